Source: an optimization exercise on an open RTL-to-GDS flow (aim: small area, a short achievable clock period and few clock cycles). Production flows keep margins and buffers that such runs may drop. Where RTL was checked, it was by simulation tests only, not by an equivalence proof against the original. The runs stand in the order in which they began. Some may have run side by side, so a run need not build on the results above it, and the first need not be the original design. The series may have gaps, and a smaller design here may also do less where the tests do not look. Function not checked in runs 1 and 3: the RTL went through the layout flow alone.

## flow/design.v

```verilog
module fxp_add #(parameter total_bits = 16)
(   input  signed  [total_bits-1:0] a,  
    input  signed  [total_bits-1:0] b,   
    output signed  [total_bits-1:0] y    
);
    assign y = a + b;  
endmodule
module fxp_mult #(
parameter int_bits =8, 
parameter frac_bits =8, 
parameter total_bits = int_bits+frac_bits 
)
(
input signed [total_bits-1:0] a,  
input signed [total_bits-1:0] b,  
output signed [total_bits-1:0] result  
);
wire signed [2*total_bits-1:0] mult_full;
assign mult_full = a*b;
assign result = mult_full[total_bits+frac_bits-1 : frac_bits];
endmodule
module mac_3x3#(
    parameter int_bits = 8,  
    parameter frac_bits = 8,    
    parameter total_bits=16   
 )
(
    input  signed [total_bits-1:0] I00, I01, I02,
    input  signed [total_bits-1:0] I10, I11, I12,
    input  signed [total_bits-1:0] I20, I21, I22,
    input  signed [total_bits-1:0] K00, K01, K02,
    input  signed [total_bits-1:0] K10, K11, K12,
    input  signed [total_bits-1:0] K20, K21, K22,
    output signed [total_bits-1:0] Y
);
    wire signed [total_bits-1:0] m00,m01,m02,m10,m11,m12,m20,m21,m22;  
    wire signed [total_bits-1:0] s1,s2,s3,s4,s5,s6,s7,s8;  
    fxp_mult #(int_bits, frac_bits) M00(I00,K00,m00);        
    fxp_mult #(int_bits, frac_bits) M01(I01,K01,m01);
    fxp_mult #(int_bits, frac_bits) M02(I02,K02,m02);
    fxp_mult #(int_bits, frac_bits) M10(I10,K10,m10);
    fxp_mult #(int_bits, frac_bits) M11(I11,K11,m11);
    fxp_mult #(int_bits, frac_bits) M12(I12,K12,m12);
    fxp_mult #(int_bits, frac_bits) M20(I20,K20,m20);
    fxp_mult #(int_bits, frac_bits) M21(I21,K21,m21);
    fxp_mult #(int_bits, frac_bits) M22(I22,K22,m22);
    fxp_add #(total_bits) A1(m00, m01, s1);
    fxp_add #(total_bits) A2(s1, m02, s2);
    fxp_add #(total_bits) A3(s2, m10, s3);
    fxp_add #(total_bits) A4(s3, m11, s4);
    fxp_add #(total_bits) A5(s4, m12, s5);
    fxp_add #(total_bits) A6(s5, m20, s6);
    fxp_add #(total_bits) A7(s6, m21, s7);
    fxp_add #(total_bits) A8(s7, m22, Y);  
endmodule
`timescale 1ns / 1ps
module conv3x3 #(
    parameter total_bits = 16, 
    parameter frac_bits  = 8,
    parameter max_rows   = 8,
    parameter max_cols   = 8
)(
    input clk,
    input rst,
    input  [3:0] rows, 
    input  [3:0] cols,
    input  [max_rows*max_cols*total_bits-1 : 0] matrix_data,  
    input  signed [total_bits-1:0] K00, K01, K02,  
    input  signed [total_bits-1:0] K10, K11, K12,
    input  signed [total_bits-1:0] K20, K21, K22,
    output reg [(max_rows-2)*(max_cols-2)*total_bits-1 : 0] filtered_matrix,
    output reg done
);
    integer r, c;    
    reg [3:0] row_cnt, col_cnt;  
    reg signed [total_bits-1:0] I00, I01, I02;
    reg signed [total_bits-1:0] I10, I11, I12;
    reg signed [total_bits-1:0] I20, I21, I22;
    wire signed [total_bits-1:0] Y;
    mac_3x3 #(
        .total_bits(total_bits),
        .frac_bits(frac_bits)
    ) mac_unit (
        .I00(I00), .I01(I01), .I02(I02),
        .I10(I10), .I11(I11), .I12(I12),
        .I20(I20), .I21(I21), .I22(I22),
        .K00(K00), .K01(K01), .K02(K02),
        .K10(K10), .K11(K11), .K12(K12),
        .K20(K20), .K21(K21), .K22(K22),
        .Y(Y)
    );
    function signed [total_bits-1:0] pixel;
        input integer row;
        input integer col;
        integer index;
        begin 
            index = (row*max_cols + col) * total_bits;   
            pixel = matrix_data[index +: total_bits];
        end
    endfunction
    localparam IDLE = 2'b00;
    localparam LOAD = 2'b01;
    localparam COMPUTE = 2'b10;
    localparam STORE = 2'b11;
    reg [1:0] state;
    always @(posedge clk or posedge rst) begin
        if (rst) begin   
            row_cnt <= 0;
            col_cnt <= 0;
            filtered_matrix <= 0;
            done <= 0;
            state <= IDLE;
        end else begin
            case (state)
                IDLE: begin
                    if (!done)
                        state <= LOAD;  
                end
                LOAD: begin
                    I00 <= pixel(row_cnt,col_cnt);
                    I01 <= pixel(row_cnt,col_cnt + 1);
                    I02 <= pixel(row_cnt,col_cnt + 2);
                    I10 <= pixel(row_cnt+1,col_cnt);
                    I11 <= pixel(row_cnt+1,col_cnt + 1);
                    I12 <= pixel(row_cnt+1,col_cnt + 2);
                    I20 <= pixel(row_cnt+2,col_cnt);
                    I21 <= pixel(row_cnt+2,col_cnt + 1);
                    I22 <= pixel(row_cnt+2,col_cnt + 2);
                    state <= COMPUTE;  
                end
                COMPUTE: begin
                    state <= STORE;  
                end
                STORE: begin
                    filtered_matrix[(((row_cnt*(cols-2)) + col_cnt)*total_bits) +: total_bits] <= Y;
                    if (col_cnt < cols - 3) begin
                        col_cnt <= col_cnt + 1;
                        state <= LOAD;
                    end else if (row_cnt < rows - 3) begin
                        col_cnt <= 0;
                        row_cnt <= row_cnt + 1;
                        state <= LOAD;
                    end else begin
                        done <= 1;   
                        state <= IDLE;  
                    end
                end
            endcase
        end
    end
endmodule
```

## flow/run.sh

```bash
#!/bin/bash
# synth_recipe.tcl (not shown) runs the flow's synth.tcl, then flattens the netlist and writes it again
# the make line also repeats each setting of config.mk as NAME=value (left out here)
make -C /OpenROAD-flow-scripts/flow DESIGN_CONFIG=/design/flow/config.mk WORK_HOME=/design/flow/orfs CLKGATE_MAP_FILE= SYNTH_SCRIPT=/design/flow/synth_recipe.tcl finish
```

## flow/config.mk

```make
export PLATFORM = sky130hd
export DESIGN_NAME = conv3x3
export DESIGN_NICKNAME = conv3x3
export VERILOG_FILES = /design/flow/design.v
export SDC_FILE = /design/flow/constraint.sdc
export NUM_CORES = 4
export LEC_CHECK = 0
export CAP_MARGIN = 35
export CORE_MARGIN = 2
export CORE_UTILIZATION = 40
export SLEW_MARGIN = 35
```

## flow/constraint.sdc

```tcl
create_clock -name core_clock -period 14.0 [get_ports {clk}]
set_input_delay 2.8000 -clock core_clock [delete_from_list [all_inputs] [get_ports {clk}]]
set_output_delay 2.8000 -clock core_clock [all_outputs]
set_load 0.01 [all_outputs]
```

==> impl_metrics.json, run 1 <==
{
  "whs_ps": 484,
  "arrival_ps": 13950,
  "overflow": 0,
  "initial_core_util": 0.402,
  "cts_buffers": 88,
  "yosysTopAreaCell": "fa_1",
  "ys_ff_latch": 731,
  "reg2regPathDepth": 43,
  "whs_path_depth": 1,
  "postSynth.asyncResetShare": 0.803,
  "nFillCells": 29200,
  "timing.fmax_mhz": 74.8,
  "cp_slowest_cell": "clkdlybuf4s50_1",
  "synth_commonest_cells": "2225 x inv_1, 1795 x fa_1, 1304 x nand2_1",
  "num-nets-final": 17200,
  "drv_slew": 0,
  "yosysSeqAreaShare": 0.152,
  "via_per_inst": 5.71,
  "largest_reg_flops": 576,
  "netlist_top_cells_area": "fa_1 29%, mux4_2 12%, dfrtp_1 12%",
  "finalWeightedCongestion": 1.11,
  "synth_cell_types": 82,
  "final_layout_size_suffix_gt1_frac": 0.166,
  "multi_input_area_um2": 95900,
  "cp.required_ps": 14590,
  "cp_max_fo": 36,
  "synth.most_common_cell": "inv_1",
  "critical_path.top_delay_family": "adder cells",
  "clk_pin_slew_ps": 60,
  "clk_latency_ps": 780,
  "die_w_um": 564,
  "drt_wl_total_um": 629000,
  "grt_antenna_before_repair": 304,
  "worstMarginPinSlew_ps": 1080,
  "ys_warn_count": 1,
  "dieArea_um2": 318000,
  "fin_tns_setup_ps": 0,
  "num_rows": 205,
  "route.vias.total": 102000,
  "grt_max_degree": 162,
  "start_kind": "primary input",
  "io_pins": 1755,
  "drc": 0,
  "drt_iter0_markers": 11000,
  "dr.pass1.iters": 6,
  "top_register": "filtered_matrix",
  "synth_top_area_share": 0.287,
  "cpPeakStageDelay_ps": 780,
  "areaGrowthSynthToFinish_pct": 22.3,
  "ant_nets": 0,
  "syn_area_um2": 125000,
  "critPathMostFrequentCell": "fa_1",
  "rsz0062_at_grt": "false",
  "post_cts_buffers": 0,
  "timing.max_cap.violations": 0,
  "timing.final.crit_share": 0.955,
  "cts_buffer_depth": 3,
  "htree_num_levels": 3,
  "crit_path_end_kind": "register",
  "wl_per_cell_um": 35.1,
  "grt_pass1_wl_um": 848000,
  "cts_root_buf": "clkbuf_16",
  "hold_viol_final": 0,
  "path_buf_inv": 13,
  "fin_crit_ps": 13360,
  "grt_pass1_vias": 101000,
  "syn-num-nets": 15600,
  "finalSetupViolCount": 0,
  "ctsHoldBuffers": 0,
  "tritoncts": "yes",
  "portBuffers": 1754,
  "cts_resized": 0,
  "crit_cells": 44,
  "relSlewSlack": 0.280,
  "hp-class": "register to register",
  "avgSynthCellArea_um2": 10.5,
  "core_area_um2": 312000,
  "synth-edff-count": 144,
  "finClkSkew_ps": 97.7,
  "synth_flop_cell": "dfrtp_1",
  "outcome": "finished clean",
  "track_usage": 0.394,
  "die_h_um": 564,
  "hpwl_um": 542000,
  "seq_area_um2": 19000,
  "criticalPathCategory": "primary input to register",
  "postSynthCellCount": 11900,
  "cts.sinks": 731
}
==> final cells by class <==
| type | instances | area share |
|---|---|---|
| multi-input cells | 8261 | 0.626 |
| repair buffers | 2175 | 0.139 |
| flip-flops and latches | 731 | 0.124 |
| inverters | 2229 | 0.0546 |
| well taps | 4140 | 0.0338 |
| clock buffers | 128 | 0.0165 |
| diodes | 211 | 0.00345 |
| clock inverters | 30 | 0.00261 |
==> cell families (layout without fill, tap and decap cells) <==
family          after synthesis  in the layout  synth area share
mux                        2069           2069             0.241
flops                       731            731             0.152
other cells                   0            211                 0
buf+inv                    2902           4562            0.0878
xor+xnor                    389            389            0.0277
fa+ha+maj                  2504           2504             0.358
compound gates              511            511            0.0248
simple gates               2788           2788             0.109
==> layout by cell type, fill, tap and decap left out, types with 110 or more instances in the layout <==
cell type and instances:
and2_1 920, diode_2 211, fa_1 1792, buf_4 356
edfxtp_1 144, inv_1 2224, mux4_2 658, ha_1 697
mux2_2 897, xnor2_1 250, clkdlybuf4s50_1 1754, dfrtp_1 583
mux2i_1 392, nand2_1 1303, o21ai_0 247, nor2_1 281
xor2_1 110
==> per-stage QoR <==
step / utilization / instance area, um^2 / setup WS, ps / std cells
floorplan: - / 125000 / 1030 / 11900
global placement: 0.479 / 149000 / 65.2 / 17500
detailed placement: 0.480 / 150000 / 21.2 / 17500
CTS: 0.490 / 153000 / 764 / 17700
global route: 0.490 / 153000 / 57.2 / 17800
finish: 0.492 / 153000 / 635 / 17900
==> worst paths after layout <==
check	startpoint	end	slack, ps
max	K00[4]	filtered_matrix[399]	640
min	filtered_matrix[324]	filtered_matrix[324]	480
max reg2reg	I00[0]	filtered_matrix[399]	2590
min reg2reg	filtered_matrix[324]	filtered_matrix[324]	480
max in group asynchronous	rst	filtered_matrix[470]	8510
min in group asynchronous	rst	state[1]	2980
==> per-layer routing <==
metal | up-vias | GRT usage | wire length [um]
met1 | 53300 | 0.477 | 231000
met4 | 184 | 0.232 | 43200
met2 | 5880 | 0.546 | 256000
met5 | - | 0 | 1420
met3 | 1247 | 0.216 | 96900
li1 | 41500 | - | -
Power of run 1 is not shown: default switching activity piles up to over one toggle a cycle in this logic, so the estimate is an artifact.
==> run 2: too many edits to list; what changed since run 1 <==
flow/design.v: 151 -> 5937 lines; modules unchanged: 3
  conv3x3: edited, 95 -> 5882 lines, shown in part
  code outside the modules changed too, not shown
==> module conv3x3, changes in run 2, first 54 of 5958 lines <==
@@ -1,95 +1,5882 @@
 module conv3x3 #(
-    parameter total_bits = 16, 
+    parameter total_bits = 16,
     parameter frac_bits  = 8,
     parameter max_rows   = 8,
     parameter max_cols   = 8
 )(
     input clk,
     input rst,
-    input  [3:0] rows, 
+    input  [3:0] rows,
     input  [3:0] cols,
-    input  [max_rows*max_cols*total_bits-1 : 0] matrix_data,  
-    input  signed [total_bits-1:0] K00, K01, K02,  
+    input  [max_rows*max_cols*total_bits-1 : 0] matrix_data,
+    input  signed [total_bits-1:0] K00, K01, K02,
     input  signed [total_bits-1:0] K10, K11, K12,
     input  signed [total_bits-1:0] K20, K21, K22,
     output reg [(max_rows-2)*(max_cols-2)*total_bits-1 : 0] filtered_matrix,
     output reg done
 );
-    integer r, c;    
-    reg [3:0] row_cnt, col_cnt;  
-    reg signed [total_bits-1:0] I00, I01, I02;
-    reg signed [total_bits-1:0] I10, I11, I12;
-    reg signed [total_bits-1:0] I20, I21, I22;
-    wire signed [total_bits-1:0] Y;
-    mac_3x3 #(
-        .total_bits(total_bits),
-        .frac_bits(frac_bits)
-    ) mac_unit (
-        .I00(I00), .I01(I01), .I02(I02),
-        .I10(I10), .I11(I11), .I12(I12),
-        .I20(I20), .I21(I21), .I22(I22),
-        .K00(K00), .K01(K01), .K02(K02),
-        .K10(K10), .K11(K11), .K12(K12),
-        .K20(K20), .K21(K21), .K22(K22),
-        .Y(Y)
-    );
-    function signed [total_bits-1:0] pixel;
-        input integer row;
-        input integer col;
-        integer index;
-        begin 
-            index = (row*max_cols + col) * total_bits;   
-            pixel = matrix_data[index +: total_bits];
+    function [15:0] pix;
+        input integer r;
+        input integer c;
+        begin
+            pix = matrix_data[(r*8 + c)*16 +: 16];
         end
     endfunction
==> impl_metrics.json, run 2 <==
{
  "ant_nets": 0,
  "overflow": 0,
  "largest_reg_flops": 576,
  "wl_per_cell_um": 44.7,
  "grt_max_degree": 169,
  "cp.required_ps": 14670,
  "synth_cell_types": 66,
  "dr_wl_met3_um": 111000,
  "dp_cells": 17100,
  "hold_viol_final": 0,
  "timing.final.crit_share": 0.541,
  "cpPeakStageDelay_ps": 580,
  "top_regs": "filtered_matrix (576), M (146)",
  "path_buf_inv": 5,
  "timing.max_cap.violations": 0,
  "cts.sinks": 1031,
  "clk_latency_ps": 880,
  "final-instance-count-excl-fill": 17600,
  "die_h_um": 519,
  "crit_path_end_kind": "register",
  "avgSynthCellArea_um2": 8.23,
  "finalWeightedCongestion": 1.21,
  "cp_slowest_cell": "fa_1",
  "num_rows": 189,
  "syn-num-nets": 15000,
  "wl_met1_um": 244000,
  "layout_commonest_cell": "a22oi_1",
  "die_w_um": 519,
  "ys_ff_latch": 1031,
  "outcome": "finished clean",
  "drv_slew": 0,
  "drt_wl_total_um": 786000,
  "cts_buffer_depth": 3,
  "final_cell_mix": "1983 x a22oi_1, 1702 x clkdlybuf4s50_1, 1362 x nand2_1",
  "postSynthCellCount": 12900,
  "netlist_top_cells_area": "fa_1 18%, edfxtp_1 16%, a22oi_1 14%",
  "dieArea_um2": 270000,
  "grt_antenna_before_repair": 261,
  "tritoncts": "yes",
  "areaGrowthSynthToFinish_pct": 23.3,
  "grt_pass1_wl_um": 1030000,
  "worstMarginPinSlew_ps": 1250,
  "timing.fmax_mhz": 132,
  "via_per_inst": 7.14,
  "criticalPathCategory": "register to register",
  "core_area_um2": 265000,
  "synth.most_common_cell": "a22oi_1",
  "fin_tns_setup_ps": 0,
  "rsz0062_at_grt": "false",
  "final_layout_size_suffix_gt1_frac": 0.0609,
  "track_usage": 0.566,
  "dr.pass1.iters": 13,
  "postSynth.asyncResetShare": 0.00679,
  "hp-class": "register to register",
  "fin_crit_ps": 7570,
  "finClkSkew_ps": 117,
  "placed_area_um2": 126000,
  "drt_iter0_markers": 24300,
  "wl_met2_um": 317000,
  "initial_core_util": 0.401,
  "ctsHoldBuffers": 0,
  "top_register": "filtered_matrix",
  "relSlewSlack": 0.165,
  "synth_commonest_cells": "1999 x a22oi_1, 1371 x nand2_1, 1243 x clkbuf_1",
  "ys_warn_count": 3,
  "arrival_ps": 8240,
  "finish.instance_area_um2": 131000,
  "yosysTopAreaCell": "fa_1",
  "synth-edff-count": 582,
  "htree_num_levels": 3,
  "synth_top_area_share": 0.175,
  "critical_path.top_delay_family": "adder cells",
  "cp_max_fo": 23,
  "clk_pin_slew_ps": 70,
  "start_kind": "register",
  "hpwl_um": 622000,
  "cts_buffers": 119,
  "post_cts_buffers": 0,
  "cts_root_buf": "clkbuf_16",
  "grt_pass1_vias": 109000,
  "whs_ps": 431,
  "route.vias.total": 125000,
  "crit_chain": "inv_1 -> fa_1 -> fa_1 -> fa_1 -> fa_1 -> inv_1 -> fa_1 -> fa_1 -> fa_1 -> fa_1 -> fa_1 -> inv_1 -> fa_1 -> inv_1 -> ha_1 -> nand2b_1 -> o31ai_1 -> a31o_2 -> a211oi_1 -> o21bai_1 -> a21oi_1 -> xnor2_1 -> nor2_4 -> buf_16",
  "portBuffers": 1754,
  "num-nets-final": 15800,
  "finalSetupViolCount": 0,
  "io_pins": 1755,
  "cts_resized": 0,
  "syn_area_um2": 106000,
  "drc": 0,
  "synth_flop_cell": "edfxtp_1",
  "dr.max_layer_used": "met5",
  "yosysSeqAreaShare": 0.250,
  "critPathMostFrequentCell": "fa_1"
}
-- run 2: area by class of cell --
type,count,area (um^2)
Fill cell,24800,134000
Multi-Input combinational cell,9500,71100
Sequential cell,1031,26700
Timing Repair Buffer,2126,20300
Tap cell,3533,4420
Inverter,884,3330
Clock buffer,151,3230
Clock inverter,76,1200
Antenna cell,275,688
-- run 2: path summary, 6_finish.rpt --
path                       startpoint                  end  slack (ps)  cells past startpoint
min                             last2                 done         430                      1
min reg2reg                     last2                 done         430                      1
max                              M[2]  filtered_matrix[47]        6430                     24
max in group asynchronous         rst               cnt[3]       10750                      3
max reg2reg                      M[2]  filtered_matrix[47]        6430                     24
min in group asynchronous         rst                 done        2670                      3
-- run 2: metrics by stage --
stage               setup WS, ps   util
detailed placement          6490  0.475
global placement            6170  0.474
finish                      6430  0.495
CTS                         6540  0.491
global route                6150  0.493
floorplan                   6580      -
-- run 2: worst register-to-register path: cells and delay by family (launching register included) --
| family | cells | cell delay, ps |
|---|---|---|
| adder cells (fa/ha/maj) | 11 | 4820 |
| flip-flops | 1 | 310 |
| AND/OR/NAND/NOR | 2 | 650 |
| XOR/XNOR | 1 | 140 |
| AO/OA/AOI/OAI | 5 | 1000 |
| buffers and inverters | 5 | 520 |
-- run 2: kinds of logic (layout without fill, tap and decap cells) --
| group | count (synthesis) | after routing | share of synthesized area |
|---|---|---|---|
| AO/OA/AOI/OAI | 4863 | 4863 | 0.304 |
| buffers and inverters | 2372 | 3237 | 0.0843 |
| flip-flops | 1031 | 1031 | 0.250 |
| AND/OR/NAND/NOR | 3057 | 3057 | 0.129 |
| other | 0 | 275 | 0 |
| adder cells (fa/ha/maj) | 1191 | 1191 | 0.200 |
| XOR/XNOR | 366 | 366 | 0.0304 |
| multiplexers | 23 | 23 | 0.00253 |
-- run 2: routing by layer --
| layer | vias to the layer above | track usage |
|---|---|---|
| li1 | 48500 | - |
| met4 | 78 | 0.640 |
| met3 | 3889 | 0.274 |
| met5 | - | 0.0165 |
| met1 | 60500 | 0.588 |
| met2 | 12500 | 0.785 |
Testbench counts for the RTL of run 2, summed over its fixed seeds: cycles 3,626.
Power of run 2 is not shown: the default activity estimate is doubtful for this run.
## Run 3: large edit since run 2, in outline
flow/design.v: 5937 -> 5884 lines; modules unchanged: 3
  conv3x3: edited, 5882 -> 5829 lines, shown in part
==> module conv3x3 as of run 3, first 51 of 5829 lines <==
module conv3x3 #(
    parameter total_bits = 16,
    parameter frac_bits  = 8,
    parameter max_rows   = 8,
    parameter max_cols   = 8
)(
    input clk,
    input rst,
    input  [3:0] rows,
    input  [3:0] cols,
    input  [max_rows*max_cols*total_bits-1 : 0] matrix_data,
    input  signed [total_bits-1:0] K00, K01, K02,
    input  signed [total_bits-1:0] K10, K11, K12,
    input  signed [total_bits-1:0] K20, K21, K22,
    output reg [(max_rows-2)*(max_cols-2)*total_bits-1 : 0] filtered_matrix,
    output reg done
);
    function [15:0] pix;
        input integer r;
        input integer c;
        begin
            pix = matrix_data[(r*8 + c)*16 +: 16];
        end
    endfunction
    reg [5:0] r1, c1;
    reg last1;
    wire [5:0] cend = (cols == 4'd3) ? 6'b000001 : (cols == 4'd4) ? 6'b000010 :
                      (cols == 4'd5) ? 6'b000100 : (cols == 4'd6) ? 6'b001000 :
                      (cols == 4'd7) ? 6'b010000 : 6'b100000;
    wire [5:0] rend = (rows == 4'd3) ? 6'b000001 : (rows == 4'd4) ? 6'b000010 :
                      (rows == 4'd5) ? 6'b000100 : (rows == 4'd6) ? 6'b001000 :
                      (rows == 4'd7) ? 6'b010000 : 6'b100000;
    wire wrapc = |(c1 & cend);
    wire lastpos = wrapc & |(r1 & rend);
    always @(posedge clk) begin
        if (rst) begin
            c1 <= (cols == 4'd3) ? 6'b000001 : 6'b000010;
            r1 <= (cols == 4'd3) ? 6'b000010 : 6'b000001;
            last1 <= (rows == 4'd3) && (cols == 4'd3);
        end else begin
            if (wrapc) begin
                c1 <= 6'b000001;
                r1 <= {r1[4:0], 1'b0};
            end else begin
                c1 <= {c1[4:0], 1'b0};
            end
            last1 <= lastpos;
        end
    end
    reg [15:0] rsel [0:2][0:7];
    reg [15:0] wsel [0:2][0:2];
--- a/flow/config.mk
+++ b/flow/config.mk
@@ -5,7 +5,8 @@
 export SDC_FILE = /design/flow/constraint.sdc
 export NUM_CORES = 4
 export LEC_CHECK = 0
+export ABC_AREA = 1
 export CAP_MARGIN = 35
 export CORE_MARGIN = 2
-export CORE_UTILIZATION = 40
+export CORE_UTILIZATION = 60
 export SLEW_MARGIN = 35
==> impl_metrics.json, run 3 <==
{
  "outcome": "aborted with a tool error",
  "lastStage": "I/O pin placement (3_2_place_iop)",
  "error": "[ERROR PPL-0024] Number of IO pins (1755) exceeds maximum number of available positions (1430). Increase the die perimeter from 1580.82um to 2386.80um.",
  "ys_warn_count": 12,
  "die_h_um": 395,
  "ys_ff_latch": 981,
  "synth_commonest_cells": "1864 x nand2_1, 1700 x inv_1, 1234 x o22ai_1",
  "synth_flop_cell": "edfxtp_1",
  "synth_cell_types": 66,
  "die_w_um": 395,
  "synth-edff-count": 582,
  "postSynthCellCount": 10900,
  "yosysSeqAreaShare": 0.278,
  "synth_top_area_share": 0.191,
  "num_rows": 143,
  "avgSynthCellArea_um2": 8.42,
  "initial_core_util": 0.604,
  "netlist_top_cells_area": "fa_1 19%, edfxtp_1 19%, xor2_1 9.4%",
  "synth.most_common_cell": "nand2_1",
  "yosysTopAreaCell": "fa_1",
  "syn-num-nets": 13100,
  "postSynth.asyncResetShare": 0.00714,
  "syn_area_um2": 91800
}
[run 3: changes by cell type after synthesis, moves of 145 or more]
cell / change
nand2_1: +493
nor2b_1: -173
xor2_1: +779
clkbuf_1: -818
nand3_1: -252
inv_1: +830
o21a_1: -145
o22ai_1: +977
buf_2: +175
nor2_1: -298
maj3_1: -248
a21oi_1: -601
a22oi_1: -1953
o21ai_0: -349
[run 3: cells by family after synthesis]
kind of cell             after synthesis  share of synthesized area
AO/OA/AOI/OAI                       2713                      0.186
AND/OR/NAND/NOR                     2638                      0.117
buffers and inverters               2521                      0.109
adder cells (fa/ha/maj)             1029                      0.212
XOR/XNOR                            1021                     0.0974
flip-flops                           981                      0.278
multiplexers                           8                   0.000872
--- run 4: outline of the changes from run 3 ---
flow/design.v: 5884 -> 7367 lines; modules unchanged: 3
  conv3x3: edited, 5829 -> 7312 lines, shown in part
==> module conv3x3, changes in run 4, first 47 of 11483 lines <==
@@ -19,19 +19,24 @@
         input integer r;
         input integer c;
         begin
-            pix = matrix_data[(r*8 + c)*16 +: 16];
+            pix = (r < 8 && c < 8) ? matrix_data[(r*8 + c)*16 +: 16] : 16'd0;
         end
     endfunction
-    reg [5:0] r1, c1;
-    reg last1;
     wire [5:0] cend = (cols == 4'd3) ? 6'b000001 : (cols == 4'd4) ? 6'b000010 :
                       (cols == 4'd5) ? 6'b000100 : (cols == 4'd6) ? 6'b001000 :
                       (cols == 4'd7) ? 6'b010000 : 6'b100000;
     wire [5:0] rend = (rows == 4'd3) ? 6'b000001 : (rows == 4'd4) ? 6'b000010 :
                       (rows == 4'd5) ? 6'b000100 : (rows == 4'd6) ? 6'b001000 :
                       (rows == 4'd7) ? 6'b010000 : 6'b100000;
-    wire wrapc = |(c1 & cend);
-    wire lastpos = wrapc & |(r1 & rend);
+    reg [5:0] cend_r, rend_r;
+    always @(posedge clk) begin
+        cend_r <= cend;
+        rend_r <= rend;
+    end
+    reg [5:0] r1, c1;
+    reg last1;
+    wire wrapc = |(c1 & cend_r);
+    wire lastpos = wrapc & |(r1 & rend_r);
     always @(posedge clk) begin
         if (rst) begin
             c1 <= (cols == 4'd3) ? 6'b000001 : 6'b000010;
@@ -47,6 +52,8 @@
             last1 <= lastpos;
         end
     end
+    wire [5:0] r1s = rst ? 6'b000001 : r1;
+    wire [5:0] c1s = rst ? 6'b000001 : c1;
     reg [15:0] rsel [0:2][0:7];
     reg [15:0] wsel [0:2][0:2];
     integer i, j, x, q;
@@ -55,2580 +62,1436 @@
             for (x = 0; x < 8; x = x + 1) begin
                 rsel[i][x] = 16'd0;
                 for (q = 0; q < 6; q = q + 1)
-                    rsel[i][x] = rsel[i][x] | ({16{r1[q]}} & pix(q + i, x));
+                    rsel[i][x] = rsel[i][x] | ({16{r1s[q]}} & pix(q + i, x));
             end
         for (i = 0; i < 3; i = i + 1)
removed: flow/run.sh
==> flow/flow/run.sh (new file) <==
#!/bin/bash
# The standard layout (standard.sh: ORFS from synthesis to finish) with two
# changes to how the layout is optimised:
#  - the port buffers that global placement adds are buf_1 cells rather than
#    the default pick (clkdlybuf4s50_1); every port still gets its own buffer;
set -euo pipefail
export BUFFER_PORTS_ARGS="-buffer_cell sky130_fd_sc_hd__buf_1"
export SETUP_SLACK_MARGIN=9.5
bash standard.sh > standard.log 2>&1
==> flow/standard.sh (new file) <==
#!/bin/bash
# synth_recipe.tcl (not shown) runs the flow's synth.tcl, then flattens the netlist and writes it again
# the make line also repeats each setting of config.mk as NAME=value (left out here)
make -C /OpenROAD-flow-scripts/flow DESIGN_CONFIG=/design/flow/config.mk WORK_HOME=/design/flow/orfs CLKGATE_MAP_FILE= SYNTH_SCRIPT=/design/flow/synth_recipe.tcl "${@:-finish}"
--- a/flow/config.mk
+++ b/flow/config.mk
@@ -8,5 +8,5 @@
 export ABC_AREA = 1
 export CAP_MARGIN = 35
 export CORE_MARGIN = 2
-export CORE_UTILIZATION = 60
+export CORE_UTILIZATION = 40
 export SLEW_MARGIN = 35
==> impl_metrics.json, run 4 <==
{
  "postSynth.asyncResetShare": 0.00629,
  "error": "[ERROR GRT-0116] Global routing finished with congestion. Check the congestion regions in the DRC Viewer.",
  "hpwl_um": 662000,
  "avgSynthCellArea_um2": 8.84,
  "lastStage": "global routing (5_1_grt)",
  "yosysSeqAreaShare": 0.304,
  "synth.most_common_cell": "inv_1",
  "synth_cell_types": 63,
  "cts_root_buf": "clkbuf_16",
  "cts.sinks": 1113,
  "cts_buffers": 120,
  "syn-num-nets": 12600,
  "postSynthCellCount": 10500,
  "synth_commonest_cells": "1754 x inv_1, 1452 x o22ai_1, 1077 x nand2_1",
  "placed_area_um2": 102000,
  "finalWeightedCongestion": 1.31,
  "place_ws_ps": 6760,
  "synth_top_area_share": 0.191,
  "outcome": "aborted with a tool error",
  "syn_area_um2": 92400,
  "synth_flop_cell": "edfxtp_1",
  "ys_warn_count": 12,
  "synth-edff-count": 582,
  "num_rows": 176,
  "grt_max_degree": 68,
  "cts_buffer_depth": 3,
  "io_pins": 1755,
  "netlist_top_cells_area": "fa_1 19%, edfxtp_1 19%, dfxtp_1 11%",
  "ys_ff_latch": 1113,
  "yosysTopAreaCell": "fa_1",
  "htree_num_levels": 3,
  "initial_core_util": 0.402,
  "portBuffers": 1754,
  "die_w_um": 485,
  "die_h_um": 485
}
-- run 4: worst max-delay path by stage --
| stage | from | to | slack, ps | cells past startpoint |
|---|---|---|---|---|
| CTS | MA[0] | filtered_matrix[505] | 9300 | 15 |
| floorplan | rst | filtered_matrix[0] | 9320 | 4 |
| global placement | rst | WA2[13] | 6770 | 10 |
| detailed placement | rst | WA3[15] | 6760 | 10 |
-- run 4: timing repair --
item                                   in CTS
gates resized for setup                   787
buffers inserted                          344
hold buffers                                0
endpoints found under the hold margin       0
pin swaps                                  45
setup endpoints to repair                1279
gates cloned                               64
-- run 4: kinds of logic after synthesis --
group / share of synthesized area
fa+ha+maj: 0.206
xor+xnor: 0.104
mux: 0.00987
compound gates: 0.183
buf+inv: 0.106
simple gates: 0.0872
flops: 0.304
-- run 4: through the flow --
step / hold WS [ps] / utilization / std cells
after floorplan: 388 / - / 10500
after global placement: 405 / 0.443 / 14700
after detailed placement: 403 / 0.444 / 14800
after CTS: 434 / 0.494 / 15400
Testbench counts for the RTL of run 4, summed over its fixed seeds: cycles 3,626.
--- run 5: outline of the changes from run 4 ---
flow/design.v: 7367 -> 14373 lines; modules unchanged: 3
  conv3x3: edited, 7312 -> 14318 lines, shown in part
==> module conv3x3, changes in run 5, first 51 of 7223 lines <==
@@ -33,64 +33,88 @@
         cend_r <= cend;
         rend_r <= rend;
     end
-    reg [5:0] r1, c1;
-    reg last1;
-    wire wrapc = |(c1 & cend_r);
-    wire lastpos = wrapc & |(r1 & rend_r);
+    reg [5:0] rA, cA;
+    reg last1, binv1;
+    wire wrapA = |(cA & cend_r);
+    wire [5:0] rB = wrapA ? {rA[4:0], 1'b0} : rA;
+    wire [5:0] cB = wrapA ? 6'b000001 : {cA[4:0], 1'b0};
+    wire wrapB = |(cB & cend_r);
+    wire [5:0] rN = wrapB ? {rB[4:0], 1'b0} : rB;
+    wire [5:0] cN = wrapB ? 6'b000001 : {cB[4:0], 1'b0};
+    wire lastA = wrapA & |(rA & rend_r);
+    wire lastB = wrapB & |(rB & rend_r);
+    wire wrap0 = cend[0];
+    wire [5:0] rB0 = wrap0 ? 6'b000010 : 6'b000001;
+    wire [5:0] cB0 = wrap0 ? 6'b000001 : 6'b000010;
+    wire wrapB0 = |(cB0 & cend);
+    wire [5:0] rN0 = wrapB0 ? {rB0[4:0], 1'b0} : rB0;
+    wire [5:0] cN0 = wrapB0 ? 6'b000001 : {cB0[4:0], 1'b0};
+    wire lastA0 = wrap0 & rend[0];
+    wire lastB0 = wrapB0 & |(rB0 & rend);
     always @(posedge clk) begin
         if (rst) begin
-            c1 <= (cols == 4'd3) ? 6'b000001 : 6'b000010;
-            r1 <= (cols == 4'd3) ? 6'b000010 : 6'b000001;
-            last1 <= (rows == 4'd3) && (cols == 4'd3);
+            rA <= rN0;
+            cA <= cN0;
+            last1 <= lastA0 | lastB0;
+            binv1 <= lastA0;
         end else begin
-            if (wrapc) begin
-                c1 <= 6'b000001;
-                r1 <= {r1[4:0], 1'b0};
-            end else begin
-                c1 <= {c1[4:0], 1'b0};
-            end
-            last1 <= lastpos;
+            rA <= rN;
+            cA <= cN;
+            last1 <= lastA | lastB;
+            binv1 <= lastA;
         end
     end
-    wire [5:0] r1s = rst ? 6'b000001 : r1;
-    wire [5:0] c1s = rst ? 6'b000001 : c1;
--- a/flow/flow/run.sh
+++ b/flow/flow/run.sh
@@ -5,5 +5,5 @@
 #    the default pick (clkdlybuf4s50_1); every port still gets its own buffer;
 set -euo pipefail
 export BUFFER_PORTS_ARGS="-buffer_cell sky130_fd_sc_hd__buf_1"
-export SETUP_SLACK_MARGIN=9.5
+export SETUP_SLACK_MARGIN=8.8
 bash standard.sh > standard.log 2>&1
==> impl_metrics.json, run 5 <==
{
  "yosysSeqAreaShare": 0.233,
  "cts_buffers": 166,
  "outcome": "finished clean",
  "top_regs": "filtered_matrix (576), MA (144), MB (144)",
  "dr.pass1.iters": 9,
  "die_h_um": 607,
  "timing.fmax_mhz": 179,
  "ant_nets": 0,
  "synth-edff-count": 576,
  "areaGrowthSynthToFinish_pct": 14.5,
  "synth_top_family_by_area": "adder cells",
  "layout_commonest_cell": "inv_1",
  "fin_crit_ps": 5580,
  "htree_num_levels": 4,
  "placed_area_um2": 157000,
  "clk_latency_ps": 1000,
  "crit_path_end_kind": "register",
  "synthXorXnorAreaFrac": 0.133,
  "reg2regPathDepth": 16,
  "finish.instance_area_um2": 166000,
  "core_area_um2": 362000,
  "hold_viol_final": 0,
  "criticalPathCategory": "primary input to register",
  "endpoint": "WB3[3]",
  "syn-num-nets": 20000,
  "synth_commonest_cells": "2645 x inv_1, 2336 x o22ai_1, 2103 x xor2_1",
  "track_usage": 0.581,
  "synth_cell_types": 61,
  "grt_max_degree": 98,
  "postSynthCellCount": 16900,
  "arrival_ps": 6430,
  "synth_top_area_share": 0.243,
  "netlist_top_cells_area": "fa_1 24%, xor2_1 13%, edfxtp_1 12%",
  "cp.required_ps": 14850,
  "die_w_um": 607,
  "portBuffers": 1754,
  "timing.max_cap.violations": 0,
  "synth.most_common_cell": "inv_1",
  "grt_antenna_before_repair": 229,
  "initial_core_util": 0.401,
  "final_layout_size_suffix_gt1_frac": 0.0852,
  "top_register": "filtered_matrix",
  "route.vias.total": 154000,
  "cts.sinks": 1403,
  "timing.final.crit_share": 0.399,
  "utilization": 0.459,
  "clk_pin_slew_ps": 60,
  "avgSynthCellArea_um2": 8.61,
  "ys_ff_latch": 1403,
  "dieArea_um2": 368000,
  "r2r_start": "b1_6_5",
  "finalSetupViolCount": 0,
  "synth_fa_ha_area_frac": 0.262,
  "num_rows": 221,
  "relSlewSlack": 0.213,
  "synth-simple-area-share": 0.0888,
  "drv_slew": 0,
  "wl_per_cell_um": 47.0,
  "cp_max_fo": 69,
  "cts_buffer_depth": 4,
  "num-nets-final": 21400,
  "crit_start": "rst",
  "synth_compound_area_frac": 0.170,
  "muxShareOfSynthArea": 0.00721,
  "r2r_slack_ps": 8480,
  "yosysTopAreaCell": "fa_1",
  "via_per_inst": 6.60,
  "io_pins": 1755,
  "rr_endpoint": "MB[138]",
  "ys_warn_count": 22,
  "largest_reg_flops": 576,
  "grt_pass1_vias": 142000,
  "cts_root_buf": "clkbuf_16",
  "start_kind": "primary input",
  "final_cell_mix": "2558 x inv_1, 2336 x o22ai_1, 2096 x xor2_1",
  "hp-class": "register to register",
  "synth_flop_cell": "dfxtp_1",
  "fin_tns_setup_ps": 0,
  "syn_area_um2": 145000,
  "drt_wl_total_um": 1100000,
  "rsz0062_at_grt": "true",
  "drc": 0,
  "grt_pass1_wl_um": 1400000,
  "finClkSkew_ps": 112,
  "overflow": 0,
  "tritoncts": "yes",
  "postSynth.asyncResetShare": 0.00499,
  "finalWeightedCongestion": 1.19,
  "drt_iter0_markers": 26400,
  "worstMarginPinSlew_ps": 1180,
  "hpwl_um": 874000
}
==> run 5: cell count changes after synthesis, sizes merged, moves of 303 or more <==
cell / delta
clkbuf: +303
fa: +880
inv: +946
nand2: +868
o22ai: +884
xor2: +1043
==> run 5: final cells by class <==
class / instances / area [um^2]
clock buffers: 214 / 4520
well taps: 4794 / 6000
multi-input cells: 11500 / 97200
inverters: 2796 / 10900
repair inverters: 3 / 22.5
clock inverters: 83 / 852
fillers: 36500 / 196000
flip-flops and latches: 1403 / 34100
repair buffers: 2386 / 12000
diodes: 260 / 651
==> run 5: repair_timing <==
action | 4_1_cts | 5_1_grt
resized for setup | 217 | 170
hold buffers | 0 | 0
pin swaps | 13 | 9
gates cloned | 17 | 4
buffers inserted | 107 | 124
endpoints found under the setup margin | 479 | 280
==> run 5: critical path: stages <==
cell	delay (ps)
clkbuf_8	330
nor2_4	80
buf_12	180
buf_6	480
buf_6	330
nand2_1	110
nand2_1	90
nor4_2	900
inv_1	170
a21oi_1	190
nand2_1	140
nand2_1	90
o21ai_1	90
==> run 5: cells by family (layout without fill, tap and decap cells) <==
| group | after synthesis | count (layout) |
|---|---|---|
| buf+inv | 4010 | 5482 |
| simple gates | 3226 | 3240 |
| mux | 93 | 93 |
| xor+xnor | 2197 | 2197 |
| other cells | 0 | 260 |
| flops | 1403 | 1403 |
| compound gates | 3943 | 3943 |
| fa+ha+maj | 1986 | 1986 |
==> run 5: how the worst min path moves through the flow <==
| stage | start | endpoint | slack, ps | cells past startpoint |
|---|---|---|---|---|
| after floorplan | binv1 | binv2 | 310 | 0 |
| after global routing | binv1 | binv2 | 350 | 0 |
| after global placement | binv1 | binv2 | 320 | 0 |
| after CTS | binv1 | binv2 | 330 | 0 |
| final | binv1 | binv2 | 350 | 0 |
| after detailed placement | binv1 | binv2 | 320 | 0 |
==> run 5: layer usage <==
metal  GRT usage  part of all wire  up-vias
met5     0.00784           0.00082        -
met2       0.805              0.39    15000
li1            -                 -    58600
met1       0.601              0.31    75700
met4       0.667              0.15       60
met3       0.283              0.15     4897
==> run 5: stage by stage <==
| step | setup WS [ps] | hold slack (ps) | std cells |
|---|---|---|---|
| 2_1_floorplan | 9410 | 310 | 16900 |
| 3_3_place_gp | 6470 | 316 | 22600 |
| 3_5_place_dp | 6360 | 321 | 22600 |
| 4_1_cts | 8760 | 335 | 23000 |
| 5_1_grt | 8660 | 355 | 23300 |
| 6_report | 8420 | 347 | 23400 |
Testbench counts for the RTL of run 5, summed over its fixed seeds: cycles 2,098.
Power of run 5 is not shown: default switching activity piles up to over one toggle a cycle in this logic, so the estimate is an artifact.
==> inputs of run 6 (changes only) <==
==> flow/design.v: back to that of run 4 <==
--- a/flow/config.mk
+++ b/flow/config.mk
@@ -8,5 +8,5 @@
 export ABC_AREA = 1
 export CAP_MARGIN = 35
 export CORE_MARGIN = 2
-export CORE_UTILIZATION = 40
+export CORE_UTILIZATION = 35
 export SLEW_MARGIN = 35
==> impl_metrics.json, run 6 <==
{
  "outcome": "finished clean",
  "postSynthCellCount": 10500,
  "areaGrowthSynthToFinish_pct": 17.7,
  "num_rows": 188,
  "fin_crit_ps": 5530,
  "track_usage": 0.526,
  "nFillCells": 27200,
  "ctsHoldBuffers": 0,
  "dp_cells": 15200,
  "hp-class": "register to register",
  "dr.pass1.iters": 9,
  "path_buf_inv": 3,
  "relSlewSlack": 0.248,
  "drt_iter0_markers": 15800,
  "top_register": "filtered_matrix",
  "arrival_ps": 6290,
  "crit_path_end_kind": "register",
  "portBuffers": 1754,
  "timing.final.crit_share": 0.395,
  "rsz0062_at_grt": "true",
  "worstMarginPinSlew_ps": 1130,
  "crit_start": "WA5[5]",
  "synth_flop_cell": "edfxtp_1",
  "postSynth.asyncResetShare": 0.00629,
  "cts.sinks": 1113,
  "synth-edff-count": 582,
  "syn_area_um2": 92400,
  "dieArea_um2": 268000,
  "r2r_slack_ps": 8470,
  "cp_slowest_cell": "dfxtp_1",
  "largest_reg_flops": 576,
  "cp_max_fo": 2,
  "seq_area_um2": 28200,
  "clk_latency_ps": 890,
  "whs_ps": 406,
  "drc": 0,
  "min-delay-start": "last2",
  "criticalPathCategory": "register to register",
  "synth_top_area_share": 0.191,
  "hpwl_um": 612000,
  "synth.most_common_cell": "inv_1",
  "htree_num_levels": 4,
  "whs_path_depth": 1,
  "ys_ff_latch": 1113,
  "drv_slew": 0,
  "clk_pin_slew_ps": 60,
  "final_layout_size_suffix_gt1_frac": 0.0663,
  "ys_warn_count": 12,
  "die_h_um": 518,
  "io_pins": 1755,
  "grt_pass1_wl_um": 924000,
  "ant_nets": 0,
  "critical_path.top_delay_family": "adder cells",
  "finClkSkew_ps": 80.4,
  "initial_core_util": 0.352,
  "final-instance-count-excl-fill": 15800,
  "core_area_um2": 263000,
  "netlist_top_cells_area": "fa_1 19%, edfxtp_1 19%, dfxtp_1 11%",
  "overflow": 0,
  "yosysTopAreaCell": "fa_1",
  "grt_antenna_before_repair": 263,
  "cts_root_buf": "clkbuf_16",
  "wl_per_cell_um": 46.6,
  "multi_input_area_um2": 55300,
  "synth_cell_types": 63,
  "finalWeightedCongestion": 1.14,
  "num-nets-final": 14100,
  "synth_commonest_cells": "1754 x inv_1, 1452 x o22ai_1, 1077 x nand2_1",
  "top_regs": "filtered_matrix (576), MA (144)",
  "grt_pass1_vias": 89500,
  "yosysSeqAreaShare": 0.304,
  "cts_buffers": 136,
  "timing.fmax_mhz": 181,
  "r2r_start": "WA5[5]",
  "cp.required_ps": 14760,
  "fin_tns_setup_ps": 0,
  "final_cell_mix": "1725 x buf_1, 1720 x inv_1, 1452 x o22ai_1",
  "reg2regPathDepth": 19,
  "start_kind": "register",
  "tritoncts": "yes",
  "cpPeakStageDelay_ps": 790,
  "syn-num-nets": 12600,
  "finalSetupViolCount": 0,
  "hold_viol_final": 0,
  "via_per_inst": 6.21,
  "die_w_um": 518,
  "route.vias.total": 98100,
  "avgSynthCellArea_um2": 8.84,
  "grt_max_degree": 118,
  "timing.max_cap.violations": 0,
  "cts_buffer_depth": 3,
  "crit_chain": "clkinvlp_4 -> buf_4 -> o22ai_1 -> xor2_1 -> fa_1 -> fa_1 -> fa_1 -> fa_1 -> xnor2_1 -> xor2_1 -> nand3_1 -> nand2_1 -> inv_1 -> nand2_1 -> nand2_1 -> nand2_1 -> nand2_1 -> nor2_1 -> nor2_1",
  "crit_cells": 19,
  "critPathMostFrequentCell": "nand2_1",
  "utilization": 0.414,
  "layout_commonest_cell": "buf_1",
  "drt_wl_total_um": 736000
}
run 6: metrics by stage:
stage | cell area, um^2 | setup WS [ps]
after floorplan | 92400 | 9000
after global placement | 102000 | 7410
after detailed placement | 102000 | 7380
after CTS | 107000 | 8620
after global routing | 108000 | 8570
final | 109000 | 8470
run 6: worst reg2reg max path, delay by kind of cell (launching register included):
family	cells	cell delay, ps
and+or+nand+nor	8	1030
buffers and inverters	3	470
adders and majority gates	4	2130
AOI/OAI and AO/OA	1	190
xor gates and xnor gates	3	820
DFF	1	790
run 6: kinds of logic after synthesis:
logic type,after synthesis,share of synthesized area
multiplexers,81,0.00987
AND/OR/NAND/NOR,1993,0.0872
XOR/XNOR,1097,0.104
buffers and inverters,2505,0.106
flip-flops,1113,0.304
AO/OA/AOI/OAI,2668,0.183
adder cells (fa/ha/maj),993,0.206
run 6: cell type report:
| type | count | share of cell area |
|---|---|---|
| clock inverter | 82 | 0.0101 |
| tap | 3515 | 0.0404 |
| multi-input combinational | 6837 | 0.508 |
| clock buffer | 166 | 0.0333 |
| inverter | 1850 | 0.0655 |
| timing repair buffer | 1970 | 0.0779 |
| antenna | 257 | 0.00591 |
| sequential | 1113 | 0.259 |
run 6: metal layers:
layer | GRT usage | vias up | routed length (um)
li1 | - | 38400 | -
met1 | 0.596 | 48800 | 251000
met2 | 0.726 | 8521 | 295000
met3 | 0.208 | 2278 | 96100
met4 | 0.553 | 90 | 92600
met5 | 0.000356 | - | 973
run 6: path summary, 6_finish.rpt:
check / end
max in group asynchronous: cnt[0]
min: done
min reg2reg: done
max reg2reg: MA[138]
max: MA[138]
min in group asynchronous: done
run 6: repair_timing:
action,4_1_cts,5_1_grt
pin swaps,3,4
gates resized for setup,59,74
buffers inserted,18,55
endpoints found under the setup margin,212,374
gates cloned,2,4
Testbench counts for the RTL of run 6, summed over its fixed seeds: cycles 3,626.
Power of run 6 is left out for the same reason.
## Run 7: large edit since run 6, in outline
flow/design.v: 7367 -> 14704 lines; modules unchanged: 3
  conv3x3: edited, 7312 -> 14649 lines, shown in part
==> module conv3x3, changes in run 7, first 53 of 12493 lines <==
@@ -33,64 +33,81 @@
         cend_r <= cend;
         rend_r <= rend;
     end
-    reg [5:0] r1, c1;
-    reg last1;
-    wire wrapc = |(c1 & cend_r);
-    wire lastpos = wrapc & |(r1 & rend_r);
+    reg [5:0] rA, cA;
+    reg seq, wv, last1, binv1, rst_q;
+    wire wrapA = |(cA & cend);
+    wire [5:0] rB = wrapA ? {rA[4:0], 1'b0} : rA;
+    wire [5:0] cB = wrapA ? 6'b000001 : {cA[4:0], 1'b0};
+    wire wrapB = |(cB & cend);
+    wire [5:0] rN = wrapB ? {rB[4:0], 1'b0} : rB;
+    wire [5:0] cN = wrapB ? 6'b000001 : {cB[4:0], 1'b0};
+    wire lastA = wrapA & |(rA & rend);
+    wire lastB = wrapB & |(rB & rend);
+    wire at0 = (rA == 6'b000001) && (cA == 6'b000001);
+    wire go = rst ? (~rst_q & at0) : seq;
     always @(posedge clk) begin
-        if (rst) begin
-            c1 <= (cols == 4'd3) ? 6'b000001 : 6'b000010;
-            r1 <= (cols == 4'd3) ? 6'b000010 : 6'b000001;
-            last1 <= (rows == 4'd3) && (cols == 4'd3);
+        rst_q <= rst;
+        wv <= go;
+        last1 <= go & (lastA | lastB);
+        binv1 <= lastA;
+        if (go & ~(lastA | lastB)) begin
+            rA <= rN;
+            cA <= cN;
+            seq <= 1'b1;
         end else begin
-            if (wrapc) begin
-                c1 <= 6'b000001;
-                r1 <= {r1[4:0], 1'b0};
-            end else begin
-                c1 <= {c1[4:0], 1'b0};
-            end
-            last1 <= lastpos;
+            rA <= 6'b000001;
+            cA <= 6'b000001;
+            seq <= rst & ~go;
         end
     end
-    wire [5:0] r1s = rst ? 6'b000001 : r1;
-    wire [5:0] c1s = rst ? 6'b000001 : c1;
-    reg [15:0] rsel [0:2][0:7];
-    reg [15:0] wsel [0:2][0:2];
+    reg [15:0] rsel [0:3][0:7];
+    reg [15:0] wselA [0:2][0:2];
+    reg [15:0] wselB [0:2][0:2];
--- a/flow/flow/run.sh
+++ b/flow/flow/run.sh
@@ -5,5 +5,5 @@
 #    the default pick (clkdlybuf4s50_1); every port still gets its own buffer;
 set -euo pipefail
 export BUFFER_PORTS_ARGS="-buffer_cell sky130_fd_sc_hd__buf_1"
-export SETUP_SLACK_MARGIN=8.8
+export SETUP_SLACK_MARGIN=9.1
 bash standard.sh > standard.log 2>&1
--- a/flow/config.mk
+++ b/flow/config.mk
@@ -8,5 +8,5 @@
 export ABC_AREA = 1
 export CAP_MARGIN = 35
 export CORE_MARGIN = 2
-export CORE_UTILIZATION = 35
+export CORE_UTILIZATION = 40
 export SLEW_MARGIN = 35
==> impl_metrics.json, run 7 <==
{
  "utilization": 0.468,
  "outcome": "finished clean",
  "drc": 0,
  "drt_iter0_markers": 24500,
  "cts_buffer_depth": 4,
  "initial_core_util": 0.402,
  "finalSetupViolCount": 0,
  "ctsHoldBuffers": 0,
  "start_kind": "register",
  "num_rows": 223,
  "synthXorXnorAreaFrac": 0.129,
  "crit_chain": "maj3_1 -> a21oi_1 -> o21ai_0 -> a22oi_2 -> fa_2 -> clkinvlp_4 -> ha_1 -> inv_1 -> fa_1 -> inv_1 -> fa_1 -> ha_1 -> o21bai_1 -> a21oi_2 -> buf_4 -> buf_6 -> nor3_4 -> nor2_2 -> nor2_2 -> nor2_2 -> xor2_2 -> nor2_4 -> clkbuf_16",
  "cp.required_ps": 14660,
  "timing.final.crit_share": 0.366,
  "synth_flop_cell": "dfxtp_1",
  "timing.fmax_mhz": 195,
  "synth_commonest_cells": "2623 x inv_1, 2485 x nand2_1, 2217 x o22ai_1",
  "postSynthCellCount": 17100,
  "rr_endpoint": "filtered_matrix[39]",
  "top_register": "filtered_matrix",
  "drt_wl_total_um": 1080000,
  "synth-simple-area-share": 0.0953,
  "yosysTopAreaCell": "fa_1",
  "portBuffers": 1754,
  "worstMarginPinSlew_ps": 1200,
  "synth_fa_ha_area_frac": 0.259,
  "die_h_um": 614,
  "top_regs": "filtered_matrix (576), MA (225), MB (225)",
  "synth-edff-count": 576,
  "drv_slew": 0,
  "hp-class": "register to register",
  "grt_max_degree": 140,
  "layout_commonest_cell": "inv_1",
  "arrival_ps": 5780,
  "finClkSkew_ps": 93.6,
  "rsz0062_at_grt": "true",
  "netlist_top_cells_area": "fa_1 24%, dfxtp_1 13%, xor2_1 12%",
  "clk_latency_ps": 950,
  "areaGrowthSynthToFinish_pct": 16.3,
  "final_layout_size_suffix_gt1_frac": 0.0995,
  "htree_num_levels": 4,
  "synth_top_area_share": 0.236,
  "final_cell_mix": "2496 x inv_1, 2470 x nand2_1, 2214 x o22ai_1",
  "postSynth.asyncResetShare": 0.00386,
  "cts_buffers": 172,
  "cp_slowest_cell": "fa_1",
  "largest_reg_flops": 576,
  "overflow": 0,
  "via_per_inst": 6.39,
  "criticalPathCategory": "register to register",
  "whs_path_depth": 1,
  "io_pins": 1755,
  "yosysSeqAreaShare": 0.249,
  "synth_top_family_by_area": "adder cells",
  "cpPeakStageDelay_ps": 400,
  "route.vias.total": 153000,
  "fin_tns_setup_ps": 0,
  "relSlewSlack": 0.196,
  "dr.pass1.iters": 8,
  "syn-num-nets": 20300,
  "reg2regPathDepth": 23,
  "cts.sinks": 1556,
  "ant_nets": 0,
  "core_area_um2": 369000,
  "grt_pass1_vias": 141000,
  "hold_viol_final": 0,
  "synth_cell_types": 65,
  "track_usage": 0.557,
  "grt_pass1_wl_um": 1380000,
  "wl_per_cell_um": 45.2,
  "syn_area_um2": 149000,
  "ys_warn_count": 40,
  "hpwl_um": 876000,
  "hold_end": "done",
  "critPathMostFrequentCell": "nor2_2",
  "cp_max_fo": 9,
  "r2r_slack_ps": 8870,
  "tritoncts": "yes",
  "cts_root_buf": "clkbuf_16",
  "crit_path_end_kind": "register",
  "dieArea_um2": 377000,
  "avgSynthCellArea_um2": 8.68,
  "muxShareOfSynthArea": 0.00773,
  "ys_ff_latch": 1556,
  "min-delay-start": "last2",
  "synth.most_common_cell": "inv_1",
  "die_w_um": 614,
  "grt_antenna_before_repair": 270,
  "r2r_start": "MA[27]",
  "num-nets-final": 21800,
  "finalWeightedCongestion": 1.16,
  "whs_ps": 442,
  "synth_compound_area_frac": 0.158,
  "timing.max_cap.violations": 0,
  "clk_pin_slew_ps": 60,
  "fin_crit_ps": 5130
}
-- run 7: changes by cell type in the layout (fill, tap and decap cells not counted), sizes merged, moves of 52 or more --
cell      before   now
nor2         576   524
inv         1769  2610
buf         1967  2542
clkinvlp      48   138
dfxtp        524   974
nand4         15    83
xor2        1060  2107
ha           109   245
nand3        121   189
o22ai       1452  2217
nand2       1087  2490
o21ai        384   581
o2111ai       76   154
fa           882  1754
-- run 7: timing repair --
action                                 in CTS  in global routing
setup endpoints to repair                 626                498
pin swaps                                  43                 28
endpoints found under the hold margin       0                  0
buffers inserted                          151                139
cloned                                      9                 16
resized for setup                         224                218
-- run 7: worst max-delay path by stage --
stage,from,to,slack [ps],cells past startpoint
detailed placement,cols[2],cA[1],7740,16
finish,MA[27],filtered_matrix[39],8870,23
CTS,MA[93],filtered_matrix[232],8880,18
global route,MA[95],filtered_matrix[135],8730,20
global placement,cols[2],WB5[8],7420,9
floorplan,MA[93],filtered_matrix[100],9110,13
-- run 7: routing by layer --
| layer | share of wire | GRT usage | vias up |
|---|---|---|---|
| li1 | - | - | 59600 |
| met1 | 0.33 | 0.599 | 75500 |
| met2 | 0.40 | 0.779 | 13900 |
| met3 | 0.13 | 0.229 | 4109 |
| met4 | 0.14 | 0.630 | 58 |
| met5 | 0.00068 | 0.00801 | - |
-- run 7: critical path: cells and delay by family (launching register included) --
family                     cells  cell delay [ps]
DFF                            1              300
AOI/OAI and AO/OA              5              930
and+or+nand+nor                5              490
xor gates and xnor gates       1              220
buffers and inverters          6              960
adders and majority gates      6             1940
-- run 7: area by class of cell --
cell class / instances / area, um^2
Timing Repair inverter: 8 / 48.8
Tap cell: 4950 / 6190
Inverter: 2764 / 10900
Fill cell: 36700 / 197000
Clock buffer: 206 / 4630
Antenna cell: 259 / 648
Timing Repair Buffer: 2553 / 13600
Clock inverter: 111 / 1460
Multi-Input combinational cell: 11600 / 98200
Sequential cell: 1556 / 37100
-- run 7: through the flow --
step | worst slack (ps) | cells | cell area (um^2)
2_1_floorplan | 9110 | 17100 | 149000
3_3_place_gp | 7420 | 23100 | 161000
3_5_place_dp | 7740 | 23100 | 162000
4_1_cts | 8880 | 23600 | 170000
5_1_grt | 8730 | 23900 | 173000
6_report | 8870 | 24000 | 173000
-- run 7: cell families (layout without fill, tap and decap cells) --
family	after synthesis	in the layout
buffers and inverters	3996	5642
AO/OA/AOI/OAI	3751	3751
AND/OR/NAND/NOR	3506	3507
XOR/XNOR	2194	2194
adder cells (fa/ha/maj)	2024	2024
flip-flops	1556	1556
multiplexers	102	102
other	0	259
Testbench counts for the RTL of run 7, summed over its fixed seeds: cycles 2,106.
Power of run 7 is left out for the same reason.
## Run 8: large edit since run 7, in outline
flow/design.v: 14704 -> 14344 lines; modules unchanged: 3
  conv3x3: edited, 14649 -> 14289 lines, shown in part
==> module conv3x3, changes in run 8, first 102 of 13817 lines <==
@@ -1517,8 +1517,8 @@
     wire c1174;
     wire s1175;
     wire c1176;
-    wire s1178;
-    wire c1179;
+    wire lgA1178;
+    wire lpA1179;
     wire s1180;
     wire c1181;
     wire s1182;
@@ -1541,10 +1541,10 @@
     wire c1199;
     wire s1200;
     wire c1201;
-    wire s1203;
-    wire c1204;
-    wire s1205;
-    wire c1206;
+    wire s1202;
+    wire c1203;
+    wire lgA1205;
+    wire lpA1206;
     wire s1207;
     wire c1208;
     wire s1209;
@@ -1565,12 +1565,12 @@
     wire c1224;
     wire s1225;
     wire c1226;
-    wire s1228;
-    wire c1229;
-    wire s1230;
-    wire c1231;
-    wire s1232;
-    wire c1233;
+    wire s1227;
+    wire c1228;
+    wire s1229;
+    wire c1230;
+    wire lgA1232;
+    wire lpA1233;
     wire s1234;
     wire c1235;
     wire s1236;
@@ -1589,14 +1589,14 @@
     wire c1249;
     wire s1250;
     wire c1251;
-    wire s1253;
-    wire c1254;
-    wire s1255;
-    wire c1256;
-    wire s1257;
-    wire c1258;
-    wire s1259;
-    wire c1260;
+    wire s1252;
+    wire c1253;
+    wire s1254;
+    wire c1255;
+    wire s1256;
+    wire c1257;
+    wire lgA1259;
+    wire lpA1260;
     wire s1261;
     wire c1262;
     wire s1263;
@@ -1613,16 +1613,16 @@
     wire c1274;
     wire s1275;
     wire c1276;
-    wire s1278;
-    wire c1279;
-    wire s1280;
-    wire c1281;
-    wire s1282;
-    wire c1283;
-    wire s1284;
-    wire c1285;
-    wire s1286;
-    wire c1287;
+    wire s1277;
+    wire c1278;
+    wire s1279;
+    wire c1280;
+    wire s1281;
+    wire c1282;
+    wire s1283;
+    wire c1284;
+    wire lgA1286;
+    wire lpA1287;
     wire s1288;
     wire c1289;
     wire s1290;
@@ -1637,18 +1637,18 @@
     wire c1299;
     wire s1300;
     wire c1301;
-    wire s1303;
-    wire c1304;
-    wire s1305;
==> impl_metrics.json, run 8 <==
{
  "outcome": "finished clean",
  "cp_max_fo": 5,
  "arrival_ps": 6030,
  "relSlewSlack": 0.260,
  "yosysSeqAreaShare": 0.236,
  "syn-num-nets": 20600,
  "top_regs": "filtered_matrix (576), MA (171), MB (171)",
  "grt_antenna_before_repair": 329,
  "utilization": 0.465,
  "final_layout_size_suffix_gt1_frac": 0.0960,
  "cts_buffers": 168,
  "fin_crit_ps": 5260,
  "clk_latency_ps": 960,
  "ys_warn_count": 40,
  "ys_ff_latch": 1448,
  "grt_max_degree": 194,
  "die_w_um": 611,
  "overflow": 0,
  "wl_per_cell_um": 45.5,
  "num_rows": 223,
  "dieArea_um2": 374000,
  "tritoncts": "yes",
  "start_kind": "register",
  "nFillCells": 36700,
  "grt_pass1_vias": 141000,
  "drc": 0,
  "worstMarginPinSlew_ps": 1110,
  "top_register": "filtered_matrix",
  "syn_area_um2": 148000,
  "rsz0062_at_grt": "true",
  "ant_nets": 0,
  "via_per_inst": 6.41,
  "synth-edff-count": 576,
  "hold_viol_final": 0,
  "drv_slew": 0,
  "grt_pass1_wl_um": 1400000,
  "cp.required_ps": 14770,
  "synth_commonest_cells": "2824 x nand2_1, 2638 x inv_1, 2155 x o22ai_1",
  "avgSynthCellArea_um2": 8.49,
  "die_h_um": 611,
  "cpPeakStageDelay_ps": 800,
  "crit_chain": "clkinvlp_4 -> buf_4 -> o22ai_1 -> xor2_1 -> fa_1 -> inv_1 -> fa_1 -> fa_1 -> inv_1 -> fa_1 -> fa_1",
  "multi_input_area_um2": 98800,
  "largest_reg_flops": 576,
  "fin_tns_setup_ps": 0,
  "netlist_top_cells_area": "fa_1 24%, xor2_1 12%, dfxtp_1 12%",
  "timing.final.crit_share": 0.376,
  "crit_path_end_kind": "register",
  "critPathMostFrequentCell": "fa_1",
  "dr.pass1.iters": 9,
  "layout_commonest_cell": "nand2_1",
  "cts_root_buf": "clkbuf_16",
  "timing.fmax_mhz": 190,
  "core_area_um2": 368000,
  "cts_buffer_depth": 4,
  "htree_num_levels": 4,
  "hpwl_um": 888000,
  "areaGrowthSynthToFinish_pct": 15.9,
  "synth_top_area_share": 0.238,
  "postSynth.asyncResetShare": 0.00414,
  "seq_area_um2": 35000,
  "finalSetupViolCount": 0,
  "finalWeightedCongestion": 1.18,
  "io_pins": 1755,
  "synth.most_common_cell": "nand2_1",
  "synth_cell_types": 61,
  "reg2regPathDepth": 11,
  "cp_slowest_cell": "dfxtp_1",
  "initial_core_util": 0.401,
  "postSynthCellCount": 17400,
  "timing.max_cap.violations": 0,
  "drt_wl_total_um": 1100000,
  "drt_iter0_markers": 26100,
  "finClkSkew_ps": 96.4,
  "portBuffers": 1754,
  "final_cell_mix": "2793 x nand2_1, 2514 x inv_1, 2155 x o22ai_1",
  "criticalPathCategory": "register to register",
  "whs_path_depth": 0,
  "hp-class": "register to register",
  "clk_pin_slew_ps": 60,
  "whs_ps": 336,
  "track_usage": 0.569,
  "cts.sinks": 1448,
  "synth_flop_cell": "dfxtp_1",
  "route.vias.total": 155000,
  "yosysTopAreaCell": "fa_1",
  "num-nets-final": 22100
}
-- run 8: worst max-delay path, delay by kind of cell (launching register included) --
kind,cells,cell delay [ps]
compound gates,1,190
xor+xnor,1,240
fa+ha+maj,5,2900
buf+inv,4,980
flops,1,800
-- run 8: cell type report --
cell class | instances | area share
clock buffers | 195 | 0.0258
diodes | 314 | 0.00460
multi-input cells | 11900 | 0.578
repair inverters | 6 | 0.000205
clock inverters | 110 | 0.00726
well taps | 4837 | 0.0354
inverters | 2762 | 0.0637
flip-flops and latches | 1448 | 0.205
repair buffers | 2554 | 0.0805
-- run 8: final timing paths --
path / startpoint / slack (ps) / end
max: WB5[14] / 8740 / MB[92]
min: binv1 / 340 / binv2
max reg2reg: WB5[14] / 8740 / MB[92]
min reg2reg: binv1 / 340 / binv2
max in group asynchronous: rst / 10740 / wcnt[2]
min in group asynchronous: rst / 2700 / done
-- run 8: stage by stage --
step,instance area (um^2),setup slack (ps),std cells
5_1_grt,171000,8790,24000
6_report,171000,8740,24200
2_1_floorplan,148000,9110,17400
4_1_cts,168000,8960,23700
3_3_place_gp,159000,6290,23200
3_5_place_dp,160000,8210,23200
-- run 8: routing by layer --
| layer | global-route usage | share of wire | vias up |
|---|---|---|---|
| li1 | - | - | 60200 |
| met1 | 0.611 | 0.32 | 76100 |
| met2 | 0.789 | 0.40 | 14200 |
| met3 | 0.251 | 0.14 | 4428 |
| met4 | 0.637 | 0.14 | 66 |
| met5 | 0.00594 | 0.00078 | - |
-- run 8: kinds of logic (layout without fill, tap and decap cells) --
| family | Yosys count | after routing | share of synthesized area |
|---|---|---|---|
| buffers and inverters | 3994 | 5627 | 0.105 |
| AO/OA/AOI/OAI | 3646 | 3646 | 0.153 |
| AND/OR/NAND/NOR | 4010 | 4010 | 0.110 |
| flip-flops | 1448 | 1448 | 0.236 |
| multiplexers | 104 | 104 | 0.00794 |
| other | 0 | 314 | 0 |
| adder cells (fa/ha/maj) | 2007 | 2007 | 0.259 |
| XOR/XNOR | 2168 | 2168 | 0.129 |
-- run 8: repair_timing --
item,CTS,global route
endpoints found under the setup margin,555,481
gates cloned,11,8
pin swaps,43,43
gates resized for setup,194,256
hold buffers,0,0
endpoints found under the hold margin,0,0
setup buffers,149,137
Testbench counts for the RTL of run 8, summed over its fixed seeds: cycles 2,106.
Power of run 8 is left out for the same reason.
==> inputs of run 9 (changes only) <==
--- a/flow/design.v
+++ b/flow/design.v
@@ -3394,100 +3394,100 @@
     wire c3005;
     wire s3006;
     wire c3007;
-    wire s3017;
-    wire c3018;
-    wire s3019;
-    wire c3020;
-    wire s3021;
-    wire c3022;
-    wire s3023;
-    wire c3024;
-    wire s3025;
-    wire c3026;
-    wire s3027;
-    wire c3028;
-    wire s3029;
-    wire c3030;
-    wire s3031;
-    wire c3032;
-    wire s3033;
-    wire c3034;
-    wire s3035;
-    wire c3036;
-    wire s3037;
-    wire c3038;
-    wire s3039;
-    wire c3040;
-    wire s3041;
-    wire c3042;
-    wire s3043;
-    wire c3044;
-    wire s3045;
-    wire c3046;
-    wire s3047;
-    wire c3048;
-    wire s3049;
-    wire c3050;
-    wire s3051;
-    wire c3052;
-    wire s3053;
-    wire c3054;
-    wire s3055;
-    wire c3056;
-    wire s3057;
-    wire c3058;
-    wire s3059;
-    wire c3060;
-    wire s3061;
-    wire c3062;
-    wire s3063;
-    wire c3064;
-    wire s3065;
-    wire c3066;
-    wire s3067;
-    wire c3068;
-    wire s3069;
-    wire c3070;
-    wire s3071;
-    wire c3072;
-    wire s3073;
-    wire c3074;
-    wire s3075;
-    wire c3076;
-    wire s3077;
-    wire c3078;
-    wire s3079;
-    wire c3080;
-    wire s3081;
-    wire c3082;
-    wire s3083;
-    wire c3084;
-    wire s3085;
-    wire c3086;
-    wire s3087;
-    wire c3088;
-    wire s3089;
-    wire c3090;
-    wire s3091;
-    wire c3092;
-    wire s3093;
-    wire c3094;
-    wire s3095;
-    wire c3096;
-    wire s3097;
-    wire c3098;
-    wire s3099;
-    wire c3100;
-    wire s3101;
-    wire c3102;
-    wire s3103;
-    wire c3104;
-    wire s3105;
-    wire c3106;
-    wire s3107;
-    wire c3108;
-    wire s3109;
-    wire c3110;
+    wire s3008;
+    wire c3009;
+    wire s3010;
+    wire c3011;
+    wire s3012;
+    wire c3013;
+    wire s3014;
+    wire c3015;
+    wire s3016;
+    wire c3017;
+    wire s3018;
+    wire c3019;
+    wire s3020;
+    wire c3021;
+    wire s3022;
+    wire c3023;
+    wire s3024;
+    wire c3025;
+    wire s3026;
+    wire c3027;
+    wire s3028;
+    wire c3029;
+    wire s3030;
+    wire c3031;
+    wire s3032;
+    wire c3033;
+    wire s3034;
+    wire c3035;
+    wire s3036;
+    wire c3037;
+    wire s3038;
+    wire c3039;
+    wire s3040;
+    wire c3041;
+    wire s3042;
+    wire c3043;
+    wire s3044;
+    wire c3045;
+    wire s3046;
+    wire c3047;
+    wire s3048;
+    wire c3049;
+    wire s3050;
+    wire c3051;
+    wire s3052;
+    wire c3053;
+    wire s3054;
+    wire c3055;
+    wire s3056;
+    wire c3057;
+    wire s3058;
+    wire c3059;
+    wire s3060;
+    wire c3061;
+    wire s3062;
+    wire c3063;
+    wire s3064;
+    wire c3065;
+    wire s3066;
+    wire c3067;
+    wire s3068;
+    wire c3069;
+    wire s3070;
+    wire c3071;
+    wire s3072;
+    wire c3073;
+    wire s3074;
+    wire c3075;
+    wire s3076;
+    wire c3077;
+    wire s3078;
+    wire c3079;
+    wire s3080;
+    wire c3081;
+    wire s3082;
+    wire c3083;
+    wire s3084;
+    wire c3085;
+    wire s3086;
+    wire c3087;
+    wire s3088;
+    wire c3089;
+    wire s3090;
+    wire c3091;
+    wire s3092;
+    wire c3093;
+    wire s3094;
+    wire c3095;
+    wire s3096;
+    wire c3097;
+    wire s3098;
+    wire c3099;
+    wire s3100;
+    wire c3101;
     wire s3111;
     wire c3112;
     wire s3113;
@@ -6658,100 +6658,100 @@
     wire c6287;
     wire s6288;
     wire c6289;
-    wire s6299;
-    wire c6300;
-    wire s6301;
-    wire c6302;
-    wire s6303;
-    wire c6304;
-    wire s6305;
-    wire c6306;
-    wire s6307;
-    wire c6308;
-    wire s6309;
-    wire c6310;
-    wire s6311;
-    wire c6312;
-    wire s6313;
-    wire c6314;
-    wire s6315;
-    wire c6316;
-    wire s6317;
-    wire c6318;
-    wire s6319;
-    wire c6320;
-    wire s6321;
-    wire c6322;
-    wire s6323;
-    wire c6324;
-    wire s6325;
-    wire c6326;
-    wire s6327;
-    wire c6328;
-    wire s6329;
-    wire c6330;
-    wire s6331;
-    wire c6332;
-    wire s6333;
-    wire c6334;
-    wire s6335;
-    wire c6336;
-    wire s6337;
-    wire c6338;
-    wire s6339;
-    wire c6340;
-    wire s6341;
-    wire c6342;
-    wire s6343;
-    wire c6344;
-    wire s6345;
-    wire c6346;
-    wire s6347;
-    wire c6348;
-    wire s6349;
-    wire c6350;
-    wire s6351;
-    wire c6352;
-    wire s6353;
-    wire c6354;
-    wire s6355;
-    wire c6356;
-    wire s6357;
-    wire c6358;
-    wire s6359;
-    wire c6360;
-    wire s6361;
-    wire c6362;
-    wire s6363;
-    wire c6364;
-    wire s6365;
-    wire c6366;
-    wire s6367;
-    wire c6368;
-    wire s6369;
-    wire c6370;
-    wire s6371;
-    wire c6372;
-    wire s6373;
-    wire c6374;
-    wire s6375;
-    wire c6376;
-    wire s6377;
-    wire c6378;
-    wire s6379;
-    wire c6380;
-    wire s6381;
-    wire c6382;
-    wire s6383;
-    wire c6384;
-    wire s6385;
-    wire c6386;
-    wire s6387;
-    wire c6388;
-    wire s6389;
-    wire c6390;
-    wire s6391;
-    wire c6392;
+    wire s6290;
+    wire c6291;
+    wire s6292;
+    wire c6293;
+    wire s6294;
+    wire c6295;
+    wire s6296;
+    wire c6297;
+    wire s6298;
+    wire c6299;
+    wire s6300;
+    wire c6301;
+    wire s6302;
+    wire c6303;
+    wire s6304;
+    wire c6305;
+    wire s6306;
+    wire c6307;
+    wire s6308;
+    wire c6309;
+    wire s6310;
+    wire c6311;
+    wire s6312;
+    wire c6313;
+    wire s6314;
+    wire c6315;
+    wire s6316;
+    wire c6317;
+    wire s6318;
+    wire c6319;
+    wire s6320;
+    wire c6321;
+    wire s6322;
+    wire c6323;
+    wire s6324;
+    wire c6325;
+    wire s6326;
+    wire c6327;
+    wire s6328;
+    wire c6329;
+    wire s6330;
+    wire c6331;
+    wire s6332;
+    wire c6333;
+    wire s6334;
+    wire c6335;
+    wire s6336;
+    wire c6337;
+    wire s6338;
+    wire c6339;
+    wire s6340;
+    wire c6341;
+    wire s6342;
+    wire c6343;
+    wire s6344;
+    wire c6345;
+    wire s6346;
+    wire c6347;
+    wire s6348;
+    wire c6349;
+    wire s6350;
+    wire c6351;
+    wire s6352;
+    wire c6353;
+    wire s6354;
+    wire c6355;
+    wire s6356;
+    wire c6357;
+    wire s6358;
+    wire c6359;
+    wire s6360;
+    wire c6361;
+    wire s6362;
+    wire c6363;
+    wire s6364;
+    wire c6365;
+    wire s6366;
+    wire c6367;
+    wire s6368;
+    wire c6369;
+    wire s6370;
+    wire c6371;
+    wire s6372;
+    wire c6373;
+    wire s6374;
+    wire c6375;
+    wire s6376;
+    wire c6377;
+    wire s6378;
+    wire c6379;
+    wire s6380;
+    wire c6381;
+    wire s6382;
+    wire c6383;
     wire s6393;
     wire c6394;
     wire s6395;
@@ -10057,6 +10057,100 @@
     assign c3005 = (s2878 & s2880) | (c2869 & (s2878 ^ s2880));
     assign s3006 = c2871 ^ c2873 ^ s2882;
     assign c3007 = (c2871 & c2873) | (s2882 & (c2871 ^ c2873));
+    assign s3008 = s2430 ^ s2432 ^ s2434;
+    assign c3009 = (s2430 & s2432) | (s2434 & (s2430 ^ s2432));
+    assign s3010 = s2436 ^ s2702;
+    assign c3011 = s2436 & s2702;
+    assign s3012 = c2705 ^ c2707 ^ c2887;
+    assign c3013 = (c2705 & c2707) | (c2887 & (c2705 ^ c2707));
+    assign s3014 = c2889 ^ s2714 ^ s2716;
+    assign c3015 = (c2889 & s2714) | (s2716 & (c2889 ^ s2714));
+    assign s3016 = s2890 ^ s2892;
+    assign c3017 = s2890 & s2892;
+    assign s3018 = c2891 ^ c2893 ^ c2895;
+    assign c3019 = (c2891 & c2893) | (c2895 & (c2891 ^ c2893));
+    assign s3020 = s2726 ^ s2728 ^ s2896;
+    assign c3021 = (s2726 & s2728) | (s2896 & (s2726 ^ s2728));
+    assign s3022 = s2898 ^ s2900 ^ s2902;
+    assign c3023 = (s2898 & s2900) | (s2902 & (s2898 ^ s2900));
+    assign s3024 = c2897 ^ c2899 ^ s2740;
+    assign c3025 = (c2897 & c2899) | (s2740 & (c2897 ^ c2899));
+    assign s3026 = s2904 ^ s2906 ^ c2901;
+    assign c3027 = (s2904 & s2906) | (c2901 & (s2904 ^ s2906));
+    assign s3028 = c2903 ^ s2908 ^ s2910;
+    assign c3029 = (c2903 & s2908) | (s2910 & (c2903 ^ s2908));
+    assign s3030 = c2905 ^ c2907 ^ s2752;
+    assign c3031 = (c2905 & c2907) | (s2752 & (c2905 ^ c2907));
+    assign s3032 = s2912 ^ c2909 ^ c2911;
+    assign c3033 = (s2912 & c2909) | (c2911 & (s2912 ^ c2909));
+    assign s3034 = s2914 ^ s2916 ^ s2918;
+    assign c3035 = (s2914 & s2916) | (s2918 & (s2914 ^ s2916));
+    assign s3036 = c2913 ^ s2764 ^ c2915;
+    assign c3037 = (c2913 & s2764) | (c2915 & (c2913 ^ s2764));
+    assign s3038 = c2917 ^ c2919 ^ s2920;
+    assign c3039 = (c2917 & c2919) | (s2920 & (c2917 ^ c2919));
+    assign s3040 = s2922 ^ s2924 ^ s2926;
+    assign c3041 = (s2922 & s2924) | (s2926 & (s2922 ^ s2924));
+    assign s3042 = s2776 ^ c2921 ^ c2923;
+    assign c3043 = (s2776 & c2921) | (c2923 & (s2776 ^ c2921));
+    assign s3044 = c2925 ^ c2927 ^ s2928;
+    assign c3045 = (c2925 & c2927) | (s2928 & (c2925 ^ c2927));
+    assign s3046 = s2930 ^ s2932 ^ s2934;
+    assign c3047 = (s2930 & s2932) | (s2934 & (s2930 ^ s2932));
+    assign s3048 = c2929 ^ c2931 ^ c2933;
+    assign c3049 = (c2929 & c2931) | (c2933 & (c2929 ^ c2931));
+    assign s3050 = c2935 ^ s2788 ^ s2936;
+    assign c3051 = (c2935 & s2788) | (s2936 & (c2935 ^ s2788));
+    assign s3052 = s2938 ^ s2940 ^ s2942;
+    assign c3053 = (s2938 & s2940) | (s2942 & (s2938 ^ s2940));
+    assign s3054 = c2937 ^ c2939 ^ c2941;
+    assign c3055 = (c2937 & c2939) | (c2941 & (c2937 ^ c2939));
+    assign s3056 = c2943 ^ s2800 ^ s2944;
+    assign c3057 = (c2943 & s2800) | (s2944 & (c2943 ^ s2800));
+    assign s3058 = s2946 ^ s2948 ^ s2950;
+    assign c3059 = (s2946 & s2948) | (s2950 & (s2946 ^ s2948));
+    assign s3060 = c2945 ^ c2947 ^ c2949;
+    assign c3061 = (c2945 & c2947) | (c2949 & (c2945 ^ c2947));
+    assign s3062 = s2812 ^ s2952 ^ s2954;
+    assign c3063 = (s2812 & s2952) | (s2954 & (s2812 ^ s2952));
+    assign s3064 = s2956 ^ c2951 ^ s2958;
+    assign c3065 = (s2956 & c2951) | (s2958 & (s2956 ^ c2951));
+    assign s3066 = c2953 ^ c2955 ^ c2957;
+    assign c3067 = (c2953 & c2955) | (c2957 & (c2953 ^ c2955));
+    assign s3068 = s2824 ^ s2960 ^ s2962;
+    assign c3069 = (s2824 & s2960) | (s2962 & (s2824 ^ s2960));
+    assign s3070 = s2964 ^ c2959 ^ s2966;
+    assign c3071 = (s2964 & c2959) | (s2966 & (s2964 ^ c2959));
+    assign s3072 = c2961 ^ c2963 ^ c2965;
+    assign c3073 = (c2961 & c2963) | (c2965 & (c2961 ^ c2963));
+    assign s3074 = s2836 ^ s2968 ^ s2970;
+    assign c3075 = (s2836 & s2968) | (s2970 & (s2836 ^ s2968));
+    assign s3076 = s2972 ^ c2967 ^ s2974;
+    assign c3077 = (s2972 & c2967) | (s2974 & (s2972 ^ c2967));
+    assign s3078 = c2837 ^ c2969 ^ c2971;
+    assign c3079 = (c2837 & c2969) | (c2971 & (c2837 ^ c2969));
+    assign s3080 = c2973 ^ s2976 ^ s2978;
+    assign c3081 = (c2973 & s2976) | (s2978 & (c2973 ^ s2976));
+    assign s3082 = s2980 ^ s2982 ^ c2975;
+    assign c3083 = (s2980 & s2982) | (c2975 & (s2980 ^ s2982));
+    assign s3084 = s2860 ^ c2977 ^ c2979;
+    assign c3085 = (s2860 & c2977) | (c2979 & (s2860 ^ c2977));
+    assign s3086 = c2981 ^ c2983 ^ s2984;
+    assign c3087 = (c2981 & c2983) | (s2984 & (c2981 ^ c2983));
+    assign s3088 = s2986 ^ s2988 ^ s2990;
+    assign c3089 = (s2986 & s2988) | (s2990 & (s2986 ^ s2988));
+    assign s3090 = s2872 ^ s2992 ^ c2985;
+    assign c3091 = (s2872 & s2992) | (c2985 & (s2872 ^ s2992));
+    assign s3092 = c2987 ^ c2989 ^ c2991;
+    assign c3093 = (c2987 & c2989) | (c2991 & (c2987 ^ c2989));
+    assign s3094 = s2994 ^ s2996 ^ s2998;
+    assign c3095 = (s2994 & s2996) | (s2998 & (s2994 ^ s2996));
+    assign s3096 = c2993 ^ s2884 ^ s3000;
+    assign c3097 = (c2993 & s2884) | (s3000 & (c2993 ^ s2884));
+    assign s3098 = s3002 ^ c2995 ^ c2997;
+    assign c3099 = (s3002 & c2995) | (c2997 & (s3002 ^ c2995));
+    assign s3100 = c2999 ^ s3004 ^ s3006;
+    assign c3101 = (c2999 & s3004) | (s3006 & (c2999 ^ s3004));
     assign ppB0_3283 = ((b1_0_0 & WB0[0])) ^ bn_0_0;
     assign ppB0_3284 = ((b1_0_0 & WB0[1]) | (b2_0_0 & WB0[0])) ^ bn_0_0;
     assign ppB0_3285 = ((b1_0_0 & WB0[2]) | (b2_0_0 & WB0[1])) ^ bn_0_0;
@@ -13190,8 +13284,102 @@
     assign c6287 = (s6160 & s6162) | (c6151 & (s6160 ^ s6162));
     assign s6288 = c6153 ^ c6155 ^ s6164;
     assign c6289 = (c6153 & c6155) | (s6164 & (c6153 ^ c6155));
-    reg [170:0] MA;
-    reg [170:0] MB;
+    assign s6290 = s5712 ^ s5714 ^ s5716;
+    assign c6291 = (s5712 & s5714) | (s5716 & (s5712 ^ s5714));
+    assign s6292 = s5718 ^ s5984;
+    assign c6293 = s5718 & s5984;
+    assign s6294 = c5987 ^ c5989 ^ c6169;
+    assign c6295 = (c5987 & c5989) | (c6169 & (c5987 ^ c5989));
+    assign s6296 = c6171 ^ s5996 ^ s5998;
+    assign c6297 = (c6171 & s5996) | (s5998 & (c6171 ^ s5996));
+    assign s6298 = s6172 ^ s6174;
+    assign c6299 = s6172 & s6174;
+    assign s6300 = c6173 ^ c6175 ^ c6177;
+    assign c6301 = (c6173 & c6175) | (c6177 & (c6173 ^ c6175));
+    assign s6302 = s6008 ^ s6010 ^ s6178;
+    assign c6303 = (s6008 & s6010) | (s6178 & (s6008 ^ s6010));
+    assign s6304 = s6180 ^ s6182 ^ s6184;
+    assign c6305 = (s6180 & s6182) | (s6184 & (s6180 ^ s6182));
+    assign s6306 = c6179 ^ c6181 ^ s6022;
+    assign c6307 = (c6179 & c6181) | (s6022 & (c6179 ^ c6181));
+    assign s6308 = s6186 ^ s6188 ^ c6183;
+    assign c6309 = (s6186 & s6188) | (c6183 & (s6186 ^ s6188));
+    assign s6310 = c6185 ^ s6190 ^ s6192;
+    assign c6311 = (c6185 & s6190) | (s6192 & (c6185 ^ s6190));
+    assign s6312 = c6187 ^ c6189 ^ s6034;
+    assign c6313 = (c6187 & c6189) | (s6034 & (c6187 ^ c6189));
+    assign s6314 = s6194 ^ c6191 ^ c6193;
+    assign c6315 = (s6194 & c6191) | (c6193 & (s6194 ^ c6191));
+    assign s6316 = s6196 ^ s6198 ^ s6200;
+    assign c6317 = (s6196 & s6198) | (s6200 & (s6196 ^ s6198));
+    assign s6318 = c6195 ^ s6046 ^ c6197;
+    assign c6319 = (c6195 & s6046) | (c6197 & (c6195 ^ s6046));
+    assign s6320 = c6199 ^ c6201 ^ s6202;
+    assign c6321 = (c6199 & c6201) | (s6202 & (c6199 ^ c6201));
+    assign s6322 = s6204 ^ s6206 ^ s6208;
+    assign c6323 = (s6204 & s6206) | (s6208 & (s6204 ^ s6206));
+    assign s6324 = s6058 ^ c6203 ^ c6205;
+    assign c6325 = (s6058 & c6203) | (c6205 & (s6058 ^ c6203));
+    assign s6326 = c6207 ^ c6209 ^ s6210;
+    assign c6327 = (c6207 & c6209) | (s6210 & (c6207 ^ c6209));
+    assign s6328 = s6212 ^ s6214 ^ s6216;
+    assign c6329 = (s6212 & s6214) | (s6216 & (s6212 ^ s6214));
+    assign s6330 = c6211 ^ c6213 ^ c6215;
+    assign c6331 = (c6211 & c6213) | (c6215 & (c6211 ^ c6213));
+    assign s6332 = c6217 ^ s6070 ^ s6218;
+    assign c6333 = (c6217 & s6070) | (s6218 & (c6217 ^ s6070));
+    assign s6334 = s6220 ^ s6222 ^ s6224;
+    assign c6335 = (s6220 & s6222) | (s6224 & (s6220 ^ s6222));
+    assign s6336 = c6219 ^ c6221 ^ c6223;
+    assign c6337 = (c6219 & c6221) | (c6223 & (c6219 ^ c6221));
+    assign s6338 = c6225 ^ s6082 ^ s6226;
+    assign c6339 = (c6225 & s6082) | (s6226 & (c6225 ^ s6082));
+    assign s6340 = s6228 ^ s6230 ^ s6232;
+    assign c6341 = (s6228 & s6230) | (s6232 & (s6228 ^ s6230));
+    assign s6342 = c6227 ^ c6229 ^ c6231;
+    assign c6343 = (c6227 & c6229) | (c6231 & (c6227 ^ c6229));
+    assign s6344 = s6094 ^ s6234 ^ s6236;
+    assign c6345 = (s6094 & s6234) | (s6236 & (s6094 ^ s6234));
+    assign s6346 = s6238 ^ c6233 ^ s6240;
+    assign c6347 = (s6238 & c6233) | (s6240 & (s6238 ^ c6233));
+    assign s6348 = c6235 ^ c6237 ^ c6239;
+    assign c6349 = (c6235 & c6237) | (c6239 & (c6235 ^ c6237));
+    assign s6350 = s6106 ^ s6242 ^ s6244;
+    assign c6351 = (s6106 & s6242) | (s6244 & (s6106 ^ s6242));
+    assign s6352 = s6246 ^ c6241 ^ s6248;
+    assign c6353 = (s6246 & c6241) | (s6248 & (s6246 ^ c6241));
+    assign s6354 = c6243 ^ c6245 ^ c6247;
+    assign c6355 = (c6243 & c6245) | (c6247 & (c6243 ^ c6245));
+    assign s6356 = s6118 ^ s6250 ^ s6252;
+    assign c6357 = (s6118 & s6250) | (s6252 & (s6118 ^ s6250));
+    assign s6358 = s6254 ^ c6249 ^ s6256;
+    assign c6359 = (s6254 & c6249) | (s6256 & (s6254 ^ c6249));
+    assign s6360 = c6119 ^ c6251 ^ c6253;
+    assign c6361 = (c6119 & c6251) | (c6253 & (c6119 ^ c6251));
+    assign s6362 = c6255 ^ s6258 ^ s6260;
+    assign c6363 = (c6255 & s6258) | (s6260 & (c6255 ^ s6258));
+    assign s6364 = s6262 ^ s6264 ^ c6257;
+    assign c6365 = (s6262 & s6264) | (c6257 & (s6262 ^ s6264));
+    assign s6366 = s6142 ^ c6259 ^ c6261;
+    assign c6367 = (s6142 & c6259) | (c6261 & (s6142 ^ c6259));
+    assign s6368 = c6263 ^ c6265 ^ s6266;
+    assign c6369 = (c6263 & c6265) | (s6266 & (c6263 ^ c6265));
+    assign s6370 = s6268 ^ s6270 ^ s6272;
+    assign c6371 = (s6268 & s6270) | (s6272 & (s6268 ^ s6270));
+    assign s6372 = s6154 ^ s6274 ^ c6267;
+    assign c6373 = (s6154 & s6274) | (c6267 & (s6154 ^ s6274));
+    assign s6374 = c6269 ^ c6271 ^ c6273;
+    assign c6375 = (c6269 & c6271) | (c6273 & (c6269 ^ c6271));
+    assign s6376 = s6276 ^ s6278 ^ s6280;
+    assign c6377 = (s6276 & s6278) | (s6280 & (s6276 ^ s6278));
+    assign s6378 = c6275 ^ s6166 ^ s6282;
+    assign c6379 = (c6275 & s6166) | (s6282 & (c6275 ^ s6166));
+    assign s6380 = s6284 ^ c6277 ^ c6279;
+    assign c6381 = (s6284 & c6277) | (c6279 & (s6284 ^ c6277));
+    assign s6382 = c6281 ^ s6286 ^ s6288;
+    assign c6383 = (c6281 & s6286) | (s6288 & (c6281 ^ s6286));
+    reg [122:0] MA;
+    reg [122:0] MB;
     reg last2, binv2;
     reg mv;
     always @(posedge clk) begin
@@ -13222,150 +13410,102 @@
         MA[24] <= lgA1394;
         MA[25] <= lpA1395;
         MA[26] <= lcA1393;
-        MA[27] <= s2430;
-        MA[28] <= s2432;
-        MA[29] <= s2434;
-        MA[30] <= s2436;
-        MA[31] <= s2702;
-        MA[32] <= s2704;
-        MA[33] <= s2706;
-        MA[34] <= s2886;
-        MA[35] <= s2888;
-        MA[36] <= c2705;
-        MA[37] <= c2707;
-        MA[38] <= s2714;
-        MA[39] <= s2716;
-        MA[40] <= s2890;
-        MA[41] <= s2892;
-        MA[42] <= s2894;
-        MA[43] <= c2887;
-        MA[44] <= c2889;
-        MA[45] <= s2726;
-        MA[46] <= s2728;
-        MA[47] <= s2896;
-        MA[48] <= s2898;
-        MA[49] <= s2900;
-        MA[50] <= s2902;
-        MA[51] <= c2891;
-        MA[52] <= c2893;
-        MA[53] <= c2895;
-        MA[54] <= s2740;
-        MA[55] <= s2904;
-        MA[56] <= s2906;
-        MA[57] <= s2908;
-        MA[58] <= s2910;
-        MA[59] <= c2897;
-        MA[60] <= c2899;
-        MA[61] <= c2901;
-        MA[62] <= c2903;
-        MA[63] <= s2752;
-        MA[64] <= s2912;
-        MA[65] <= s2914;
-        MA[66] <= s2916;
-        MA[67] <= s2918;
-        MA[68] <= c2905;
-        MA[69] <= c2907;
-        MA[70] <= c2909;
-        MA[71] <= c2911;
-        MA[72] <= s2764;
-        MA[73] <= s2920;
-        MA[74] <= s2922;
-        MA[75] <= s2924;
-        MA[76] <= s2926;
-        MA[77] <= c2913;
-        MA[78] <= c2915;
-        MA[79] <= c2917;
-        MA[80] <= c2919;
-        MA[81] <= s2776;
-        MA[82] <= s2928;
-        MA[83] <= s2930;
-        MA[84] <= s2932;
-        MA[85] <= s2934;
-        MA[86] <= c2921;
-        MA[87] <= c2923;
-        MA[88] <= c2925;
-        MA[89] <= c2927;
-        MA[90] <= s2788;
-        MA[91] <= s2936;
-        MA[92] <= s2938;
-        MA[93] <= s2940;
-        MA[94] <= s2942;
-        MA[95] <= c2929;
-        MA[96] <= c2931;
-        MA[97] <= c2933;
-        MA[98] <= c2935;
-        MA[99] <= s2800;
-        MA[100] <= s2944;
-        MA[101] <= s2946;
-        MA[102] <= s2948;
-        MA[103] <= s2950;
-        MA[104] <= c2937;
-        MA[105] <= c2939;
-        MA[106] <= c2941;
-        MA[107] <= c2943;
-        MA[108] <= s2812;
-        MA[109] <= s2952;
-        MA[110] <= s2954;
-        MA[111] <= s2956;
-        MA[112] <= s2958;
-        MA[113] <= c2945;
-        MA[114] <= c2947;
-        MA[115] <= c2949;
-        MA[116] <= c2951;
-        MA[117] <= s2824;
-        MA[118] <= s2960;
-        MA[119] <= s2962;
-        MA[120] <= s2964;
-        MA[121] <= s2966;
-        MA[122] <= c2953;
-        MA[123] <= c2955;
-        MA[124] <= c2957;
-        MA[125] <= c2959;
-        MA[126] <= s2836;
-        MA[127] <= s2968;
-        MA[128] <= s2970;
-        MA[129] <= s2972;
-        MA[130] <= s2974;
-        MA[131] <= c2961;
-        MA[132] <= c2963;
-        MA[133] <= c2965;
-        MA[134] <= c2967;
-        MA[135] <= c2837;
-        MA[136] <= s2976;
-        MA[137] <= s2978;
-        MA[138] <= s2980;
-        MA[139] <= s2982;
-        MA[140] <= c2969;
-        MA[141] <= c2971;
-        MA[142] <= c2973;
-        MA[143] <= c2975;
-        MA[144] <= s2860;
-        MA[145] <= s2984;
-        MA[146] <= s2986;
-        MA[147] <= s2988;
-        MA[148] <= s2990;
-        MA[149] <= c2977;
-        MA[150] <= c2979;
-        MA[151] <= c2981;
-        MA[152] <= c2983;
-        MA[153] <= s2872;
-        MA[154] <= s2992;
-        MA[155] <= s2994;
-        MA[156] <= s2996;
-        MA[157] <= s2998;
-        MA[158] <= c2985;
-        MA[159] <= c2987;
-        MA[160] <= c2989;
-        MA[161] <= c2991;
-        MA[162] <= s2884;
-        MA[163] <= s3000;
-        MA[164] <= s3002;
-        MA[165] <= s3004;
-        MA[166] <= s3006;
-        MA[167] <= c2993;
-        MA[168] <= c2995;
-        MA[169] <= c2997;
-        MA[170] <= c2999;
+        MA[27] <= s2704;
+        MA[28] <= s2706;
+        MA[29] <= s2886;
+        MA[30] <= s2888;
+        MA[31] <= s3008;
+        MA[32] <= s3010;
+        MA[33] <= s2894;
+        MA[34] <= s3012;
+        MA[35] <= s3014;
+        MA[36] <= s3016;
+        MA[37] <= c3009;
+        MA[38] <= c3011;
+        MA[39] <= s3018;
+        MA[40] <= s3020;
+        MA[41] <= s3022;
+        MA[42] <= c3013;
+        MA[43] <= c3015;
+        MA[44] <= c3017;
+        MA[45] <= s3024;
+        MA[46] <= s3026;
+        MA[47] <= s3028;
+        MA[48] <= c3019;
+        MA[49] <= c3021;
+        MA[50] <= c3023;
+        MA[51] <= s3030;
+        MA[52] <= s3032;
+        MA[53] <= s3034;
+        MA[54] <= c3025;
+        MA[55] <= c3027;
+        MA[56] <= c3029;
+        MA[57] <= s3036;
+        MA[58] <= s3038;
+        MA[59] <= s3040;
+        MA[60] <= c3031;
+        MA[61] <= c3033;
+        MA[62] <= c3035;
+        MA[63] <= s3042;
+        MA[64] <= s3044;
+        MA[65] <= s3046;
+        MA[66] <= c3037;
+        MA[67] <= c3039;
+        MA[68] <= c3041;
+        MA[69] <= s3048;
+        MA[70] <= s3050;
+        MA[71] <= s3052;
+        MA[72] <= c3043;
+        MA[73] <= c3045;
+        MA[74] <= c3047;
+        MA[75] <= s3054;
+        MA[76] <= s3056;
+        MA[77] <= s3058;
+        MA[78] <= c3049;
+        MA[79] <= c3051;
+        MA[80] <= c3053;
+        MA[81] <= s3060;
+        MA[82] <= s3062;
+        MA[83] <= s3064;
+        MA[84] <= c3055;
+        MA[85] <= c3057;
+        MA[86] <= c3059;
+        MA[87] <= s3066;
+        MA[88] <= s3068;
+        MA[89] <= s3070;
+        MA[90] <= c3061;
+        MA[91] <= c3063;
+        MA[92] <= c3065;
+        MA[93] <= s3072;
+        MA[94] <= s3074;
+        MA[95] <= s3076;
+        MA[96] <= c3067;
+        MA[97] <= c3069;
+        MA[98] <= c3071;
+        MA[99] <= s3078;
+        MA[100] <= s3080;
+        MA[101] <= s3082;
+        MA[102] <= c3073;
+        MA[103] <= c3075;
+        MA[104] <= c3077;
+        MA[105] <= s3084;
+        MA[106] <= s3086;
+        MA[107] <= s3088;
+        MA[108] <= c3079;
+        MA[109] <= c3081;
+        MA[110] <= c3083;
+        MA[111] <= s3090;
+        MA[112] <= s3092;
+        MA[113] <= s3094;
+        MA[114] <= c3085;
+        MA[115] <= c3087;
+        MA[116] <= c3089;
+        MA[117] <= s3096;
+        MA[118] <= s3098;
+        MA[119] <= s3100;
+        MA[120] <= c3091;
+        MA[121] <= c3093;
+        MA[122] <= c3095;
         MB[0] <= lgB4460;
         MB[1] <= lpB4461;
         MB[2] <= lcB4459;
@@ -13393,371 +13533,229 @@
         MB[24] <= lgB4676;
         MB[25] <= lpB4677;
         MB[26] <= lcB4675;
-        MB[27] <= s5712;
-        MB[28] <= s5714;
-        MB[29] <= s5716;
-        MB[30] <= s5718;
-        MB[31] <= s5984;
-        MB[32] <= s5986;
-        MB[33] <= s5988;
-        MB[34] <= s6168;
-        MB[35] <= s6170;
-        MB[36] <= c5987;
-        MB[37] <= c5989;
-        MB[38] <= s5996;
-        MB[39] <= s5998;
-        MB[40] <= s6172;
-        MB[41] <= s6174;
-        MB[42] <= s6176;
-        MB[43] <= c6169;
-        MB[44] <= c6171;
-        MB[45] <= s6008;
-        MB[46] <= s6010;
-        MB[47] <= s6178;
-        MB[48] <= s6180;
-        MB[49] <= s6182;
-        MB[50] <= s6184;
-        MB[51] <= c6173;
-        MB[52] <= c6175;
-        MB[53] <= c6177;
-        MB[54] <= s6022;
-        MB[55] <= s6186;
-        MB[56] <= s6188;
-        MB[57] <= s6190;
-        MB[58] <= s6192;
-        MB[59] <= c6179;
-        MB[60] <= c6181;
-        MB[61] <= c6183;
-        MB[62] <= c6185;
-        MB[63] <= s6034;
-        MB[64] <= s6194;
-        MB[65] <= s6196;
-        MB[66] <= s6198;
-        MB[67] <= s6200;
-        MB[68] <= c6187;
-        MB[69] <= c6189;
-        MB[70] <= c6191;
-        MB[71] <= c6193;
-        MB[72] <= s6046;
-        MB[73] <= s6202;
-        MB[74] <= s6204;
-        MB[75] <= s6206;
-        MB[76] <= s6208;
-        MB[77] <= c6195;
-        MB[78] <= c6197;
-        MB[79] <= c6199;
-        MB[80] <= c6201;
-        MB[81] <= s6058;
-        MB[82] <= s6210;
-        MB[83] <= s6212;
-        MB[84] <= s6214;
-        MB[85] <= s6216;
-        MB[86] <= c6203;
-        MB[87] <= c6205;
-        MB[88] <= c6207;
-        MB[89] <= c6209;
-        MB[90] <= s6070;
-        MB[91] <= s6218;
-        MB[92] <= s6220;
-        MB[93] <= s6222;
-        MB[94] <= s6224;
-        MB[95] <= c6211;
-        MB[96] <= c6213;
-        MB[97] <= c6215;
-        MB[98] <= c6217;
-        MB[99] <= s6082;
-        MB[100] <= s6226;
-        MB[101] <= s6228;
-        MB[102] <= s6230;
-        MB[103] <= s6232;
-        MB[104] <= c6219;
-        MB[105] <= c6221;
-        MB[106] <= c6223;
-        MB[107] <= c6225;
-        MB[108] <= s6094;
-        MB[109] <= s6234;
-        MB[110] <= s6236;
-        MB[111] <= s6238;
-        MB[112] <= s6240;
-        MB[113] <= c6227;
-        MB[114] <= c6229;
-        MB[115] <= c6231;
-        MB[116] <= c6233;
-        MB[117] <= s6106;
-        MB[118] <= s6242;
-        MB[119] <= s6244;
-        MB[120] <= s6246;
-        MB[121] <= s6248;
-        MB[122] <= c6235;
-        MB[123] <= c6237;
-        MB[124] <= c6239;
-        MB[125] <= c6241;
-        MB[126] <= s6118;
-        MB[127] <= s6250;
-        MB[128] <= s6252;
-        MB[129] <= s6254;
-        MB[130] <= s6256;
-        MB[131] <= c6243;
-        MB[132] <= c6245;
-        MB[133] <= c6247;
-        MB[134] <= c6249;
-        MB[135] <= c6119;
-        MB[136] <= s6258;
-        MB[137] <= s6260;
-        MB[138] <= s6262;
-        MB[139] <= s6264;
-        MB[140] <= c6251;
-        MB[141] <= c6253;
-        MB[142] <= c6255;
-        MB[143] <= c6257;
-        MB[144] <= s6142;
-        MB[145] <= s6266;
-        MB[146] <= s6268;
-        MB[147] <= s6270;
-        MB[148] <= s6272;
-        MB[149] <= c6259;
-        MB[150] <= c6261;
-        MB[151] <= c6263;
-        MB[152] <= c6265;
-        MB[153] <= s6154;
-        MB[154] <= s6274;
-        MB[155] <= s6276;
-        MB[156] <= s6278;
-        MB[157] <= s6280;
-        MB[158] <= c6267;
-        MB[159] <= c6269;
-        MB[160] <= c6271;
-        MB[161] <= c6273;
-        MB[162] <= s6166;
-        MB[163] <= s6282;
-        MB[164] <= s6284;
-        MB[165] <= s6286;
-        MB[166] <= s6288;
-        MB[167] <= c6275;
-        MB[168] <= c6277;
-        MB[169] <= c6279;
-        MB[170] <= c6281;
+        MB[27] <= s5986;
+        MB[28] <= s5988;
+        MB[29] <= s6168;
+        MB[30] <= s6170;
+        MB[31] <= s6290;
+        MB[32] <= s6292;
+        MB[33] <= s6176;
+        MB[34] <= s6294;
+        MB[35] <= s6296;
+        MB[36] <= s6298;
+        MB[37] <= c6291;
+        MB[38] <= c6293;
+        MB[39] <= s6300;
+        MB[40] <= s6302;
+        MB[41] <= s6304;
+        MB[42] <= c6295;
+        MB[43] <= c6297;
+        MB[44] <= c6299;
+        MB[45] <= s6306;
+        MB[46] <= s6308;
+        MB[47] <= s6310;
+        MB[48] <= c6301;
+        MB[49] <= c6303;
+        MB[50] <= c6305;
+        MB[51] <= s6312;
+        MB[52] <= s6314;
+        MB[53] <= s6316;
+        MB[54] <= c6307;
+        MB[55] <= c6309;
+        MB[56] <= c6311;
+        MB[57] <= s6318;
+        MB[58] <= s6320;
+        MB[59] <= s6322;
+        MB[60] <= c6313;
+        MB[61] <= c6315;
+        MB[62] <= c6317;
+        MB[63] <= s6324;
+        MB[64] <= s6326;
+        MB[65] <= s6328;
+        MB[66] <= c6319;
+        MB[67] <= c6321;
+        MB[68] <= c6323;
+        MB[69] <= s6330;
+        MB[70] <= s6332;
+        MB[71] <= s6334;
+        MB[72] <= c6325;
+        MB[73] <= c6327;
+        MB[74] <= c6329;
+        MB[75] <= s6336;
+        MB[76] <= s6338;
+        MB[77] <= s6340;
+        MB[78] <= c6331;
+        MB[79] <= c6333;
+        MB[80] <= c6335;
+        MB[81] <= s6342;
+        MB[82] <= s6344;
+        MB[83] <= s6346;
+        MB[84] <= c6337;
+        MB[85] <= c6339;
+        MB[86] <= c6341;
+        MB[87] <= s6348;
+        MB[88] <= s6350;
+        MB[89] <= s6352;
+        MB[90] <= c6343;
+        MB[91] <= c6345;
+        MB[92] <= c6347;
+        MB[93] <= s6354;
+        MB[94] <= s6356;
+        MB[95] <= s6358;
+        MB[96] <= c6349;
+        MB[97] <= c6351;
+        MB[98] <= c6353;
+        MB[99] <= s6360;
+        MB[100] <= s6362;
+        MB[101] <= s6364;
+        MB[102] <= c6355;
+        MB[103] <= c6357;
+        MB[104] <= c6359;
+        MB[105] <= s6366;
+        MB[106] <= s6368;
+        MB[107] <= s6370;
+        MB[108] <= c6361;
+        MB[109] <= c6363;
+        MB[110] <= c6365;
+        MB[111] <= s6372;
+        MB[112] <= s6374;
+        MB[113] <= s6376;
+        MB[114] <= c6367;
+        MB[115] <= c6369;
+        MB[116] <= c6371;
+        MB[117] <= s6378;
+        MB[118] <= s6380;
+        MB[119] <= s6382;
+        MB[120] <= c6373;
+        MB[121] <= c6375;
+        MB[122] <= c6377;
         last2 <= rst ? 1'b0 : last1;
         mv <= ~rst & wv;
         binv2 <= binv1;
     end
-    assign lcA3008 = MA[0] | (MA[1] & MA[2]);
-    assign lcA3009 = MA[3] | (MA[4] & MA[5]);
-    assign lcA3010 = MA[6] | (MA[7] & MA[8]);
-    assign lcA3011 = MA[9] | (MA[10] & MA[11]);
-    assign lcA3012 = MA[12] | (MA[13] & MA[14]);
-    assign lcA3013 = MA[15] | (MA[16] & MA[17]);
-    assign lcA3014 = MA[18] | (MA[19] & MA[20]);
-    assign lcA3015 = MA[21] | (MA[22] & MA[23]);
-    assign lcA3016 = MA[24] | (MA[25] & MA[26]);
-    assign s3017 = MA[27] ^ MA[28] ^ MA[29];
-    assign c3018 = (MA[27] & MA[28]) | (MA[29] & (MA[27] ^ MA[28]));
-    assign s3019 = MA[30] ^ MA[31] ^ MA[32];
-    assign c3020 = (MA[30] & MA[31]) | (MA[32] & (MA[30] ^ MA[31]));
-    assign s3021 = MA[33] ^ MA[34];
-    assign c3022 = MA[33] & MA[34];
-    assign s3023 = MA[35] ^ lcA3008 ^ lcA3009;
-    assign c3024 = (MA[35] & lcA3008) | (lcA3009 & (MA[35] ^ lcA3008));
-    assign s3025 = lcA3010 ^ lcA3011 ^ lcA3012;
-    assign c3026 = (lcA3010 & lcA3011) | (lcA3012 & (lcA3010 ^ lcA3011));
-    assign s3027 = MA[36] ^ MA[37] ^ MA[38];
-    assign c3028 = (MA[36] & MA[37]) | (MA[38] & (MA[36] ^ MA[37]));
-    assign s3029 = MA[39] ^ MA[40] ^ MA[41];
-    assign c3030 = (MA[39] & MA[40]) | (MA[41] & (MA[39] ^ MA[40]));
-    assign s3031 = MA[42] ^ MA[43];
-    assign c3032 = MA[42] & MA[43];
-    assign s3033 = MA[45] ^ MA[46] ^ MA[47];
-    assign c3034 = (MA[45] & MA[46]) | (MA[47] & (MA[45] ^ MA[46]));
-    assign s3035 = MA[48] ^ MA[49];
-    assign c3036 = MA[48] & MA[49];
-    assign s3037 = MA[54] ^ MA[55] ^ MA[56];
-    assign c3038 = (MA[54] & MA[55]) | (MA[56] & (MA[54] ^ MA[55]));
-    assign s3039 = MA[63] ^ MA[64];
-    assign c3040 = MA[63] & MA[64];
-    assign s3041 = MA[72] ^ MA[73];
-    assign c3042 = MA[72] & MA[73];
-    assign s3043 = MA[81] ^ MA[82];
-    assign c3044 = MA[81] & MA[82];
-    assign s3045 = MA[90] ^ MA[91];
-    assign c3046 = MA[90] & MA[91];
-    assign s3047 = MA[100] ^ MA[101];
-    assign c3048 = MA[100] & MA[101];
-    assign s3049 = MA[108] ^ MA[109];
-    assign c3050 = MA[108] & MA[109];
-    assign s3051 = MA[117] ^ MA[118];
-    assign c3052 = MA[117] & MA[118];
-    assign s3053 = MA[126] ^ MA[127];
-    assign c3054 = MA[126] & MA[127];
-    assign s3055 = MA[135] ^ MA[136];
-    assign c3056 = MA[135] & MA[136];
-    assign s3057 = MA[144] ^ MA[145];
-    assign c3058 = MA[144] & MA[145];
-    assign s3059 = MA[153] ^ MA[154];
-    assign c3060 = MA[153] & MA[154];
-    assign s3061 = MA[162] ^ MA[163];
-    assign c3062 = MA[162] & MA[163];
-    assign s3063 = lcA3013 ^ lcA3014 ^ lcA3015;
-    assign c3064 = (lcA3013 & lcA3014) | (lcA3015 & (lcA3013 ^ lcA3014));
-    assign s3065 = lcA3016 ^ s3017;
-    assign c3066 = lcA3016 & s3017;
-    assign s3067 = MA[44] ^ c3018 ^ c3020;
-    assign c3068 = (MA[44] & c3018) | (c3020 & (MA[44] ^ c3018));
-    assign s3069 = c3022 ^ s3027 ^ s3029;
-    assign c3070 = (c3022 & s3027) | (s3029 & (c3022 ^ s3027));
-    assign s3071 = s3031 ^ c3024;
-    assign c3072 = s3031 & c3024;
-    assign s3073 = MA[50] ^ MA[51] ^ MA[52];
-    assign c3074 = (MA[50] & MA[51]) | (MA[52] & (MA[50] ^ MA[51]));
-    assign s3075 = MA[53] ^ c3028 ^ c3030;
-    assign c3076 = (MA[53] & c3028) | (c3030 & (MA[53] ^ c3028));
-    assign s3077 = c3032 ^ s3033 ^ s3035;
-    assign c3078 = (c3032 & s3033) | (s3035 & (c3032 ^ s3033));
-    assign s3079 = MA[57] ^ MA[58] ^ MA[59];
-    assign c3080 = (MA[57] & MA[58]) | (MA[59] & (MA[57] ^ MA[58]));
-    assign s3081 = MA[60] ^ MA[61] ^ MA[62];
-    assign c3082 = (MA[60] & MA[61]) | (MA[62] & (MA[60] ^ MA[61]));
-    assign s3083 = c3034 ^ c3036 ^ s3037;
-    assign c3084 = (c3034 & c3036) | (s3037 & (c3034 ^ c3036));
-    assign s3085 = MA[65] ^ MA[66] ^ MA[67];
-    assign c3086 = (MA[65] & MA[66]) | (MA[67] & (MA[65] ^ MA[66]));
-    assign s3087 = MA[68] ^ MA[69] ^ MA[70];
-    assign c3088 = (MA[68] & MA[69]) | (MA[70] & (MA[68] ^ MA[69]));
-    assign s3089 = MA[71] ^ c3038 ^ s3039;
-    assign c3090 = (MA[71] & c3038) | (s3039 & (MA[71] ^ c3038));
-    assign s3091 = MA[74] ^ MA[75] ^ MA[76];
-    assign c3092 = (MA[74] & MA[75]) | (MA[76] & (MA[74] ^ MA[75]));
-    assign s3093 = MA[77] ^ MA[78] ^ MA[79];
-    assign c3094 = (MA[77] & MA[78]) | (MA[79] & (MA[77] ^ MA[78]));
-    assign s3095 = MA[80] ^ c3040 ^ s3041;
-    assign c3096 = (MA[80] & c3040) | (s3041 & (MA[80] ^ c3040));
-    assign s3097 = MA[83] ^ MA[84] ^ MA[85];
-    assign c3098 = (MA[83] & MA[84]) | (MA[85] & (MA[83] ^ MA[84]));
-    assign s3099 = MA[86] ^ MA[87] ^ MA[88];
-    assign c3100 = (MA[86] & MA[87]) | (MA[88] & (MA[86] ^ MA[87]));
-    assign s3101 = MA[89] ^ c3042 ^ s3043;
-    assign c3102 = (MA[89] & c3042) | (s3043 & (MA[89] ^ c3042));
-    assign s3103 = MA[92] ^ MA[93] ^ MA[94];
-    assign c3104 = (MA[92] & MA[93]) | (MA[94] & (MA[92] ^ MA[93]));
-    assign s3105 = MA[95] ^ MA[96] ^ MA[97];
-    assign c3106 = (MA[95] & MA[96]) | (MA[97] & (MA[95] ^ MA[96]));
-    assign s3107 = MA[98] ^ c3044 ^ s3045;
-    assign c3108 = (MA[98] & c3044) | (s3045 & (MA[98] ^ c3044));
-    assign s3109 = MA[102] ^ MA[103] ^ MA[104];
-    assign c3110 = (MA[102] & MA[103]) | (MA[104] & (MA[102] ^ MA[103]));
-    assign s3111 = MA[105] ^ MA[106] ^ MA[107];
-    assign c3112 = (MA[105] & MA[106]) | (MA[107] & (MA[105] ^ MA[106]));
-    assign s3113 = MA[99] ^ c3046 ^ s3047;
-    assign c3114 = (MA[99] & c3046) | (s3047 & (MA[99] ^ c3046));
-    assign s3115 = MA[110] ^ MA[111] ^ MA[112];
-    assign c3116 = (MA[110] & MA[111]) | (MA[112] & (MA[110] ^ MA[111]));
-    assign s3117 = MA[113] ^ MA[114] ^ MA[115];
-    assign c3118 = (MA[113] & MA[114]) | (MA[115] & (MA[113] ^ MA[114]));
-    assign s3119 = MA[116] ^ c3048 ^ s3049;
-    assign c3120 = (MA[116] & c3048) | (s3049 & (MA[116] ^ c3048));
-    assign s3121 = MA[119] ^ MA[120] ^ MA[121];
-    assign c3122 = (MA[119] & MA[120]) | (MA[121] & (MA[119] ^ MA[120]));
-    assign s3123 = MA[122] ^ MA[123] ^ MA[124];
-    assign c3124 = (MA[122] & MA[123]) | (MA[124] & (MA[122] ^ MA[123]));
-    assign s3125 = MA[125] ^ c3050 ^ s3051;
-    assign c3126 = (MA[125] & c3050) | (s3051 & (MA[125] ^ c3050));
-    assign s3127 = MA[128] ^ MA[129] ^ MA[130];
-    assign c3128 = (MA[128] & MA[129]) | (MA[130] & (MA[128] ^ MA[129]));
-    assign s3129 = MA[131] ^ MA[132] ^ MA[133];
-    assign c3130 = (MA[131] & MA[132]) | (MA[133] & (MA[131] ^ MA[132]));
-    assign s3131 = MA[134] ^ c3052 ^ s3053;
-    assign c3132 = (MA[134] & c3052) | (s3053 & (MA[134] ^ c3052));
-    assign s3133 = MA[137] ^ MA[138] ^ MA[139];
-    assign c3134 = (MA[137] & MA[138]) | (MA[139] & (MA[137] ^ MA[138]));
-    assign s3135 = MA[140] ^ MA[141] ^ MA[142];
-    assign c3136 = (MA[140] & MA[141]) | (MA[142] & (MA[140] ^ MA[141]));
-    assign s3137 = MA[143] ^ c3054 ^ s3055;
-    assign c3138 = (MA[143] & c3054) | (s3055 & (MA[143] ^ c3054));
-    assign s3139 = MA[146] ^ MA[147] ^ MA[148];
-    assign c3140 = (MA[146] & MA[147]) | (MA[148] & (MA[146] ^ MA[147]));
-    assign s3141 = MA[149] ^ MA[150] ^ MA[151];
-    assign c3142 = (MA[149] & MA[150]) | (MA[151] & (MA[149] ^ MA[150]));
-    assign s3143 = MA[152] ^ c3056 ^ s3057;
-    assign c3144 = (MA[152] & c3056) | (s3057 & (MA[152] ^ c3056));
-    assign s3145 = MA[155] ^ MA[156] ^ MA[157];
-    assign c3146 = (MA[155] & MA[156]) | (MA[157] & (MA[155] ^ MA[156]));
-    assign s3147 = MA[158] ^ MA[159] ^ MA[160];
-    assign c3148 = (MA[158] & MA[159]) | (MA[160] & (MA[158] ^ MA[159]));
-    assign s3149 = MA[161] ^ c3058 ^ s3059;
-    assign c3150 = (MA[161] & c3058) | (s3059 & (MA[161] ^ c3058));
-    assign s3151 = MA[164] ^ MA[165] ^ MA[166];
-    assign c3152 = (MA[164] & MA[165]) | (MA[166] & (MA[164] ^ MA[165]));
-    assign s3153 = MA[167] ^ MA[168] ^ MA[169];
-    assign c3154 = (MA[167] & MA[168]) | (MA[169] & (MA[167] ^ MA[168]));
-    assign s3155 = MA[170] ^ c3060 ^ s3061;
-    assign c3156 = (MA[170] & c3060) | (s3061 & (MA[170] ^ c3060));
-    assign s3157 = s3019 ^ s3021 ^ s3023;
-    assign c3158 = (s3019 & s3021) | (s3023 & (s3019 ^ s3021));
-    assign s3159 = c3026 ^ c3064 ^ c3066;
-    assign c3160 = (c3026 & c3064) | (c3066 & (c3026 ^ c3064));
-    assign s3161 = s3067 ^ s3069;
-    assign c3162 = s3067 & s3069;
-    assign s3163 = s3073 ^ c3068 ^ c3070;
-    assign c3164 = (s3073 & c3068) | (c3070 & (s3073 ^ c3068));
-    assign s3165 = s3075 ^ s3077 ^ c3072;
-    assign c3166 = (s3075 & s3077) | (c3072 & (s3075 ^ s3077));
-    assign s3167 = c3074 ^ s3079 ^ s3081;
-    assign c3168 = (c3074 & s3079) | (s3081 & (c3074 ^ s3079));
-    assign s3169 = c3076 ^ c3078 ^ s3083;
-    assign c3170 = (c3076 & c3078) | (s3083 & (c3076 ^ c3078));
-    assign s3171 = c3080 ^ c3082 ^ s3085;
-    assign c3172 = (c3080 & c3082) | (s3085 & (c3080 ^ c3082));
-    assign s3173 = s3087 ^ c3084 ^ s3089;
-    assign c3174 = (s3087 & c3084) | (s3089 & (s3087 ^ c3084));
-    assign s3175 = c3086 ^ c3088 ^ s3091;
-    assign c3176 = (c3086 & c3088) | (s3091 & (c3086 ^ c3088));
-    assign s3177 = s3093 ^ c3090 ^ s3095;
-    assign c3178 = (s3093 & c3090) | (s3095 & (s3093 ^ c3090));
-    assign s3179 = c3092 ^ c3094 ^ s3097;
-    assign c3180 = (c3092 & c3094) | (s3097 & (c3092 ^ c3094));
-    assign s3181 = s3099 ^ c3096 ^ s3101;
-    assign c3182 = (s3099 & c3096) | (s3101 & (s3099 ^ c3096));
-    assign s3183 = c3098 ^ c3100 ^ s3103;
-    assign c3184 = (c3098 & c3100) | (s3103 & (c3098 ^ c3100));
-    assign s3185 = s3105 ^ c3102 ^ s3107;
-    assign c3186 = (s3105 & c3102) | (s3107 & (s3105 ^ c3102));
-    assign s3187 = c3104 ^ c3106 ^ s3109;
-    assign c3188 = (c3104 & c3106) | (s3109 & (c3104 ^ c3106));
-    assign s3189 = s3111 ^ c3108 ^ s3113;
-    assign c3190 = (s3111 & c3108) | (s3113 & (s3111 ^ c3108));
-    assign s3191 = c3110 ^ c3112 ^ s3115;
-    assign c3192 = (c3110 & c3112) | (s3115 & (c3110 ^ c3112));
-    assign s3193 = s3117 ^ c3114 ^ s3119;
-    assign c3194 = (s3117 & c3114) | (s3119 & (s3117 ^ c3114));
-    assign s3195 = c3116 ^ c3118 ^ s3121;
-    assign c3196 = (c3116 & c3118) | (s3121 & (c3116 ^ c3118));
-    assign s3197 = s3123 ^ c3120 ^ s3125;
-    assign c3198 = (s3123 & c3120) | (s3125 & (s3123 ^ c3120));
-    assign s3199 = c3122 ^ c3124 ^ s3127;
-    assign c3200 = (c3122 & c3124) | (s3127 & (c3122 ^ c3124));
-    assign s3201 = s3129 ^ c3126 ^ s3131;
-    assign c3202 = (s3129 & c3126) | (s3131 & (s3129 ^ c3126));
-    assign s3203 = c3128 ^ c3130 ^ s3133;
-    assign c3204 = (c3128 & c3130) | (s3133 & (c3128 ^ c3130));
-    assign s3205 = s3135 ^ c3132 ^ s3137;
-    assign c3206 = (s3135 & c3132) | (s3137 & (s3135 ^ c3132));
-    assign s3207 = c3134 ^ c3136 ^ s3139;
-    assign c3208 = (c3134 & c3136) | (s3139 & (c3134 ^ c3136));
-    assign s3209 = s3141 ^ c3138 ^ s3143;
-    assign c3210 = (s3141 & c3138) | (s3143 & (s3141 ^ c3138));
-    assign s3211 = c3140 ^ c3142 ^ s3145;
-    assign c3212 = (c3140 & c3142) | (s3145 & (c3140 ^ c3142));
-    assign s3213 = s3147 ^ c3144 ^ s3149;
-    assign c3214 = (s3147 & c3144) | (s3149 & (s3147 ^ c3144));
-    assign s3215 = c3146 ^ c3148 ^ s3151;
-    assign c3216 = (c3146 & c3148) | (s3151 & (c3146 ^ c3148));
-    assign s3217 = s3153 ^ c3150 ^ s3155;
-    assign c3218 = (s3153 & c3150) | (s3155 & (s3153 ^ c3150));
-    assign s3219 = s3025 ^ s3063;
-    assign c3220 = s3025 & s3063;
-    assign s3221 = c3158 ^ s3071 ^ s3159;
-    assign c3222 = (c3158 & s3071) | (s3159 & (c3158 ^ s3071));
-    assign s3223 = c3160 ^ c3162 ^ s3163;
-    assign c3224 = (c3160 & c3162) | (s3163 & (c3160 ^ c3162));
+    assign lcA3102 = MA[0] | (MA[1] & MA[2]);
+    assign lcA3103 = MA[3] | (MA[4] & MA[5]);
+    assign lcA3104 = MA[6] | (MA[7] & MA[8]);
+    assign lcA3105 = MA[9] | (MA[10] & MA[11]);
+    assign lcA3106 = MA[12] | (MA[13] & MA[14]);
+    assign lcA3107 = MA[15] | (MA[16] & MA[17]);
+    assign lcA3108 = MA[18] | (MA[19] & MA[20]);
+    assign lcA3109 = MA[21] | (MA[22] & MA[23]);
+    assign lcA3110 = MA[24] | (MA[25] & MA[26]);
+    assign s3111 = MA[27] ^ MA[28] ^ MA[29];
+    assign c3112 = (MA[27] & MA[28]) | (MA[29] & (MA[27] ^ MA[28]));
+    assign s3113 = MA[30] ^ MA[31] ^ MA[32];
+    assign c3114 = (MA[30] & MA[31]) | (MA[32] & (MA[30] ^ MA[31]));
+    assign s3115 = lcA3102 ^ lcA3103 ^ lcA3104;
+    assign c3116 = (lcA3102 & lcA3103) | (lcA3104 & (lcA3102 ^ lcA3103));
+    assign s3117 = lcA3105 ^ lcA3106 ^ lcA3107;
+    assign c3118 = (lcA3105 & lcA3106) | (lcA3107 & (lcA3105 ^ lcA3106));
+    assign s3119 = lcA3108 ^ lcA3109;
+    assign c3120 = lcA3108 & lcA3109;
+    assign s3121 = MA[33] ^ MA[34] ^ MA[35];
+    assign c3122 = (MA[33] & MA[34]) | (MA[35] & (MA[33] ^ MA[34]));
+    assign s3123 = MA[36] ^ MA[37] ^ MA[38];
+    assign c3124 = (MA[36] & MA[37]) | (MA[38] & (MA[36] ^ MA[37]));
+    assign s3125 = c3112 ^ c3114;
+    assign c3126 = c3112 & c3114;
+    assign s3127 = MA[39] ^ MA[40] ^ MA[41];
+    assign c3128 = (MA[39] & MA[40]) | (MA[41] & (MA[39] ^ MA[40]));
+    assign s3129 = MA[42] ^ MA[43];
+    assign c3130 = MA[42] & MA[43];
+    assign s3131 = MA[45] ^ MA[46] ^ MA[47];
+    assign c3132 = (MA[45] & MA[46]) | (MA[47] & (MA[45] ^ MA[46]));
+    assign s3133 = MA[51] ^ MA[52];
+    assign c3134 = MA[51] & MA[52];
+    assign s3135 = MA[57] ^ MA[58];
+    assign c3136 = MA[57] & MA[58];
+    assign s3137 = MA[63] ^ MA[64];
+    assign c3138 = MA[63] & MA[64];
+    assign s3139 = MA[69] ^ MA[70];
+    assign c3140 = MA[69] & MA[70];
+    assign s3141 = MA[75] ^ MA[76];
+    assign c3142 = MA[75] & MA[76];
+    assign s3143 = MA[81] ^ MA[82];
+    assign c3144 = MA[81] & MA[82];
+    assign s3145 = MA[87] ^ MA[88];
+    assign c3146 = MA[87] & MA[88];
+    assign s3147 = MA[93] ^ MA[94];
+    assign c3148 = MA[93] & MA[94];
+    assign s3149 = MA[100] ^ MA[101];
+    assign c3150 = MA[100] & MA[101];
+    assign s3151 = MA[105] ^ MA[106];
+    assign c3152 = MA[105] & MA[106];
+    assign s3153 = MA[111] ^ MA[112];
+    assign c3154 = MA[111] & MA[112];
+    assign s3155 = MA[117] ^ MA[118];
+    assign c3156 = MA[117] & MA[118];
+    assign s3157 = lcA3110 ^ s3111 ^ s3113;
+    assign c3158 = (lcA3110 & s3111) | (s3113 & (lcA3110 ^ s3111));
+    assign s3159 = s3121 ^ s3123 ^ c3116;
+    assign c3160 = (s3121 & s3123) | (c3116 & (s3121 ^ s3123));
+    assign s3161 = c3118 ^ c3120;
+    assign c3162 = c3118 & c3120;
+    assign s3163 = MA[44] ^ c3122 ^ c3124;
+    assign c3164 = (MA[44] & c3122) | (c3124 & (MA[44] ^ c3122));
+    assign s3165 = s3127 ^ s3129 ^ c3126;
+    assign c3166 = (s3127 & s3129) | (c3126 & (s3127 ^ s3129));
+    assign s3167 = MA[48] ^ MA[49] ^ MA[50];
+    assign c3168 = (MA[48] & MA[49]) | (MA[50] & (MA[48] ^ MA[49]));
+    assign s3169 = c3128 ^ c3130 ^ s3131;
+    assign c3170 = (c3128 & c3130) | (s3131 & (c3128 ^ c3130));
+    assign s3171 = MA[53] ^ MA[54] ^ MA[55];
+    assign c3172 = (MA[53] & MA[54]) | (MA[55] & (MA[53] ^ MA[54]));
+    assign s3173 = MA[56] ^ c3132 ^ s3133;
+    assign c3174 = (MA[56] & c3132) | (s3133 & (MA[56] ^ c3132));
+    assign s3175 = MA[59] ^ MA[60] ^ MA[61];
+    assign c3176 = (MA[59] & MA[60]) | (MA[61] & (MA[59] ^ MA[60]));
+    assign s3177 = MA[62] ^ c3134 ^ s3135;
+    assign c3178 = (MA[62] & c3134) | (s3135 & (MA[62] ^ c3134));
+    assign s3179 = MA[65] ^ MA[66] ^ MA[67];
+    assign c3180 = (MA[65] & MA[66]) | (MA[67] & (MA[65] ^ MA[66]));
+    assign s3181 = MA[68] ^ c3136 ^ s3137;
+    assign c3182 = (MA[68] & c3136) | (s3137 & (MA[68] ^ c3136));
+    assign s3183 = MA[71] ^ MA[72] ^ MA[73];
+    assign c3184 = (MA[71] & MA[72]) | (MA[73] & (MA[71] ^ MA[72]));
+    assign s3185 = MA[74] ^ c3138 ^ s3139;
+    assign c3186 = (MA[74] & c3138) | (s3139 & (MA[74] ^ c3138));
+    assign s3187 = MA[77] ^ MA[78] ^ MA[79];
+    assign c3188 = (MA[77] & MA[78]) | (MA[79] & (MA[77] ^ MA[78]));
+    assign s3189 = MA[80] ^ c3140 ^ s3141;
+    assign c3190 = (MA[80] & c3140) | (s3141 & (MA[80] ^ c3140));
+    assign s3191 = MA[83] ^ MA[84] ^ MA[85];
+    assign c3192 = (MA[83] & MA[84]) | (MA[85] & (MA[83] ^ MA[84]));
+    assign s3193 = MA[86] ^ c3142 ^ s3143;
+    assign c3194 = (MA[86] & c3142) | (s3143 & (MA[86] ^ c3142));
+    assign s3195 = MA[89] ^ MA[90] ^ MA[91];
+    assign c3196 = (MA[89] & MA[90]) | (MA[91] & (MA[89] ^ MA[90]));
+    assign s3197 = MA[92] ^ c3144 ^ s3145;
+    assign c3198 = (MA[92] & c3144) | (s3145 & (MA[92] ^ c3144));
+    assign s3199 = MA[95] ^ MA[96] ^ MA[97];
+    assign c3200 = (MA[95] & MA[96]) | (MA[97] & (MA[95] ^ MA[96]));
+    assign s3201 = MA[98] ^ c3146 ^ s3147;
+    assign c3202 = (MA[98] & c3146) | (s3147 & (MA[98] ^ c3146));
+    assign s3203 = MA[102] ^ MA[103] ^ MA[104];
+    assign c3204 = (MA[102] & MA[103]) | (MA[104] & (MA[102] ^ MA[103]));
+    assign s3205 = MA[99] ^ c3148 ^ s3149;
+    assign c3206 = (MA[99] & c3148) | (s3149 & (MA[99] ^ c3148));
+    assign s3207 = MA[107] ^ MA[108] ^ MA[109];
+    assign c3208 = (MA[107] & MA[108]) | (MA[109] & (MA[107] ^ MA[108]));
+    assign s3209 = MA[110] ^ c3150 ^ s3151;
+    assign c3210 = (MA[110] & c3150) | (s3151 & (MA[110] ^ c3150));
+    assign s3211 = MA[113] ^ MA[114] ^ MA[115];
+    assign c3212 = (MA[113] & MA[114]) | (MA[115] & (MA[113] ^ MA[114]));
+    assign s3213 = MA[116] ^ c3152 ^ s3153;
+    assign c3214 = (MA[116] & c3152) | (s3153 & (MA[116] ^ c3152));
+    assign s3215 = MA[119] ^ MA[120] ^ MA[121];
+    assign c3216 = (MA[119] & MA[120]) | (MA[121] & (MA[119] ^ MA[120]));
+    assign s3217 = MA[122] ^ c3154 ^ s3155;
+    assign c3218 = (MA[122] & c3154) | (s3155 & (MA[122] ^ c3154));
+    assign s3219 = s3115 ^ s3117;
+    assign c3220 = s3115 & s3117;
+    assign s3221 = c3158 ^ s3125 ^ s3159;
+    assign c3222 = (c3158 & s3125) | (s3159 & (c3158 ^ s3125));
+    assign s3223 = s3163 ^ c3160 ^ c3162;
+    assign c3224 = (s3163 & c3160) | (c3162 & (s3163 ^ c3160));
     assign s3225 = s3167 ^ c3164 ^ s3169;
     assign c3226 = (s3167 & c3164) | (s3169 & (s3167 ^ c3164));
     assign s3227 = c3168 ^ s3171 ^ c3170;
@@ -13784,14 +13782,14 @@
     assign c3248 = (c3208 & s3211) | (c3210 & (c3208 ^ s3211));
     assign s3249 = c3212 ^ s3215 ^ c3214;
     assign c3250 = (c3212 & s3215) | (c3214 & (c3212 ^ s3215));
-    assign s3251 = s3065 ^ s3157;
-    assign c3252 = s3065 & s3157;
+    assign s3251 = s3119 ^ s3157;
+    assign c3252 = s3119 & s3157;
     assign s3253 = c3220 ^ s3161 ^ s3221;
     assign c3254 = (c3220 & s3161) | (s3221 & (c3220 ^ s3161));
-    assign s3255 = c3222 ^ s3165 ^ s3223;
-    assign c3256 = (c3222 & s3165) | (s3223 & (c3222 ^ s3165));
-    assign s3257 = c3166 ^ c3224 ^ s3225;
-    assign c3258 = (c3166 & c3224) | (s3225 & (c3166 ^ c3224));
+    assign s3255 = s3165 ^ c3222 ^ s3223;
+    assign c3256 = (s3165 & c3222) | (s3223 & (s3165 ^ c3222));
+    assign s3257 = c3166 ^ s3225 ^ c3224;
+    assign c3258 = (c3166 & s3225) | (c3224 & (c3166 ^ s3225));
     assign s3259 = s3173 ^ c3226 ^ s3227;
     assign c3260 = (s3173 & c3226) | (s3227 & (s3173 ^ c3226));
     assign s3261 = s3177 ^ c3228 ^ s3229;
@@ -13929,223 +13927,129 @@
     wire YA_G3_15 = YA_G2_15 | (YA_P2_15 & YA_G2_7);
     wire YA_P3_15 = YA_P2_15 & YA_P2_7;
     wire [15:0] YA = {(YA_x15 ^ YA_G3_14), (YA_x14 ^ YA_G3_13), (YA_x13 ^ YA_G3_12), (YA_x12 ^ YA_G3_11), (YA_x11 ^ YA_G3_10), (YA_x10 ^ YA_G3_9), (YA_x9 ^ YA_G3_8), (YA_x8 ^ YA_G2_7), (YA_x7 ^ YA_G2_6), (YA_x6 ^ YA_G2_5), (YA_x5 ^ YA_G2_4), (YA_x4 ^ YA_G1_3), (YA_x3 ^ YA_G1_2), (YA_x2 ^ YA_G0_1), (YA_x1 ^ YA_g0), (YA_x0)};
-    assign lcB6290 = MB[0] | (MB[1] & MB[2]);
-    assign lcB6291 = MB[3] | (MB[4] & MB[5]);
-    assign lcB6292 = MB[6] | (MB[7] & MB[8]);
-    assign lcB6293 = MB[9] | (MB[10] & MB[11]);
-    assign lcB6294 = MB[12] | (MB[13] & MB[14]);
-    assign lcB6295 = MB[15] | (MB[16] & MB[17]);
-    assign lcB6296 = MB[18] | (MB[19] & MB[20]);
-    assign lcB6297 = MB[21] | (MB[22] & MB[23]);
-    assign lcB6298 = MB[24] | (MB[25] & MB[26]);
-    assign s6299 = MB[27] ^ MB[28] ^ MB[29];
-    assign c6300 = (MB[27] & MB[28]) | (MB[29] & (MB[27] ^ MB[28]));
-    assign s6301 = MB[30] ^ MB[31] ^ MB[32];
-    assign c6302 = (MB[30] & MB[31]) | (MB[32] & (MB[30] ^ MB[31]));
-    assign s6303 = MB[33] ^ MB[34];
-    assign c6304 = MB[33] & MB[34];
-    assign s6305 = MB[35] ^ lcB6290 ^ lcB6291;
-    assign c6306 = (MB[35] & lcB6290) | (lcB6291 & (MB[35] ^ lcB6290));
-    assign s6307 = lcB6292 ^ lcB6293 ^ lcB6294;
-    assign c6308 = (lcB6292 & lcB6293) | (lcB6294 & (lcB6292 ^ lcB6293));
-    assign s6309 = MB[36] ^ MB[37] ^ MB[38];
-    assign c6310 = (MB[36] & MB[37]) | (MB[38] & (MB[36] ^ MB[37]));
-    assign s6311 = MB[39] ^ MB[40] ^ MB[41];
-    assign c6312 = (MB[39] & MB[40]) | (MB[41] & (MB[39] ^ MB[40]));
-    assign s6313 = MB[42] ^ MB[43];
-    assign c6314 = MB[42] & MB[43];
-    assign s6315 = MB[45] ^ MB[46] ^ MB[47];
-    assign c6316 = (MB[45] & MB[46]) | (MB[47] & (MB[45] ^ MB[46]));
-    assign s6317 = MB[48] ^ MB[49];
-    assign c6318 = MB[48] & MB[49];
-    assign s6319 = MB[54] ^ MB[55] ^ MB[56];
-    assign c6320 = (MB[54] & MB[55]) | (MB[56] & (MB[54] ^ MB[55]));
-    assign s6321 = MB[63] ^ MB[64];
-    assign c6322 = MB[63] & MB[64];
-    assign s6323 = MB[72] ^ MB[73];
-    assign c6324 = MB[72] & MB[73];
-    assign s6325 = MB[81] ^ MB[82];
-    assign c6326 = MB[81] & MB[82];
-    assign s6327 = MB[90] ^ MB[91];
-    assign c6328 = MB[90] & MB[91];
-    assign s6329 = MB[100] ^ MB[101];
-    assign c6330 = MB[100] & MB[101];
-    assign s6331 = MB[108] ^ MB[109];
-    assign c6332 = MB[108] & MB[109];
-    assign s6333 = MB[117] ^ MB[118];
-    assign c6334 = MB[117] & MB[118];
-    assign s6335 = MB[126] ^ MB[127];
-    assign c6336 = MB[126] & MB[127];
-    assign s6337 = MB[135] ^ MB[136];
-    assign c6338 = MB[135] & MB[136];
-    assign s6339 = MB[144] ^ MB[145];
-    assign c6340 = MB[144] & MB[145];
-    assign s6341 = MB[153] ^ MB[154];
-    assign c6342 = MB[153] & MB[154];
-    assign s6343 = MB[162] ^ MB[163];
-    assign c6344 = MB[162] & MB[163];
-    assign s6345 = lcB6295 ^ lcB6296 ^ lcB6297;
-    assign c6346 = (lcB6295 & lcB6296) | (lcB6297 & (lcB6295 ^ lcB6296));
-    assign s6347 = lcB6298 ^ s6299;
-    assign c6348 = lcB6298 & s6299;
-    assign s6349 = MB[44] ^ c6300 ^ c6302;
-    assign c6350 = (MB[44] & c6300) | (c6302 & (MB[44] ^ c6300));
-    assign s6351 = c6304 ^ s6309 ^ s6311;
-    assign c6352 = (c6304 & s6309) | (s6311 & (c6304 ^ s6309));
-    assign s6353 = s6313 ^ c6306;
-    assign c6354 = s6313 & c6306;
-    assign s6355 = MB[50] ^ MB[51] ^ MB[52];
-    assign c6356 = (MB[50] & MB[51]) | (MB[52] & (MB[50] ^ MB[51]));
-    assign s6357 = MB[53] ^ c6310 ^ c6312;
-    assign c6358 = (MB[53] & c6310) | (c6312 & (MB[53] ^ c6310));
-    assign s6359 = c6314 ^ s6315 ^ s6317;
-    assign c6360 = (c6314 & s6315) | (s6317 & (c6314 ^ s6315));
-    assign s6361 = MB[57] ^ MB[58] ^ MB[59];
-    assign c6362 = (MB[57] & MB[58]) | (MB[59] & (MB[57] ^ MB[58]));
-    assign s6363 = MB[60] ^ MB[61] ^ MB[62];
-    assign c6364 = (MB[60] & MB[61]) | (MB[62] & (MB[60] ^ MB[61]));
-    assign s6365 = c6316 ^ c6318 ^ s6319;
-    assign c6366 = (c6316 & c6318) | (s6319 & (c6316 ^ c6318));
-    assign s6367 = MB[65] ^ MB[66] ^ MB[67];
-    assign c6368 = (MB[65] & MB[66]) | (MB[67] & (MB[65] ^ MB[66]));
-    assign s6369 = MB[68] ^ MB[69] ^ MB[70];
-    assign c6370 = (MB[68] & MB[69]) | (MB[70] & (MB[68] ^ MB[69]));
-    assign s6371 = MB[71] ^ c6320 ^ s6321;
-    assign c6372 = (MB[71] & c6320) | (s6321 & (MB[71] ^ c6320));
-    assign s6373 = MB[74] ^ MB[75] ^ MB[76];
-    assign c6374 = (MB[74] & MB[75]) | (MB[76] & (MB[74] ^ MB[75]));
-    assign s6375 = MB[77] ^ MB[78] ^ MB[79];
-    assign c6376 = (MB[77] & MB[78]) | (MB[79] & (MB[77] ^ MB[78]));
-    assign s6377 = MB[80] ^ c6322 ^ s6323;
-    assign c6378 = (MB[80] & c6322) | (s6323 & (MB[80] ^ c6322));
-    assign s6379 = MB[83] ^ MB[84] ^ MB[85];
-    assign c6380 = (MB[83] & MB[84]) | (MB[85] & (MB[83] ^ MB[84]));
-    assign s6381 = MB[86] ^ MB[87] ^ MB[88];
-    assign c6382 = (MB[86] & MB[87]) | (MB[88] & (MB[86] ^ MB[87]));
-    assign s6383 = MB[89] ^ c6324 ^ s6325;
-    assign c6384 = (MB[89] & c6324) | (s6325 & (MB[89] ^ c6324));
-    assign s6385 = MB[92] ^ MB[93] ^ MB[94];
-    assign c6386 = (MB[92] & MB[93]) | (MB[94] & (MB[92] ^ MB[93]));
-    assign s6387 = MB[95] ^ MB[96] ^ MB[97];
-    assign c6388 = (MB[95] & MB[96]) | (MB[97] & (MB[95] ^ MB[96]));
-    assign s6389 = MB[98] ^ c6326 ^ s6327;
-    assign c6390 = (MB[98] & c6326) | (s6327 & (MB[98] ^ c6326));
-    assign s6391 = MB[102] ^ MB[103] ^ MB[104];
-    assign c6392 = (MB[102] & MB[103]) | (MB[104] & (MB[102] ^ MB[103]));
-    assign s6393 = MB[105] ^ MB[106] ^ MB[107];
-    assign c6394 = (MB[105] & MB[106]) | (MB[107] & (MB[105] ^ MB[106]));
-    assign s6395 = MB[99] ^ c6328 ^ s6329;
-    assign c6396 = (MB[99] & c6328) | (s6329 & (MB[99] ^ c6328));
-    assign s6397 = MB[110] ^ MB[111] ^ MB[112];
-    assign c6398 = (MB[110] & MB[111]) | (MB[112] & (MB[110] ^ MB[111]));
-    assign s6399 = MB[113] ^ MB[114] ^ MB[115];
-    assign c6400 = (MB[113] & MB[114]) | (MB[115] & (MB[113] ^ MB[114]));
-    assign s6401 = MB[116] ^ c6330 ^ s6331;
-    assign c6402 = (MB[116] & c6330) | (s6331 & (MB[116] ^ c6330));
-    assign s6403 = MB[119] ^ MB[120] ^ MB[121];
-    assign c6404 = (MB[119] & MB[120]) | (MB[121] & (MB[119] ^ MB[120]));
-    assign s6405 = MB[122] ^ MB[123] ^ MB[124];
-    assign c6406 = (MB[122] & MB[123]) | (MB[124] & (MB[122] ^ MB[123]));
-    assign s6407 = MB[125] ^ c6332 ^ s6333;
-    assign c6408 = (MB[125] & c6332) | (s6333 & (MB[125] ^ c6332));
-    assign s6409 = MB[128] ^ MB[129] ^ MB[130];
-    assign c6410 = (MB[128] & MB[129]) | (MB[130] & (MB[128] ^ MB[129]));
-    assign s6411 = MB[131] ^ MB[132] ^ MB[133];
-    assign c6412 = (MB[131] & MB[132]) | (MB[133] & (MB[131] ^ MB[132]));
-    assign s6413 = MB[134] ^ c6334 ^ s6335;
-    assign c6414 = (MB[134] & c6334) | (s6335 & (MB[134] ^ c6334));
-    assign s6415 = MB[137] ^ MB[138] ^ MB[139];
-    assign c6416 = (MB[137] & MB[138]) | (MB[139] & (MB[137] ^ MB[138]));
-    assign s6417 = MB[140] ^ MB[141] ^ MB[142];
-    assign c6418 = (MB[140] & MB[141]) | (MB[142] & (MB[140] ^ MB[141]));
-    assign s6419 = MB[143] ^ c6336 ^ s6337;
-    assign c6420 = (MB[143] & c6336) | (s6337 & (MB[143] ^ c6336));
-    assign s6421 = MB[146] ^ MB[147] ^ MB[148];
-    assign c6422 = (MB[146] & MB[147]) | (MB[148] & (MB[146] ^ MB[147]));
-    assign s6423 = MB[149] ^ MB[150] ^ MB[151];
-    assign c6424 = (MB[149] & MB[150]) | (MB[151] & (MB[149] ^ MB[150]));
-    assign s6425 = MB[152] ^ c6338 ^ s6339;
-    assign c6426 = (MB[152] & c6338) | (s6339 & (MB[152] ^ c6338));
-    assign s6427 = MB[155] ^ MB[156] ^ MB[157];
-    assign c6428 = (MB[155] & MB[156]) | (MB[157] & (MB[155] ^ MB[156]));
-    assign s6429 = MB[158] ^ MB[159] ^ MB[160];
-    assign c6430 = (MB[158] & MB[159]) | (MB[160] & (MB[158] ^ MB[159]));
-    assign s6431 = MB[161] ^ c6340 ^ s6341;
-    assign c6432 = (MB[161] & c6340) | (s6341 & (MB[161] ^ c6340));
-    assign s6433 = MB[164] ^ MB[165] ^ MB[166];
-    assign c6434 = (MB[164] & MB[165]) | (MB[166] & (MB[164] ^ MB[165]));
-    assign s6435 = MB[167] ^ MB[168] ^ MB[169];
-    assign c6436 = (MB[167] & MB[168]) | (MB[169] & (MB[167] ^ MB[168]));
-    assign s6437 = MB[170] ^ c6342 ^ s6343;
-    assign c6438 = (MB[170] & c6342) | (s6343 & (MB[170] ^ c6342));
-    assign s6439 = s6301 ^ s6303 ^ s6305;
-    assign c6440 = (s6301 & s6303) | (s6305 & (s6301 ^ s6303));
-    assign s6441 = c6308 ^ c6346 ^ c6348;
-    assign c6442 = (c6308 & c6346) | (c6348 & (c6308 ^ c6346));
-    assign s6443 = s6349 ^ s6351;
-    assign c6444 = s6349 & s6351;
-    assign s6445 = s6355 ^ c6350 ^ c6352;
-    assign c6446 = (s6355 & c6350) | (c6352 & (s6355 ^ c6350));
-    assign s6447 = s6357 ^ s6359 ^ c6354;
-    assign c6448 = (s6357 & s6359) | (c6354 & (s6357 ^ s6359));
-    assign s6449 = c6356 ^ s6361 ^ s6363;
-    assign c6450 = (c6356 & s6361) | (s6363 & (c6356 ^ s6361));
-    assign s6451 = c6358 ^ c6360 ^ s6365;
-    assign c6452 = (c6358 & c6360) | (s6365 & (c6358 ^ c6360));
-    assign s6453 = c6362 ^ c6364 ^ s6367;
-    assign c6454 = (c6362 & c6364) | (s6367 & (c6362 ^ c6364));
-    assign s6455 = s6369 ^ c6366 ^ s6371;
-    assign c6456 = (s6369 & c6366) | (s6371 & (s6369 ^ c6366));
-    assign s6457 = c6368 ^ c6370 ^ s6373;
-    assign c6458 = (c6368 & c6370) | (s6373 & (c6368 ^ c6370));
-    assign s6459 = s6375 ^ c6372 ^ s6377;
-    assign c6460 = (s6375 & c6372) | (s6377 & (s6375 ^ c6372));
-    assign s6461 = c6374 ^ c6376 ^ s6379;
-    assign c6462 = (c6374 & c6376) | (s6379 & (c6374 ^ c6376));
-    assign s6463 = s6381 ^ c6378 ^ s6383;
-    assign c6464 = (s6381 & c6378) | (s6383 & (s6381 ^ c6378));
-    assign s6465 = c6380 ^ c6382 ^ s6385;
-    assign c6466 = (c6380 & c6382) | (s6385 & (c6380 ^ c6382));
-    assign s6467 = s6387 ^ c6384 ^ s6389;
-    assign c6468 = (s6387 & c6384) | (s6389 & (s6387 ^ c6384));
-    assign s6469 = c6386 ^ c6388 ^ s6391;
-    assign c6470 = (c6386 & c6388) | (s6391 & (c6386 ^ c6388));
-    assign s6471 = s6393 ^ c6390 ^ s6395;
-    assign c6472 = (s6393 & c6390) | (s6395 & (s6393 ^ c6390));
-    assign s6473 = c6392 ^ c6394 ^ s6397;
-    assign c6474 = (c6392 & c6394) | (s6397 & (c6392 ^ c6394));
-    assign s6475 = s6399 ^ c6396 ^ s6401;
-    assign c6476 = (s6399 & c6396) | (s6401 & (s6399 ^ c6396));
-    assign s6477 = c6398 ^ c6400 ^ s6403;
-    assign c6478 = (c6398 & c6400) | (s6403 & (c6398 ^ c6400));
-    assign s6479 = s6405 ^ c6402 ^ s6407;
-    assign c6480 = (s6405 & c6402) | (s6407 & (s6405 ^ c6402));
-    assign s6481 = c6404 ^ c6406 ^ s6409;
-    assign c6482 = (c6404 & c6406) | (s6409 & (c6404 ^ c6406));
-    assign s6483 = s6411 ^ c6408 ^ s6413;
-    assign c6484 = (s6411 & c6408) | (s6413 & (s6411 ^ c6408));
-    assign s6485 = c6410 ^ c6412 ^ s6415;
-    assign c6486 = (c6410 & c6412) | (s6415 & (c6410 ^ c6412));
-    assign s6487 = s6417 ^ c6414 ^ s6419;
-    assign c6488 = (s6417 & c6414) | (s6419 & (s6417 ^ c6414));
-    assign s6489 = c6416 ^ c6418 ^ s6421;
-    assign c6490 = (c6416 & c6418) | (s6421 & (c6416 ^ c6418));
-    assign s6491 = s6423 ^ c6420 ^ s6425;
-    assign c6492 = (s6423 & c6420) | (s6425 & (s6423 ^ c6420));
-    assign s6493 = c6422 ^ c6424 ^ s6427;
-    assign c6494 = (c6422 & c6424) | (s6427 & (c6422 ^ c6424));
-    assign s6495 = s6429 ^ c6426 ^ s6431;
-    assign c6496 = (s6429 & c6426) | (s6431 & (s6429 ^ c6426));
-    assign s6497 = c6428 ^ c6430 ^ s6433;
-    assign c6498 = (c6428 & c6430) | (s6433 & (c6428 ^ c6430));
-    assign s6499 = s6435 ^ c6432 ^ s6437;
-    assign c6500 = (s6435 & c6432) | (s6437 & (s6435 ^ c6432));
-    assign s6501 = s6307 ^ s6345;
-    assign c6502 = s6307 & s6345;
-    assign s6503 = c6440 ^ s6353 ^ s6441;
-    assign c6504 = (c6440 & s6353) | (s6441 & (c6440 ^ s6353));
-    assign s6505 = c6442 ^ c6444 ^ s6445;
-    assign c6506 = (c6442 & c6444) | (s6445 & (c6442 ^ c6444));
+    assign lcB6384 = MB[0] | (MB[1] & MB[2]);
+    assign lcB6385 = MB[3] | (MB[4] & MB[5]);
+    assign lcB6386 = MB[6] | (MB[7] & MB[8]);
+    assign lcB6387 = MB[9] | (MB[10] & MB[11]);
+    assign lcB6388 = MB[12] | (MB[13] & MB[14]);
+    assign lcB6389 = MB[15] | (MB[16] & MB[17]);
+    assign lcB6390 = MB[18] | (MB[19] & MB[20]);
+    assign lcB6391 = MB[21] | (MB[22] & MB[23]);
+    assign lcB6392 = MB[24] | (MB[25] & MB[26]);
+    assign s6393 = MB[27] ^ MB[28] ^ MB[29];
+    assign c6394 = (MB[27] & MB[28]) | (MB[29] & (MB[27] ^ MB[28]));
+    assign s6395 = MB[30] ^ MB[31] ^ MB[32];
+    assign c6396 = (MB[30] & MB[31]) | (MB[32] & (MB[30] ^ MB[31]));
+    assign s6397 = lcB6384 ^ lcB6385 ^ lcB6386;
+    assign c6398 = (lcB6384 & lcB6385) | (lcB6386 & (lcB6384 ^ lcB6385));
+    assign s6399 = lcB6387 ^ lcB6388 ^ lcB6389;
+    assign c6400 = (lcB6387 & lcB6388) | (lcB6389 & (lcB6387 ^ lcB6388));
+    assign s6401 = lcB6390 ^ lcB6391;
+    assign c6402 = lcB6390 & lcB6391;
+    assign s6403 = MB[33] ^ MB[34] ^ MB[35];
+    assign c6404 = (MB[33] & MB[34]) | (MB[35] & (MB[33] ^ MB[34]));
+    assign s6405 = MB[36] ^ MB[37] ^ MB[38];
+    assign c6406 = (MB[36] & MB[37]) | (MB[38] & (MB[36] ^ MB[37]));
+    assign s6407 = c6394 ^ c6396;
+    assign c6408 = c6394 & c6396;
+    assign s6409 = MB[39] ^ MB[40] ^ MB[41];
+    assign c6410 = (MB[39] & MB[40]) | (MB[41] & (MB[39] ^ MB[40]));
+    assign s6411 = MB[42] ^ MB[43];
+    assign c6412 = MB[42] & MB[43];
+    assign s6413 = MB[45] ^ MB[46] ^ MB[47];
+    assign c6414 = (MB[45] & MB[46]) | (MB[47] & (MB[45] ^ MB[46]));
+    assign s6415 = MB[51] ^ MB[52];
+    assign c6416 = MB[51] & MB[52];
+    assign s6417 = MB[57] ^ MB[58];
+    assign c6418 = MB[57] & MB[58];
+    assign s6419 = MB[63] ^ MB[64];
+    assign c6420 = MB[63] & MB[64];
+    assign s6421 = MB[69] ^ MB[70];
+    assign c6422 = MB[69] & MB[70];
+    assign s6423 = MB[75] ^ MB[76];
+    assign c6424 = MB[75] & MB[76];
+    assign s6425 = MB[81] ^ MB[82];
+    assign c6426 = MB[81] & MB[82];
+    assign s6427 = MB[87] ^ MB[88];
+    assign c6428 = MB[87] & MB[88];
+    assign s6429 = MB[93] ^ MB[94];
+    assign c6430 = MB[93] & MB[94];
+    assign s6431 = MB[100] ^ MB[101];
+    assign c6432 = MB[100] & MB[101];
+    assign s6433 = MB[105] ^ MB[106];
+    assign c6434 = MB[105] & MB[106];
+    assign s6435 = MB[111] ^ MB[112];
+    assign c6436 = MB[111] & MB[112];
+    assign s6437 = MB[117] ^ MB[118];
+    assign c6438 = MB[117] & MB[118];
+    assign s6439 = lcB6392 ^ s6393 ^ s6395;
+    assign c6440 = (lcB6392 & s6393) | (s6395 & (lcB6392 ^ s6393));
+    assign s6441 = s6403 ^ s6405 ^ c6398;
+    assign c6442 = (s6403 & s6405) | (c6398 & (s6403 ^ s6405));
+    assign s6443 = c6400 ^ c6402;
+    assign c6444 = c6400 & c6402;
+    assign s6445 = MB[44] ^ c6404 ^ c6406;
+    assign c6446 = (MB[44] & c6404) | (c6406 & (MB[44] ^ c6404));
+    assign s6447 = s6409 ^ s6411 ^ c6408;
+    assign c6448 = (s6409 & s6411) | (c6408 & (s6409 ^ s6411));
+    assign s6449 = MB[48] ^ MB[49] ^ MB[50];
+    assign c6450 = (MB[48] & MB[49]) | (MB[50] & (MB[48] ^ MB[49]));
+    assign s6451 = c6410 ^ c6412 ^ s6413;
+    assign c6452 = (c6410 & c6412) | (s6413 & (c6410 ^ c6412));
+    assign s6453 = MB[53] ^ MB[54] ^ MB[55];
+    assign c6454 = (MB[53] & MB[54]) | (MB[55] & (MB[53] ^ MB[54]));
+    assign s6455 = MB[56] ^ c6414 ^ s6415;
+    assign c6456 = (MB[56] & c6414) | (s6415 & (MB[56] ^ c6414));
+    assign s6457 = MB[59] ^ MB[60] ^ MB[61];
+    assign c6458 = (MB[59] & MB[60]) | (MB[61] & (MB[59] ^ MB[60]));
+    assign s6459 = MB[62] ^ c6416 ^ s6417;
+    assign c6460 = (MB[62] & c6416) | (s6417 & (MB[62] ^ c6416));
+    assign s6461 = MB[65] ^ MB[66] ^ MB[67];
+    assign c6462 = (MB[65] & MB[66]) | (MB[67] & (MB[65] ^ MB[66]));
+    assign s6463 = MB[68] ^ c6418 ^ s6419;
+    assign c6464 = (MB[68] & c6418) | (s6419 & (MB[68] ^ c6418));
+    assign s6465 = MB[71] ^ MB[72] ^ MB[73];
+    assign c6466 = (MB[71] & MB[72]) | (MB[73] & (MB[71] ^ MB[72]));
+    assign s6467 = MB[74] ^ c6420 ^ s6421;
+    assign c6468 = (MB[74] & c6420) | (s6421 & (MB[74] ^ c6420));
+    assign s6469 = MB[77] ^ MB[78] ^ MB[79];
+    assign c6470 = (MB[77] & MB[78]) | (MB[79] & (MB[77] ^ MB[78]));
+    assign s6471 = MB[80] ^ c6422 ^ s6423;
+    assign c6472 = (MB[80] & c6422) | (s6423 & (MB[80] ^ c6422));
+    assign s6473 = MB[83] ^ MB[84] ^ MB[85];
+    assign c6474 = (MB[83] & MB[84]) | (MB[85] & (MB[83] ^ MB[84]));
+    assign s6475 = MB[86] ^ c6424 ^ s6425;
+    assign c6476 = (MB[86] & c6424) | (s6425 & (MB[86] ^ c6424));
+    assign s6477 = MB[89] ^ MB[90] ^ MB[91];
+    assign c6478 = (MB[89] & MB[90]) | (MB[91] & (MB[89] ^ MB[90]));
+    assign s6479 = MB[92] ^ c6426 ^ s6427;
+    assign c6480 = (MB[92] & c6426) | (s6427 & (MB[92] ^ c6426));
+    assign s6481 = MB[95] ^ MB[96] ^ MB[97];
+    assign c6482 = (MB[95] & MB[96]) | (MB[97] & (MB[95] ^ MB[96]));
+    assign s6483 = MB[98] ^ c6428 ^ s6429;
+    assign c6484 = (MB[98] & c6428) | (s6429 & (MB[98] ^ c6428));
+    assign s6485 = MB[102] ^ MB[103] ^ MB[104];
+    assign c6486 = (MB[102] & MB[103]) | (MB[104] & (MB[102] ^ MB[103]));
+    assign s6487 = MB[99] ^ c6430 ^ s6431;
+    assign c6488 = (MB[99] & c6430) | (s6431 & (MB[99] ^ c6430));
+    assign s6489 = MB[107] ^ MB[108] ^ MB[109];
+    assign c6490 = (MB[107] & MB[108]) | (MB[109] & (MB[107] ^ MB[108]));
+    assign s6491 = MB[110] ^ c6432 ^ s6433;
+    assign c6492 = (MB[110] & c6432) | (s6433 & (MB[110] ^ c6432));
+    assign s6493 = MB[113] ^ MB[114] ^ MB[115];
+    assign c6494 = (MB[113] & MB[114]) | (MB[115] & (MB[113] ^ MB[114]));
+    assign s6495 = MB[116] ^ c6434 ^ s6435;
+    assign c6496 = (MB[116] & c6434) | (s6435 & (MB[116] ^ c6434));
+    assign s6497 = MB[119] ^ MB[120] ^ MB[121];
+    assign c6498 = (MB[119] & MB[120]) | (MB[121] & (MB[119] ^ MB[120]));
+    assign s6499 = MB[122] ^ c6436 ^ s6437;
+    assign c6500 = (MB[122] & c6436) | (s6437 & (MB[122] ^ c6436));
+    assign s6501 = s6397 ^ s6399;
+    assign c6502 = s6397 & s6399;
+    assign s6503 = c6440 ^ s6407 ^ s6441;
+    assign c6504 = (c6440 & s6407) | (s6441 & (c6440 ^ s6407));
+    assign s6505 = s6445 ^ c6442 ^ c6444;
+    assign c6506 = (s6445 & c6442) | (c6444 & (s6445 ^ c6442));
     assign s6507 = s6449 ^ c6446 ^ s6451;
     assign c6508 = (s6449 & c6446) | (s6451 & (s6449 ^ c6446));
     assign s6509 = c6450 ^ s6453 ^ c6452;
@@ -14172,14 +14076,14 @@
     assign c6530 = (c6490 & s6493) | (c6492 & (c6490 ^ s6493));
     assign s6531 = c6494 ^ s6497 ^ c6496;
     assign c6532 = (c6494 & s6497) | (c6496 & (c6494 ^ s6497));
-    assign s6533 = s6347 ^ s6439;
-    assign c6534 = s6347 & s6439;
+    assign s6533 = s6401 ^ s6439;
+    assign c6534 = s6401 & s6439;
     assign s6535 = c6502 ^ s6443 ^ s6503;
     assign c6536 = (c6502 & s6443) | (s6503 & (c6502 ^ s6443));
-    assign s6537 = c6504 ^ s6447 ^ s6505;
-    assign c6538 = (c6504 & s6447) | (s6505 & (c6504 ^ s6447));
-    assign s6539 = c6448 ^ c6506 ^ s6507;
-    assign c6540 = (c6448 & c6506) | (s6507 & (c6448 ^ c6506));
+    assign s6537 = s6447 ^ c6504 ^ s6505;
+    assign c6538 = (s6447 & c6504) | (s6505 & (s6447 ^ c6504));
+    assign s6539 = c6448 ^ s6507 ^ c6506;
+    assign c6540 = (c6448 & s6507) | (c6506 & (c6448 ^ s6507));
     assign s6541 = s6455 ^ c6508 ^ s6509;
     assign c6542 = (s6455 & c6508) | (s6509 & (s6455 ^ c6508));
     assign s6543 = s6459 ^ c6510 ^ s6511;
==> impl_metrics.json, run 9 <==
{
  "synth_cell_types": 61,
  "worstMarginPinSlew_ps": 1190,
  "cts_buffer_depth": 4,
  "tritoncts": "yes",
  "synth_top_area_share": 0.244,
  "cts_buffers": 160,
  "drt_wl_total_um": 1080000,
  "finalWeightedCongestion": 1.17,
  "htree_num_levels": 4,
  "hp-class": "register to register",
  "num-nets-final": 21700,
  "cts_root_buf": "clkbuf_16",
  "grt_pass1_wl_um": 1380000,
  "clk_latency_ps": 960,
  "arrival_ps": 6020,
  "outcome": "finished clean",
  "portBuffers": 1754,
  "r2r_slack_ps": 8830,
  "num_rows": 220,
  "ctsHoldBuffers": 0,
  "yosysSeqAreaShare": 0.229,
  "avgSynthCellArea_um2": 8.64,
  "top_register": "filtered_matrix",
  "synth_flop_cell": "dfxtp_1",
  "drt_iter0_markers": 26000,
  "largest_reg_flops": 576,
  "postSynthCellCount": 16600,
  "hold_viol_final": 0,
  "synth_commonest_cells": "2415 x inv_1, 2395 x nand2_1, 2251 x o22ai_1",
  "initial_core_util": 0.401,
  "postSynth.asyncResetShare": 0.00444,
  "hpwl_um": 872000,
  "crit_start": "WB4[9]",
  "synth-edff-count": 576,
  "syn-num-nets": 19800,
  "top_regs": "filtered_matrix (576), MA (123), MB (123)",
  "timing.fmax_mhz": 193,
  "start_kind": "register",
  "fin_tns_setup_ps": 0,
  "dr.pass1.iters": 10,
  "layout_commonest_cell": "nand2_1",
  "r2r_start": "WB4[9]",
  "cts.sinks": 1352,
  "timing.final.crit_share": 0.369,
  "rsz0062_at_grt": "true",
  "synth.most_common_cell": "inv_1",
  "finClkSkew_ps": 112,
  "dieArea_um2": 364000,
  "clk_pin_slew_ps": 80,
  "syn_area_um2": 144000,
  "die_w_um": 603,
  "via_per_inst": 6.48,
  "io_pins": 1755,
  "timing.max_cap.violations": 0,
  "wl_per_cell_um": 45.5,
  "final_layout_size_suffix_gt1_frac": 0.159,
  "yosysTopAreaCell": "fa_1",
  "netlist_top_cells_area": "fa_1 24%, xor2_1 13%, edfxtp_1 12%",
  "finalSetupViolCount": 0,
  "reg2regPathDepth": 19,
  "ys_warn_count": 40,
  "route.vias.total": 154000,
  "grt_pass1_vias": 142000,
  "relSlewSlack": 0.206,
  "ys_ff_latch": 1352,
  "criticalPathCategory": "register to register",
  "endpoint": "MB[119]",
  "cp_max_fo": 11,
  "fin_crit_ps": 5170,
  "track_usage": 0.574,
  "overflow": 0,
  "rr_endpoint": "MB[119]",
  "drv_slew": 0,
  "core_area_um2": 358000,
  "die_h_um": 603,
  "ant_nets": 0,
  "grt_max_degree": 118,
  "areaGrowthSynthToFinish_pct": 21.5,
  "cp.required_ps": 14850,
  "crit_path_end_kind": "register",
  "final_cell_mix": "2378 x nand2_1, 2187 x inv_1, 2163 x o22ai_1",
  "drc": 0,
  "grt_antenna_before_repair": 248
}
-- run 9: cell types whose count changed after synthesis, sizes merged, moves of 43 or more --
cell    change
a21oi      -66
a221oi     +43
buf       -101
clkbuf    +100
dfxtp      -96
inv       -221
nand2     -428
nand3      -63
nand4     -100
nor2       -62
nor4       +70
o211ai     +47
o221ai     +66
o22ai      +96
-- run 9: worst max-delay path, stage by stage (launching register included) --
cell and delay (ps):
dfxtp_2 490, clkinvlp_4 210, buf_4 250, buf_4 180, o22ai_1 140, xor2_1 400
fa_1 560, fa_2 480, fa_1 650, inv_1 80, fa_1 480, xor2_1 230
nand3_1 160, nand3_1 120, nand2_1 120, nand2_1 100, inv_1 40, nor2_1 230
nor2_1 70, nor2_1 100
-- run 9: metrics by stage --
stage	area, um^2	util	hold slack [ps]	worst slack [ps]	cells
floorplan	144000	-	310	9110	16600
CTS	170000	0.476	332	8790	23300
finish	175000	0.487	332	8830	23700
detailed placement	157000	0.439	318	7800	22500
global placement	156000	0.435	310	7470	22400
global route	174000	0.487	348	8740	23600
-- run 9: cell families after synthesis --
logic type	count (synthesis)	share of synthesized area
fa+ha+maj	2009	0.267
simple gates	3373	0.0948
buf+inv	3772	0.100
flops	1352	0.229
mux	89	0.00696
xor+xnor	2182	0.133
compound gates	3851	0.169
-- run 9: per-layer routing --
metal	wire length, um	share of wire	up-vias	global-route usage
met5	1380	0.0013	-	0.0168
met4	154000	0.14	66	0.643
met3	147000	0.14	4489	0.245
met2	428000	0.40	14600	0.800
met1	348000	0.32	75200	0.616
li1	-	-	59400	-
-- run 9: area by class of cell --
cell class | count | area [um^2]
well taps | 4773 | 5970
fillers | 35100 | 184000
diodes | 274 | 686
clock buffers | 195 | 4280
inverters | 2541 | 10500
multi-input cells | 11500 | 100000
clock inverters | 98 | 1140
repair inverters | 13 | 92.6
repair buffers | 2959 | 18000
flip-flops and latches | 1352 | 33500
-- run 9: worst min path at each step --
stage,cells past startpoint,start,to,slack [ps]
after global placement,0,binv1,binv2,310
after floorplan,0,binv1,binv2,310
after CTS,0,binv1,binv2,330
after global routing,0,binv1,binv2,350
final,0,binv1,binv2,330
after detailed placement,0,binv1,binv2,320
-- run 9: repair_timing --
| item | in CTS | in global routing |
|---|---|---|
| pin swaps | 148 | 213 |
| buffers inserted | 517 | 118 |
| cloned | 21 | 12 |
| gates resized for setup | 1028 | 537 |
| endpoints found under the setup margin | 583 | 473 |
Testbench counts for the RTL of run 9, summed over its fixed seeds: cycles 2,106.
Power of run 9 is left out for the same reason.

[separate check: timing with driven ports]
In the flow no input, the clock included, has a driving cell. The finished layouts below were timed again as built, in two steps. Step 1: set_driving_cell puts a clkbuf_16 on clk and a buf_2 on each other input, an assumption about the parent block. Step 2 also shifts input and output timing later by t, the mid clock arrival at the registers, as if the neighbouring blocks saw the same clock. Three values: no drivers, after step 1, after step 2; two values: the first two.
| run | t (ns) | setup WS [ns] | worst register clock-pin slew, ns |
|---|---|---|---|
| run 1 | 0.822 | 0.635 / 0.695 / -0.127 | 0.07 / 0.07 |
| run 2 | 0.945 | 6.431 / 6.431 / 6.431 | 0.09 / 0.09 |
| run 5 | 1.079 | 8.418 / 8.482 / 7.426 | 0.08 / 0.08 |
| run 6 | 0.976 | 8.472 / 8.472 / 7.674 | 0.08 / 0.08 |
| run 7 | 1.034 | 8.872 / 8.872 / 8.252 | 0.09 / 0.09 |
| run 8 | 1.042 | 8.740 / 8.740 / 8.203 | 0.09 / 0.09 |
| run 9 | 1.043 | 8.829 / 8.829 / 7.978 | 0.08 / 0.08 |
With both steps, setup timing fails in run 1, where it was met with ideal ports. The setup slack of run 5, which loses most, moves by +0.064 ns with the drivers and by -0.992 ns with both steps.
